What follows belongs to an exercise in optimizing a design on an open flow for small area; a production flow would make more cautious choices.
Function was checked by simulation only, so behaviour that the tests miss may differ from the original.
Order is by start time. A run may have started before the one above it ended, and the first run may already hold edits.
The series may have gaps, and a smaller design here may also do less where the tests do not look.

$ cat flow/run.sh
#!/bin/bash
# synth_recipe.tcl (not shown) runs the flow's synth.tcl, then flattens the netlist and writes it again
# the make line also repeats each setting of config.mk as NAME=value (left out here)
make -C /OpenROAD-flow-scripts/flow DESIGN_CONFIG=/design/flow/config.mk WORK_HOME=/design/flow/orfs CLKGATE_MAP_FILE= SYNTH_SCRIPT=/design/flow/synth_recipe.tcl finish
$ cat flow/config.mk
export PLATFORM = sky130hd
export DESIGN_NAME = rx_frontend
export DESIGN_NICKNAME = rx_frontend
export VERILOG_FILES = /design/flow/design.v
export SDC_FILE = /design/flow/constraint.sdc
export NUM_CORES = 4
export LEC_CHECK = 0
export CAP_MARGIN = 20
export CORE_MARGIN = 2
export CORE_UTILIZATION = 40
export SLEW_MARGIN = 20
$ cat flow/constraint.sdc
create_clock -name core_clock -period 6.0 [get_ports {clk}]
set_input_delay 1.2000 -clock core_clock [delete_from_list [all_inputs] [get_ports {clk}]]
set_output_delay 1.2000 -clock core_clock [all_outputs]
set_load 0.01 [all_outputs]
$ cat flow/design.v
module cic_integrator( clock, strobe, in_data,  out_data );
parameter WIDTH = 64;
input clock;
input strobe;
input signed [WIDTH-1:0] in_data;
output reg signed [WIDTH-1:0] out_data;
always @(posedge clock)
  if (strobe) out_data <= out_data + in_data;
endmodule
module cic_comb( clock, strobe,  in_data,  out_data );
parameter WIDTH = 64;
input clock;
input strobe;
input signed [WIDTH-1:0] in_data;
output reg signed [WIDTH-1:0] out_data;
reg signed [WIDTH-1:0] prev_data;
always @(posedge clock)  
  if (strobe) 
    begin
    out_data <= in_data - prev_data;
    prev_data <= in_data;
    end
endmodule
/*verilator lint_on WIDTH*/
module cic( rst_all, clock, in_strobe, out_strobe, in_data, out_data );
parameter STAGES = 3;
parameter DECIMATION = 5;
parameter IN_WIDTH = 18;
parameter ACC_WIDTH = 25;  
parameter OUT_WIDTH = 16;  
input rst_all;
input clock;
input in_strobe;
output reg out_strobe;
input signed [IN_WIDTH-1:0] in_data;
output signed [OUT_WIDTH-1:0] out_data;
reg [15:0] sample_no;
always @(posedge clock)
  if (rst_all) begin
    sample_no <= 0;
    out_strobe <= 0;
  end else if (in_strobe) begin
    if (sample_no == (DECIMATION-1))
      begin
      sample_no <= 0;
      out_strobe <= 1;
      end
    else
      begin
      sample_no <= sample_no + 16'd1;
      out_strobe <= 0;
      end
    end
  else
    out_strobe <= 0;
wire signed [ACC_WIDTH-1:0] integrator_data [0:STAGES];
wire signed [ACC_WIDTH-1:0] comb_data [0:STAGES];
assign integrator_data[0] = in_data;
assign comb_data[0] = integrator_data[STAGES];
genvar i;
generate
  for (i=0; i<STAGES; i=i+1)
    begin : cic_stages
    cic_integrator #(ACC_WIDTH) cic_integrator_inst(
      .clock(clock),
      .strobe(in_strobe),
      .in_data(integrator_data[i]),
      .out_data(integrator_data[i+1])
      );
    cic_comb #(ACC_WIDTH) cic_comb_inst(
      .clock(clock),
      .strobe(out_strobe),
      .in_data(comb_data[i]),
      .out_data(comb_data[i+1])
      );
    end
endgenerate
assign out_data = comb_data[STAGES][ACC_WIDTH-1:ACC_WIDTH-OUT_WIDTH] +
  {{(OUT_WIDTH-1){1'b0}}, comb_data[STAGES][ACC_WIDTH-OUT_WIDTH-1]};
endmodule
/*verilator lint_on WIDTH*/
/*verilator lint_off WIDTH*/
module varcic(rst_all, decimation, clock, in_strobe,  out_strobe, in_data, out_data );
  parameter STAGES = 5;
  parameter IN_WIDTH = 18;
  parameter ACC_WIDTH = 45;
  parameter OUT_WIDTH = 18;
  parameter CICRATE = 12;
  input rst_all;
  input [5:0] decimation;
  input clock;
  input in_strobe;
  output reg out_strobe;
  input signed [IN_WIDTH-1:0] in_data;
  output reg signed [OUT_WIDTH-1:0] out_data;
reg [15:0] sample_no;
always @(posedge clock)
  if (rst_all) begin
    sample_no <= 0;
    out_strobe <= 0;
  end else if (in_strobe)
    begin
    if (sample_no == {10'b0,(decimation - 6'h1)})
      begin
      sample_no <= 0;
      out_strobe <= 1;
      end
    else
      begin
      sample_no <= sample_no + 16'd1;
      out_strobe <= 0;
      end
    end
  else
    out_strobe <= 0;
wire signed [ACC_WIDTH-1:0] integrator_data [0:STAGES];
wire signed [ACC_WIDTH-1:0] comb_data [0:STAGES];
assign integrator_data[0] = in_data;
assign comb_data[0] = integrator_data[STAGES];
genvar i;
generate
  for (i=0; i<STAGES; i=i+1)
    begin : cic_stages
    cic_integrator #(ACC_WIDTH) cic_integrator_inst(
      .clock(clock),
      .strobe(in_strobe),
      .in_data(integrator_data[i]),
      .out_data(integrator_data[i+1])
      );
    cic_comb #(ACC_WIDTH) cic_comb_inst(
      .clock(clock),
      .strobe(out_strobe),
      .in_data(comb_data[i]),
      .out_data(comb_data[i+1])
      );
    end
endgenerate
localparam GROWTH2  =  5;
localparam GROWTH4  = 10;
localparam GROWTH8  = 15;
localparam GROWTH16 = 20;
localparam MSB2  =  (IN_WIDTH + GROWTH2)  - 1;           
localparam LSB2  =  (IN_WIDTH + GROWTH2)  - OUT_WIDTH;   
localparam MSB4  =  (IN_WIDTH + GROWTH4)  - 1;            
localparam LSB4  =  (IN_WIDTH + GROWTH4)  - OUT_WIDTH;  
localparam MSB8  =  (IN_WIDTH + GROWTH8)  - 1;           
localparam LSB8  =  (IN_WIDTH + GROWTH8)  - OUT_WIDTH;  
localparam MSB16 =  (IN_WIDTH + GROWTH16) - 1;       
localparam LSB16 =  (IN_WIDTH + GROWTH16) - OUT_WIDTH;
localparam GROWTH3  =  8;
localparam GROWTH6  = 13;
localparam GROWTH12  = 18;
localparam GROWTH24 = 23;
localparam MSB3  =  (IN_WIDTH + GROWTH3)  - 1;           
localparam LSB3  =  (IN_WIDTH + GROWTH3)  - OUT_WIDTH;   
localparam MSB6  =  (IN_WIDTH + GROWTH6)  - 1;            
localparam LSB6  =  (IN_WIDTH + GROWTH6)  - OUT_WIDTH;  
localparam MSB12  =  (IN_WIDTH + GROWTH12)  - 1;           
localparam LSB12  =  (IN_WIDTH + GROWTH12)  - OUT_WIDTH;  
localparam MSB24 =  (IN_WIDTH + GROWTH24) - 1;       
localparam LSB24 =  (IN_WIDTH + GROWTH24) - OUT_WIDTH;
localparam GROWTH5  =  12;
localparam GROWTH10  = 17;
localparam GROWTH20  = 22;
localparam GROWTH40 = 27;
localparam MSB5  =  (IN_WIDTH + GROWTH5)  - 1;           
localparam LSB5  =  (IN_WIDTH + GROWTH5)  - OUT_WIDTH;   
localparam MSB10  =  (IN_WIDTH + GROWTH10)  - 1;            
localparam LSB10  =  (IN_WIDTH + GROWTH10)  - OUT_WIDTH;  
localparam MSB20  =  (IN_WIDTH + GROWTH20)  - 1;           
localparam LSB20  =  (IN_WIDTH + GROWTH20)  - OUT_WIDTH;  
localparam MSB40 =  (IN_WIDTH + GROWTH40) - 1;       
localparam LSB40 =  (IN_WIDTH + GROWTH40) - OUT_WIDTH;
generate
  if (CICRATE == 10)
    always @(posedge clock)
      case (decimation)
         2: out_data <= comb_data[STAGES][MSB2:LSB2]   + comb_data[STAGES][LSB2-1];
         4: out_data <= comb_data[STAGES][MSB4:LSB4]   + comb_data[STAGES][LSB4-1];
         8: out_data <= comb_data[STAGES][MSB8:LSB8]   + comb_data[STAGES][LSB8-1];
        default: out_data <= comb_data[STAGES][MSB16:LSB16] + comb_data[STAGES][LSB16-1];        
      endcase
  else if (CICRATE == 13)
    always @(posedge clock)
      case (decimation)
         2: out_data <= comb_data[STAGES][MSB2:LSB2]   + comb_data[STAGES][LSB2-1];
         4: out_data <= comb_data[STAGES][MSB4:LSB4]   + comb_data[STAGES][LSB4-1];
         8: out_data <= comb_data[STAGES][MSB8:LSB8]   + comb_data[STAGES][LSB8-1];
        default: out_data <= comb_data[STAGES][MSB16:LSB16] + comb_data[STAGES][LSB16-1];        
      endcase
  else if (CICRATE == 5)
    always @(posedge clock)
      case (decimation)
         5: out_data <= comb_data[STAGES][MSB5:LSB5]   + comb_data[STAGES][LSB5-1];
         10: out_data <= comb_data[STAGES][MSB10:LSB10]   + comb_data[STAGES][LSB10-1];
         20: out_data <= comb_data[STAGES][MSB20:LSB20]   + comb_data[STAGES][LSB20-1];
        default: out_data <= comb_data[STAGES][MSB40:LSB40] + comb_data[STAGES][LSB40-1];    
      endcase 
  else
    always @(posedge clock)
      case (decimation)
         3: out_data <= comb_data[STAGES][MSB3:LSB3]   + comb_data[STAGES][LSB3-1];
         6: out_data <= comb_data[STAGES][MSB6:LSB6]   + comb_data[STAGES][LSB6-1];
         12: out_data <= comb_data[STAGES][MSB12:LSB12]   + comb_data[STAGES][LSB12-1];
        default: out_data <= comb_data[STAGES][MSB24:LSB24] + comb_data[STAGES][LSB24-1];        
      endcase
endgenerate    
endmodule
/*verilator lint_on WIDTH*/
module cordic( clock, frequency, in_data, out_data_I, out_data_Q );
parameter IN_WIDTH   = 12;  
parameter EXTRA_BITS = 6;   
localparam WR =  IN_WIDTH + EXTRA_BITS + 1;  
localparam OUT_WIDTH = 18;                   
localparam WZ =  IN_WIDTH + EXTRA_BITS - 1;  
localparam STG = IN_WIDTH + EXTRA_BITS - 2;  
localparam WO = OUT_WIDTH;
localparam WF = 32;  
localparam WP = WF;  
input clock;
input signed [WF-1:0] frequency;
input signed [IN_WIDTH-1:0] in_data;
output signed [WO-1:0] out_data_I;
output signed [WO-1:0] out_data_Q;
localparam WT = 32;
wire signed [WT-1:0] atan_table [1:WT-1];
assign atan_table[01] = 32'b00100101110010000000101000111011;  
assign atan_table[02] = 32'b00010011111101100111000010110111;  
assign atan_table[03] = 32'b00001010001000100010001110101000;  
assign atan_table[04] = 32'b00000101000101100001101010000110;  
assign atan_table[05] = 32'b00000010100010111010111111000011;  
assign atan_table[06] = 32'b00000001010001011110110000111101;  
assign atan_table[07] = 32'b00000000101000101111100010101010;  
assign atan_table[08] = 32'b00000000010100010111110010100111;  
assign atan_table[09] = 32'b00000000001010001011111001011101;  
assign atan_table[10] = 32'b00000000000101000101111100110000;  
assign atan_table[11] = 32'b00000000000010100010111110011000;  
assign atan_table[12] = 32'b00000000000001010001011111001100;  
assign atan_table[13] = 32'b00000000000000101000101111100110;  
assign atan_table[14] = 32'b00000000000000010100010111110011;  
assign atan_table[15] = 32'b00000000000000001010001011111010;  
assign atan_table[16] = 32'b00000000000000000101000101111101;  
assign atan_table[17] = 32'b00000000000000000010100010111110;  
assign atan_table[18] = 32'b00000000000000000001010001011111;  
assign atan_table[19] = 32'b00000000000000000000101000110000;  
assign atan_table[20] = 32'b00000000000000000000010100011000;  
assign atan_table[21] = 32'b00000000000000000000001010001100;  
assign atan_table[22] = 32'b00000000000000000000000101000110;  
assign atan_table[23] = 32'b00000000000000000000000010100011;  
assign atan_table[24] = 32'b00000000000000000000000001010001;  
assign atan_table[25] = 32'b00000000000000000000000000101001;  
assign atan_table[26] = 32'b00000000000000000000000000010100;  
assign atan_table[27] = 32'b00000000000000000000000000001010;  
assign atan_table[28] = 32'b00000000000000000000000000000101;  
assign atan_table[29] = 32'b00000000000000000000000000000011;  
assign atan_table[30] = 32'b00000000000000000000000000000001;  
assign atan_table[31] = 32'b00000000000000000000000000000001;  
reg [WP-1:0] phase;
reg signed [WR-1:0] X [0:STG-1];
reg signed [WR-1:0] Y [0:STG-1];
reg signed [WZ-1:0] Z [0:STG-1];
wire signed [WR-1:0] in_data_ext = {in_data[IN_WIDTH-1], in_data, {EXTRA_BITS{1'b0}}};
wire [1:0] quadrant = phase[WP-1:WP-2];
always @(posedge clock)
  begin
  case (quadrant)
    0: begin X[0] <=  in_data_ext;   Y[0] <=  in_data_ext; end
    1: begin X[0] <= -in_data_ext;   Y[0] <=  in_data_ext; end
    2: begin X[0] <= -in_data_ext;   Y[0] <= -in_data_ext; end
    3: begin X[0] <=  in_data_ext;   Y[0] <= -in_data_ext; end
  endcase
  Z[0] <= {~phase[WP-3], ~phase[WP-3], phase[WP-4:WP-WZ-1]};
  if (frequency == 1'b0)
    phase <= 1'b0;
  else
    phase <= phase + frequency;
  end
genvar n;
generate
  for (n=0; n<=(STG-2); n=n+1)
    begin : stages
    wire signed [WR-1:0] X_shr = {{(n+1){X[n][WR-1]}}, X[n][WR-1:n+1]};
    wire signed [WR-1:0] Y_shr = {{(n+1){Y[n][WR-1]}}, Y[n][WR-1:n+1]};
    wire [WZ-2-n:0] atan = atan_table[n+1][WT-2-n:WT-WZ] + atan_table[n+1][WT-WZ-1];
    wire Z_sign = Z[n][WZ-1-n];
    always @(posedge clock)
      begin
      X[n+1] <= Z_sign ? X[n] + Y_shr + Y[n][n] : X[n] - Y_shr - Y[n][n];
      Y[n+1] <= Z_sign ? Y[n] - X_shr - X[n][n] : Y[n] + X_shr + X[n][n];
      if (n < STG-2)
        begin : angles
        Z[n+1][WZ-2-n:0] <= Z_sign ? Z[n][WZ-2-n:0] + atan : Z[n][WZ-2-n:0] - atan;
        end
      end
    end
endgenerate
generate
  if (OUT_WIDTH == WR)
    begin
    assign out_data_I = X[STG-1];
    assign out_data_Q = Y[STG-1];
    end
  else
    begin
    reg signed [WR-1:0] rounded_I;
    reg signed [WR-1:0] rounded_Q;
    always @(posedge clock)
      begin
     rounded_I <= X[STG-1][WR-1 :0]
							+ {{(WO){1'b0}},
							X[STG-1][WR-WO],
							{(WR-WO-1){!X[STG-1][WR-WO]}}};
		rounded_Q <= Y[STG-1][WR-1 :0]
							+ {{(WO){1'b0}},
							Y[STG-1][WR-WO],
							{(WR-WO-1){!Y[STG-1][WR-WO]}}};
      end
    assign out_data_I = rounded_I[WR-1:WR-WO];
    assign out_data_Q = rounded_Q[WR-1:WR-WO];
    end
endgenerate
endmodule
module rx_frontend(
  input clk,
  input rst,
  input [5:0] rate,
  input [31:0] frequency,
  input signed [11:0] in_data,
  output out_strobe,
  output signed [15:0] out_I,
  output signed [15:0] out_Q
  );
  localparam CICRATE = 5;
  localparam VARCICWIDTH = (CICRATE == 10) ? 36 : (CICRATE == 13) ? 36 : (CICRATE == 5) ? 43 : 39;
  localparam ACCWIDTH = (CICRATE == 10) ? 28 : (CICRATE == 13) ? 30 : (CICRATE == 5) ? 25 : 27;
  wire signed [17:0] cordic_outdata_I;
  wire signed [17:0] cordic_outdata_Q;
  cordic cordic_inst(
    .clock(clk),
    .in_data(in_data),
    .frequency(frequency),
    .out_data_I(cordic_outdata_I),
    .out_data_Q(cordic_outdata_Q)
    );
  wire decimA_avail;
  wire signed [15:0] decimA_real, decimA_imag;
  cic #(.STAGES(3), .DECIMATION(CICRATE), .IN_WIDTH(18), .ACC_WIDTH(ACCWIDTH), .OUT_WIDTH(16))
    cic_inst_I2(
      .rst_all(rst),
      .clock(clk),
      .in_strobe(1'b1),
      .out_strobe(decimA_avail),
      .in_data(cordic_outdata_I),
      .out_data(decimA_real)
      );
  cic #(.STAGES(3), .DECIMATION(CICRATE), .IN_WIDTH(18), .ACC_WIDTH(ACCWIDTH), .OUT_WIDTH(16))
    cic_inst_Q2(
      .rst_all(rst),
      .clock(clk),
      .in_strobe(1'b1),
      .out_strobe(),
      .in_data(cordic_outdata_Q),
      .out_data(decimA_imag)
      );
  varcic #(.STAGES(5), .IN_WIDTH(16), .ACC_WIDTH(VARCICWIDTH), .OUT_WIDTH(16), .CICRATE(CICRATE))
    varcic_inst_I1(
      .rst_all(rst),
      .clock(clk),
      .in_strobe(decimA_avail),
      .decimation(rate),
      .out_strobe(out_strobe),
      .in_data(decimA_real),
      .out_data(out_I)
      );
  varcic #(.STAGES(5), .IN_WIDTH(16), .ACC_WIDTH(VARCICWIDTH), .OUT_WIDTH(16), .CICRATE(CICRATE))
    varcic_inst_Q1(
      .rst_all(rst),
      .clock(clk),
      .in_strobe(decimA_avail),
      .decimation(rate),
      .out_strobe(),
      .in_data(decimA_imag),
      .out_data(out_Q)
      );
endmodule
==> results of run 1 <==
-- cell type report --
type / count / area (µm²)
clock buffers: 405 / 8623
diodes: 2 / 5.005
multi-input cells: 15380 / 114600
fillers: 46350 / 269300
inverters: 2607 / 9786
clock inverters: 178 / 2248
well taps: 6425 / 8039
flip-flops and latches: 2593 / 67470
repair buffers: 144 / 1386
-- per-layer routing --
layer  share of wire (%)  track usage, %  vias to the layer above
li1                    -               -                    74110
met1                  46           20.87                    65870
met2                  48           29.44                     1669
met3                 2.8           1.599                      645
met4                 2.6           4.329                        0
met5                   0               0                        -
-- sequential cells by signal (all words and copies together), names as in the netlist, 147 cells and up --
register / flops
varcic_inst_I1.cic_stages.cic_comb_inst.prev_data: 215
varcic_inst_I1.cic_stages.cic_integrator_inst.out_data: 215
varcic_inst_Q1.cic_stages.cic_comb_inst.out_data: 204
varcic_inst_Q1.cic_stages.cic_integrator_inst.out_data: 215
cordic_inst.Y: 290
varcic_inst_Q1.cic_stages.cic_comb_inst.prev_data: 215
cordic_inst.Z: 147
varcic_inst_I1.cic_stages.cic_comb_inst.out_data: 204
cordic_inst.X: 286
-- Yosys cell counts (157+ instances only) --
library cell	instances
a21o_1	779
a21oi_1	1931
a31oi_1	179
and3_1	196
clkbuf_1	302
dfxtp_1	1041
edfxtp_1	1552
ha_1	2717
inv_1	2604
nand2_1	1065
nand2b_1	251
nand3_1	386
nand4_1	195
nor2_1	1341
nor2b_1	289
nor3_1	313
o21a_1	201
o21ai_0	1134
o21bai_1	264
or3_1	157
xnor2_1	1506
xor2_1	706
-- critical path, cell delays in order, from the launching register on --
cell      delay [ns]
edfxtp_1        0.35
ha_1            0.20
nand4_1         0.16
nor3_1          0.30
nor3b_1         0.37
xor2_2          0.10
buf_4           0.25
ha_1            0.49
a21o_1          0.18
a21oi_1         0.09
o211ai_1        0.18
o21ba_2         0.20
o31ai_1         0.36
nand2_1         0.20
o41ai_1         0.47
a221oi_1        0.19
o21ai_0         0.24
xor2_1          0.09
-- path summary, 6_finish.rpt --
check | end | cells after the start | slack [ns]
min | cordic_inst.Z[1][0] | 0 | 0.32
min reg2reg | cordic_inst.Z[1][0] | 0 | 0.32
max | flip-flop | 17 | 1.32
max reg2reg | flip-flop | 17 | 1.32
-- logic make-up (layout without fill, tap and decap cells) --
| family | after synthesis | in the layout | synth area share (%) |
|---|---|---|---|
| muxes | 99 | 99 | 0.5355 |
| xor gates and xnor gates | 2212 | 2212 | 10.04 |
| other | 0 | 2 | 0 |
| and+or+nand+nor | 4601 | 4601 | 11.50 |
| AOI/OAI and AO/OA | 5606 | 5606 | 18.15 |
| adders and majority gates | 2861 | 2861 | 19.11 |
| buffers and inverters | 2935 | 3334 | 5.710 |
| DFF | 2593 | 2593 | 34.95 |
-- stage by stage --
stage	worst slack (ns)	instance area, µm²	instances
floorplan	0.2319	193000	20910
global placement	1.320	201200	27150
detailed placement	1.293	201200	27150
CTS	1.260	212100	27730
global route	0.8600	212100	27730
finish	1.319	212100	27730
==> flow_metrics.env, run 1 <==
export IMPL_synth_top_area_cell="edfxtp_1"
export IMPL_nNetsFinal=23960
export IMPL_startpoint_type="flip-flop"
export IMPL_ys_seq_area_share_pct=34.95
export IMPL_grt_start_max_net_pins=171
export IMPL_cts_htree_levels=5
export IMPL_cts_setup_buffers=0
export IMPL_coreArea_um2=481500
export IMPL_chipHeight_um=698.6
export IMPL_ant_nets=0
export IMPL_cts_sinks=2593
export IMPL_via_count=142300
export IMPL_drive_above_1_share_pct=3.398
export IMPL_initial_core_util_pct=40.08
export IMPL_slew_limit_headroom_pct=23.11
export IMPL_rsz0062_at_grt="no"
export IMPL_post_drt_via_cell_ratio=5.131
export IMPL_clockRootBuffer="clkbuf_16"
export IMPL_syn_inst=20910
export IMPL_synth_area_leaders="edfxtp_1 (24%), ha_1 (18%), dfxtp_1 (11%)"
export IMPL_drt_iter0_markers=6992
export IMPL_ys_warn_count=10
export IMPL_routed_wl_um=411500
export IMPL_fin_util_pct=44.06
export IMPL_syn_nets=23820
export IMPL_synthArstFlopShare_pct=0
export IMPL_post_route_period_util_pct=78.02
export IMPL_tns_ns=0
export IMPL_syn_area_um2=193000
export IMPL_cp_required_ns=6.69
export IMPL_path_class="reg -> reg"
export IMPL_max_cap_violations=0
export IMPL_synth_avg_cell_area_um2=9.231
export IMPL_arrival_ns=5.37
export IMPL_grt_ovfl_total=0
export IMPL_worstMarginPinSlew_ns=1.153
export IMPL_grtUsageTotal_pct=16.38
export IMPL_cts_buffers=317
export IMPL_final_cell_mix="ha_1 (2717), inv_1 (2604), a21oi_1 (1931)"
export IMPL_mostFrequentLayoutCell="ha_1"
export IMPL_finalHoldWorstSlack_ns=0.3170
export IMPL_die_area_um2=488000
export IMPL_max_freq_ghz=0.2136
export IMPL_status="complete, no violations"
export IMPL_ys_ff_latch=2593
export IMPL_crit_fanout=28
export IMPL_yosysUniqueCellTypes=85
export IMPL_cts_tree="built"
export IMPL_first_global_vias=140000
export IMPL_layout_min_cycle_time_ns=4.681
export IMPL_hpwlAfterDp_um=317700
export IMPL_grt_first_pass_wirelength_um=684600
export IMPL_dr_pass1_iters=6
export IMPL_synthFlopType="edfxtp_1"
export IMPL_ctsResizeCount=0
export IMPL_clkLatencyLatePin_ns=0.96
export IMPL_post_drt_wl_per_cell_um=14.84
export IMPL_synth_edf_count=1552
export IMPL_fp_row_count=255
export IMPL_antenna_found_initial=1
export IMPL_port_buffers=84
export IMPL_setup_viol=0
export IMPL_hold_viol=0
export IMPL_cts_buffer_depth=4
export IMPL_io_pins=85
export IMPL_fin_skew_ns=0.05983
export IMPL_hold_buffers=0
export IMPL_hp_start="cordic_inst.Z[0][0]"
export IMPL_slew_viol_final=0
export IMPL_hold_class="reg -> reg"
export IMPL_place_gp_congestion=0.8677
export IMPL_die_w_um=698.6
export IMPL_clkTransAtPathRegs_ns=0.07
export IMPL_synth_top_cell_area_share_pct=24.15
export IMPL_drc=0
export IMPL_area_growth_pct=9.910
export IMPL_end_kind="flip-flop"
Power of run 1 is not shown: the default activity estimate is doubtful for this run.
==> inputs of run 2 (changes only) <==
==> flow/design.v (replaced) <==
module cic_integrator( clock, strobe, in_data,  out_data );
parameter WIDTH = 64;
input clock;
input strobe;
input signed [WIDTH-1:0] in_data;
output reg signed [WIDTH-1:0] out_data;
always @(posedge clock)
  if (strobe) out_data <= out_data + in_data;
endmodule
module cic_comb( clock, strobe,  in_data,  out_data );
parameter WIDTH = 64;
input clock;
input strobe;
input signed [WIDTH-1:0] in_data;
output reg signed [WIDTH-1:0] out_data;
reg signed [WIDTH-1:0] prev_data;
always @(posedge clock)  
  if (strobe) 
    begin
    out_data <= in_data - prev_data;
    prev_data <= in_data;
    end
endmodule
module cic( clock, take, in_data, out_data, out_round );
input clock;
input take;
input signed [17:0] in_data;
output reg [15:0] out_data;
output reg out_round;
reg [24:0] i1, i2, i3;
reg [24:0] p1, p2, p3;
always @(posedge clock) begin
  i1 <= i1 + {{7{in_data[17]}}, in_data};
  i2 <= i2 + i1;
  i3 <= i3 + i2;
end
wire [24:0] d1 = i3 - p1;
wire [24:0] d2 = d1 - p2;
wire [24:0] d3 = d2 - p3;
always @(posedge clock) begin
  if (take) begin
    p1 <= i3;
    p2 <= d1;
    p3 <= d2;
  end
  out_data <= d3[24:9];
  out_round <= d3[8];
end
endmodule
module varcic( clock, inject, in_data, in_round, load, act, shift, rsel, out_data );
input clock;
input inject;
input signed [15:0] in_data;
input in_round;
input load;
input act;
input shift;
input [1:0] rsel;
output [15:0] out_data;
reg [42:0] w0, w1, w2, w3, w4;
wire [42:0] opb = inject ? {{27{in_data[15]}}, in_data} : w1;
wire ci = inject & in_round;
wire [43:0] sumw = {w0, ci} + {opb, ci};
always @(posedge clock) begin
  w0 <= w1; w1 <= w2; w2 <= w3; w3 <= w4; w4 <= sumw[43:1];
end
reg [42:0] q0, q1, q2, q3, q4;
reg [42:0] t;
always @(posedge clock) begin
  q0 <= q1; q1 <= q2; q2 <= q3; q3 <= q4; q4 <= act ? t : q0;
  t <= load ? w4 : t - (q0 & {43{act}});
end
reg [16:0] sl;
always @(*)
  case (rsel)
    2'd0: sl = t[27:11];
    2'd1: sl = t[32:16];
    2'd2: sl = t[37:21];
    default: sl = t[42:26];
  endcase
wire [15:0] rnd = sl[16:1] + {15'b0, sl[0]};
reg [15:0] d0, d1, d2, d3, d4;
always @(posedge clock)
  if (shift) begin
    d0 <= rnd; d1 <= d0; d2 <= d1; d3 <= d2; d4 <= d3;
  end
assign out_data = d4;
endmodule
module cordic( clock, frequency, in_data, out_data_I, out_data_Q );
parameter [16:0] REGMASK = 17'h1ffff;
input clock;
input [31:0] frequency;
input signed [11:0] in_data;
output signed [17:0] out_data_I;
output signed [17:0] out_data_Q;
function [15:0] atan_r;
  input integer n;
  reg [31:0] a;
  reg [31:0] t;
  begin
    case (n)
      0:  a = 32'd633866811;
      1:  a = 32'd334917815;
      2:  a = 32'd170009512;
      3:  a = 32'd85334662;
      4:  a = 32'd42708931;
      5:  a = 32'd21359677;
      6:  a = 32'd10680490;
      7:  a = 32'd5340327;
      8:  a = 32'd2670173;
      9:  a = 32'd1335088;
      10: a = 32'd667544;
      11: a = 32'd333772;
      12: a = 32'd166886;
      13: a = 32'd83443;
      default: a = 32'd41722;
    endcase
    t = (a >> 15) + ((a >> 14) & 32'd1);
    atan_r = t[15:0];
  end
endfunction
reg [31:0] phase;
always @(posedge clock)
  if (frequency == 32'd0) phase <= 32'd0;
  else phase <= phase + frequency;
wire signed [18:0] in_ext = {in_data[11], in_data, 6'b0};
wire [1:0] quadrant = phase[31:30];
wire signed [18:0] x0 = (quadrant == 2'd1 || quadrant == 2'd2) ? -in_ext : in_ext;
wire signed [18:0] y0 = quadrant[1] ? -in_ext : in_ext;
wire [16:0] z0 = {~phase[29], ~phase[29], phase[28:14]};
wire [18:0] xs [0:15];
wire [18:0] ys [0:15];
wire [16:0] zs [0:15];
generate
  if (REGMASK[0]) begin : r0
    reg [18:0] xr, yr; reg [16:0] zr;
    always @(posedge clock) begin xr <= x0; yr <= y0; zr <= z0; end
    assign xs[0] = xr; assign ys[0] = yr; assign zs[0] = zr;
  end else begin : c0
    assign xs[0] = x0; assign ys[0] = y0; assign zs[0] = z0;
  end
endgenerate
genvar n;
generate
  for (n = 0; n <= 14; n = n + 1) begin : stages
    wire [18:0] x = xs[n];
    wire [18:0] y = ys[n];
    wire [16-n:0] z = zs[n][16-n:0];
    wire s = z[16-n];
    wire [18:0] x_shr = {{(n+1){x[18]}}, x[18:n+1]};
    wire [18:0] y_shr = {{(n+1){y[18]}}, y[18:n+1]};
    wire cx = y[n] ^ ~s;
    wire cy = x[n] ^ s;
    wire [19:0] xw = {x, cx} + {y_shr ^ {19{~s}}, cx};
    wire [19:0] yw = {y, cy} + {x_shr ^ {19{s}}, cy};
    wire [18:0] xn = xw[19:1];
    wire [18:0] yn = yw[19:1];
    wire [16:0] zn;
    if (n < 14) begin : zu
      localparam [15:0] AT = atan_r(n);
      wire [15-n:0] at = AT[15-n:0];
      wire [15-n:0] atn = -at;
      assign zn[15-n:0] = z[15-n:0] + (s ? at : atn);
      if (n > 0) begin : zpad
        assign zn[16:16-n] = {(n+1){1'b0}};
      end else begin : zpad0
        assign zn[16] = 1'b0;
      end
    end else begin : zl
      assign zn = 17'b0;
    end
    if (REGMASK[n+1]) begin : r
      reg [18:0] xr, yr; reg [15-n:0] zr;
      always @(posedge clock) begin xr <= xn; yr <= yn; zr <= zn[15-n:0]; end
      assign xs[n+1] = xr; assign ys[n+1] = yr;
      if (n > 0) begin : zp
        assign zs[n+1] = {{(n+1){1'b0}}, zr};
      end else begin : zp0
        assign zs[n+1] = {1'b0, zr};
      end
    end else begin : c
      assign xs[n+1] = xn; assign ys[n+1] = yn; assign zs[n+1] = zn;
    end
  end
endgenerate
wire [17:0] ri = xs[15][18:1] + {17'b0, xs[15][1] & xs[15][0]};
wire [17:0] rq = ys[15][18:1] + {17'b0, ys[15][1] & ys[15][0]};
generate
  if (REGMASK[16]) begin : rr
    reg [17:0] oi, oq;
    always @(posedge clock) begin oi <= ri; oq <= rq; end
    assign out_data_I = oi; assign out_data_Q = oq;
  end else begin : rc
    assign out_data_I = ri; assign out_data_Q = rq;
  end
endgenerate
endmodule
module rx_frontend(
  input clk,
  input rst,
  input [5:0] rate,
  input [31:0] frequency,
  input signed [11:0] in_data,
  output reg out_strobe,
  output signed [15:0] out_I,
  output signed [15:0] out_Q
  );
  localparam [16:0] REGMASK = 17'h1ffff;
  function integer popc;
    input [16:0] m;
    integer i;
    begin
      popc = 0;
      for (i = 0; i < 17; i = i + 1) popc = popc + m[i];
    end
  endfunction
  localparam integer LC = popc(REGMASK) - 1;
  localparam integer PH_TAKE = (LC - 16 + 50) % 5;    
  localparam integer PH_INJ  = (LC - 30 + 50) % 5;    
  localparam integer LD_OFF  = 33 - LC;               
  localparam integer PH_LD   = (5 - (LD_OFF % 5)) % 5;
  localparam integer K_LD    = (LD_OFF + 4) / 5;      
  localparam integer PH_ACT  = (PH_LD + 1) % 5;
  localparam integer K_ACT   = (PH_LD == 4) ? K_LD - 1 : K_LD;
  reg [2:0] ph;
  reg [5:0] kr;
  wire [2:0] phe = (ph == 3'd5) ? 3'd0 : ph;
  always @(posedge clk)
    if (rst) begin
      ph <= 3'd5;
      kr <= 6'd0;
      out_strobe <= 1'b0;
    end else begin
      ph <= (phe == 3'd4) ? 3'd0 : phe + 3'd1;
      if (phe == 3'd4) kr <= (kr == rate - 6'd1) ? 6'd0 : kr + 6'd1;
      out_strobe <= (ph == 3'd0) && (kr == 6'd0);
    end
  wire take = (phe == PH_TAKE);
  wire inject = (phe == PH_INJ);
  wire load = (phe == PH_LD) && (kr == rate - K_LD);
  wire act = (phe >= PH_ACT) ? (kr == rate - K_ACT) : (kr == rate - K_ACT + 6'd1) || (K_ACT == 1 && kr == 6'd0);
  reg [1:0] rsel;
  always @(*)
    case (rate)
      6'd5: rsel = 2'd0;
      6'd10: rsel = 2'd1;
      6'd20: rsel = 2'd2;
      default: rsel = 2'd3;
    endcase
  wire signed [17:0] cordic_outdata_I;
  wire signed [17:0] cordic_outdata_Q;
  cordic #(.REGMASK(REGMASK)) cordic_inst(
    .clock(clk),
    .in_data(in_data),
    .frequency(frequency),
    .out_data_I(cordic_outdata_I),
    .out_data_Q(cordic_outdata_Q)
    );
  wire [15:0] a_i, a_q;
  wire r_i, r_q;
  cic cic_inst_I2(.clock(clk), .take(take), .in_data(cordic_outdata_I), .out_data(a_i), .out_round(r_i));
  cic cic_inst_Q2(.clock(clk), .take(take), .in_data(cordic_outdata_Q), .out_data(a_q), .out_round(r_q));
  varcic varcic_inst_I1(.clock(clk), .inject(inject), .in_data(a_i), .in_round(r_i),
    .load(load), .act(act), .shift(out_strobe), .rsel(rsel), .out_data(out_I));
  varcic varcic_inst_Q1(.clock(clk), .inject(inject), .in_data(a_q), .in_round(r_q),
    .load(load), .act(act), .shift(out_strobe), .rsel(rsel), .out_data(out_Q));
endmodule
==> run 2 against run 1 <==
Highest routed layer unchanged. Non-clock buffer count rose by 437. Fmax fell by 21%. Register-to-register slack got worse by 1.1 ns. Worst hold slack got worse by 0.016 ns. Die area fell by 45%. Flip-flop and latch count fell by 349. Sequential share of layout area rose by 7.1 points. Via count fell by 48%. Count of clock-buffer cells in the layout fell by 91. Design area fell by 42%. Still clean on timing, DRC and antenna. Largest cell class unchanged. Cell count fell by 46%.
==> flow_metrics.env, run 2 <==
export IMPL_status="complete, no violations"
export IMPL_coreArea_um2=262500
export IMPL_ys_seq_area_share_pct=45.48
export IMPL_whs_path_depth=0
export IMPL_cp_required_ns=6.77
export IMPL_synthArstFlopShare_pct=0
export IMPL_drive_above_1_share_pct=10.91
export IMPL_hold_class="reg -> reg"
export IMPL_mostFrequentLayoutCell="dfxtp_1"
export IMPL_critPathLaunch="rate[3]"
export IMPL_ys_warn_count=4
export IMPL_io_pins=85
export IMPL_max_freq_ghz=0.1697
export IMPL_rrSetupSlack_ns=0.25
export IMPL_worstMarginPinSlew_ns=1.018
export IMPL_post_drt_wl_per_cell_um=15.95
export IMPL_syn_area_um2=105600
export IMPL_synth_top_cell_area_share_pct=36.66
export IMPL_r2r_end="cic_inst_I2.out_data[15]"
export IMPL_chipHeight_um=517.8
export IMPL_post_route_period_util_pct=98.20
export IMPL_antenna_found_initial=3
export IMPL_synthFlopType="dfxtp_1"
export IMPL_ant_nets=0
export IMPL_die_w_um=517.8
export IMPL_routed_wl_um=236700
export IMPL_synth_area_leaders="dfxtp_1 (37%), ha_1 (13%), edfxtp_1 (8.8%)"
export IMPL_startpoint_type="input pin"
export IMPL_end_kind="flip-flop"
export IMPL_fp_row_count=188
export IMPL_cts_buffer_depth=4
export IMPL_synth_most_common_cell="dfxtp_1"
export IMPL_slew_viol_final=0
export IMPL_die_area_um2=268100
export IMPL_slew_limit_headroom_pct=31.92
export IMPL_drt_iter0_markers=3588
export IMPL_synth_top_area_cell="dfxtp_1"
export IMPL_synth_avg_cell_area_um2=10.10
export IMPL_grt_start_max_net_pins=151
export IMPL_endpoint="varcic_inst_Q1.t[34]"
export IMPL_hold_viol=0
export IMPL_rsz0062_at_grt="yes"
export IMPL_first_global_vias=74180
export IMPL_clkLatencyLatePin_ns=0.89
export IMPL_layout_min_cycle_time_ns=5.892
export IMPL_grt_ovfl_total=0
export IMPL_slowest_delay_ns=0.53
export IMPL_fin_skew_ns=0.05031
export IMPL_hpwlAfterDp_um=180900
export IMPL_cts_htree_levels=4
export IMPL_arrival_ns=6.67
export IMPL_yosysUniqueCellTypes=79
export IMPL_drc=0
export IMPL_finalWorstSetupSlack_ns=0.1081
export IMPL_cts_buffers=238
export IMPL_postLayoutCellArea_um2=123600
export IMPL_area_growth_pct=17.04
export IMPL_cts_sinks=2244
export IMPL_max_cap_violations=0
export IMPL_setup_viol=0
export IMPL_clockRootBuffer="clkbuf_16"
export IMPL_crit_fanout=8
export IMPL_initial_core_util_pct=40.23
export IMPL_syn_inst=10450
export IMPL_grtUsageTotal_pct=17.11
export IMPL_dr_pass1_iters=6
export IMPL_place_gp_congestion=0.8693
export IMPL_path_class="in -> reg"
export IMPL_worstRegToRegCells=34
export IMPL_pre_cts_slack_ns=-1.646
export IMPL_timing_rr_start="cic_inst_I2.p1[1]"
export IMPL_crit_path_top_delay_cell="or4_4"
export IMPL_final_cell_mix="dfxtp_1 (1928), ha_1 (1106), xnor2_1 (943)"
export IMPL_syn_nets=11680
export IMPL_grt_first_pass_wirelength_um=380000
export IMPL_via_count=73580
export IMPL_cts_tree="built"
export IMPL_ys_ff_latch=2244
export IMPL_synth_edf_count=310
export IMPL_clkTransAtPathRegs_ns=0.06
export IMPL_nNetsFinal=12360
export IMPL_placed_cell_area_um2=114100
export IMPL_n_antenna_cell=0
export IMPL_reg_top3="cordic_inst.stages.r.xr: 277 flops, cordic_inst.stages.r.yr: 277 flops, cordic_inst.stages.r.zr: 131 flops"
export IMPL_finalHoldWorstSlack_ns=0.3011
export IMPL_port_buffers=84
export IMPL_synthTopCellsByCount="dfxtp_1 (1934), ha_1 (1128), xnor2_1 (946)"
export IMPL_post_drt_via_cell_ratio=4.958
[run 2: changes by cell type after synthesis, moves of 201 or more]
| cell | previous run | this run |
|---|---|---|
| nor2_1 | 1341 | 717 |
| dfxtp_1 | 1041 | 1934 |
| xnor2_1 | 1506 | 946 |
| nand2_1 | 1065 | 709 |
| o21ai_0 | 1134 | 490 |
| inv_1 | 2604 | 619 |
| xor2_1 | 706 | 476 |
| a21oi_1 | 1931 | 795 |
| nand3_1 | 386 | 130 |
| a21o_1 | 779 | 357 |
| clkbuf_1 | 302 | 101 |
| ha_1 | 2717 | 1128 |
| edfxtp_1 | 1552 | 310 |
[run 2: worst min-delay path by stage]
stage / end / from
2_1_floorplan: cordic_inst.stages[0].r.zr[0] / cordic_inst.r0.zr[0]
3_3_place_gp: varcic_inst_Q1.w1[14] / varcic_inst_Q1.w2[14]
3_5_place_dp: varcic_inst_Q1.q0[8] / varcic_inst_Q1.q1[8]
4_1_cts: varcic_inst_I1.w1[18] / varcic_inst_I1.w2[18]
5_1_grt: varcic_inst_I1.w1[18] / varcic_inst_I1.w2[18]
6_report: varcic_inst_Q1.q2[19] / varcic_inst_Q1.q3[19]
[run 2: per-layer routing]
layer | routed length [µm] | global-route usage, % | vias up
met2 | 114700 | 30.29 | 992
li1 | - | - | 37830
met5 | 0 | 0 | -
met1 | 107700 | 21.51 | 34340
met3 | 7001 | 1.944 | 415
met4 | 7315 | 5.663 | 0
[run 2: layout make-up]
type,instances,area (µm²)
fillers,24260,138900
multi-input cells,7441,55660
flip-flops and latches,2244,48040
clock buffers,314,6813
repair buffers,581,4781
well taps,3515,4398
inverters,619,2338
clock inverters,128,1563
[run 2: through the flow]
stage	TNS, ns	std cells	utilization, %
after global placement	-83.08	14350	43.46
after CTS	-0.4484	14800	46.79
after global routing	-1.327	14840	47.08
after detailed placement	-85.69	14350	43.46
after floorplan	-23.89	10450	-
final	0	14840	47.08
[run 2: kinds of logic after synthesis]
family	count (synthesis)	share of synthesized area, %
compound gates	2420	14.51
mux	88	0.9372
simple gates	2329	10.14
fa+ha+maj	1180	14.35
flops	2244	45.48
xor+xnor	1423	11.82
buf+inv	768	2.763
[run 2: timing repair]
action,4_1_cts,5_1_grt
endpoints found under the setup margin,54,59
hold buffers,0,0
setup buffers,16,38
gates cloned,1,3
pin swaps,54,120
resized for setup,72,115
[run 2: critical path: cells and delay by family]
family	cells	cell delay (ns)
buf+inv	7	0.89
fa+ha+maj	3	0.69
xor+xnor	1	0.16
compound gates	8	1.61
simple gates	10	2.11
Power of run 2 is not shown: default switching activity piles up to over one toggle a cycle in this logic, so the estimate is an artifact.
==> inputs of run 3 (changes only) <==
--- a/flow/design.v
+++ b/flow/design.v
@@ -48,5 +48,5 @@
 end
 endmodule
-module varcic( clock, inject, in_data, in_round, load, act, shift, rsel, out_data );
+module varcic #(parameter integer DLY = 0) ( clock, inject, in_data, in_round, load, act, shift, rsel, out_data );
 input clock;
 input inject;
@@ -65,9 +65,10 @@
   w0 <= w1; w1 <= w2; w2 <= w3; w3 <= w4; w4 <= sumw[43:1];
 end
+wire [42:0] xsrc = (DLY == 0) ? w4 : (DLY == 1) ? w3 : (DLY == 2) ? w2 : (DLY == 3) ? w1 : w0;
 reg [42:0] q0, q1, q2, q3, q4;
 reg [42:0] t;
 always @(posedge clock) begin
   q0 <= q1; q1 <= q2; q2 <= q3; q3 <= q4; q4 <= act ? t : q0;
-  t <= load ? w4 : t - (q0 & {43{act}});
+  t <= load ? xsrc : t - (q0 & {43{act}});
 end
 reg [16:0] sl;
@@ -131,12 +132,14 @@
 wire [18:0] xs [0:15];
 wire [18:0] ys [0:15];
-wire [16:0] zs [0:15];
+wire [16:0] zin [0:15];
+wire [14:0] dd;
+assign zin[0] = z0;
 generate
   if (REGMASK[0]) begin : r0
-    reg [18:0] xr, yr; reg [16:0] zr;
-    always @(posedge clock) begin xr <= x0; yr <= y0; zr <= z0; end
-    assign xs[0] = xr; assign ys[0] = yr; assign zs[0] = zr;
+    reg [18:0] xr, yr;
+    always @(posedge clock) begin xr <= x0; yr <= y0; end
+    assign xs[0] = xr; assign ys[0] = yr;
   end else begin : c0
-    assign xs[0] = x0; assign ys[0] = y0; assign zs[0] = z0;
+    assign xs[0] = x0; assign ys[0] = y0;
   end
 endgenerate
@@ -144,8 +147,33 @@
 generate
   for (n = 0; n <= 14; n = n + 1) begin : stages
+    wire [16-n:0] z = zin[n][16-n:0];
+    wire zs = z[16-n];
+    if (n < 14) begin : zu
+      localparam [15:0] AT = atan_r(n);
+      wire [15-n:0] at = AT[15-n:0];
+      wire [15-n:0] atn = -at;
+      wire [15-n:0] zo = z[15-n:0] + (zs ? at : atn);
+      if (REGMASK[n]) begin : zr
+        reg [15-n:0] zreg;
+        reg dreg;
+        always @(posedge clock) begin zreg <= zo; dreg <= zs; end
+        assign zin[n+1] = {{(n+1){1'b0}}, zreg};
+        assign dd[n] = dreg;
+      end else begin : zc
+        assign zin[n+1] = {{(n+1){1'b0}}, zo};
+        assign dd[n] = zs;
+      end
+    end else begin : zl
+      if (REGMASK[n]) begin : zr
+        reg dreg;
+        always @(posedge clock) dreg <= zs;
+        assign dd[n] = dreg;
+      end else begin : zc
+        assign dd[n] = zs;
+      end
+    end
     wire [18:0] x = xs[n];
     wire [18:0] y = ys[n];
-    wire [16-n:0] z = zs[n][16-n:0];
-    wire s = z[16-n];
+    wire s = dd[n];
     wire [18:0] x_shr = {{(n+1){x[18]}}, x[18:n+1]};
     wire [18:0] y_shr = {{(n+1){y[18]}}, y[18:n+1]};
@@ -156,29 +184,10 @@
     wire [18:0] xn = xw[19:1];
     wire [18:0] yn = yw[19:1];
-    wire [16:0] zn;
-    if (n < 14) begin : zu
-      localparam [15:0] AT = atan_r(n);
-      wire [15-n:0] at = AT[15-n:0];
-      wire [15-n:0] atn = -at;
-      assign zn[15-n:0] = z[15-n:0] + (s ? at : atn);
-      if (n > 0) begin : zpad
-        assign zn[16:16-n] = {(n+1){1'b0}};
-      end else begin : zpad0
-        assign zn[16] = 1'b0;
-      end
-    end else begin : zl
-      assign zn = 17'b0;
-    end
     if (REGMASK[n+1]) begin : r
-      reg [18:0] xr, yr; reg [15-n:0] zr;
-      always @(posedge clock) begin xr <= xn; yr <= yn; zr <= zn[15-n:0]; end
+      reg [18:0] xr, yr;
+      always @(posedge clock) begin xr <= xn; yr <= yn; end
       assign xs[n+1] = xr; assign ys[n+1] = yr;
-      if (n > 0) begin : zp
-        assign zs[n+1] = {{(n+1){1'b0}}, zr};
-      end else begin : zp0
-        assign zs[n+1] = {1'b0, zr};
-      end
     end else begin : c
-      assign xs[n+1] = xn; assign ys[n+1] = yn; assign zs[n+1] = zn;
+      assign xs[n+1] = xn; assign ys[n+1] = yn;
     end
   end
@@ -206,5 +215,5 @@
   output signed [15:0] out_Q
   );
-  localparam [16:0] REGMASK = 17'h1ffff;
+  localparam [16:0] REGMASK = 17'b0_1010_1010_1010_1010;
   function integer popc;
     input [16:0] m;
@@ -218,5 +227,6 @@
   localparam integer PH_TAKE = (LC - 16 + 50) % 5;    
   localparam integer PH_INJ  = (LC - 30 + 50) % 5;    
-  localparam integer LD_OFF  = 33 - LC;               
+  localparam integer DLY     = (LC >= 9) ? 0 : 9 - LC;   
+  localparam integer LD_OFF  = 33 - LC - DLY;               
   localparam integer PH_LD   = (5 - (LD_OFF % 5)) % 5;
   localparam integer K_LD    = (LD_OFF + 4) / 5;      
@@ -226,26 +236,25 @@
   reg [5:0] kr;
   wire [2:0] phe = (ph == 3'd5) ? 3'd0 : ph;
-  always @(posedge clk)
-    if (rst) begin
-      ph <= 3'd5;
-      kr <= 6'd0;
-      out_strobe <= 1'b0;
-    end else begin
-      ph <= (phe == 3'd4) ? 3'd0 : phe + 3'd1;
-      if (phe == 3'd4) kr <= (kr == rate - 6'd1) ? 6'd0 : kr + 6'd1;
-      out_strobe <= (ph == 3'd0) && (kr == 6'd0);
-    end
-  wire take = (phe == PH_TAKE);
-  wire inject = (phe == PH_INJ);
-  wire load = (phe == PH_LD) && (kr == rate - K_LD);
-  wire act = (phe >= PH_ACT) ? (kr == rate - K_ACT) : (kr == rate - K_ACT + 6'd1) || (K_ACT == 1 && kr == 6'd0);
+  wire wrap = (kr == rate - 6'd1);
+  wire [2:0] ph_n = rst ? 3'd5 : (phe == 3'd4) ? 3'd0 : phe + 3'd1;
+  wire [5:0] kr_n = rst ? 6'd0 : (phe == 3'd4) ? (wrap ? 6'd0 : kr + 6'd1) : kr;
+  wire [2:0] phe_n = (ph_n == 3'd5) ? 3'd0 : ph_n;
+  reg take, inject, load, act;
   reg [1:0] rsel;
-  always @(*)
+  always @(posedge clk) begin
+    ph <= ph_n;
+    kr <= kr_n;
+    out_strobe <= !rst && (ph == 3'd0) && (kr == 6'd0);
+    take <= (phe_n == PH_TAKE);
+    inject <= (phe_n == PH_INJ);
+    load <= (phe_n == PH_LD) && (kr_n == rate - K_LD);
+    act <= (phe_n >= PH_ACT) ? (kr_n == rate - K_ACT) : ((kr_n == rate - K_ACT + 6'd1) || (K_ACT == 1 && kr_n == 6'd0));
     case (rate)
-      6'd5: rsel = 2'd0;
-      6'd10: rsel = 2'd1;
-      6'd20: rsel = 2'd2;
-      default: rsel = 2'd3;
+      6'd5: rsel <= 2'd0;
+      6'd10: rsel <= 2'd1;
+      6'd20: rsel <= 2'd2;
+      default: rsel <= 2'd3;
     endcase
+  end
   wire signed [17:0] cordic_outdata_I;
   wire signed [17:0] cordic_outdata_Q;
@@ -261,7 +270,7 @@
   cic cic_inst_I2(.clock(clk), .take(take), .in_data(cordic_outdata_I), .out_data(a_i), .out_round(r_i));
   cic cic_inst_Q2(.clock(clk), .take(take), .in_data(cordic_outdata_Q), .out_data(a_q), .out_round(r_q));
-  varcic varcic_inst_I1(.clock(clk), .inject(inject), .in_data(a_i), .in_round(r_i),
+  varcic #(.DLY(DLY)) varcic_inst_I1(.clock(clk), .inject(inject), .in_data(a_i), .in_round(r_i),
     .load(load), .act(act), .shift(out_strobe), .rsel(rsel), .out_data(out_I));
-  varcic varcic_inst_Q1(.clock(clk), .inject(inject), .in_data(a_q), .in_round(r_q),
+  varcic #(.DLY(DLY)) varcic_inst_Q1(.clock(clk), .inject(inject), .in_data(a_q), .in_round(r_q),
     .load(load), .act(act), .shift(out_strobe), .rsel(rsel), .out_data(out_Q));
 endmodule
==> run 3 against run 2 <==
Still clean on timing, DRC and antenna. Flip-flop and latch count down 394. Cell count down 6.8%. Synthesized area down 6.2%. Clock skew up 0.034 ns. First-iteration DRC count up 4.8%. Worst setup slack better by 0.14 ns. Global-route usage down 0.49 points. Sequential share of layout area down 3.3 points. Via count down 4.0%. Non-clock buffer count down 288. Wire length down 10%.
==> flow_metrics.env, run 3 <==
export IMPL_final_cell_mix="dfxtp_1 (1528), ha_1 (1120), xnor2_1 (994)"
export IMPL_worstRegToRegCells=27
export IMPL_syn_area_um2=99070
export IMPL_chipHeight_um=501.7
export IMPL_grt_ovfl_total=0
export IMPL_die_w_um=501.7
export IMPL_dr_pass1_iters=7
export IMPL_pre_cts_slack_ns=-0.1948
export IMPL_syn_nets=11230
export IMPL_hold_class="reg -> reg"
export IMPL_slew_viol_final=0
export IMPL_synthSimpleGateAreaFrac_pct=10.63
export IMPL_hp_start="varcic_inst_I1.q2[6]"
export IMPL_rrSetupSlack_ns=0.25
export IMPL_end_kind="flip-flop"
export IMPL_startpoint_type="flip-flop"
export IMPL_muxShareOfSynthArea_pct=2.164
export IMPL_nFillCells=23060
export IMPL_area_growth_pct=13.90
export IMPL_routed_wl_um=212200
export IMPL_post_route_period_util_pct=95.78
export IMPL_hold_end="varcic_inst_I1.q1[6]"
export IMPL_grtUsageTotal_pct=16.62
export IMPL_ant_nets=0
export IMPL_hpwlAfterDp_um=162900
export IMPL_drt_iter0_markers=3759
export IMPL_synth_area_leaders="dfxtp_1 (31%), ha_1 (14%), edfxtp_1 (9.4%)"
export IMPL_path_class="reg -> reg"
export IMPL_r2r_end="cordic_inst.stages[12].r.yr[18]"
export IMPL_clockRootBuffer="clkbuf_16"
export IMPL_via_count=70650
export IMPL_cts_buffer_depth=3
export IMPL_grt_first_pass_wirelength_um=350900
export IMPL_drc=0
export IMPL_dp_cells=13450
export IMPL_initial_core_util_pct=40.24
export IMPL_first_global_vias=70120
export IMPL_fin_skew_ns=0.08407
export IMPL_cts_htree_levels=4
export IMPL_tns_ns=0
export IMPL_grt_start_max_net_pins=76
export IMPL_setup_viol=0
export IMPL_finalWorstSetupSlack_ns=0.2530
export IMPL_reg_top3="cordic_inst.stages.r.xr: 147 flops, cordic_inst.stages.r.yr: 147 flops, cordic_inst.stages.zu.zr.zreg: 61 flops"
export IMPL_synth_compound_area_share_pct=15.98
export IMPL_rsz0062_at_grt="yes"
export IMPL_synth_top_area_cell="dfxtp_1"
export IMPL_ys_ff_latch=1850
export IMPL_synthAdderAreaFrac_pct=15.16
export IMPL_mostFrequentLayoutCell="dfxtp_1"
export IMPL_final_cells=13830
export IMPL_synth_avg_cell_area_um2=9.904
export IMPL_post_drt_wl_per_cell_um=15.34
export IMPL_coreArea_um2=246200
export IMPL_synth_top_family_by_area="compound AO/OA/AOI/OAI gates"
export IMPL_io_pins=85
export IMPL_syn_inst=10000
export IMPL_port_buffers=84
export IMPL_arrival_ns=6.43
export IMPL_clkLatencyLatePin_ns=0.86
export IMPL_yosysUniqueCellTypes=96
export IMPL_synth_xor_area_share_pct=12.77
export IMPL_clkTransAtPathRegs_ns=0.06
export IMPL_synth_most_common_cell="dfxtp_1"
export IMPL_timing_rr_start="cordic_inst.stages[11].zu.zr.dreg"
export IMPL_nNetsFinal=11570
export IMPL_worstMarginPinSlew_ns=1.045
export IMPL_synthFlopType="dfxtp_1"
export IMPL_drive_above_1_share_pct=8.547
export IMPL_cp_required_ns=6.68
export IMPL_die_area_um2=251700
export IMPL_post_drt_via_cell_ratio=5.108
export IMPL_layout_min_cycle_time_ns=5.747
export IMPL_place_gp_congestion=0.8792
export IMPL_cts_buffers=197
export IMPL_synthTopCellsByCount="dfxtp_1 (1540), ha_1 (1122), xnor2_1 (1002)"
export IMPL_ys_seq_area_share_pct=40.52
export IMPL_synthArstFlopShare_pct=0
export IMPL_max_cap_violations=0
export IMPL_status="complete, no violations"
export IMPL_antenna_found_initial=5
export IMPL_max_freq_ghz=0.1740
export IMPL_slew_limit_headroom_pct=30.33
export IMPL_whs_path_depth=0
export IMPL_synth_top_cell_area_share_pct=31.12
export IMPL_fp_row_count=182
export IMPL_cts_sinks=1850
export IMPL_hold_viol=0
export IMPL_synth_edf_count=310
export IMPL_ys_warn_count=4
export IMPL_cts_tree="built"
export IMPL_crit_fanout=7
[run 3: kinds of logic (layout without fill, tap and decap cells)]
family,after synthesis,in the layout
multiplexers,169,169
adder cells (fa/ha/maj),1171,1171
AO/OA/AOI/OAI,2489,2489
XOR/XNOR,1424,1424
other,0,1
buffers and inverters,729,1244
AND/OR/NAND/NOR,2171,2171
flip-flops,1850,1850
[run 3: worst max path at each step]
stage                                            from                               to  slack [ns]  depth (start not counted)
floorplan           cordic_inst.stages[13].zu.zr.dreg  cordic_inst.stages[14].r.xr[17]        0.03                         25
global placement                    cic_inst_I2.p1[0]         cic_inst_I2.out_data[15]       -0.29                         31
detailed placement                  cic_inst_I2.p1[0]         cic_inst_I2.out_data[15]       -0.19                         31
CTS                                 cic_inst_Q2.p1[1]         cic_inst_Q2.out_data[15]        0.02                         30
global route        cordic_inst.stages[11].zu.zr.dreg  cordic_inst.stages[12].r.yr[18]       -0.11                         27
finish              cordic_inst.stages[11].zu.zr.dreg  cordic_inst.stages[12].r.yr[18]        0.25                         27
[run 3: metrics by stage]
step	hold slack [ns]	cell area, µm²	utilization (%)
after global routing	0.2799	112800	45.84
final	0.2746	112800	45.84
after CTS	0.2649	112300	45.61
after floorplan	0.3096	99080	-
after global placement	0.3097	105000	42.66
after detailed placement	0.3121	105000	42.66
[run 3: what timing repair did]
action                     in CTS  in global routing
hold buffers                    0                  0
setup endpoints to repair      10                 54
buffers inserted                1                 12
pin swaps                       1                 30
resized for setup              22                116
[run 3: final cells by class]
type                            count  area, µm²  share of cell area (%)
Multi-Input combinational cell   7424      56720                   50.26
Sequential cell                  1850      40170                   35.60
Clock buffer                      263       5642                   5.000
Tap cell                         3312       4144                   3.672
Timing Repair Buffer              293       2446                   2.168
Inverter                          583       2188                   1.939
Clock inverter                    105       1530                   1.356
Antenna cell                        1      2.502                0.002218
[run 3: worst max-delay path, cell delays in order, from the launching register on]
cell and delay [ns]:
dfxtp_4 0.37, buf_6 0.15, xnor2_1 0.16, ha_1 0.27
a21o_1 0.20, a21oi_2 0.17, o21bai_1 0.08, a21o_1 0.21
a21oi_2 0.18, o21ai_0 0.10, a21oi_1 0.20, nor2_1 0.09
o41ai_2 0.43, nor2b_4 0.23, xnor2_2 0.13, xnor2_1 0.09
ha_1 0.36, and4_4 0.21, a31oi_2 0.20, o21ai_2 0.10
a211oi_2 0.29, a31oi_4 0.16, o41ai_4 0.39, o21ai_2 0.10
o41a_1 0.35, a21o_1 0.20, a21oi_2 0.14, xnor2_1 0.07
[run 3: metal layers]
layer | vias to the layer above | part of all wire (%) | global-route usage (%)
met5 | - | 0 | 0
met4 | 0 | 1.9 | 3.732
met3 | 298 | 3.6 | 2.133
met2 | 1013 | 45 | 27.47
met1 | 33130 | 49 | 23.03
li1 | 36210 | - | -
Power of run 3 is left out for the same reason.
==> inputs of run 4 (changes only) <==
--- a/flow/config.mk
+++ b/flow/config.mk
@@ -8,4 +8,6 @@
 export CAP_MARGIN = 20
 export CORE_MARGIN = 2
-export CORE_UTILIZATION = 40
+export CORE_UTILIZATION = 55
+export CTS_BUF_LIST = sky130_fd_sc_hd__clkbuf_8
+export CTS_CLUSTER_SIZE = 24
 export SLEW_MARGIN = 20
==> run 4 against run 3 <==
Global-route usage up 6.4 points. Register-to-register slack improved by 0.03 ns. Synthesized area did not move. Cell count fell by 5.4%. Still clean on timing, DRC and antenna. Count of clock-buffer cells in the layout is 134 higher. Critical path type unchanged. Highest routed layer unchanged. Worst hold slack gained 0.0028 ns. First-iteration DRC count shrank 12%. Worst setup slack better by 0.025 ns. Core utilization increased by 16 points. Wire length grew 0.89%. Largest cell class unchanged.
==> flow_metrics.env, run 4 <==
export IMPL_nNetsFinal=11730
export IMPL_max_freq_ghz=0.1748
export IMPL_ant_nets=0
export IMPL_nFillCells=15130
export IMPL_synth_top_area_cell="dfxtp_1"
export IMPL_whs_path_depth=0
export IMPL_rsz0062_at_grt="yes"
export IMPL_synth_area_leaders="dfxtp_1 (31%), ha_1 (14%), edfxtp_1 (9.4%)"
export IMPL_coreArea_um2=178600
export IMPL_syn_area_um2=99070
export IMPL_dp_cells=12510
export IMPL_io_pins=85
export IMPL_first_global_vias=70550
export IMPL_hold_class="reg -> reg"
export IMPL_slew_viol_final=0
export IMPL_cts_sinks=1850
export IMPL_reg_top3="cordic_inst.stages.r.xr: 147 flops, cordic_inst.stages.r.yr: 147 flops, cordic_inst.stages.zu.zr.zreg: 61 flops"
export IMPL_hold_buffers=0
export IMPL_antenna_found_initial=5
export IMPL_chipHeight_um=428.4
export IMPL_cts_buffers=321
export IMPL_end_kind="flip-flop"
export IMPL_fp_row_count=155
export IMPL_post_route_period_util_pct=95.36
export IMPL_crit_fanout=5
export IMPL_drc=0
export IMPL_syn_nets=11230
export IMPL_port_buffers=84
export IMPL_area_growth_pct=12.32
export IMPL_synth_most_common_cell="dfxtp_1"
export IMPL_synth_top_cell_area_share_pct=31.12
export IMPL_ys_warn_count=4
export IMPL_worstRegToRegCells=29
export IMPL_layout_min_cycle_time_ns=5.722
export IMPL_cts_htree_levels=5
export IMPL_grt_util_met2_pct=40.26
export IMPL_grt_use_met1_pct=28.55
export IMPL_die_area_um2=183500
export IMPL_crit_path_top_delay_cell="fa_1"
export IMPL_cts_tree="built"
export IMPL_ys_seq_area_share_pct=40.52
export IMPL_routed_wl_um=214100
export IMPL_arrival_ns=6.60
export IMPL_setup_viol=0
export IMPL_grtUsageTotal_pct=22.98
export IMPL_grt_first_pass_wirelength_um=350700
export IMPL_final_cells=13090
export IMPL_hpwlAfterDp_um=164400
export IMPL_path_class="reg -> reg"
export IMPL_status="complete, no violations"
export IMPL_clockRootBuffer="clkbuf_8"
export IMPL_grt_start_max_net_pins=75
export IMPL_yosysUniqueCellTypes=96
export IMPL_max_cap_violations=0
export IMPL_cp_required_ns=6.88
export IMPL_post_drt_wl_per_cell_um=16.36
export IMPL_drive_above_1_share_pct=9.777
export IMPL_cts_buffer_depth=4
export IMPL_fin_skew_ns=0.07320
export IMPL_clkTransAtPathRegs_ns=0.06
export IMPL_place_gp_congestion=0.8755
export IMPL_worstMarginPinSlew_ns=1.251
export IMPL_slowest_delay_ns=0.40
export IMPL_slew_limit_headroom_pct=15.99
export IMPL_hold_viol=0
export IMPL_synthArstFlopShare_pct=0
export IMPL_dr_pass1_iters=5
export IMPL_syn_inst=10000
export IMPL_grt_busiest_layer="met2"
export IMPL_drt_iter0_markers=3309
export IMPL_die_w_um=428.4
export IMPL_clkLatencyLatePin_ns=1.04
export IMPL_startpoint_type="flip-flop"
export IMPL_ys_ff_latch=1850
export IMPL_initial_core_util_pct=55.46
export IMPL_grt_util_met3_pct=3.098
export IMPL_synthTopCellsByCount="dfxtp_1 (1540), ha_1 (1122), xnor2_1 (1002)"
export IMPL_via_count=70740
export IMPL_synthFlopType="dfxtp_1"
export IMPL_synth_edf_count=310
export IMPL_final_cell_mix="dfxtp_1 (1527), ha_1 (1118), xnor2_1 (993)"
export IMPL_synth_avg_cell_area_um2=9.904
export IMPL_post_drt_via_cell_ratio=5.404
export IMPL_grt_ovfl_total=0
export IMPL_mostFrequentLayoutCell="dfxtp_1"
run 4: cell counts after synthesis:
Identical to the previous run, type by type.
run 4: final cells by class:
cell class                 count  area [µm²]  share of cell area [%]
sequential                  1850       40170                   36.10
inverter                     583        2188                   1.967
antenna                        5       12.51                 0.01124
timing repair buffer         322        2689                   2.416
clock buffer                 397        5464                   4.910
clock inverter               153        1064                  0.9558
tap                         2355        2947                   2.648
multi-input combinational   7424       56740                   50.99
run 4: path summary, 6_finish.rpt:
check / endpoint / slack [ns] / from
max: cic_inst_Q2.out_data[15] / 0.28 / cic_inst_Q2.i3[0]
min: varcic_inst_Q1.w2[10] / 0.28 / varcic_inst_Q1.w3[10]
max reg2reg: cic_inst_Q2.out_data[15] / 0.28 / cic_inst_Q2.i3[0]
min reg2reg: varcic_inst_Q1.w2[10] / 0.28 / varcic_inst_Q1.w3[10]
run 4: logic make-up (layout without fill, tap and decap cells):
group / after synthesis / in the layout / synth area share (%)
xor+xnor: 1424 / 1424 / 12.77
other cells: 0 / 5 / 0
compound gates: 2489 / 2489 / 15.98
buf+inv: 729 / 1455 / 2.785
simple gates: 2171 / 2171 / 10.63
mux: 169 / 169 / 2.164
fa+ha+maj: 1171 / 1171 / 15.16
flops: 1850 / 1850 / 40.52
run 4: routing by layer:
layer / vias up / share of wire, %
met2: 928 / 48
li1: 36550 / -
met4: 0 / 3.7
met3: 427 / 2.7
met5: - / 0
met1: 32830 / 45
run 4: critical path, delay by kind of cell, from the launching register on:
kind | cells | cell delay (ns)
adders and majority gates | 4 | 1.16
AOI/OAI and AO/OA | 12 | 2.14
xor gates and xnor gates | 3 | 0.47
DFF | 1 | 0.32
and+or+nand+nor | 8 | 1.38
buffers and inverters | 2 | 0.12
run 4: timing repair:
| action | CTS | global route |
|---|---|---|
| pin swaps | 6 | 51 |
| endpoints found under the setup margin | 8 | 58 |
| setup buffers | 5 | 24 |
| gates resized for setup | 14 | 138 |
run 4: stage by stage:
| step | setup TNS (ns) | utilization [%] | worst slack, ns | area [µm²] | hold slack (ns) |
|---|---|---|---|---|---|
| 2_1_floorplan | 0 | - | 0.03101 | 99080 | 0.3096 |
| 3_3_place_gp | -0.2269 | 58.19 | -0.2158 | 103900 | 0.3096 |
| 3_5_place_dp | -0.8317 | 58.19 | -0.2276 | 103900 | 0.3121 |
| 4_1_cts | 0 | 61.89 | 0.003331 | 110500 | 0.2761 |
| 5_1_grt | -0.3791 | 62.30 | -0.1336 | 111300 | 0.2812 |
| 6_report | 0 | 62.30 | 0.2782 | 111300 | 0.2774 |
Power of run 4 is left out for the same reason.
==> inputs of run 5 (changes only) <==
--- a/flow/design.v
+++ b/flow/design.v
@@ -1,10 +1,23 @@
-module cic_integrator( clock, strobe, in_data,  out_data );
-parameter WIDTH = 64;
-input clock;
-input strobe;
-input signed [WIDTH-1:0] in_data;
-output reg signed [WIDTH-1:0] out_data;
-always @(posedge clock)
-  if (strobe) out_data <= out_data + in_data;
+module padd #(parameter integer W = 8) (
+  input [W-1:0] a, input [W-1:0] b, input ci, output [W-1:0] s);
+  reg [W-1:0] g, p, pp;
+  reg [W:0] c;
+  integer i, j, l;
+  always @(*) begin
+    pp = a ^ b;
+    g = a & b;
+    p = pp;
+    g[0] = g[0] | (p[0] & ci);
+    for (l = 0; l < 7; l = l + 1)
+      for (i = 0; i < W; i = i + 1)
+        if (((i >> l) & 1) == 1) begin
+          j = ((i >> l) << l) - 1;
+          g[i] = g[i] | (p[i] & g[j]);
+          p[i] = p[i] & p[j];
+        end
+    c[0] = ci;
+    for (i = 0; i < W; i = i + 1) c[i + 1] = g[i];
+  end
+  assign s = pp ^ c[W-1:0];
 endmodule
 module cic_comb( clock, strobe,  in_data,  out_data );
@@ -30,8 +43,12 @@
 reg [24:0] i1, i2, i3;
 reg [24:0] p1, p2, p3;
-always @(posedge clock) begin
-  i1 <= i1 + {{7{in_data[17]}}, in_data};
-  i2 <= i2 + i1;
-  i3 <= i3 + i2;
+wire [24:0] s1, s2, s3;
+padd #(.W(25)) add1(.a(i1), .b({{7{in_data[17]}}, in_data}), .ci(1'b0), .s(s1));
+padd #(.W(25)) add2(.a(i2), .b(i1), .ci(1'b0), .s(s2));
+padd #(.W(25)) add3(.a(i3), .b(i2), .ci(1'b0), .s(s3));
+always @(posedge clock) begin
+  i1 <= s1;
+  i2 <= s2;
+  i3 <= s3;
 end
 wire [24:0] d1 = i3 - p1;
@@ -61,14 +78,17 @@
 wire [42:0] opb = inject ? {{27{in_data[15]}}, in_data} : w1;
 wire ci = inject & in_round;
-wire [43:0] sumw = {w0, ci} + {opb, ci};
-always @(posedge clock) begin
-  w0 <= w1; w1 <= w2; w2 <= w3; w3 <= w4; w4 <= sumw[43:1];
+wire [42:0] sumw;
+padd #(.W(43)) iadd(.a(w0), .b(opb), .ci(ci), .s(sumw));
+always @(posedge clock) begin
+  w0 <= w1; w1 <= w2; w2 <= w3; w3 <= w4; w4 <= sumw;
 end
 wire [42:0] xsrc = (DLY == 0) ? w4 : (DLY == 1) ? w3 : (DLY == 2) ? w2 : (DLY == 3) ? w1 : w0;
 reg [42:0] q0, q1, q2, q3, q4;
 reg [42:0] t;
+wire [42:0] diff;
+padd #(.W(43)) csub(.a(t), .b(~(q0 & {43{act}})), .ci(1'b1), .s(diff));
 always @(posedge clock) begin
   q0 <= q1; q1 <= q2; q2 <= q3; q3 <= q4; q4 <= act ? t : q0;
-  t <= load ? xsrc : t - (q0 & {43{act}});
+  t <= load ? xsrc : diff;
 end
 reg [16:0] sl;
@@ -122,7 +142,9 @@
 endfunction
 reg [31:0] phase;
+wire [31:0] phase_sum;
+padd #(.W(32)) phase_add(.a(phase), .b(frequency), .ci(1'b0), .s(phase_sum));
 always @(posedge clock)
   if (frequency == 32'd0) phase <= 32'd0;
-  else phase <= phase + frequency;
+  else phase <= phase_sum;
 wire signed [18:0] in_ext = {in_data[11], in_data, 6'b0};
 wire [1:0] quadrant = phase[31:30];
--- a/flow/config.mk
+++ b/flow/config.mk
@@ -8,6 +8,4 @@
 export CAP_MARGIN = 20
 export CORE_MARGIN = 2
-export CORE_UTILIZATION = 55
-export CTS_BUF_LIST = sky130_fd_sc_hd__clkbuf_8
-export CTS_CLUSTER_SIZE = 24
+export CORE_UTILIZATION = 40
 export SLEW_MARGIN = 20
==> run 5 against run 4 <==
Still clean. Via count is 5.7% lower. Wire length is 8.2% lower. Synthesized cell count shrank 4.3%. Core utilization fell by 16 points. Worst hold slack better by 0.018 ns. Worst setup slack got worse by 0.19 ns. Cell count up 1.8%. Count of clock-buffer cells in the layout decreased by 140. Largest cell class unchanged. Highest routed layer is now met5.
==> flow_metrics.env, run 5 <==
export IMPL_grt_ovfl_total=0
export IMPL_ys_ff_latch=1850
export IMPL_ant_nets=0
export IMPL_cts_htree_levels=4
export IMPL_finalWorstSetupSlack_ns=0.08566
export IMPL_drive_above_1_share_pct=9.321
export IMPL_clockRootBuffer="clkbuf_16"
export IMPL_synth_edf_count=310
export IMPL_hp_start="varcic_inst_Q1.w4[38]"
export IMPL_crit_fanout=4
export IMPL_arrival_ns=6.63
export IMPL_clkTransAtPathRegs_ns=0.06
export IMPL_max_freq_ghz=0.1691
export IMPL_grt_start_max_net_pins=170
export IMPL_drt_iter0_markers=3014
export IMPL_initial_core_util_pct=40.21
export IMPL_post_drt_via_cell_ratio=5.008
export IMPL_startpoint_type="flip-flop"
export IMPL_nFillCells=22290
export IMPL_path_class="reg -> reg"
export IMPL_worstRegToRegCells=30
export IMPL_area_growth_pct=14.36
export IMPL_coreArea_um2=240300
export IMPL_max_cap_violations=0
export IMPL_cts_tree="built"
export IMPL_status="complete, no violations"
export IMPL_syn_inst=9571
export IMPL_syn_area_um2=96630
export IMPL_multi_input_area_um2=54390
export IMPL_fin_util_pct=45.98
export IMPL_synth_top_area_cell="dfxtp_1"
export IMPL_synthFlopType="dfxtp_1"
export IMPL_yosysUniqueCellTypes=93
export IMPL_clkLatencyLatePin_ns=0.83
export IMPL_rsz0062_at_grt="yes"
export IMPL_drc=0
export IMPL_ys_warn_count=7
export IMPL_cp_required_ns=6.72
export IMPL_antenna_found_initial=8
export IMPL_dr_pass1_iters=5
export IMPL_chipHeight_um=495.5
export IMPL_ys_seq_area_share_pct=41.54
export IMPL_synth_top_cell_area_share_pct=31.91
export IMPL_port_buffers=84
export IMPL_placed_cell_area_um2=102700
export IMPL_post_route_period_util_pct=98.57
export IMPL_fin_skew_ns=0.04454
export IMPL_pre_cts_slack_ns=-0.4118
export IMPL_synth_most_common_cell="dfxtp_1"
export IMPL_routed_wl_um=196500
export IMPL_hold_end="varcic_inst_Q1.w3[38]"
export IMPL_crit_path_top_delay_cell="edfxtp_1"
export IMPL_mostFrequentLayoutCell="dfxtp_1"
export IMPL_whs_path_depth=0
export IMPL_setup_viol=0
export IMPL_hold_class="reg -> reg"
export IMPL_die_w_um=495.5
export IMPL_slew_viol_final=0
export IMPL_timing_rr_start="cic_inst_I2.p1[1]"
export IMPL_syn_nets=10830
export IMPL_first_global_vias=66920
export IMPL_slowest_delay_ns=0.39
export IMPL_synth_area_leaders="dfxtp_1 (32%), ha_1 (14%), edfxtp_1 (9.6%)"
export IMPL_hold_viol=0
export IMPL_ff_latch_area_um2=40170
export IMPL_reg_top3="cordic_inst.stages.r.xr: 147 flops, cordic_inst.stages.r.yr: 147 flops, cordic_inst.stages.zu.zr.zreg: 61 flops"
export IMPL_grtUsageTotal_pct=15.71
export IMPL_layout_min_cycle_time_ns=5.914
export IMPL_die_area_um2=245500
export IMPL_io_pins=85
export IMPL_grt_first_pass_wirelength_um=324200
export IMPL_postLayoutCellArea_um2=110500
export IMPL_rrSetupSlack_ns=0.09
export IMPL_cts_buffer_depth=3
export IMPL_nNetsFinal=11220
export IMPL_critPathLaunch="cic_inst_I2.p1[1]"
export IMPL_final_cell_mix="dfxtp_1 (1525), ha_1 (1099), xnor2_1 (883)"
export IMPL_hold_buffers=0
export IMPL_slew_limit_headroom_pct=27.35
export IMPL_end_kind="flip-flop"
export IMPL_hpwlAfterDp_um=149700
export IMPL_synthArstFlopShare_pct=0
export IMPL_r2r_end="cic_inst_I2.out_data[15]"
export IMPL_cts_sinks=1850
export IMPL_cts_buffers=189
export IMPL_synth_avg_cell_area_um2=10.10
export IMPL_fp_row_count=180
export IMPL_synthTopCellsByCount="dfxtp_1 (1540), ha_1 (1106), xnor2_1 (897)"
export IMPL_post_drt_wl_per_cell_um=14.75
export IMPL_worstMarginPinSlew_ns=1.090
export IMPL_via_count=66710
export IMPL_place_gp_congestion=0.8563
-- run 5: cell count changes after synthesis, sizes merged, moves of 33 or more --
cell and change:
a21o -61, o21ai -55, xnor2 -104, nor2 +43, a21oi -181, fa +50, o21bai -52, inv +66
nand2b -33
-- run 5: cells by family after synthesis --
family	Yosys count	synth area share, %
DFF	1850	41.54
and+or+nand+nor	2130	10.57
buffers and inverters	780	3.048
xor gates and xnor gates	1325	12.24
muxes	170	2.258
AOI/OAI and AO/OA	2111	13.97
adders and majority gates	1205	16.37
-- run 5: critical path: cells and delay by family, from the launching register on --
family                     cells  cell delay, ns
and+or+nand+nor                8            1.50
DFF                            1            0.39
adders and majority gates      3            0.87
buffers and inverters          2            0.19
AOI/OAI and AO/OA             14            2.46
xor gates and xnor gates       3            0.37
-- run 5: cell type report --
class	count	area share [%]
clock buffer	257	4.872
tap	3185	3.606
antenna	6	0.01359
clock inverter	98	1.188
timing repair buffer	334	2.543
sequential	1850	36.36
inverter	648	2.201
multi-input combinational	6941	49.22
-- run 5: repair_timing --
action / in CTS / in global routing
setup buffers: 9 / 29
setup endpoints to repair: 14 / 78
resized for setup: 32 / 184
pin swaps: 20 / 78
-- run 5: stage by stage --
step	setup TNS, ns	hold slack (ns)	cells
after detailed placement	-1.404	0.3121	12920
after global routing	-0.7031	0.3113	13320
after global placement	-1.486	0.3096	12920
after CTS	-0.09299	0.3020	13280
after floorplan	0	0.3096	9571
final	0	0.2951	13320
-- run 5: how the worst max path moves through the flow --
stage / end / slack (ns) / cells after the start
3_3_place_gp: cic_inst_I2.out_data[15] / -0.55 / 31
3_5_place_dp: cic_inst_I2.out_data[15] / -0.41 / 31
4_1_cts: cic_inst_I2.out_data[15] / -0.09 / 30
2_1_floorplan: cordic_inst.stages[14].r.xr[15] / 0.03 / 24
5_1_grt: cic_inst_I2.out_data[15] / -0.25 / 30
6_report: cic_inst_I2.out_data[15] / 0.09 / 30
-- run 5: per-layer routing --
| layer | part of all wire (%) | GRT usage [%] |
|---|---|---|
| met5 | 0.0056 | 0 |
| met4 | 2.6 | 4.909 |
| met3 | 3.2 | 2.360 |
| met2 | 47 | 26.75 |
| met1 | 47 | 20.40 |
Power of run 5 is left out for the same reason.
==> inputs of run 6 (changes only) <==
--- a/flow/design.v
+++ b/flow/design.v
@@ -41,22 +41,20 @@
 output reg [15:0] out_data;
 output reg out_round;
-reg [24:0] i1, i2, i3;
-reg [24:0] p1, p2, p3;
+reg [24:0] i1, i2, j;
+reg [24:0] p2, p3;
 wire [24:0] s1, s2, s3;
 padd #(.W(25)) add1(.a(i1), .b({{7{in_data[17]}}, in_data}), .ci(1'b0), .s(s1));
 padd #(.W(25)) add2(.a(i2), .b(i1), .ci(1'b0), .s(s2));
-padd #(.W(25)) add3(.a(i3), .b(i2), .ci(1'b0), .s(s3));
+padd #(.W(25)) add3(.a(j & {25{~take}}), .b(i2), .ci(1'b0), .s(s3));
 always @(posedge clock) begin
   i1 <= s1;
   i2 <= s2;
-  i3 <= s3;
-end
-wire [24:0] d1 = i3 - p1;
-wire [24:0] d2 = d1 - p2;
+  j <= s3;
+end
+wire [24:0] d2 = j - p2;
 wire [24:0] d3 = d2 - p3;
 always @(posedge clock) begin
   if (take) begin
-    p1 <= i3;
-    p2 <= d1;
+    p2 <= j;
     p3 <= d2;
   end
@@ -175,5 +173,6 @@
       wire [15-n:0] at = AT[15-n:0];
       wire [15-n:0] atn = -at;
-      wire [15-n:0] zo = z[15-n:0] + (zs ? at : atn);
+      wire [15-n:0] zo;
+      padd #(.W(16-n)) zadd(.a(z[15-n:0]), .b(zs ? at : atn), .ci(1'b0), .s(zo));
       if (REGMASK[n]) begin : zr
         reg [15-n:0] zreg;
--- a/flow/config.mk
+++ b/flow/config.mk
@@ -8,4 +8,7 @@
 export CAP_MARGIN = 20
 export CORE_MARGIN = 2
-export CORE_UTILIZATION = 40
+export CORE_UTILIZATION = 55
+export CTS_BUF_LIST = sky130_fd_sc_hd__clkbuf_16
+export CTS_CLUSTER_DIAMETER = 100
+export CTS_CLUSTER_SIZE = 24
 export SLEW_MARGIN = 20
==> run 6 against run 5 <==
Critical path type unchanged. Global-route usage increased by 4.7 points. Cell count fell by 13%. Still clean. Synthesized cell count fell by 4.7%. Register-to-register slack better by 0.24 ns. Count of clock-buffer cells in the layout is 166 lower. Sequential share of layout area increased by 2.3 points. Via count shrank 7.0%. Highest routed layer is now met4.
==> flow_metrics.env, run 6 <==
export IMPL_max_freq_ghz=0.1764
export IMPL_final_cell_mix="dfxtp_1 (1524), ha_1 (1036), xnor2_1 (834)"
export IMPL_synth_most_common_cell="dfxtp_1"
export IMPL_end_kind="flip-flop"
export IMPL_grt_ovfl_total=0
export IMPL_grtUsageTotal_pct=20.36
export IMPL_clockRootBuffer="clkbuf_16"
export IMPL_finalHoldWorstSlack_ns=0.3071
export IMPL_synthTopCellsByCount="dfxtp_1 (1540), ha_1 (1036), xnor2_1 (840)"
export IMPL_ys_seq_area_share_pct=41.69
export IMPL_drive_above_1_share_pct=6.324
export IMPL_synth_edf_count=260
export IMPL_via_count=62020
export IMPL_critPathMostFrequentCell="a21oi_2"
export IMPL_ant_nets=0
export IMPL_io_pins=85
export IMPL_syn_nets=10330
export IMPL_status="complete, no violations"
export IMPL_drt_iter0_markers=3001
export IMPL_synth_top_family_by_area="adder cells"
export IMPL_grt_start_max_net_pins=96
export IMPL_synth_top_cell_area_share_pct=33.27
export IMPL_initial_core_util_pct=55.42
export IMPL_routed_wl_um=178400
export IMPL_cp_required_ns=6.65
export IMPL_synthSimpleGateAreaFrac_pct=10.97
export IMPL_max_cap_violations=0
export IMPL_syn_area_um2=92670
export IMPL_worstMarginPinSlew_ns=1.041
export IMPL_coreArea_um2=167200
export IMPL_final_cells=11570
export IMPL_synth_area_leaders="dfxtp_1 (33%), ha_1 (14%), edfxtp_1 (8.4%)"
export IMPL_syn_inst=9123
export IMPL_post_drt_via_cell_ratio=5.362
export IMPL_cts_buffer_depth=3
export IMPL_path_class="reg -> reg"
export IMPL_grt_first_pass_wirelength_um=297000
export IMPL_synth_top_area_cell="dfxtp_1"
export IMPL_ys_warn_count=21
export IMPL_ys_ff_latch=1800
export IMPL_die_w_um=414.5
export IMPL_synth_xor_area_share_pct=11.94
export IMPL_antenna_found_initial=0
export IMPL_slew_viol_final=0
export IMPL_post_drt_wl_per_cell_um=15.42
export IMPL_post_route_period_util_pct=94.49
export IMPL_cts_sinks=1800
export IMPL_arrival_ns=6.32
export IMPL_chipHeight_um=414.5
export IMPL_rsz0062_at_grt="yes"
export IMPL_reg_top3="cordic_inst.stages.r.xr: 147 flops, cordic_inst.stages.r.yr: 147 flops, cordic_inst.stages.zu.zr.zreg: 61 flops"
export IMPL_clkTransAtPathRegs_ns=0.09
export IMPL_nFillCells=14260
export IMPL_cts_tree="built"
export IMPL_synth_compound_area_share_pct=13.57
export IMPL_drc=0
export IMPL_synthArstFlopShare_pct=0
export IMPL_dp_cells=11420
export IMPL_nNetsFinal=10520
export IMPL_cts_htree_levels=3
export IMPL_slew_limit_headroom_pct=30.10
export IMPL_muxShareOfSynthArea_pct=2.364
export IMPL_layout_min_cycle_time_ns=5.670
export IMPL_hold_viol=0
export IMPL_n_antenna_cell=0
export IMPL_setup_viol=0
export IMPL_synthAdderAreaFrac_pct=16.61
export IMPL_crit_path_top_delay_cell="a311o_1"
export IMPL_hpwlAfterDp_um=138700
export IMPL_synth_avg_cell_area_um2=10.16
export IMPL_fin_skew_ns=0.05331
export IMPL_mostFrequentLayoutCell="dfxtp_1"
export IMPL_fp_row_count=150
export IMPL_synthFlopType="dfxtp_1"
export IMPL_cts_buffers=90
export IMPL_hold_class="reg -> reg"
export IMPL_startpoint_type="flip-flop"
export IMPL_slowest_delay_ns=0.43
export IMPL_first_global_vias=61000
export IMPL_port_buffers=84
export IMPL_dr_pass1_iters=5
export IMPL_clkLatencyLatePin_ns=0.74
export IMPL_die_area_um2=171800
export IMPL_yosysUniqueCellTypes=106
export IMPL_area_growth_pct=7.924
export IMPL_crit_fanout=10
export IMPL_place_gp_congestion=0.8643
-- run 6: changes by cell type in the layout (fill, tap and decap cells not counted), sizes merged, moves of 46 or more --
cell,previous run,this run
a21o,306,223
a21oi,591,538
buf,250,147
clkbuf,257,91
clkinv,58,12
edfxtp,310,260
ha,1106,1036
inv,657,598
nand2,551,483
nor2b,118,181
xnor2,899,842
-- run 6: critical path: cells and delay by family (launching register included) --
family	cells	cell delay, ns
AO/OA/AOI/OAI	18	3.48
adder cells (fa/ha/maj)	2	0.51
buffers and inverters	3	0.49
XOR/XNOR	3	0.47
flip-flops	1	0.38
AND/OR/NAND/NOR	2	0.27
-- run 6: final cells by class --
class / instances / area, µm² / share of cell area (%)
Clock buffer: 91 / 2277 / 2.277
Timing Repair Buffer: 231 / 1993 / 1.993
Inverter: 563 / 2113 / 2.113
Sequential cell: 1800 / 38680 / 38.67
Clock inverter: 50 / 478.0 / 0.4779
Multi-Input combinational cell: 6626 / 51710 / 51.71
Tap cell: 2204 / 2758 / 2.757
-- run 6: cell families after synthesis --
logic type / count (synthesis)
AND/OR/NAND/NOR: 2098
AO/OA/AOI/OAI: 1947
flip-flops: 1800
XOR/XNOR: 1252
adder cells (fa/ha/maj): 1158
buffers and inverters: 697
multiplexers: 171
-- run 6: stage by stage --
| stage | utilization (%) | worst slack [ns] | cell area (µm²) | setup TNS (ns) |
|---|---|---|---|---|
| after floorplan | - | 0.08359 | 92670 | 0 |
| after global placement | 57.94 | -0.02241 | 96880 | -0.02241 |
| after detailed placement | 57.94 | -0.08030 | 96880 | -0.09291 |
| after CTS | 59.59 | 0.009110 | 99650 | 0 |
| after global routing | 59.81 | -0.04695 | 100000 | -0.1015 |
| final | 59.81 | 0.3304 | 100000 | 0 |
-- run 6: routing by layer --
metal | track usage, % | up-vias | routed length (µm)
met3 | 2.176 | 195 | 4265
met1 | 27.89 | 29040 | 87510
met2 | 34.85 | 554 | 83230
li1 | - | 32230 | -
met4 | 4.048 | 0 | 3357
met5 | 0 | - | 0
-- run 6: final timing paths --
path,start,endpoint,slack (ns),cells after the start
worst max-delay path,cordic_inst.stages[9].zu.zr.dreg,cordic_inst.stages[10].r.yr[17],0.33,28
worst min-delay path,varcic_inst_I1.w3[34],varcic_inst_I1.w2[34],0.31,0
worst max register to register,cordic_inst.stages[9].zu.zr.dreg,cordic_inst.stages[10].r.yr[17],0.33,28
worst min register to register,varcic_inst_I1.w3[34],varcic_inst_I1.w2[34],0.31,0
-- run 6: repair_timing --
action                     4_1_cts  5_1_grt
cloned                           0        0
hold buffers                     0        0
resized for setup                7      100
pin swaps                        0        9
setup endpoints to repair        8       63
setup buffers                    0        2
Power of run 6 is left out for the same reason.
==> inputs of run 7 (changes only) <==
--- a/flow/config.mk
+++ b/flow/config.mk
@@ -9,6 +9,6 @@
 export CORE_MARGIN = 2
 export CORE_UTILIZATION = 55
-export CTS_BUF_LIST = sky130_fd_sc_hd__clkbuf_16
-export CTS_CLUSTER_DIAMETER = 100
-export CTS_CLUSTER_SIZE = 24
+export CTS_BUF_LIST = sky130_fd_sc_hd__clkbuf_8
+export CTS_CLUSTER_DIAMETER = 80
+export CTS_CLUSTER_SIZE = 16
 export SLEW_MARGIN = 20
==> run 7 against run 6 <==
First-iteration DRC count fell by 5.3%. Still clean on timing, DRC and antenna. Register-to-register slack improved by 0.05 ns. Critical path type unchanged. Sequential share of layout area rose by 0.062 points. Largest cell class unchanged.
==> flow_metrics.env, run 7 <==
export IMPL_arrival_ns=6.40
export IMPL_ys_warn_count=21
export IMPL_post_drt_wl_per_cell_um=15.40
export IMPL_grtUsageTotal_pct=20.57
export IMPL_via_count=62380
export IMPL_coreArea_um2=167200
export IMPL_synth_top_area_cell="dfxtp_1"
export IMPL_synth_most_common_cell="dfxtp_1"
export IMPL_drc=0
export IMPL_synth_area_leaders="dfxtp_1 (33%), ha_1 (14%), edfxtp_1 (8.4%)"
export IMPL_syn_inst=9123
export IMPL_crit_fanout=7
export IMPL_grt_ovfl_total=0
export IMPL_place_gp_congestion=0.8643
export IMPL_setup_viol=0
export IMPL_synth_top_cell_area_share_pct=33.27
export IMPL_slowest_delay_ns=0.45
export IMPL_synthFlopType="dfxtp_1"
export IMPL_io_pins=85
export IMPL_hold_class="reg -> reg"
export IMPL_mostFrequentLayoutCell="dfxtp_1"
export IMPL_worstRegToRegCells=28
export IMPL_die_w_um=414.5
export IMPL_layout_min_cycle_time_ns=5.616
export IMPL_nNetsFinal=10570
export IMPL_drive_above_1_share_pct=7.056
export IMPL_synthArstFlopShare_pct=0
export IMPL_antenna_found_initial=1
export IMPL_hpwlAfterDp_um=138700
export IMPL_path_class="reg -> reg"
export IMPL_grt_first_pass_wirelength_um=298500
export IMPL_finalHoldWorstSlack_ns=0.2709
export IMPL_post_route_period_util_pct=93.60
export IMPL_port_buffers=84
export IMPL_syn_nets=10330
export IMPL_synth_edf_count=260
export IMPL_crit_path_top_delay_cell="fa_1"
export IMPL_max_cap_violations=0
export IMPL_dr_pass1_iters=7
export IMPL_cts_tree="built"
export IMPL_grt_start_max_net_pins=96
export IMPL_slew_viol_final=0
export IMPL_max_freq_ghz=0.1781
export IMPL_clkLatencyLatePin_ns=0.93
export IMPL_synth_avg_cell_area_um2=10.16
export IMPL_ys_ff_latch=1800
export IMPL_startpoint_type="flip-flop"
export IMPL_cts_buffers=141
export IMPL_ant_nets=0
export IMPL_area_growth_pct=7.758
export IMPL_yosysUniqueCellTypes=106
export IMPL_initial_core_util_pct=55.42
export IMPL_clkTransAtPathRegs_ns=0.10
export IMPL_hold_viol=0
export IMPL_cts_buffer_depth=3
export IMPL_cts_sinks=1800
export IMPL_whs_path_depth=0
export IMPL_syn_area_um2=92670
export IMPL_nFillCells=14360
export IMPL_fin_skew_ns=0.06160
export IMPL_routed_wl_um=179300
export IMPL_cts_htree_levels=4
export IMPL_chipHeight_um=414.5
export IMPL_end_kind="flip-flop"
export IMPL_worstMarginPinSlew_ns=1.036
export IMPL_clockRootBuffer="clkbuf_8"
export IMPL_reg_top3="cordic_inst.stages.r.xr: 147 flops, cordic_inst.stages.r.yr: 147 flops, cordic_inst.stages.zu.zr.zreg: 61 flops"
export IMPL_die_area_um2=171800
export IMPL_drt_iter0_markers=2841
export IMPL_critPathMostFrequentCell="o21bai_1"
export IMPL_status="complete, no violations"
export IMPL_synthTopCellsByCount="dfxtp_1 (1540), ha_1 (1036), xnor2_1 (840)"
export IMPL_final_cell_mix="dfxtp_1 (1524), ha_1 (1036), xnor2_1 (833)"
export IMPL_first_global_vias=61360
export IMPL_ys_seq_area_share_pct=41.69
export IMPL_post_drt_via_cell_ratio=5.357
export IMPL_cp_required_ns=6.78
export IMPL_slew_limit_headroom_pct=30.47
export IMPL_fp_row_count=150
==> run 7: cell count changes in the layout (fill, tap and decap cells not counted), sizes merged <==
| cell | previous run | this run |
|---|---|---|
| inv | 598 | 616 |
| clkinvlp | 1 | 4 |
| clkbuf | 91 | 148 |
| diode | 0 | 1 |
==> run 7: routing by layer <==
layer	global-route usage, %	wire (µm)	up-vias	part of all wire (%)
met5	0	0	-	0
met4	4.936	3552	0	2.0
met3	2.634	4942	230	2.8
met2	34.85	83660	656	47
met1	27.87	87180	29150	49
li1	-	-	32340	-
==> run 7: timing repair <==
item,4_1_cts,5_1_grt
hold buffers,0,0
buffers inserted,0,2
pin swaps,0,10
resized for setup,10,101
setup endpoints to repair,9,58
==> run 7: cell type report <==
class,instances,area [µm²],area share (%)
timing repair buffer,231,1993,1.996
inverter,563,2113,2.116
tap,2204,2758,2.762
antenna,1,2.502,0.002506
sequential,1800,38680,38.73
clock inverter,71,545.5,0.5463
clock buffer,148,2037,2.040
multi-input combinational,6626,51730,51.80
==> run 7: path summary, 6_finish.rpt <==
kind                                      from                         endpoint  slack, ns
max          cordic_inst.stages[11].zu.zr.dreg  cordic_inst.stages[12].r.yr[17]       0.38
min reg2reg              varcic_inst_Q1.w4[21]            varcic_inst_Q1.w3[21]       0.27
max reg2reg  cordic_inst.stages[11].zu.zr.dreg  cordic_inst.stages[12].r.yr[17]       0.38
min                      varcic_inst_Q1.w4[21]            varcic_inst_Q1.w3[21]       0.27
==> run 7: worst max-delay path: cells and delay by family, from the launching register on <==
kind / cells / cell delay (ns)
AND/OR/NAND/NOR: 4 / 0.42
AO/OA/AOI/OAI: 18 / 3.23
XOR/XNOR: 4 / 0.68
flip-flops: 1 / 0.39
adder cells (fa/ha/maj): 2 / 0.75
==> run 7: metrics by stage <==
stage	utilization, %	cells	TNS [ns]	area, µm²	setup slack (ns)
5_1_grt	59.71	11640	-0.007863	99860	-0.004311
2_1_floorplan	-	9123	0	92670	0.08359
6_report	59.71	11640	0	99860	0.3842
3_3_place_gp	57.94	11420	-0.02241	96880	-0.02241
3_5_place_dp	57.94	11420	-0.09291	96880	-0.08030
4_1_cts	59.50	11640	0	99490	0.02537
==> run 7: cells by family (layout without fill, tap and decap cells) <==
group           Yosys count  count (layout)  share of synthesized area (%)
compound gates         1947            1947                          13.57
xor+xnor               1252            1252                          11.94
fa+ha+maj              1158            1158                          16.61
buf+inv                 697            1013                          2.848
flops                  1800            1800                          41.69
mux                     171             171                          2.364
other cells               0               1                              0
simple gates           2098            2098                          10.97
Power of run 7 is left out for the same reason.
==> inputs of run 8 (changes only) <==
--- a/flow/config.mk
+++ b/flow/config.mk
@@ -8,5 +8,5 @@
 export CAP_MARGIN = 20
 export CORE_MARGIN = 2
-export CORE_UTILIZATION = 55
+export CORE_UTILIZATION = 65
 export CTS_BUF_LIST = sky130_fd_sc_hd__clkbuf_8
 export CTS_CLUSTER_DIAMETER = 80
==> run 8 against run 7 <==
Still clean. Synthesized area stayed put. Worst hold slack better by 0.049 ns. Non-clock buffer count fell by 22. Fmax fell by 1.5%. Sequential share of layout area up 0.32 points. Design area is 0.82% lower. Flip-flop and latch count unchanged.
==> flow_metrics.env, run 8 <==
export IMPL_status="complete, no violations"
export IMPL_cts_buffer_depth=3
export IMPL_syn_area_um2=92670
export IMPL_setup_viol=0
export IMPL_postLayoutCellArea_um2=99040
export IMPL_reg_top3="cordic_inst.stages.r.xr: 147 flops, cordic_inst.stages.r.yr: 147 flops, cordic_inst.stages.zu.zr.zreg: 61 flops"
export IMPL_port_buffers=84
export IMPL_worstMarginPinSlew_ns=0.9434
export IMPL_ys_seq_area_share_pct=41.69
export IMPL_die_area_um2=145600
export IMPL_crit_fanout=7
export IMPL_path_class="reg -> reg"
export IMPL_synth_area_leaders="dfxtp_1 (33%), ha_1 (14%), edfxtp_1 (8.4%)"
export IMPL_slowest_delay_ns=0.41
export IMPL_grtUsageTotal_pct=24.28
export IMPL_crit_path_top_delay_cell="a311o_1"
export IMPL_synth_top_cell_area_share_pct=33.27
export IMPL_ant_nets=0
export IMPL_cts_htree_levels=4
export IMPL_placed_cell_area_um2=96300
export IMPL_cts_tree="built"
export IMPL_grt_ovfl_total=0
export IMPL_routed_wl_um=178400
export IMPL_synthTopCellsByCount="dfxtp_1 (1540), ha_1 (1036), xnor2_1 (840)"
export IMPL_max_cap_violations=0
export IMPL_synth_avg_cell_area_um2=10.16
export IMPL_antenna_found_initial=1
export IMPL_syn_nets=10330
export IMPL_post_route_period_util_pct=95.05
export IMPL_synth_top_area_cell="dfxtp_1"
export IMPL_nFillCells=10980
export IMPL_syn_inst=9123
export IMPL_synth_most_common_cell="dfxtp_1"
export IMPL_coreArea_um2=141600
export IMPL_hold_viol=0
export IMPL_clockRootBuffer="clkbuf_8"
export IMPL_first_global_vias=62310
export IMPL_ys_warn_count=21
export IMPL_slew_viol_final=0
export IMPL_dr_pass1_iters=6
export IMPL_cts_sinks=1800
export IMPL_nNetsFinal=10540
export IMPL_drive_above_1_share_pct=6.599
export IMPL_fp_row_count=138
export IMPL_cts_buffers=135
export IMPL_synthFlopType="dfxtp_1"
export IMPL_path_buf_inv=4
export IMPL_cpLargestDelayFamily="compound AO/OA/AOI/OAI gates"
export IMPL_hold_class="reg -> reg"
export IMPL_grt_start_max_net_pins=90
export IMPL_slew_limit_headroom_pct=37.11
export IMPL_ys_ff_latch=1800
export IMPL_max_freq_ghz=0.1754
export IMPL_chipHeight_um=381.6
export IMPL_yosysUniqueCellTypes=106
export IMPL_die_w_um=381.6
export IMPL_end_kind="flip-flop"
export IMPL_fin_skew_ns=0.04254
export IMPL_synthArstFlopShare_pct=0
export IMPL_drc=0
export IMPL_grt_first_pass_wirelength_um=298300
export IMPL_cp_required_ns=6.85
export IMPL_post_drt_wl_per_cell_um=15.80
export IMPL_clkLatencyLatePin_ns=0.90
export IMPL_clkTransAtPathRegs_ns=0.10
export IMPL_whs_path_depth=0
export IMPL_startpoint_type="flip-flop"
export IMPL_hold_buffers=0
export IMPL_synth_edf_count=260
export IMPL_initial_core_util_pct=65.45
export IMPL_layout_min_cycle_time_ns=5.703
export IMPL_area_growth_pct=6.874
export IMPL_hpwlAfterDp_um=137800
export IMPL_final_cell_mix="dfxtp_1 (1524), ha_1 (1035), xnor2_1 (833)"
export IMPL_via_count=62910
export IMPL_post_drt_via_cell_ratio=5.574
export IMPL_place_gp_congestion=0.8928
export IMPL_io_pins=85
export IMPL_worstRegToRegCells=29
export IMPL_rsz0062_at_grt="yes"
export IMPL_mostFrequentLayoutCell="dfxtp_1"
export IMPL_arrival_ns=6.55
export IMPL_cp_depth=29
export IMPL_drt_iter0_markers=3047
run 8: cell counts after synthesis:
No cell type changed its count.
run 8: area by class of cell:
class	count	area, µm²	area share [%]
Multi-Input combinational cell	6626	51770	52.27
Sequential cell	1800	38670	39.05
Tap cell	1890	2365	2.388
Inverter	563	2113	2.134
Clock buffer	138	1899	1.918
Timing Repair Buffer	209	1807	1.824
Clock inverter	60	405.4	0.4093
Antenna cell	1	2.502	0.002527
run 8: final timing paths:
| check | start | endpoint | slack [ns] |
|---|---|---|---|
| hold / removal | varcic_inst_Q1.q2[19] | varcic_inst_Q1.q1[19] | 0.32 |
| hold reg to reg | varcic_inst_Q1.q2[19] | varcic_inst_Q1.q1[19] | 0.32 |
| setup / recovery | cordic_inst.stages[9].zu.zr.dreg | cordic_inst.stages[10].r.yr[17] | 0.30 |
| setup reg to reg | cordic_inst.stages[9].zu.zr.dreg | cordic_inst.stages[10].r.yr[17] | 0.30 |
run 8: per-layer routing:
layer | global-route usage [%] | share of wire (%)
met2 | 42.19 | 48
met3 | 2.916 | 3.1
met4 | 5.351 | 1.6
met1 | 32.42 | 47
met5 | 0 | 0
run 8: worst reg2reg max path, delay by kind of cell, from the launching register on:
family | cells | cell delay [ns]
AOI/OAI and AO/OA | 19 | 3.57
buffers and inverters | 4 | 0.58
adders and majority gates | 2 | 0.58
xor gates and xnor gates | 3 | 0.47
DFF | 1 | 0.37
and+or+nand+nor | 1 | 0.09
run 8: cell families (layout without fill, tap and decap cells):
family          count (synthesis)  after routing  synth area share [%]
xor+xnor                     1252           1252                 11.94
simple gates                 2098           2098                 10.97
buf+inv                       697            970                 2.848
compound gates               1947           1947                 13.57
flops                        1800           1800                 41.69
fa+ha+maj                    1158           1158                 16.61
other cells                     0              1                     0
mux                           171            171                 2.364
run 8: timing repair:
action,4_1_cts,5_1_grt
buffers inserted,0,3
gates resized for setup,6,94
setup endpoints to repair,6,69
pin swaps,0,12
run 8: per-stage QoR:
step / setup WS, ns / hold WS (ns) / setup TNS (ns) / cells / utilization, %
5_1_grt: -0.03481 / 0.3206 / -0.08877 / 11290 / 69.95
2_1_floorplan: 0.08359 / 0.3096 / 0 / 9123 / -
3_5_place_dp: -0.04006 / 0.3121 / -0.04006 / 11090 / 68.02
4_1_cts: 0.03072 / 0.3131 / 0 / 11280 / 69.66
6_report: 0.2973 / 0.3199 / 0 / 11290 / 69.95
3_3_place_gp: 0.09464 / 0.3096 / 0 / 11090 / 68.02
Power of run 8 is left out for the same reason.
==> inputs of run 9 (changes only) <==
--- a/flow/config.mk
+++ b/flow/config.mk
@@ -12,3 +12,4 @@
 export CTS_CLUSTER_DIAMETER = 80
 export CTS_CLUSTER_SIZE = 16
+export GPL_TIMING_DRIVEN = 0
 export SLEW_MARGIN = 20
==> run 9 against run 8 <==
Still clean. Die area is the same. Sequential share of layout area is 0.33 points lower. Synthesized cell count unchanged. Global-route usage rose by 0.19 points. Via count is 0.62% higher. Clock skew up 0.013 ns. Flip-flop and latch count unchanged. Cell count grew 0.53%. Worst hold slack lost 0.035 ns. Register-to-register slack got worse by 0.07 ns. First-iteration DRC count rose by 8.2%. Critical path type unchanged.
==> flow_metrics.env, run 9 <==
export IMPL_dr_pass1_iters=6
export IMPL_worstMarginPinSlew_ns=1.124
export IMPL_ys_warn_count=21
export IMPL_synth_edf_count=260
export IMPL_die_w_um=381.6
export IMPL_clockRootBuffer="clkbuf_8"
export IMPL_cts_sinks=1800
export IMPL_rsz0062_at_grt="yes"
export IMPL_hold_end="varcic_inst_Q1.q1[28]"
export IMPL_synth_top_area_cell="dfxtp_1"
export IMPL_nNetsFinal=10590
export IMPL_hold_viol=0
export IMPL_drt_iter0_markers=3298
export IMPL_cts_buffers=138
export IMPL_ant_nets=0
export IMPL_synth_area_leaders="dfxtp_1 (33%), ha_1 (14%), edfxtp_1 (8.4%)"
export IMPL_grtUsageTotal_pct=24.47
export IMPL_pre_cts_slack_ns=-1.424
export IMPL_clkTransAtPathRegs_ns=0.11
export IMPL_startpoint_type="flip-flop"
export IMPL_cp_required_ns=6.78
export IMPL_layout_min_cycle_time_ns=5.773
export IMPL_post_drt_via_cell_ratio=5.578
export IMPL_slew_viol_final=0
export IMPL_end_kind="flip-flop"
export IMPL_synthArstFlopShare_pct=0
export IMPL_synth_most_common_cell="dfxtp_1"
export IMPL_synthTopCellsByCount="dfxtp_1 (1540), ha_1 (1036), xnor2_1 (840)"
export IMPL_mostFrequentLayoutCell="dfxtp_1"
export IMPL_whs_path_depth=0
export IMPL_slew_limit_headroom_pct=25.08
export IMPL_coreArea_um2=141600
export IMPL_via_count=63300
export IMPL_hold_buffers=0
export IMPL_grt_start_max_net_pins=59
export IMPL_antenna_found_initial=3
export IMPL_crit_fanout=10
export IMPL_max_cap_violations=0
export IMPL_die_area_um2=145600
export IMPL_clkLatencyLatePin_ns=0.90
export IMPL_tns_ns=0
export IMPL_final_cell_mix="dfxtp_1 (1529), ha_1 (1034), xnor2_1 (814)"
export IMPL_cts_tree="built"
export IMPL_synth_avg_cell_area_um2=10.16
export IMPL_finalHoldWorstSlack_ns=0.2853
export IMPL_hpwlAfterDp_um=140200
export IMPL_finalWorstSetupSlack_ns=0.2269
export IMPL_first_global_vias=62140
export IMPL_routed_wl_um=181400
export IMPL_drc=0
export IMPL_final_cells=11350
export IMPL_rrSetupSlack_ns=0.23
export IMPL_drive_above_1_share_pct=7.002
export IMPL_synth_top_cell_area_share_pct=33.27
export IMPL_cts_buffer_depth=3
export IMPL_post_route_period_util_pct=96.22
export IMPL_fp_row_count=138
export IMPL_io_pins=85
export IMPL_setup_viol=0
export IMPL_initial_core_util_pct=65.45
export IMPL_chipHeight_um=381.6
export IMPL_port_buffers=81
export IMPL_r2r_end="cordic_inst.stages[12].r.xr[18]"
export IMPL_status="complete, no violations"
export IMPL_grt_ovfl_total=0
export IMPL_ys_ff_latch=1800
export IMPL_timing_rr_start="cordic_inst.stages[11].zu.zr.dreg"
export IMPL_ys_seq_area_share_pct=41.69
export IMPL_post_drt_wl_per_cell_um=15.98
export IMPL_yosysUniqueCellTypes=106
export IMPL_arrival_ns=6.56
export IMPL_nFillCells=10800
export IMPL_cts_htree_levels=4
export IMPL_reg_top3="cordic_inst.stages.r.xr: 147 flops, cordic_inst.stages.r.yr: 147 flops, cordic_inst.stages.zu.zr.zreg: 61 flops"
export IMPL_synthFlopType="dfxtp_1"
export IMPL_worstRegToRegCells=26
export IMPL_path_class="reg -> reg"
export IMPL_place_gp_congestion=0.8687
export IMPL_syn_nets=10330
export IMPL_max_freq_ghz=0.1732
export IMPL_syn_area_um2=92670
export IMPL_fin_skew_ns=0.05601
export IMPL_area_growth_pct=7.762
export IMPL_syn_inst=9123
export IMPL_grt_first_pass_wirelength_um=298600
export IMPL_hp_start="varcic_inst_Q1.q2[28]"
export IMPL_hold_class="reg -> reg"
export IMPL_dp_cells=11100
-- run 9: cell counts after synthesis --
Identical to the previous run, type by type.
-- run 9: worst max-delay path by stage --
stage / slack [ns] / to / cells past startpoint / startpoint
after global placement: -1.31 / varcic_inst_I1.w4[41] / 20 / inject
final: 0.23 / cordic_inst.stages[12].r.xr[18] / 26 / cordic_inst.stages[11].zu.zr.dreg
after global routing: -0.23 / cordic_inst.stages[8].r.xr[17] / 30 / cordic_inst.stages[7].zu.zr.dreg
after CTS: 0.02 / cordic_inst.stages[8].r.xr[17] / 30 / cordic_inst.stages[7].zu.zr.dreg
after detailed placement: -1.42 / varcic_inst_I1.w4[41] / 20 / inject
after floorplan: 0.08 / cordic_inst.stages[10].r.yr[16] / 24 / cordic_inst.stages[9].zu.zr.dreg
-- run 9: critical path, cell delays in order, from the launching register on --
cell and delay (ns):
dfxtp_1 0.32, buf_6 0.13, buf_12 0.15, xor2_1 0.20, fa_1 0.43, a21o_1 0.17
a21o_1 0.19, a21oi_1 0.20, o21ai_0 0.11, a21oi_1 0.24, o21bai_1 0.14, a31oi_1 0.20
o21ai_1 0.16, nor2_2 0.18, xnor2_2 0.17, xnor2_2 0.11, ha_1 0.39, and3_1 0.18
a21oi_1 0.15, nor3b_1 0.09, a211oi_2 0.37, a21oi_2 0.15, o211ai_1 0.24, a21oi_1 0.14
or3_1 0.39, a311oi_1 0.34, xnor2_1 0.16
-- run 9: kinds of logic after synthesis --
| kind of cell | share of synthesized area, % |
|---|---|
| buf+inv | 2.848 |
| simple gates | 10.97 |
| fa+ha+maj | 16.61 |
| mux | 2.364 |
| xor+xnor | 11.94 |
| compound gates | 13.57 |
| flops | 41.69 |
-- run 9: through the flow --
stage | instance area, µm² | util (%)
after floorplan | 92670 | -
after global placement | 95850 | 67.70
after detailed placement | 95960 | 67.77
after CTS | 99010 | 69.93
after global routing | 99860 | 70.53
final | 99860 | 70.53
-- run 9: final cells by class --
class	count	area, µm²	share of cell area, %
antenna	3	7.507	0.007518
buffer	127	629.4	0.6302
clock buffer	139	1913	1.916
clock inverter	73	539.3	0.5400
inverter	563	2118	2.121
multi-input combinational	6626	52390	52.46
sequential	1800	38670	38.72
tap	1890	2365	2.368
timing repair buffer	126	1232	1.234
-- run 9: timing repair --
item	in CTS	in global routing
endpoints found under the setup margin	181	93
pin swaps	12	41
hold endpoints to repair	0	0
resized for setup	136	153
setup buffers	13	27
-- run 9: metal layers --
metal	global-route usage, %	part of all wire, %	routed length (µm)
met1	31.91	46	83880
met2	43.14	49	88560
met3	2.797	2.7	4926
met4	6.234	2.2	3993
met5	0	0	0
Power of run 9 is left out for the same reason.
==> inputs of run 10 (changes only) <==
--- a/flow/design.v
+++ b/flow/design.v
@@ -21,73 +21,136 @@
   assign s = pp ^ c[W-1:0];
 endmodule
-module cic_comb( clock, strobe,  in_data,  out_data );
-parameter WIDTH = 64;
-input clock;
-input strobe;
-input signed [WIDTH-1:0] in_data;
-output reg signed [WIDTH-1:0] out_data;
-reg signed [WIDTH-1:0] prev_data;
-always @(posedge clock)  
-  if (strobe) 
-    begin
-    out_data <= in_data - prev_data;
-    prev_data <= in_data;
+module rip #(parameter integer W = 8) (
+  input [W-1:0] a, input [W-1:0] b, input ci, output [W-1:0] s, output co);
+  wire [W:0] c;
+  assign c[0] = ci;
+  genvar i;
+  generate
+    for (i = 0; i < W; i = i + 1) begin : bits
+      assign s[i] = a[i] ^ b[i] ^ c[i];
+      assign c[i + 1] = (a[i] & b[i]) | (c[i] & (a[i] ^ b[i]));
     end
+  endgenerate
+  assign co = c[W];
 endmodule
 module cic( clock, take, in_data, out_data, out_round );
 input clock;
-input take;
+input [2:0] take;             
 input signed [17:0] in_data;
-output reg [15:0] out_data;
+output [15:0] out_data;
 output reg out_round;
-reg [24:0] i1, i2, j;
-reg [24:0] p2, p3;
-wire [24:0] s1, s2, s3;
-padd #(.W(25)) add1(.a(i1), .b({{7{in_data[17]}}, in_data}), .ci(1'b0), .s(s1));
-padd #(.W(25)) add2(.a(i2), .b(i1), .ci(1'b0), .s(s2));
-padd #(.W(25)) add3(.a(j & {25{~take}}), .b(i2), .ci(1'b0), .s(s3));
+reg [7:0] c_mid;
+reg sg1, sg2;
 always @(posedge clock) begin
-  i1 <= s1;
-  i2 <= s2;
-  j <= s3;
+  c_mid <= in_data[16:9];
+  sg1 <= in_data[17];
+  sg2 <= sg1;
 end
-wire [24:0] d2 = j - p2;
-wire [24:0] d3 = d2 - p3;
-always @(posedge clock) begin
-  if (take) begin
-    p2 <= j;
-    p3 <= d2;
+wire [24:0] cx = {{8{sg2}}, c_mid, in_data[8:0]};
+wire [24:0] d3;
+genvar q;
+generate
+  for (q = 0; q < 3; q = q + 1) begin : part
+    localparam integer LO = (q == 0) ? 0 : (q == 1) ? 9 : 17;
+    localparam integer WP = (q == 0) ? 9 : 8;
+    reg [WP-1:0] i1, i2, j, p2, p3;
+    wire c1i, c2i, c3i, b2i, b3i;
+    wire c1o, c2o, c3o, b2o, b3o;
+    wire [WP-1:0] s1, s2, s3, e2, e3;
+    rip #(.W(WP)) add1(.a(i1), .b(cx[LO+WP-1:LO]), .ci(c1i), .s(s1), .co(c1o));
+    rip #(.W(WP)) add2(.a(i2), .b(i1), .ci(c2i), .s(s2), .co(c2o));
+    rip #(.W(WP)) add3(.a(j & {WP{~take[q]}}), .b(i2), .ci(c3i), .s(s3), .co(c3o));
+    rip #(.W(WP)) sub2(.a(j), .b(~p2), .ci(b2i), .s(e2), .co(b2o));
+    rip #(.W(WP)) sub3(.a(e2), .b(~p3), .ci(b3i), .s(e3), .co(b3o));
+    assign d3[LO+WP-1:LO] = e3;
+    always @(posedge clock) begin
+      i1 <= s1;
+      i2 <= s2;
+      j <= s3;
+      if (take[q]) begin
+        p2 <= j;
+        p3 <= e2;
+      end
+    end
+    if (q == 0) begin : c0
+      assign c1i = 1'b0; assign c2i = 1'b0; assign c3i = 1'b0;
+      assign b2i = 1'b1; assign b3i = 1'b1;
+    end else begin : cq
+      reg c1r, c2r, c3r, b2r, b3r;
+      always @(posedge clock) begin
+        c1r <= part[q-1].c1o; c2r <= part[q-1].c2o; c3r <= part[q-1].c3o;
+        b2r <= part[q-1].b2o; b3r <= part[q-1].b3o;
+      end
+      assign c1i = c1r; assign c2i = c2r; assign c3i = c3r;
+      assign b2i = b2r; assign b3i = b3r;
+    end
   end
-  out_data <= d3[24:9];
-  out_round <= d3[8];
+endgenerate
+reg [7:0] a_lo, a_hi;
+always @(posedge clock) begin
+  if (take[0]) out_round <= d3[8];
+  if (take[1]) a_lo <= d3[16:9];
+  a_hi <= d3[24:17];
 end
+assign out_data = {a_hi, a_lo};
 endmodule
-module varcic #(parameter integer DLY = 0) ( clock, inject, in_data, in_round, load, act, shift, rsel, out_data );
+module varcic #(parameter integer DLY = 0)
+  ( clock, inject, in_data, in_round, load, act, shift, rsel, out_data );
 input clock;
-input inject;
+input [3:0] inject;
 input signed [15:0] in_data;
 input in_round;
-input load;
-input act;
+input [3:0] load;
+input [3:0] act;
 input shift;
 input [1:0] rsel;
 output [15:0] out_data;
-reg [42:0] w0, w1, w2, w3, w4;
-wire [42:0] opb = inject ? {{27{in_data[15]}}, in_data} : w1;
-wire ci = inject & in_round;
-wire [42:0] sumw;
-padd #(.W(43)) iadd(.a(w0), .b(opb), .ci(ci), .s(sumw));
+reg [4:0] a_hi;
+reg s2, s3;
 always @(posedge clock) begin
-  w0 <= w1; w1 <= w2; w2 <= w3; w3 <= w4; w4 <= sumw;
-end
-wire [42:0] xsrc = (DLY == 0) ? w4 : (DLY == 1) ? w3 : (DLY == 2) ? w2 : (DLY == 3) ? w1 : w0;
-reg [42:0] q0, q1, q2, q3, q4;
-reg [42:0] t;
-wire [42:0] diff;
-padd #(.W(43)) csub(.a(t), .b(~(q0 & {43{act}})), .ci(1'b1), .s(diff));
-always @(posedge clock) begin
-  q0 <= q1; q1 <= q2; q2 <= q3; q3 <= q4; q4 <= act ? t : q0;
-  t <= load ? xsrc : diff;
+  a_hi <= in_data[15:11];
+  s2 <= a_hi[4];
+  s3 <= s2;
 end
+wire [42:0] a_ext = {{10{s3}}, {11{s2}}, {6{a_hi[4]}}, a_hi, in_data[10:0]};
+wire [42:0] t;
+genvar q;
+generate
+  for (q = 0; q < 4; q = q + 1) begin : part
+    localparam integer LO = 11 * q;
+    localparam integer WP = (q == 3) ? 10 : 11;
+    reg [WP-1:0] w0, w1, w2, w3, w4;
+    wire [WP-1:0] opb = inject[q] ? a_ext[LO+WP-1:LO] : w1;
+    wire ci, co;
+    wire [WP-1:0] sum;
+    rip #(.W(WP)) iadd(.a(w0), .b(opb), .ci(ci), .s(sum), .co(co));
+    always @(posedge clock) begin
+      w0 <= w1; w1 <= w2; w2 <= w3; w3 <= w4; w4 <= sum;
+    end
+    wire [WP-1:0] x = (DLY == 0) ? w4 : (DLY == 1) ? w3 : (DLY == 2) ? w2 : (DLY == 3) ? w1 : w0;
+    reg [WP-1:0] p0, p1, p2, p3, p4;
+    reg [WP-1:0] tr;
+    wire bi, bo;
+    wire [WP-1:0] diff;
+    rip #(.W(WP)) csub(.a(tr), .b(~(p0 & {WP{act[q]}})), .ci(bi), .s(diff), .co(bo));
+    always @(posedge clock) begin
+      p0 <= p1; p1 <= p2; p2 <= p3; p3 <= p4; p4 <= act[q] ? tr : p0;
+      tr <= load[q] ? x : diff;
+    end
+    assign t[LO+WP-1:LO] = tr;
+    if (q == 0) begin : c0
+      assign ci = inject[0] & in_round;
+      assign bi = 1'b1;
+    end else begin : cq
+      reg cr, br;
+      always @(posedge clock) begin
+        cr <= part[q-1].co;
+        br <= part[q-1].bo;
+      end
+      assign ci = cr;
+      assign bi = br;
+    end
+  end
+endgenerate
 reg [16:0] sl;
 always @(*)
@@ -247,7 +310,8 @@
   localparam integer LC = popc(REGMASK) - 1;
   localparam integer PH_TAKE = (LC - 16 + 50) % 5;    
-  localparam integer PH_INJ  = (LC - 30 + 50) % 5;    
-  localparam integer DLY     = (LC >= 9) ? 0 : 9 - LC;   
-  localparam integer LD_OFF  = 33 - LC - DLY;               
+  localparam integer LC2 = LC + 2;
+  localparam integer PH_INJ  = (LC2 - 30 + 50) % 5;   
+  localparam integer DLY     = (LC2 >= 9) ? 0 : 9 - LC2;   
+  localparam integer LD_OFF  = 33 - LC2 - DLY;               
   localparam integer PH_LD   = (5 - (LD_OFF % 5)) % 5;
   localparam integer K_LD    = (LD_OFF + 4) / 5;      
@@ -262,4 +326,12 @@
   wire [2:0] phe_n = (ph_n == 3'd5) ? 3'd0 : ph_n;
   reg take, inject, load, act;
+  reg [3:1] inject_d, load_d, act_d;
+  reg [2:1] take_d;
+  always @(posedge clk) begin
+    take_d <= {take_d[1], take};
+    inject_d <= {inject_d[2:1], inject};
+    load_d <= {load_d[2:1], load};
+    act_d <= {act_d[2:1], act};
+  end
   reg [1:0] rsel;
   always @(posedge clk) begin
@@ -289,9 +361,9 @@
   wire [15:0] a_i, a_q;
   wire r_i, r_q;
-  cic cic_inst_I2(.clock(clk), .take(take), .in_data(cordic_outdata_I), .out_data(a_i), .out_round(r_i));
-  cic cic_inst_Q2(.clock(clk), .take(take), .in_data(cordic_outdata_Q), .out_data(a_q), .out_round(r_q));
-  varcic #(.DLY(DLY)) varcic_inst_I1(.clock(clk), .inject(inject), .in_data(a_i), .in_round(r_i),
-    .load(load), .act(act), .shift(out_strobe), .rsel(rsel), .out_data(out_I));
-  varcic #(.DLY(DLY)) varcic_inst_Q1(.clock(clk), .inject(inject), .in_data(a_q), .in_round(r_q),
-    .load(load), .act(act), .shift(out_strobe), .rsel(rsel), .out_data(out_Q));
+  cic cic_inst_I2(.clock(clk), .take({take_d, take}), .in_data(cordic_outdata_I), .out_data(a_i), .out_round(r_i));
+  cic cic_inst_Q2(.clock(clk), .take({take_d, take}), .in_data(cordic_outdata_Q), .out_data(a_q), .out_round(r_q));
+  varcic #(.DLY(DLY)) varcic_inst_I1(.clock(clk), .inject({inject_d, inject}), .in_data(a_i), .in_round(r_i),
+    .load({load_d, load}), .act({act_d, act}), .shift(out_strobe), .rsel(rsel), .out_data(out_I));
+  varcic #(.DLY(DLY)) varcic_inst_Q1(.clock(clk), .inject({inject_d, inject}), .in_data(a_q), .in_round(r_q),
+    .load({load_d, load}), .act({act_d, act}), .shift(out_strobe), .rsel(rsel), .out_data(out_Q));
 endmodule
--- a/flow/config.mk
+++ b/flow/config.mk
@@ -12,4 +12,3 @@
 export CTS_CLUSTER_DIAMETER = 80
 export CTS_CLUSTER_SIZE = 16
-export GPL_TIMING_DRIVEN = 0
 export SLEW_MARGIN = 20
==> run 10 against run 9 <==
Still clean on timing, DRC and antenna. Global-route usage is 0.68 points higher. Fmax up 1.4%. First-iteration DRC count is 24% lower. Synthesized cell count shrank 12%. Synthesized area shrank 4.2%. Flip-flop and latch count up 77. Sequential share of layout area is 3.8 points higher. Non-clock buffer count decreased by 59. Critical endpoint is now cordic_inst.stages[14].r.yr[14].
==> flow_metrics.env, run 10 <==
export IMPL_status="complete, no violations"
export IMPL_post_route_period_util_pct=94.87
export IMPL_synth_most_common_cell="dfxtp_1"
export IMPL_cp_required_ns=6.77
export IMPL_slew_limit_headroom_pct=32.15
export IMPL_initial_core_util_pct=65.54
export IMPL_post_drt_via_cell_ratio=5.426
export IMPL_clkTransAtPathRegs_ns=0.11
export IMPL_drc=0
export IMPL_nFillCells=10030
export IMPL_finalWorstSetupSlack_ns=0.3080
export IMPL_chipHeight_um=373.6
export IMPL_via_count=54590
export IMPL_finalHoldWorstSlack_ns=0.2911
export IMPL_grt_start_max_net_pins=78
export IMPL_die_area_um2=139600
export IMPL_ant_nets=0
export IMPL_path_class="reg -> reg"
export IMPL_hp_start="varcic_inst_Q1.part[2].p3[0]"
export IMPL_area_growth_pct=7.056
export IMPL_slowest_delay_ns=0.56
export IMPL_routed_wl_um=173000
export IMPL_antenna_found_initial=10
export IMPL_io_pins=85
export IMPL_slew_viol_final=0
export IMPL_synthFlopType="dfxtp_1"
export IMPL_rrSetupSlack_ns=0.31
export IMPL_synth_avg_cell_area_um2=11.11
export IMPL_grtUsageTotal_pct=25.15
export IMPL_synthTopCellsByCount="dfxtp_1 (1599), xnor2_1 (748), inv_1 (739)"
export IMPL_startpoint_type="flip-flop"
export IMPL_tns_ns=0
export IMPL_synth_top_area_cell="dfxtp_1"
export IMPL_pre_cts_slack_ns=-0.3741
export IMPL_ys_warn_count=19
export IMPL_worstMarginPinSlew_ns=1.010
export IMPL_nNetsFinal=9358
export IMPL_max_cap_violations=0
export IMPL_hold_buffers=0
export IMPL_cts_tree="built"
export IMPL_first_global_vias=55040
export IMPL_fin_skew_ns=0.06821
export IMPL_cts_htree_levels=4
export IMPL_cts_buffers=143
export IMPL_post_drt_wl_per_cell_um=17.19
export IMPL_arrival_ns=6.46
export IMPL_layout_min_cycle_time_ns=5.692
export IMPL_worstRegToRegCells=24
export IMPL_fp_row_count=135
export IMPL_grt_first_pass_wirelength_um=282600
export IMPL_reg_top3="cordic_inst.stages.r.xr: 147 flops, cordic_inst.stages.r.yr: 147 flops, cordic_inst.stages.zu.zr.zreg: 61 flops"
export IMPL_synth_edf_count=278
export IMPL_hold_end="varcic_inst_Q1.part[2].p2[0]"
export IMPL_setup_viol=0
export IMPL_fin_util_pct=70.16
export IMPL_hold_viol=0
export IMPL_final_cell_mix="dfxtp_1 (1582), inv_1 (786), xnor2_1 (743)"
export IMPL_clkLatencyLatePin_ns=0.94
export IMPL_syn_nets=9152
export IMPL_hold_class="reg -> reg"
export IMPL_ys_seq_area_share_pct=45.46
export IMPL_ys_ff_latch=1877
export IMPL_port_buffers=84
export IMPL_yosysUniqueCellTypes=94
export IMPL_place_gp_congestion=0.9049
export IMPL_cts_buffer_depth=3
export IMPL_max_freq_ghz=0.1757
export IMPL_mostFrequentLayoutCell="dfxtp_1"
export IMPL_timing_rr_start="cordic_inst.stages[12].r.yr[18]"
export IMPL_syn_inst=7990
export IMPL_dr_pass1_iters=5
export IMPL_end_kind="flip-flop"
export IMPL_synthArstFlopShare_pct=0
export IMPL_coreArea_um2=135500
export IMPL_worstPathCellList="xnor2_4, buf_12, buf_4, ha_1, a21oi_1, nor2_1, a2111oi_4, nand2_1, a21o_1, a21oi_1, xnor2_1, xnor2_1, ha_1, and2_1, and4_1, o211a_1, nor4_2, and2_1, o21a_1, a221oi_4, maj3_1, a21oi_1, mux2i_1, xnor2_1"
export IMPL_synth_top_cell_area_share_pct=36.06
export IMPL_clockRootBuffer="clkbuf_8"
export IMPL_cts_sinks=1877
export IMPL_whs_path_depth=0
export IMPL_synth_area_leaders="dfxtp_1 (36%), fa_1 (10%), edfxtp_1 (9.4%)"
export IMPL_syn_area_um2=88780
export IMPL_r2r_end="cordic_inst.stages[14].r.yr[14]"
export IMPL_drive_above_1_share_pct=6.793
export IMPL_crit_path_top_delay_cell="a2111oi_4"
export IMPL_hpwlAfterDp_um=136400
export IMPL_die_w_um=373.6
export IMPL_grt_ovfl_total=0
export IMPL_crit_fanout=10
export IMPL_drt_iter0_markers=2521
[run 10: worst max-delay path: cells and delay by family (launching register included)]
family	cells	cell delay, ns
flip-flops	1	0.45
XOR/XNOR	4	0.62
buffers and inverters	2	0.28
AND/OR/NAND/NOR	6	1.19
adder cells (fa/ha/maj)	3	0.92
multiplexers	1	0.23
AO/OA/AOI/OAI	8	1.85
[run 10: cell families after synthesis]
family                     count (synthesis)  synth area share [%]
muxes                                    188                 2.724
AOI/OAI and AO/OA                       1334                 9.607
adders and majority gates               1112                 19.43
DFF                                     1877                 45.46
and+or+nand+nor                         1565                 8.640
xor gates and xnor gates                1036                 10.39
buffers and inverters                    878                 3.747
[run 10: worst max-delay path by stage]
stage	from	to	slack, ns	depth (start not counted)
after detailed placement	cordic_inst.stages[12].r.yr[18]	cordic_inst.stages[14].r.yr[14]	-0.37	22
after global placement	cordic_inst.stages[13].zu.zr.dreg	cordic_inst.stages[14].r.yr[14]	-0.36	22
after global routing	cordic_inst.stages[9].zu.zr.dreg	cordic_inst.stages[10].r.yr[17]	-0.04	27
final	cordic_inst.stages[12].r.yr[18]	cordic_inst.stages[14].r.yr[14]	0.31	24
after CTS	cordic_inst.stages[9].zu.zr.dreg	cordic_inst.stages[10].r.xr[16]	0.04	26
after floorplan	cordic_inst.stages[9].zu.zr.dreg	cordic_inst.stages[10].r.xr[16]	0.04	23
[run 10: what timing repair did]
item                                    4_1_cts  5_1_grt
buffers inserted                              0        3
endpoints found under the setup margin        7       59
pin swaps                                     0        4
resized for setup                             4       54
[run 10: area by class of cell]
cell class,instances,area [µm²],area share [%]
clock buffer,144,1982,2.085
timing repair buffer,194,1687,1.775
sequential,1877,40380,42.49
inverter,745,2796,2.942
antenna,7,17.52,0.01843
clock inverter,78,608.1,0.6398
tap,1781,2228,2.345
multi-input combinational,5235,45340,47.71
[run 10: routing by layer]
layer	track usage, %	share of wire, %	up-vias
met4	8.754	3.3	0
met2	44.45	50	747
li1	-	-	27370
met1	31.90	44	26220
met3	2.973	2.8	253
met5	0	0	-
[run 10: metrics by stage]
| stage | instances | area [µm²] |
|---|---|---|
| after floorplan | 7990 | 88790 |
| final | 10060 | 95050 |
| after global routing | 10060 | 95040 |
| after CTS | 10050 | 94780 |
| after global placement | 9829 | 92150 |
| after detailed placement | 9829 | 92150 |
Power of run 10 is left out for the same reason.
==> inputs of run 11 (changes only) <==
--- a/flow/config.mk
+++ b/flow/config.mk
@@ -8,5 +8,5 @@
 export CAP_MARGIN = 20
 export CORE_MARGIN = 2
-export CORE_UTILIZATION = 65
+export CORE_UTILIZATION = 75
 export CTS_BUF_LIST = sky130_fd_sc_hd__clkbuf_8
 export CTS_CLUSTER_DIAMETER = 80
==> run 11 against run 10 <==
Still clean on timing, DRC and antenna. Via count rose by 2.7%. Core utilization increased by 10 points. Register-to-register slack worse by 0.17 ns. Worst hold slack gained 0.012 ns. Synthesized cell count is the same. Cell count fell by 2.7%. Critical path type unchanged. Critical endpoint is now varcic_inst_I1.part[0].w4[10].
==> flow_metrics.env, run 11 <==
export IMPL_ys_ff_latch=1877
export IMPL_chipHeight_um=348.1
export IMPL_syn_inst=7990
export IMPL_fp_row_count=126
export IMPL_grtUsageTotal_pct=30.68
export IMPL_syn_area_um2=88780
export IMPL_startpoint_type="flip-flop"
export IMPL_slew_viol_final=0
export IMPL_clockRootBuffer="clkbuf_8"
export IMPL_grt_start_max_net_pins=97
export IMPL_hold_class="reg -> reg"
export IMPL_synthTopCellsByCount="dfxtp_1 (1599), xnor2_1 (748), inv_1 (739)"
export IMPL_arrival_ns=6.71
export IMPL_antenna_found_initial=11
export IMPL_hold_viol=0
export IMPL_grt_busiest_layer="met2"
export IMPL_synth_most_common_cell="dfxtp_1"
export IMPL_die_area_um2=121100
export IMPL_r2r_end="varcic_inst_I1.part[0].w4[10]"
export IMPL_cts_buffers=138
export IMPL_synthArstFlopShare_pct=0
export IMPL_status="complete, no violations"
export IMPL_layout_min_cycle_time_ns=5.864
export IMPL_nNetsFinal=9349
export IMPL_dr_pass1_iters=6
export IMPL_max_freq_ghz=0.1705
export IMPL_hold_buffers=0
export IMPL_reg_top3="cordic_inst.stages.r.xr: 147 flops, cordic_inst.stages.r.yr: 147 flops, cordic_inst.stages.zu.zr.zreg: 61 flops"
export IMPL_slew_limit_headroom_pct=34.94
export IMPL_clkLatencyLatePin_ns=0.92
export IMPL_cts_buffer_depth=3
export IMPL_timing_rr_start="inject"
export IMPL_clkTransAtPathRegs_ns=0.10
export IMPL_critPathLaunch="inject"
export IMPL_max_cap_violations=0
export IMPL_drt_iter0_markers=3045
export IMPL_cp_required_ns=6.85
export IMPL_worstMarginPinSlew_ns=0.9748
export IMPL_post_drt_wl_per_cell_um=18.80
export IMPL_mostFrequentLayoutCell="dfxtp_1"
export IMPL_grt_ovfl_total=0
export IMPL_die_w_um=348.1
export IMPL_post_drt_via_cell_ratio=5.723
export IMPL_drive_above_1_share_pct=6.762
export IMPL_cts_htree_levels=4
export IMPL_port_buffers=84
export IMPL_initial_core_util_pct=75.39
export IMPL_setup_viol=0
export IMPL_area_growth_pct=6.576
export IMPL_routed_wl_um=184100
export IMPL_yosysUniqueCellTypes=94
export IMPL_syn_nets=9152
export IMPL_post_route_period_util_pct=97.73
export IMPL_io_pins=85
export IMPL_pre_cts_slack_ns=-0.01869
export IMPL_grt_use_met1_pct=37.72
export IMPL_first_global_vias=58010
export IMPL_finalWorstSetupSlack_ns=0.1362
export IMPL_drc=0
export IMPL_hpwlAfterDp_um=138200
export IMPL_synthFlopType="dfxtp_1"
export IMPL_coreArea_um2=117800
export IMPL_ys_seq_area_share_pct=45.46
export IMPL_rrSetupSlack_ns=0.14
export IMPL_synth_top_cell_area_share_pct=36.06
export IMPL_fin_skew_ns=0.04765
export IMPL_hp_start="varcic_inst_I1.part[2].p4[8]"
export IMPL_ys_warn_count=19
export IMPL_cts_tree="built"
export IMPL_grt_first_pass_wirelength_um=297000
export IMPL_synth_top_area_cell="dfxtp_1"
export IMPL_crit_fanout=6
export IMPL_worstRegToRegCells=16
export IMPL_hold_end="varcic_inst_I1.part[2].p3[8]"
export IMPL_path_class="reg -> reg"
export IMPL_end_kind="flip-flop"
export IMPL_grt_util_met3_pct=4.114
export IMPL_whs_path_depth=0
export IMPL_final_cell_mix="dfxtp_1 (1584), inv_1 (781), xnor2_1 (736)"
export IMPL_cts_sinks=1877
export IMPL_synth_area_leaders="dfxtp_1 (36%), fa_1 (10%), edfxtp_1 (9.4%)"
export IMPL_synth_avg_cell_area_um2=11.11
export IMPL_synth_edf_count=278
export IMPL_via_count=56050
export IMPL_grt_util_met2_pct=54.96
export IMPL_ant_nets=0
export IMPL_place_gp_congestion=0.9318
## run 11: kinds of logic (layout without fill, tap and decap cells)
kind of cell / after synthesis / in the layout / share of synthesized area (%)
flops: 1877 / 1877 / 45.46
simple gates: 1565 / 1565 / 8.640
compound gates: 1334 / 1334 / 9.607
fa+ha+maj: 1112 / 1112 / 19.43
xor+xnor: 1036 / 1036 / 10.39
buf+inv: 878 / 1140 / 3.747
mux: 188 / 188 / 2.724
other cells: 0 / 5 / 0
## run 11: how the worst max path moves through the flow
stage / end / slack, ns
finish: varcic_inst_I1.part[0].w4[10] / 0.14
global route: cordic_inst.stages[8].r.xr[15] / -0.01
CTS: cordic_inst.stages[10].r.xr[16] / 0.02
detailed placement: cordic_inst.stages[14].r.yr[16] / -0.02
global placement: cordic_inst.stages[10].r.xr[16] / 0.07
floorplan: cordic_inst.stages[10].r.xr[16] / 0.04
## run 11: worst max-delay path: stages, from the launching register on
cell and delay, ns:
dfxtp_1 0.51, mux2_2 0.40, fa_1 0.47, fa_1 0.43, fa_1 0.45, fa_1 0.47
fa_1 0.44, fa_1 0.44, fa_1 0.45, fa_1 0.42, inv_1 0.10, fa_1 0.17
inv_1 0.06, fa_1 0.43, inv_1 0.11, fa_1 0.41, inv_1 0.06
## run 11: area by class of cell
| class | instances | area, µm² |
|---|---|---|
| Multi-Input combinational cell | 5235 | 45410 |
| Sequential cell | 1877 | 40380 |
| Clock buffer | 142 | 1954 |
| Inverter | 745 | 2796 |
| Fill cell | 6923 | 23150 |
| Clock inverter | 63 | 494.2 |
| Antenna cell | 5 | 12.51 |
| Timing Repair Buffer | 190 | 1652 |
| Tap cell | 1536 | 1922 |
## run 11: through the flow
stage	utilization (%)	cell area [µm²]	std cells	hold slack (ns)	setup TNS, ns
3_5_place_dp	77.96	91810	9580	0.3121	-0.01869
5_1_grt	80.34	94620	9792	0.3055	-0.01518
2_1_floorplan	-	88790	7990	0.3096	0
3_3_place_gp	77.96	91810	9580	0.3096	0
4_1_cts	80.05	94270	9785	0.3001	0
6_report	80.35	94620	9793	0.3026	0
## run 11: layer usage
| layer | vias up | wire, µm |
|---|---|---|
| met3 | 415 | 7546 |
| met5 | - | 55 |
| met1 | 27090 | 75100 |
| li1 | 27310 | - |
| met2 | 1229 | 93980 |
| met4 | 8 | 7449 |
## run 11: what timing repair did
item                                   CTS  global route
resized for setup                        1            73
setup buffers                            0             3
pin swaps                                0             3
endpoints found under the hold margin    0             0
setup endpoints to repair                1            59
Power of run 11 is left out for the same reason.
==> inputs of run 12 (changes only) <==
==> flow/flow/run.sh (new file) <==
#!/bin/bash
# The standard layout (standard.sh, unchanged synthesis, floorplan,
# power grid and placement) with two changes: clock tree synthesis without
# dummy loads, and power recovery (downsizing gates off the critical paths)
# after global routing. Each run's full output goes to its own log here.
set -euo pipefail
bash standard.sh RECOVER_POWER=100 \
  "CTS_ARGS=-sink_clustering_enable -repair_clock_nets -sink_clustering_size 16 -sink_clustering_max_diameter 80 -buf_list sky130_fd_sc_hd__clkbuf_8 -dont_use_dummy_load" \
  finish > standard_flow.log 2>&1
==> flow/standard.sh (new file) <==
#!/bin/bash
# synth_recipe.tcl (not shown) runs the flow's synth.tcl, then flattens the netlist and writes it again
# the make line also repeats each setting of config.mk as NAME=value (left out here)
make -C /OpenROAD-flow-scripts/flow DESIGN_CONFIG=/design/flow/config.mk WORK_HOME=/design/flow/orfs CLKGATE_MAP_FILE= SYNTH_SCRIPT=/design/flow/synth_recipe.tcl "${@:-finish}"
--- a/flow/config.mk
+++ b/flow/config.mk
@@ -8,5 +8,5 @@
 export CAP_MARGIN = 20
 export CORE_MARGIN = 2
-export CORE_UTILIZATION = 75
+export CORE_UTILIZATION = 65
 export CTS_BUF_LIST = sky130_fd_sc_hd__clkbuf_8
 export CTS_CLUSTER_DIAMETER = 80
removed: flow/run.sh
==> run 12 against run 11 <==
The layout now fails its checks (max-capacitance violations, max-slew violations). Sequential share of layout area grew 0.12 points. Synthesized cell count stayed put. Die area up 15%. Register-to-register slack better by 0.10 ns. Critical endpoint is now varcic_inst_Q1.part[2].w4[10].
==> flow_metrics.env, run 12 <==
export IMPL_via_count=54430
export IMPL_synthTopCellsByCount="dfxtp_1 (1599), xnor2_1 (748), inv_1 (739)"
export IMPL_mostFrequentLayoutCell="dfxtp_1"
export IMPL_post_route_period_util_pct=96.04
export IMPL_chipHeight_um=373.6
export IMPL_final_cell_mix="dfxtp_1 (1591), xnor2_1 (742), inv_1 (740)"
export IMPL_synthArstFlopShare_pct=0
export IMPL_tns_ns=0
export IMPL_post_drt_via_cell_ratio=5.452
export IMPL_hold_class="reg -> reg"
export IMPL_clockRootBuffer="clkbuf_8"
export IMPL_multi_input_area_um2=45340
export IMPL_cts_sinks=1877
export IMPL_cts_buffer_depth=3
export IMPL_worstRegToRegCells=18
export IMPL_ff_latch_area_um2=40370
export IMPL_die_area_um2=139600
export IMPL_reg_top3="cordic_inst.stages.r.xr: 147 flops, cordic_inst.stages.r.yr: 147 flops, cordic_inst.stages.zu.zr.zreg: 61 flops"
export IMPL_place_gp_congestion=0.9049
export IMPL_cts_htree_levels=4
export IMPL_ys_warn_count=19
export IMPL_post_drt_wl_per_cell_um=17.27
export IMPL_synthFlopType="dfxtp_1"
export IMPL_synth_edf_count=278
export IMPL_max_cap_violations=8
export IMPL_whs_path_depth=0
export IMPL_path_class="reg -> reg"
export IMPL_syn_inst=7990
export IMPL_syn_nets=9152
export IMPL_first_global_vias=54960
export IMPL_dr_pass1_iters=5
export IMPL_synth_area_leaders="dfxtp_1 (36%), fa_1 (10%), edfxtp_1 (9.4%)"
export IMPL_drc=0
export IMPL_cts_buffers=143
export IMPL_status="complete, but fails checks"
export IMPL_crit_fanout=11
export IMPL_setup_viol=0
export IMPL_arrival_ns=6.58
export IMPL_end_kind="flip-flop"
export IMPL_timing_rr_start="inject_d[2]"
export IMPL_synth_avg_cell_area_um2=11.11
export IMPL_fp_row_count=135
export IMPL_grt_ovfl_total=0
export IMPL_layout_min_cycle_time_ns=5.763
export IMPL_cp_required_ns=6.82
export IMPL_ys_seq_area_share_pct=45.46
export IMPL_startpoint_type="flip-flop"
export IMPL_clkLatencyLatePin_ns=0.90
export IMPL_coreArea_um2=135500
export IMPL_hp_start="varcic_inst_Q1.part[2].p3[0]"
export IMPL_initial_core_util_pct=65.54
export IMPL_die_w_um=373.6
export IMPL_pre_cts_slack_ns=-0.3741
export IMPL_hold_end="varcic_inst_Q1.part[2].p2[0]"
export IMPL_port_buffers=84
export IMPL_routed_wl_um=172400
export IMPL_synth_top_area_cell="dfxtp_1"
export IMPL_synth_most_common_cell="dfxtp_1"
export IMPL_final_cells=9983
export IMPL_worstMarginPinSlew_ns=3.671
export IMPL_r2r_end="varcic_inst_Q1.part[2].w4[10]"
export IMPL_check_failures="max-capacitance violations, max-slew violations"
export IMPL_clkTransAtPathRegs_ns=0.11
export IMPL_rrSetupSlack_ns=0.24
export IMPL_finalHoldWorstSlack_ns=0.2944
export IMPL_ant_nets=0
export IMPL_area_growth_pct=6.240
export IMPL_nFillCells=10150
export IMPL_drt_iter0_markers=2593
export IMPL_grtUsageTotal_pct=25.10
export IMPL_cts_tree="built"
export IMPL_yosysUniqueCellTypes=94
export IMPL_dp_cells=9829
export IMPL_antenna_found_initial=10
export IMPL_hpwlAfterDp_um=136400
export IMPL_synth_top_cell_area_share_pct=36.06
export IMPL_syn_area_um2=88780
export IMPL_ys_ff_latch=1877
export IMPL_max_freq_ghz=0.1735
export IMPL_fin_skew_ns=0.1199
export IMPL_nNetsFinal=9358
export IMPL_io_pins=85
export IMPL_grt_start_max_net_pins=78
export IMPL_finalWorstSetupSlack_ns=0.2374
export IMPL_slew_viol_final=330
export IMPL_drive_above_1_share_pct=5.968
export IMPL_grt_first_pass_wirelength_um=281900
export IMPL_slew_limit_headroom_pct=-144.7
export IMPL_hold_viol=0
==> run 12: cell count changes in the layout (fill, tap and decap cells not counted), sizes merged <==
cell           previous run  this run
inv                     795       743
clkinvlp                  2         0
clkbuf                  142       167
diode                     5         8
clkinv                    8         2
clkdlybuf4s50            84        46
buf                     106        86
bufinv                    3         0
dlygate4sd3               0        38
==> run 12: critical path, cell delays in order, from the launching register on <==
cell and delay (ns):
dfxtp_1 0.50, buf_4 0.28, nand2_1 0.09, o21ai_0 0.12
fa_1 0.49, fa_1 0.43, fa_1 0.42, fa_1 0.44
fa_1 0.43, fa_1 0.44, fa_1 0.43, fa_1 0.39
inv_1 0.08, fa_1 0.16, inv_1 0.05, fa_1 0.37
inv_1 0.08, fa_1 0.41, inv_1 0.06
==> run 12: layout make-up <==
type / count / share of cell area [%]
Antenna cell: 8 / 0.02122
Clock buffer: 143 / 2.087
Inverter: 745 / 2.965
Multi-Input combinational cell: 5235 / 48.07
Sequential cell: 1877 / 42.80
Tap cell: 1781 / 2.363
Timing Repair Buffer: 194 / 1.701
==> run 12: kinds of logic (layout without fill, tap and decap cells) <==
kind of cell	count (synthesis)	after routing	share of synthesized area (%)
buf+inv	878	1082	3.747
mux	188	188	2.724
simple gates	1565	1565	8.640
fa+ha+maj	1112	1112	19.43
other cells	0	8	0
compound gates	1334	1334	9.607
xor+xnor	1036	1036	10.39
flops	1877	1877	45.46
==> run 12: worst max-delay path by stage <==
stage	end	start	depth (start not counted)	slack, ns
after CTS	cordic_inst.stages[10].r.xr[16]	cordic_inst.stages[9].zu.zr.dreg	26	0.02
after floorplan	cordic_inst.stages[10].r.xr[16]	cordic_inst.stages[9].zu.zr.dreg	23	0.04
after detailed placement	cordic_inst.stages[14].r.yr[14]	cordic_inst.stages[12].r.yr[18]	22	-0.37
after global routing	cordic_inst.stages[10].r.yr[17]	cordic_inst.stages[9].zu.zr.dreg	26	-0.03
after global placement	cordic_inst.stages[14].r.yr[14]	cordic_inst.stages[13].zu.zr.dreg	22	-0.36
final	varcic_inst_Q1.part[2].w4[10]	inject_d[2]	18	0.24
==> run 12: routing by layer <==
metal | GRT usage [%] | wire, µm | up-vias
met5 | 0 | 0 | -
met2 | 44.32 | 86190 | 756
li1 | - | - | 27270
met4 | 8.800 | 6034 | 0
met3 | 3.001 | 5199 | 273
met1 | 31.82 | 74960 | 26130
==> run 12: repair_timing <==
action | CTS | global route
pin swaps | 0 | 5
buffers inserted | 0 | 3
resized for setup | 4 | 51
setup endpoints to repair | 7 | 54
hold endpoints to repair | 0 | 0
hold buffers | 0 | 0
==> run 12: per-stage QoR <==
stage	instance area, µm²	utilization (%)
finish	94320	69.63
global route	94310	69.62
CTS	94150	69.50
detailed placement	92150	68.03
global placement	92150	68.03
floorplan	88790	-
Power of run 12 is left out for the same reason.
==> inputs of run 13 (changes only) <==
==> flow/run.sh (new file) <==
#!/bin/bash
# synth_recipe.tcl (not shown) runs the flow's synth.tcl, then flattens the netlist and writes it again
# the make line also repeats each setting of config.mk as NAME=value (left out here)
make -C /OpenROAD-flow-scripts/flow DESIGN_CONFIG=/design/flow/config.mk WORK_HOME=/design/flow/orfs CLKGATE_MAP_FILE= SYNTH_SCRIPT=/design/flow/synth_recipe.tcl finish
--- a/flow/config.mk
+++ b/flow/config.mk
@@ -9,6 +9,6 @@
 export CORE_MARGIN = 2
 export CORE_UTILIZATION = 65
-export CTS_BUF_LIST = sky130_fd_sc_hd__clkbuf_8
-export CTS_CLUSTER_DIAMETER = 80
-export CTS_CLUSTER_SIZE = 16
+export CTS_BUF_LIST = sky130_fd_sc_hd__clkbuf_16
+export CTS_CLUSTER_DIAMETER = 100
+export CTS_CLUSTER_SIZE = 28
 export SLEW_MARGIN = 20
removed: flow/flow/run.sh
removed: flow/standard.sh
==> run 13 against run 12 <==
Now clean on timing, DRC and antenna. Flip-flop and latch count unchanged. Via count down 0.20%. Synthesized area unchanged. Count of clock-buffer cells in the layout down 61. Clock skew down 0.081 ns. Worst hold slack gained 0.027 ns. Wire length up 0.18%. Core utilization rose by 0.46 points. Cell count decreased by 0.15%.
==> flow_metrics.env, run 13 <==
export IMPL_syn_area_um2=88780
export IMPL_fin_skew_ns=0.03934
export IMPL_place_gp_congestion=0.9049
export IMPL_cts_buffers=82
export IMPL_slew_limit_headroom_pct=32.16
export IMPL_synthTopCellsByCount="dfxtp_1 (1599), xnor2_1 (748), inv_1 (739)"
export IMPL_clkTransAtPathRegs_ns=0.11
export IMPL_final_cell_mix="dfxtp_1 (1583), inv_1 (769), xnor2_1 (742)"
export IMPL_port_buffers=84
export IMPL_grt_start_max_net_pins=78
export IMPL_synth_avg_cell_area_um2=11.11
export IMPL_cp_required_ns=6.60
export IMPL_io_pins=85
export IMPL_drive_above_1_share_pct=6.001
export IMPL_clockRootBuffer="clkbuf_16"
export IMPL_initial_core_util_pct=65.54
export IMPL_hpwlAfterDp_um=136400
export IMPL_syn_inst=7990
export IMPL_routed_wl_um=172700
export IMPL_startpoint_type="flip-flop"
export IMPL_antenna_found_initial=11
export IMPL_grt_ovfl_total=0
export IMPL_yosysUniqueCellTypes=94
export IMPL_synthArstFlopShare_pct=0
export IMPL_cts_htree_levels=3
export IMPL_cts_tree="built"
export IMPL_cts_setup_buffers=0
export IMPL_synth_area_leaders="dfxtp_1 (36%), fa_1 (10%), edfxtp_1 (9.4%)"
export IMPL_synth_top_cell_area_share_pct=36.06
export IMPL_end_kind="flip-flop"
export IMPL_die_w_um=373.6
export IMPL_worstMarginPinSlew_ns=1.010
export IMPL_synthFlopType="dfxtp_1"
export IMPL_dr_pass1_iters=5
export IMPL_first_global_vias=54810
export IMPL_syn_nets=9152
export IMPL_synth_edf_count=278
export IMPL_final_cells=9968
export IMPL_hold_class="reg -> reg"
export IMPL_grtUsageTotal_pct=25.00
export IMPL_nNetsFinal=9294
export IMPL_synth_top_area_cell="dfxtp_1"
export IMPL_arrival_ns=6.31
export IMPL_post_route_period_util_pct=95.16
export IMPL_crit_fanout=11
export IMPL_reg_top3="cordic_inst.stages.r.xr: 147 flops, cordic_inst.stages.r.yr: 147 flops, cordic_inst.stages.zu.zr.zreg: 61 flops"
export IMPL_clkLatencyLatePin_ns=0.73
export IMPL_ys_warn_count=19
export IMPL_hold_buffers=0
export IMPL_drc=0
export IMPL_setup_viol=0
export IMPL_dp_cells=9829
export IMPL_via_count=54320
export IMPL_drt_iter0_markers=2610
export IMPL_max_freq_ghz=0.1751
export IMPL_fp_row_count=135
export IMPL_slowest_delay_ns=0.57
export IMPL_rsz0062_at_grt="yes"
export IMPL_hold_viol=0
export IMPL_status="complete, no violations"
export IMPL_nFillCells=10010
export IMPL_slew_viol_final=0
export IMPL_area_growth_pct=6.935
export IMPL_coreArea_um2=135500
export IMPL_ys_ff_latch=1877
export IMPL_layout_min_cycle_time_ns=5.709
export IMPL_post_drt_wl_per_cell_um=17.33
export IMPL_worstPathCellList="xnor2_4, ha_1, a21oi_1, nor2_1, a2111oi_4, nand2_1, a21o_1, a21oi_1, xnor2_1, xnor2_1, ha_1, and2_1, and4_1, o211a_1, nor4_2, and2_1, o21a_1, a221oi_4, maj3_1, a21oi_1, mux2i_1, xnor2_1"
export IMPL_post_drt_via_cell_ratio=5.449
export IMPL_ant_nets=0
export IMPL_cts_buffer_depth=3
export IMPL_mostFrequentLayoutCell="dfxtp_1"
export IMPL_crit_path_top_delay_cell="a2111oi_4"
export IMPL_die_area_um2=139600
export IMPL_finalHoldWorstSlack_ns=0.3212
export IMPL_max_cap_violations=0
export IMPL_path_class="reg -> reg"
export IMPL_synth_most_common_cell="dfxtp_1"
export IMPL_grt_first_pass_wirelength_um=282400
export IMPL_chipHeight_um=373.6
export IMPL_ys_seq_area_share_pct=45.46
export IMPL_cts_sinks=1877
-- run 13: cell counts after synthesis --
No cell type changed its count.
-- run 13: critical path: cells and delay by family (launching register included) --
family                     cells  cell delay (ns)
muxes                          1             0.23
AOI/OAI and AO/OA              8             1.87
and+or+nand+nor                6             1.19
DFF                            1             0.39
xor gates and xnor gates       4             0.88
adders and majority gates      3             1.06
-- run 13: metrics by stage --
stage | utilization [%] | worst slack (ns) | cell area (µm²) | TNS [ns]
after floorplan | - | 0.03553 | 88790 | 0
after global placement | 68.03 | -0.3631 | 92150 | -1.076
final | 70.08 | 0.2905 | 94940 | 0
after detailed placement | 68.03 | -0.3741 | 92150 | -1.189
after global routing | 70.07 | -0.04711 | 94930 | -0.06443
after CTS | 69.90 | 0.008517 | 94700 | 0
-- run 13: logic make-up after synthesis --
family	count (synthesis)	synth area share (%)
buffers and inverters	878	3.747
adder cells (fa/ha/maj)	1112	19.43
AND/OR/NAND/NOR	1565	8.640
XOR/XNOR	1036	10.39
flip-flops	1877	45.46
multiplexers	188	2.724
AO/OA/AOI/OAI	1334	9.607
-- run 13: final cells by class --
cell class | count | area [µm²] | area share (%)
diodes | 5 | 12.51 | 0.01318
clock inverters | 52 | 464.2 | 0.4889
inverters | 745 | 2796 | 2.946
well taps | 1781 | 2228 | 2.347
repair buffers | 191 | 1652 | 1.740
clock buffers | 82 | 2052 | 2.161
multi-input cells | 5235 | 45350 | 47.77
flip-flops and latches | 1877 | 40380 | 42.54
-- run 13: final timing paths --
check | start | end | slack (ns) | cells after the start
setup reg to reg | cordic_inst.stages[12].r.yr[18] | cordic_inst.stages[14].r.yr[14] | 0.29 | 22
hold reg to reg | varcic_inst_Q1.part[2].p1[2] | varcic_inst_Q1.part[2].p0[2] | 0.32 | 0
setup / recovery | cordic_inst.stages[12].r.yr[18] | cordic_inst.stages[14].r.yr[14] | 0.29 | 22
hold / removal | varcic_inst_Q1.part[2].p1[2] | varcic_inst_Q1.part[2].p0[2] | 0.32 | 0
-- run 13: what timing repair did --
action                     4_1_cts  5_1_grt
resized for setup                3       58
pin swaps                        0        2
setup endpoints to repair        6       54
cloned                           0        0
-- run 13: routing by layer --
layer | GRT usage, % | share of wire [%]
met5 | 0 | 0
met4 | 8.158 | 3.3
met3 | 2.173 | 2.6
met2 | 44.64 | 50
met1 | 32.03 | 44
Power of run 13 is left out for the same reason.
==> inputs of run 14 (changes only) <==
--- a/flow/design.v
+++ b/flow/design.v
@@ -91,5 +91,5 @@
   if (take[0]) out_round <= d3[8];
   if (take[1]) a_lo <= d3[16:9];
-  a_hi <= d3[24:17];
+  if (take[2]) a_hi <= d3[24:17];
 end
 assign out_data = {a_hi, a_lo};
@@ -106,12 +106,5 @@
 input [1:0] rsel;
 output [15:0] out_data;
-reg [4:0] a_hi;
-reg s2, s3;
-always @(posedge clock) begin
-  a_hi <= in_data[15:11];
-  s2 <= a_hi[4];
-  s3 <= s2;
-end
-wire [42:0] a_ext = {{10{s3}}, {11{s2}}, {6{a_hi[4]}}, a_hi, in_data[10:0]};
+wire [42:0] a_ext = {{27{in_data[15]}}, in_data};
 wire [42:0] t;
 genvar q;
--- a/flow/config.mk
+++ b/flow/config.mk
@@ -9,6 +9,6 @@
 export CORE_MARGIN = 2
 export CORE_UTILIZATION = 65
-export CTS_BUF_LIST = sky130_fd_sc_hd__clkbuf_16
-export CTS_CLUSTER_DIAMETER = 100
-export CTS_CLUSTER_SIZE = 28
+export CTS_BUF_LIST = sky130_fd_sc_hd__clkbuf_8
+export CTS_CLUSTER_DIAMETER = 80
+export CTS_CLUSTER_SIZE = 16
 export SLEW_MARGIN = 20
==> run 14 against run 13 <==
Largest cell class unchanged. Global-route usage is 0.93 points lower. Fmax is 1.2% lower. First-iteration DRC count is 21% higher. Via count is 0.64% higher. Critical endpoint is now cordic_inst.stages[12].r.xr[12]. Core utilization is 0.068 points lower. Still clean.
==> flow_metrics.env, run 14 <==
export IMPL_hold_buffers=0
export IMPL_hold_end="varcic_inst_I1.part[1].p1[10]"
export IMPL_dr_pass1_iters=6
export IMPL_setup_viol=0
export IMPL_synthArstFlopShare_pct=0
export IMPL_fin_skew_ns=0.04781
export IMPL_rrSetupSlack_ns=0.22
export IMPL_post_drt_wl_per_cell_um=16.49
export IMPL_worstRegToRegCells=24
export IMPL_final_cell_mix="dfxtp_1 (1556), inv_1 (791), xnor2_1 (739)"
export IMPL_ys_ff_latch=1863
export IMPL_drt_iter0_markers=3169
export IMPL_cts_htree_levels=4
export IMPL_cts_buffer_depth=3
export IMPL_clkLatencyLatePin_ns=0.90
export IMPL_clockRootBuffer="clkbuf_8"
export IMPL_syn_area_um2=88750
export IMPL_mostFrequentLayoutCell="dfxtp_1"
export IMPL_end_kind="flip-flop"
export IMPL_synth_avg_cell_area_um2=11.11
export IMPL_hpwlAfterDp_um=129800
export IMPL_cts_buffers=139
export IMPL_hp_start="varcic_inst_I1.part[1].p2[10]"
export IMPL_cp_required_ns=6.83
export IMPL_path_class="reg -> reg"
export IMPL_max_cap_violations=0
export IMPL_arrival_ns=6.61
export IMPL_drive_above_1_share_pct=6.672
export IMPL_routed_wl_um=165900
export IMPL_nNetsFinal=9359
export IMPL_die_w_um=373.5
export IMPL_placed_cell_area_um2=92180
export IMPL_first_global_vias=54660
export IMPL_antenna_found_initial=1
export IMPL_startpoint_type="flip-flop"
export IMPL_synthAdderAreaFrac_pct=19.42
export IMPL_ys_seq_area_share_pct=45.34
export IMPL_grt_start_max_net_pins=83
export IMPL_clkTransAtPathRegs_ns=0.10
export IMPL_place_gp_congestion=0.9050
export IMPL_tns_ns=0
export IMPL_r2r_end="cordic_inst.stages[12].r.xr[12]"
export IMPL_die_area_um2=139500
export IMPL_crit_fanout=6
export IMPL_post_route_period_util_pct=96.27
export IMPL_port_buffers=84
export IMPL_finalWorstSetupSlack_ns=0.2237
export IMPL_post_drt_via_cell_ratio=5.436
export IMPL_synth_top_cell_area_share_pct=35.39
export IMPL_cts_setup_buffers=0
export IMPL_pre_cts_slack_ns=0.1517
export IMPL_rsz0062_at_grt="yes"
export IMPL_drc=0
export IMPL_chipHeight_um=373.5
export IMPL_cts_sinks=1863
export IMPL_synth_area_leaders="dfxtp_1 (35%), fa_1 (10%), edfxtp_1 (9.9%)"
export IMPL_layout_min_cycle_time_ns=5.776
export IMPL_area_growth_pct=6.872
export IMPL_via_count=54670
export IMPL_synth_top_family_by_area="adder cells"
export IMPL_timing_rr_start="cordic_inst.stages[11].zu.zr.dreg"
export IMPL_initial_core_util_pct=65.51
export IMPL_synth_xor_area_share_pct=10.30
export IMPL_status="complete, no violations"
export IMPL_fp_row_count=135
export IMPL_syn_inst=7991
export IMPL_muxShareOfSynthArea_pct=2.803
export IMPL_synth_most_common_cell="dfxtp_1"
export IMPL_synth_top_area_cell="dfxtp_1"
export IMPL_whs_path_depth=0
export IMPL_slew_limit_headroom_pct=32.18
export IMPL_synthTopCellsByCount="dfxtp_1 (1569), xnor2_1 (745), inv_1 (743)"
export IMPL_max_freq_ghz=0.1731
export IMPL_yosysUniqueCellTypes=99
export IMPL_worstMarginPinSlew_ns=1.016
export IMPL_postLayoutCellArea_um2=94850
export IMPL_reg_top3="cordic_inst.stages.r.xr: 147 flops, cordic_inst.stages.r.yr: 147 flops, cordic_inst.stages.zu.zr.zreg: 61 flops"
export IMPL_ys_warn_count=19
export IMPL_grt_first_pass_wirelength_um=274600
export IMPL_grtUsageTotal_pct=24.06
export IMPL_ant_nets=0
export IMPL_slew_viol_final=0
export IMPL_cts_tree="built"
export IMPL_synth_edf_count=294
export IMPL_hold_class="reg -> reg"
export IMPL_synthFlopType="dfxtp_1"
export IMPL_synth_compound_area_share_pct=9.490
export IMPL_hold_viol=0
export IMPL_io_pins=85
export IMPL_coreArea_um2=135500
export IMPL_syn_nets=9152
export IMPL_grt_ovfl_total=0
export IMPL_synthSimpleGateAreaFrac_pct=8.896
run 14: cell count changes in the layout (fill, tap and decap cells not counted), moves of 22 or more:
| cell | change |
|---|---|
| nand3_1 | -29 |
| nand2_1 | -22 |
| clkbuf_8 | +143 |
| o21ai_0 | -25 |
| dfxtp_1 | -27 |
| inv_1 | +22 |
| o21ai_1 | +25 |
| clkbuf_16 | -82 |
run 14: layout make-up:
type	instances	area (µm²)
antenna	3	7.507
timing repair buffer	198	1713
sequential	1863	40260
tap	1781	2228
clock inverter	73	518.0
multi-input combinational	5246	45340
fill	10070	40620
clock buffer	143	1968
inverter	750	2815
run 14: layer usage:
| layer | global-route usage [%] | part of all wire [%] |
|---|---|---|
| met1 | 33.09 | 47 |
| met2 | 40.36 | 48 |
| met3 | 2.932 | 3.2 |
| met4 | 6.623 | 2.3 |
| met5 | 0 | 0 |
run 14: critical path, stage by stage (launching register included):
cell and delay [ns]:
dfxtp_2 0.37, buf_4 0.18, xor2_1 0.20, fa_1 0.45, a21o_1 0.18, a21o_1 0.20, a21o_1 0.20, a21oi_2 0.17
o21bai_1 0.11, a21oi_1 0.21, nor2_1 0.08, o31a_1 0.26, or4_1 0.43, a31o_1 0.23, a21o_1 0.20, xnor3_1 0.20
ha_1 0.35, a21oi_1 0.15, nor2_1 0.07, or4_1 0.39, a21o_1 0.20, a31o_1 0.23, a311o_1 0.34, a21oi_1 0.18
xnor2_1 0.13
run 14: timing repair:
item	in CTS	in global routing
endpoints found under the setup margin	0	46
hold endpoints to repair	0	0
gates resized for setup	0	41
run 14: cells by family (layout without fill, tap and decap cells):
kind of cell    Yosys count  count (layout)
mux                     195             195
buf+inv                 882            1164
xor+xnor               1028            1028
fa+ha+maj              1111            1111
simple gates           1585            1585
flops                  1863            1863
compound gates         1327            1327
other cells               0               3
run 14: worst max path at each step:
stage / endpoint / startpoint / slack (ns)
floorplan: cordic_inst.stages[12].r.xr[12] / cordic_inst.stages[11].zu.zr.dreg / 0.10
global placement: cordic_inst.stages[12].r.xr[12] / cordic_inst.stages[11].zu.zr.dreg / 0.25
detailed placement: cordic_inst.stages[8].r.yr[17] / cordic_inst.stages[7].zu.zr.dreg / 0.15
CTS: cordic_inst.stages[8].r.yr[17] / cordic_inst.stages[7].zu.zr.dreg / 0.07
global route: cordic_inst.stages[6].r.xr[15] / cordic_inst.stages[5].zu.zr.dreg / -0.01
finish: cordic_inst.stages[12].r.xr[12] / cordic_inst.stages[11].zu.zr.dreg / 0.22
run 14: stage by stage:
step,cells,hold WS (ns),util (%)
finish,10060,0.3084,70.01
global placement,9838,0.3095,68.04
global route,10060,0.3145,70.01
detailed placement,9838,0.3121,68.04
CTS,10050,0.3115,69.88
floorplan,7991,0.3096,-
Power of run 14 is left out for the same reason.
==> inputs of run 15 (changes only) <==
--- a/flow/config.mk
+++ b/flow/config.mk
@@ -12,3 +12,4 @@
 export CTS_CLUSTER_DIAMETER = 80
 export CTS_CLUSTER_SIZE = 16
+export PLACE_DENSITY = 0.8
 export SLEW_MARGIN = 20
==> run 15 against run 14 <==
Synthesized cell count is the same. Largest cell class unchanged. Clock skew grew 0.0088 ns. Non-clock buffer count shrank 28. Count of clock-buffer cells in the layout decreased by 1. Critical path depth did not move. Register-to-register slack lost 0.04 ns. Synthesized area unchanged. Sequential share of layout area rose by 0.067 points. Global-route usage up 0.11 points. Worst hold slack hardly changed. Via count increased by 0.70%. First-iteration DRC count increased by 8.0%.
==> flow_metrics.env, run 15 <==
export IMPL_slowest_delay_ns=0.45
export IMPL_ys_ff_latch=1863
export IMPL_status="complete, no violations"
export IMPL_synth_avg_cell_area_um2=11.11
export IMPL_synthFlopType="dfxtp_1"
export IMPL_drt_iter0_markers=3422
export IMPL_drive_above_1_share_pct=6.468
export IMPL_ant_nets=0
export IMPL_die_area_um2=139500
export IMPL_hpwlAfterDp_um=130500
export IMPL_post_drt_via_cell_ratio=5.490
export IMPL_die_w_um=373.5
export IMPL_max_freq_ghz=0.1719
export IMPL_routed_wl_um=168100
export IMPL_slew_limit_headroom_pct=38.30
export IMPL_grt_first_pass_wirelength_um=276800
export IMPL_first_global_vias=55800
export IMPL_slew_viol_final=0
export IMPL_fin_skew_ns=0.05659
export IMPL_finalWorstSetupSlack_ns=0.1834
export IMPL_ys_warn_count=19
export IMPL_pre_cts_slack_ns=0.1737
export IMPL_fp_row_count=135
export IMPL_postLayoutCellArea_um2=94690
export IMPL_clkLatencyLatePin_ns=0.92
export IMPL_grt_ovfl_total=0
export IMPL_coreArea_um2=135500
export IMPL_clkTransAtPathRegs_ns=0.09
export IMPL_fin_util_pct=69.90
export IMPL_synth_edf_count=294
export IMPL_max_cap_violations=0
export IMPL_grt_start_max_net_pins=68
export IMPL_antenna_found_initial=4
export IMPL_syn_area_um2=88750
export IMPL_ys_seq_area_share_pct=45.34
export IMPL_crit_fanout=5
export IMPL_arrival_ns=6.62
export IMPL_post_route_period_util_pct=96.94
export IMPL_cts_buffers=139
export IMPL_hold_viol=0
export IMPL_post_drt_wl_per_cell_um=16.77
export IMPL_cts_tree="built"
export IMPL_via_count=55050
export IMPL_clockRootBuffer="clkbuf_8"
export IMPL_synthTopCellsByCount="dfxtp_1 (1569), xnor2_1 (745), inv_1 (743)"
export IMPL_startpoint_type="flip-flop"
export IMPL_cts_sinks=1863
export IMPL_worstPathCellList="buf_4, xor2_1, fa_1, a21o_1, a21o_1, a21o_1, a21oi_2, o21bai_1, a21oi_1, nor2_1, o31a_1, or4_1, a31o_1, a21o_1, xnor3_1, ha_1, a21oi_1, nor2_1, or4_1, a21o_1, a31o_1, a311o_1, a21oi_1, xnor2_1"
export IMPL_worstMarginPinSlew_ns=0.9245
export IMPL_synth_top_area_cell="dfxtp_1"
export IMPL_initial_core_util_pct=65.51
export IMPL_grtUsageTotal_pct=24.17
export IMPL_synth_area_leaders="dfxtp_1 (35%), fa_1 (10%), edfxtp_1 (9.9%)"
export IMPL_mostFrequentLayoutCell="dfxtp_1"
export IMPL_io_pins=85
export IMPL_drc=0
export IMPL_final_cell_mix="dfxtp_1 (1558), inv_1 (789), xnor2_1 (742)"
export IMPL_area_growth_pct=6.697
export IMPL_end_kind="flip-flop"
export IMPL_cts_buffer_depth=3
export IMPL_syn_nets=9152
export IMPL_cts_htree_levels=4
export IMPL_crit_path_top_delay_cell="fa_1"
export IMPL_place_gp_congestion=0.8955
export IMPL_dr_pass1_iters=7
export IMPL_yosysUniqueCellTypes=99
export IMPL_port_buffers=84
export IMPL_critPathMostFrequentCell="a21o_1"
export IMPL_placed_cell_area_um2=91960
export IMPL_chipHeight_um=373.5
export IMPL_synthArstFlopShare_pct=0
export IMPL_layout_min_cycle_time_ns=5.817
export IMPL_hold_buffers=0
export IMPL_setup_viol=0
export IMPL_path_class="reg -> reg"
export IMPL_nNetsFinal=9331
export IMPL_cp_required_ns=6.80
export IMPL_syn_inst=7991
export IMPL_synth_most_common_cell="dfxtp_1"
export IMPL_synth_top_cell_area_share_pct=35.39
export IMPL_hold_class="reg -> reg"
export IMPL_reg_top3="cordic_inst.stages.r.xr: 147 flops, cordic_inst.stages.r.yr: 147 flops, cordic_inst.stages.zu.zr.zreg: 61 flops"
[run 15: worst paths after layout]
check | start | endpoint | slack (ns) | cells after the start
setup / recovery | cordic_inst.stages[11].zu.zr.dreg | cordic_inst.stages[12].r.xr[12] | 0.18 | 24
hold / removal | varcic_inst_Q1.part[1].p1[3] | varcic_inst_Q1.part[1].p0[3] | 0.31 | 0
setup reg to reg | cordic_inst.stages[11].zu.zr.dreg | cordic_inst.stages[12].r.xr[12] | 0.18 | 24
hold reg to reg | varcic_inst_Q1.part[1].p1[3] | varcic_inst_Q1.part[1].p0[3] | 0.31 | 0
[run 15: routing by layer]
metal  wire length, µm  GRT usage [%]
met5                11              0
met4              4032          6.546
met3              6330          3.047
met2             82240          41.63
met1             75490          32.25
[run 15: layout make-up]
class | instances | area (µm²)
multi-input cells | 5246 | 45400
fillers | 9645 | 40780
flip-flops and latches | 1863 | 40260
inverters | 750 | 2815
well taps | 1781 | 2228
clock buffers | 142 | 1954
repair buffers | 170 | 1486
clock inverters | 70 | 535.5
diodes | 4 | 10.01
[run 15: cell families (layout without fill, tap and decap cells)]
logic type      Yosys count  after routing  share of synthesized area [%]
flops                  1863           1863                          45.34
simple gates           1585           1585                          8.896
compound gates         1327           1327                          9.490
fa+ha+maj              1111           1111                          19.42
xor+xnor               1028           1028                          10.30
buf+inv                 882           1132                          3.746
mux                     195            195                          2.803
other cells               0              4                              0
[run 15: through the flow]
stage	instances	hold WS (ns)	TNS (ns)
floorplan	7991	0.3096	0
global placement	9809	0.3098	0
detailed placement	9809	0.3121	0
CTS	10020	0.3002	0
global route	10030	0.3085	-0.03937
finish	10030	0.3084	0
[run 15: repair_timing]
action                     CTS  global route
setup endpoints to repair    0            38
setup buffers                0             1
resized for setup            0            52
[run 15: critical path, delay by kind of cell (launching register included)]
kind / cells / cell delay, ns
compound gates: 14 / 2.84
buf+inv: 1 / 0.17
xor+xnor: 3 / 0.53
fa+ha+maj: 2 / 0.81
flops: 1 / 0.35
simple gates: 4 / 1.03
Power of run 15 is left out for the same reason.
==> inputs of run 16 (changes only) <==
--- a/flow/config.mk
+++ b/flow/config.mk
@@ -9,7 +9,7 @@
 export CORE_MARGIN = 2
 export CORE_UTILIZATION = 65
-export CTS_BUF_LIST = sky130_fd_sc_hd__clkbuf_8
-export CTS_CLUSTER_DIAMETER = 80
-export CTS_CLUSTER_SIZE = 16
+export CTS_BUF_LIST = sky130_fd_sc_hd__clkbuf_16
+export CTS_CLUSTER_DIAMETER = 100
+export CTS_CLUSTER_SIZE = 28
 export PLACE_DENSITY = 0.8
 export SLEW_MARGIN = 20
==> run 16 against run 15 <==
Clock skew decreased by 0.023 ns. Largest cell class unchanged. Wire length increased by 0.68%. Synthesized area unchanged. Critical endpoint unchanged.
==> flow_metrics.env, run 16 <==
export IMPL_synth_edf_count=294
export IMPL_routed_wl_um=169200
export IMPL_slowest_delay_ns=0.45
export IMPL_worstPathCellList="buf_4, xor2_1, fa_1, a21o_1, a21o_1, a21o_1, a21oi_2, o21bai_1, a21oi_2, nor2_1, o31a_1, or4_1, a31o_1, a21o_1, xnor3_1, ha_1, a21oi_1, nor2_1, or4_1, a21o_1, a31o_1, a311o_1, a21oi_1, xnor2_1"
export IMPL_reg_top3="cordic_inst.stages.r.xr: 147 flops, cordic_inst.stages.r.yr: 147 flops, cordic_inst.stages.zu.zr.zreg: 61 flops"
export IMPL_slew_viol_final=0
export IMPL_synthArstFlopShare_pct=0
export IMPL_final_cells=9935
export IMPL_cts_htree_levels=3
export IMPL_hold_end="varcic_inst_Q1.part[2].p1[5]"
export IMPL_post_drt_wl_per_cell_um=17.04
export IMPL_clockRootBuffer="clkbuf_16"
export IMPL_crit_path_top_delay_cell="fa_1"
export IMPL_initial_core_util_pct=65.51
export IMPL_grt_ovfl_total=0
export IMPL_port_buffers=84
export IMPL_ys_seq_area_share_pct=45.34
export IMPL_crit_fanout=5
export IMPL_synth_most_common_cell="dfxtp_1"
export IMPL_layout_min_cycle_time_ns=5.717
export IMPL_ys_ff_latch=1863
export IMPL_hp_start="varcic_inst_Q1.part[2].p2[5]"
export IMPL_cpLargestDelayFamily="compound AO/OA/AOI/OAI gates"
export IMPL_chipHeight_um=373.5
export IMPL_dr_pass1_iters=5
export IMPL_r2r_end="cordic_inst.stages[12].r.xr[12]"
export IMPL_synth_avg_cell_area_um2=11.11
export IMPL_path_class="reg -> reg"
export IMPL_clkLatencyLatePin_ns=0.74
export IMPL_critPathMostFrequentCell="a21o_1"
export IMPL_max_cap_violations=0
export IMPL_synth_area_leaders="dfxtp_1 (35%), fa_1 (10%), edfxtp_1 (9.9%)"
export IMPL_timing_rr_start="cordic_inst.stages[11].zu.zr.dreg"
export IMPL_dp_cells=9809
export IMPL_cts_buffers=79
export IMPL_die_w_um=373.5
export IMPL_grt_first_pass_wirelength_um=278100
export IMPL_first_global_vias=55630
export IMPL_coreArea_um2=135500
export IMPL_synth_top_area_cell="dfxtp_1"
export IMPL_cts_buffer_depth=3
export IMPL_hold_class="reg -> reg"
export IMPL_cp_required_ns=6.65
export IMPL_end_kind="flip-flop"
export IMPL_drc=0
export IMPL_status="complete, no violations"
export IMPL_area_growth_pct=6.516
export IMPL_setup_viol=0
export IMPL_cts_tree="built"
export IMPL_place_gp_congestion=0.8955
export IMPL_syn_area_um2=88750
export IMPL_max_freq_ghz=0.1749
export IMPL_fin_util_pct=69.78
export IMPL_ant_nets=0
export IMPL_arrival_ns=6.37
export IMPL_synthTopCellsByCount="dfxtp_1 (1569), xnor2_1 (745), inv_1 (743)"
export IMPL_grt_start_max_net_pins=68
export IMPL_hpwlAfterDp_um=130500
export IMPL_finalHoldWorstSlack_ns=0.3157
export IMPL_synthFlopType="dfxtp_1"
export IMPL_rrSetupSlack_ns=0.28
export IMPL_via_count=54750
export IMPL_tns_ns=0
export IMPL_drive_above_1_share_pct=5.654
export IMPL_whs_path_depth=0
export IMPL_antenna_found_initial=1
export IMPL_syn_inst=7991
export IMPL_post_route_period_util_pct=95.28
export IMPL_grtUsageTotal_pct=24.24
export IMPL_syn_nets=9152
export IMPL_fp_row_count=135
export IMPL_worstMarginPinSlew_ns=0.9239
export IMPL_drt_iter0_markers=3324
export IMPL_ys_warn_count=19
export IMPL_startpoint_type="flip-flop"
export IMPL_mostFrequentLayoutCell="dfxtp_1"
export IMPL_slew_limit_headroom_pct=38.34
export IMPL_nNetsFinal=9271
export IMPL_clkTransAtPathRegs_ns=0.11
export IMPL_rsz0062_at_grt="no"
export IMPL_synth_top_cell_area_share_pct=35.39
export IMPL_io_pins=85
export IMPL_cts_sinks=1863
export IMPL_worstRegToRegCells=24
export IMPL_die_area_um2=139500
export IMPL_post_drt_via_cell_ratio=5.510
export IMPL_final_cell_mix="dfxtp_1 (1557), inv_1 (771), xnor2_1 (743)"
export IMPL_hold_viol=0
export IMPL_path_buf_inv=1
export IMPL_yosysUniqueCellTypes=99
export IMPL_fin_skew_ns=0.03324
-- run 16: cell types whose count changed in the layout (fill, tap and decap cells not counted), moves of 3 or more --
cell | previous run | this run
clkbuf_16 | 0 | 79
clkinv_16 | 0 | 4
inv_8 | 3 | 0
clkinv_8 | 4 | 1
clkbuf_8 | 142 | 0
inv_12 | 4 | 0
diode_2 | 4 | 1
inv_1 | 789 | 771
-- run 16: what timing repair did --
item,CTS,global route
buffers inserted,0,1
resized for setup,0,50
endpoints found under the setup margin,0,39
hold endpoints to repair,0,0
hold buffers,0,0
-- run 16: layout make-up --
type                       instances  area, µm²
multi-input combinational       5246      45380
fill                            9630      40940
sequential                      1863      40260
inverter                         750       2815
tap                             1781       2228
clock buffer                      79       1977
timing repair buffer             170       1486
clock inverter                    45      377.9
antenna                            1      2.502
-- run 16: routing by layer --
layer / vias to the layer above / track usage [%] / wire length [µm]
met1: 26480 / 32.25 / 76190
met5: - / 0 / 0
li1: 27170 / - / -
met4: 0 / 6.119 / 4153
met3: 248 / 2.601 / 5264
met2: 852 / 42.42 / 83640
-- run 16: worst max-delay path by stage --
stage,start,end,cells past startpoint
floorplan,cordic_inst.stages[11].zu.zr.dreg,cordic_inst.stages[12].r.xr[12],22
global placement,cordic_inst.stages[11].zu.zr.dreg,cordic_inst.stages[12].r.yr[17],22
detailed placement,cordic_inst.stages[5].zu.zr.dreg,cordic_inst.stages[6].r.xr[18],24
CTS,cordic_inst.stages[5].zu.zr.dreg,cordic_inst.stages[6].r.xr[18],24
global route,cordic_inst.stages[9].zu.zr.dreg,cordic_inst.stages[10].r.xr[17],22
finish,cordic_inst.stages[11].zu.zr.dreg,cordic_inst.stages[12].r.xr[12],24
-- run 16: per-stage QoR --
stage | worst slack [ns] | instance area [µm²]
6_report | 0.2830 | 94530
3_5_place_dp | 0.1737 | 91960
5_1_grt | 0.006332 | 94530
3_3_place_gp | 0.2553 | 91960
4_1_cts | 0.1208 | 94320
2_1_floorplan | 0.1040 | 88750
-- run 16: cells by family after synthesis --
family,Yosys count,share of synthesized area (%)
adder cells (fa/ha/maj),1111,19.42
flip-flops,1863,45.34
multiplexers,195,2.803
XOR/XNOR,1028,10.30
buffers and inverters,882,3.746
AND/OR/NAND/NOR,1585,8.896
AO/OA/AOI/OAI,1327,9.490
Power of run 16 is left out for the same reason.
==> inputs of run 17 (changes only) <==
--- a/flow/config.mk
+++ b/flow/config.mk
@@ -6,5 +6,5 @@
 export NUM_CORES = 4
 export LEC_CHECK = 0
-export CAP_MARGIN = 20
+export CAP_MARGIN = 5
 export CORE_MARGIN = 2
 export CORE_UTILIZATION = 65
@@ -13,3 +13,3 @@
 export CTS_CLUSTER_SIZE = 28
 export PLACE_DENSITY = 0.8
-export SLEW_MARGIN = 20
+export SLEW_MARGIN = 5
==> run 17 against run 16 <==
Still clean. Synthesized area unchanged. Fmax did not move. Count of clock-buffer cells in the layout stayed put. Critical endpoint unchanged. Largest cell class unchanged.
==> flow_metrics.env, run 17 <==
export IMPL_status="complete, no violations"
export IMPL_cts_htree_levels=3
export IMPL_post_drt_via_cell_ratio=5.510
export IMPL_antenna_found_initial=1
export IMPL_initial_core_util_pct=65.51
export IMPL_syn_area_um2=88750
export IMPL_ys_ff_latch=1863
export IMPL_synthTopCellsByCount="dfxtp_1 (1569), xnor2_1 (745), inv_1 (743)"
export IMPL_synth_most_common_cell="dfxtp_1"
export IMPL_cts_sinks=1863
export IMPL_end_kind="flip-flop"
export IMPL_cp_required_ns=6.65
export IMPL_synth_edf_count=294
export IMPL_tns_ns=0
export IMPL_r2r_end="cordic_inst.stages[12].r.xr[12]"
export IMPL_cts_buffer_depth=3
export IMPL_timing_rr_start="cordic_inst.stages[11].zu.zr.dreg"
export IMPL_startpoint_type="flip-flop"
export IMPL_layout_min_cycle_time_ns=5.717
export IMPL_clkLatencyLatePin_ns=0.74
export IMPL_cts_buffers=79
export IMPL_critPathLaunch="cordic_inst.stages[11].zu.zr.dreg"
export IMPL_endpoint="cordic_inst.stages[12].r.xr[12]"
export IMPL_drc=0
export IMPL_nFillCells=9630
export IMPL_ys_seq_area_share_pct=45.34
export IMPL_area_growth_pct=6.516
export IMPL_dr_pass1_iters=5
export IMPL_max_cap_violations=0
export IMPL_final_cells=9935
export IMPL_path_class="reg -> reg"
export IMPL_rsz0062_at_grt="no"
export IMPL_syn_nets=9152
export IMPL_final_cell_mix="dfxtp_1 (1557), inv_1 (771), xnor2_1 (743)"
export IMPL_grt_use_met1_pct=32.25
export IMPL_via_count=54750
export IMPL_grt_ovfl_total=0
export IMPL_routed_wl_um=169200
export IMPL_clkTransAtPathRegs_ns=0.11
export IMPL_reg_top3="cordic_inst.stages.r.xr: 147 flops, cordic_inst.stages.r.yr: 147 flops, cordic_inst.stages.zu.zr.zreg: 61 flops"
export IMPL_dp_cells=9809
export IMPL_io_pins=85
export IMPL_hold_viol=0
export IMPL_port_buffers=84
export IMPL_nNetsFinal=9271
export IMPL_worstMarginPinSlew_ns=0.9239
export IMPL_crit_fanout=5
export IMPL_drive_above_1_share_pct=5.654
export IMPL_drt_iter0_markers=3324
export IMPL_slew_limit_headroom_pct=38.34
export IMPL_die_area_um2=139500
export IMPL_post_drt_wl_per_cell_um=17.04
export IMPL_setup_viol=0
export IMPL_fin_skew_ns=0.03324
export IMPL_mostFrequentLayoutCell="dfxtp_1"
export IMPL_rrSetupSlack_ns=0.28
export IMPL_post_route_period_util_pct=95.28
export IMPL_syn_inst=7991
export IMPL_synthArstFlopShare_pct=0
export IMPL_chipHeight_um=373.5
export IMPL_synthFlopType="dfxtp_1"
export IMPL_first_global_vias=55630
export IMPL_clockRootBuffer="clkbuf_16"
export IMPL_grt_util_met2_pct=42.42
export IMPL_coreArea_um2=135500
export IMPL_cts_tree="built"
export IMPL_max_freq_ghz=0.1749
export IMPL_hold_buffers=0
export IMPL_ys_warn_count=19
export IMPL_synth_top_area_cell="dfxtp_1"
export IMPL_yosysUniqueCellTypes=99
export IMPL_grt_util_met3_pct=2.601
export IMPL_worstRegToRegCells=24
export IMPL_synth_area_leaders="dfxtp_1 (35%), fa_1 (10%), edfxtp_1 (9.9%)"
export IMPL_hpwlAfterDp_um=130500
export IMPL_hold_class="reg -> reg"
export IMPL_whs_path_depth=0
export IMPL_synth_avg_cell_area_um2=11.11
export IMPL_grt_first_pass_wirelength_um=278100
export IMPL_grt_busiest_layer="met2"
export IMPL_grt_start_max_net_pins=68
export IMPL_fp_row_count=135
export IMPL_ant_nets=0
export IMPL_arrival_ns=6.37
export IMPL_die_w_um=373.5
export IMPL_grtUsageTotal_pct=24.24
export IMPL_slew_viol_final=0
export IMPL_place_gp_congestion=0.8955
export IMPL_synth_top_cell_area_share_pct=35.39
run 17: cell counts in the layout (fill, tap and decap cells not counted):
Identical to the previous run, type by type.
run 17: worst min path at each step:
stage                                        startpoint                             to  slack [ns]
after CTS                  varcic_inst_Q1.part[2].p2[5]   varcic_inst_Q1.part[2].p1[5]        0.31
after global placement     varcic_inst_Q1.part[1].p1[7]   varcic_inst_Q1.part[1].p0[7]        0.31
after floorplan                         cic_inst_I2.sg1                cic_inst_I2.sg2        0.31
after global routing      varcic_inst_I1.part[2].p4[10]  varcic_inst_I1.part[2].p3[10]        0.32
after detailed placement   varcic_inst_I1.part[2].p1[7]   varcic_inst_I1.part[2].p0[7]        0.31
final                      varcic_inst_Q1.part[2].p2[5]   varcic_inst_Q1.part[2].p1[5]        0.32
run 17: final cells by class:
cell class | count | area (µm²) | share of cell area, %
Clock inverter | 45 | 377.9 | 0.3997
Antenna cell | 1 | 2.502 | 0.002647
Clock buffer | 79 | 1977 | 2.091
Sequential cell | 1863 | 40260 | 42.59
Tap cell | 1781 | 2228 | 2.357
Multi-Input combinational cell | 5246 | 45380 | 48.01
Inverter | 750 | 2815 | 2.978
Timing Repair Buffer | 170 | 1486 | 1.572
run 17: metal layers:
metal,vias up,wire [µm]
met2,852,83640
met4,0,4153
met1,26480,76190
met5,-,0
li1,27170,-
met3,248,5264
run 17: cell families (layout without fill, tap and decap cells):
logic type,count (synthesis),after routing,synth area share (%)
other,0,1,0
adders and majority gates,1111,1111,19.42
xor gates and xnor gates,1028,1028,10.30
buffers and inverters,882,1044,3.746
DFF,1863,1863,45.34
muxes,195,195,2.803
and+or+nand+nor,1585,1585,8.896
AOI/OAI and AO/OA,1327,1327,9.490
run 17: repair_timing:
action | in CTS | in global routing
endpoints found under the setup margin | 0 | 41
buffers inserted | 0 | 1
gates resized for setup | 0 | 51
run 17: critical path: stages, from the launching register on:
cell and delay (ns):
dfxtp_1 0.36, buf_4 0.17, xor2_1 0.20, fa_1 0.45, a21o_1 0.18, a21o_1 0.19
a21o_1 0.18, a21oi_2 0.17, o21bai_1 0.10, a21oi_2 0.17, nor2_1 0.07, o31a_1 0.26
or4_1 0.44, a31o_1 0.24, a21o_1 0.20, xnor3_1 0.20, ha_1 0.34, a21oi_1 0.15
nor2_1 0.08, or4_1 0.41, a21o_1 0.20, a31o_1 0.22, a311o_1 0.34, a21oi_1 0.17
xnor2_1 0.13
run 17: through the flow:
step / setup WS, ns / hold slack, ns / cell area, µm² / utilization, %
6_report: 0.2830 / 0.3157 / 94530 / 69.78
5_1_grt: 0.006332 / 0.3248 / 94530 / 69.78
2_1_floorplan: 0.1040 / 0.3096 / 88750 / -
4_1_cts: 0.1208 / 0.3136 / 94320 / 69.62
3_5_place_dp: 0.1737 / 0.3121 / 91960 / 67.88
3_3_place_gp: 0.2553 / 0.3098 / 91960 / 67.88
Power of run 17 is left out for the same reason.
==> inputs of run 18 (changes only) <==
--- a/flow/config.mk
+++ b/flow/config.mk
@@ -6,5 +6,5 @@
 export NUM_CORES = 4
 export LEC_CHECK = 0
-export CAP_MARGIN = 5
+export CAP_MARGIN = 20
 export CORE_MARGIN = 2
 export CORE_UTILIZATION = 65
@@ -12,4 +12,5 @@
 export CTS_CLUSTER_DIAMETER = 100
 export CTS_CLUSTER_SIZE = 28
+export GPL_ROUTABILITY_DRIVEN = 0
 export PLACE_DENSITY = 0.8
-export SLEW_MARGIN = 5
+export SLEW_MARGIN = 20
==> run 18 against run 17 <==
First-iteration DRC count is 3.0% higher. Synthesized area stayed put. Non-clock buffer count is 3 lower. Worst setup slack worse by 0.071 ns. Count of clock-buffer cells in the layout stayed put. Clock skew is 0.015 ns higher. Synthesized cell count stayed put. Largest cell class unchanged.
==> flow_metrics.env, run 18 <==
export IMPL_drt_iter0_markers=3423
export IMPL_fin_skew_ns=0.04776
export IMPL_grt_util_met3_pct=2.624
export IMPL_startpoint_type="flip-flop"
export IMPL_syn_area_um2=88750
export IMPL_ys_warn_count=19
export IMPL_worstPathCellList="buf_4, xor2_1, fa_1, a21o_1, a21o_1, a21o_1, a21oi_2, o21bai_1, a21oi_2, nor2_1, o31a_1, or4_1, a31o_1, a21o_1, xnor3_1, ha_1, a21oi_2, nor2_1, or4_1, a21o_1, a31o_1, a311o_1, a21oi_1, xnor2_1"
export IMPL_nFillCells=9559
export IMPL_mostFrequentLayoutCell="dfxtp_1"
export IMPL_initial_core_util_pct=65.51
export IMPL_io_pins=85
export IMPL_tns_ns=0
export IMPL_reg_top3="cordic_inst.stages.r.xr: 147 flops, cordic_inst.stages.r.yr: 147 flops, cordic_inst.stages.zu.zr.zreg: 61 flops"
export IMPL_area_growth_pct=6.590
export IMPL_worstMarginPinSlew_ns=0.9837
export IMPL_grt_use_met1_pct=32.70
export IMPL_drive_above_1_share_pct=5.678
export IMPL_whs_path_depth=0
export IMPL_routed_wl_um=170000
export IMPL_grt_busiest_layer="met2"
export IMPL_die_w_um=373.5
export IMPL_max_cap_violations=0
export IMPL_end_kind="flip-flop"
export IMPL_cts_tree="built"
export IMPL_clkTransAtPathRegs_ns=0.11
export IMPL_synth_top_family_by_area="adder cells"
export IMPL_fin_util_pct=69.83
export IMPL_via_count=55140
export IMPL_grtUsageTotal_pct=24.49
export IMPL_fp_row_count=135
export IMPL_first_global_vias=56210
export IMPL_post_drt_via_cell_ratio=5.550
export IMPL_synth_compound_area_share_pct=9.490
export IMPL_arrival_ns=6.47
export IMPL_slew_viol_final=0
export IMPL_chipHeight_um=373.5
export IMPL_n_antenna_cell=0
export IMPL_path_class="reg -> reg"
export IMPL_setup_viol=0
export IMPL_synth_top_cell_area_share_pct=35.39
export IMPL_ys_seq_area_share_pct=45.34
export IMPL_syn_nets=9152
export IMPL_rrSetupSlack_ns=0.21
export IMPL_yosysUniqueCellTypes=99
export IMPL_slowest_delay_ns=0.45
export IMPL_synthFlopType="dfxtp_1"
export IMPL_cts_setup_buffers=0
export IMPL_post_route_period_util_pct=96.47
export IMPL_clockRootBuffer="clkbuf_16"
export IMPL_syn_inst=7991
export IMPL_cts_htree_levels=3
export IMPL_synth_top_area_cell="dfxtp_1"
export IMPL_hold_end="cordic_inst.stages[11].zu.zr.zreg[0]"
export IMPL_ant_nets=0
export IMPL_worstRegToRegCells=24
export IMPL_synthSimpleGateAreaFrac_pct=8.896
export IMPL_layout_min_cycle_time_ns=5.788
export IMPL_final_cell_mix="dfxtp_1 (1557), inv_1 (772), xnor2_1 (738)"
export IMPL_hold_viol=0
export IMPL_status="complete, no violations"
export IMPL_slew_limit_headroom_pct=34.42
export IMPL_ys_ff_latch=1863
export IMPL_r2r_end="cordic_inst.stages[12].r.xr[12]"
export IMPL_synthArstFlopShare_pct=0
export IMPL_muxShareOfSynthArea_pct=2.803
export IMPL_synth_edf_count=294
export IMPL_synthAdderAreaFrac_pct=19.42
export IMPL_hp_start="cordic_inst.stages[9].zu.zr.zreg[0]"
export IMPL_path_buf_inv=1
export IMPL_hpwlAfterDp_um=130600
export IMPL_crit_path_top_delay_cell="fa_1"
export IMPL_cpLargestDelayFamily="compound AO/OA/AOI/OAI gates"
export IMPL_grt_ovfl_total=0
export IMPL_multi_input_area_um2=45440
export IMPL_cp_required_ns=6.68
export IMPL_clkLatencyLatePin_ns=0.75
export IMPL_dr_pass1_iters=6
export IMPL_ff_latch_area_um2=40260
export IMPL_synth_avg_cell_area_um2=11.11
export IMPL_post_drt_wl_per_cell_um=17.11
export IMPL_port_buffers=84
export IMPL_nNetsFinal=9268
export IMPL_synth_most_common_cell="dfxtp_1"
export IMPL_synth_xor_area_share_pct=10.30
export IMPL_cts_sinks=1863
export IMPL_rsz0062_at_grt="no"
export IMPL_cts_buffer_depth=3
export IMPL_synthTopCellsByCount="dfxtp_1 (1569), xnor2_1 (745), inv_1 (743)"
export IMPL_crit_fanout=6
export IMPL_grt_util_met2_pct=42.70
export IMPL_critPathMostFrequentCell="a21o_1"
export IMPL_antenna_found_initial=1
export IMPL_max_freq_ghz=0.1728
export IMPL_cts_buffers=79
export IMPL_coreArea_um2=135500
export IMPL_drc=0
export IMPL_hold_class="reg -> reg"
export IMPL_grt_start_max_net_pins=83
export IMPL_synth_area_leaders="dfxtp_1 (35%), fa_1 (10%), edfxtp_1 (9.9%)"
export IMPL_die_area_um2=139500
export IMPL_timing_rr_start="cordic_inst.stages[11].zu.zr.dreg"
export IMPL_grt_first_pass_wirelength_um=281800
-- run 18: cell counts after synthesis --
No cell type changed its count.
-- run 18: repair_timing --
item	CTS	global route
endpoints found under the setup margin	0	40
hold buffers	0	0
endpoints found under the hold margin	0	0
resized for setup	0	52
-- run 18: worst register-to-register path: stages, from the launching register on --
cell and delay, ns:
dfxtp_1 0.35, buf_4 0.18, xor2_1 0.21, fa_1 0.45
a21o_1 0.17, a21o_1 0.19, a21o_1 0.19, a21oi_2 0.16
o21bai_1 0.11, a21oi_2 0.19, nor2_1 0.08, o31a_1 0.28
or4_1 0.45, a31o_1 0.23, a21o_1 0.20, xnor3_1 0.19
ha_1 0.35, a21oi_2 0.18, nor2_1 0.07, or4_1 0.40
a21o_1 0.20, a31o_1 0.24, a311o_1 0.35, a21oi_1 0.18
xnor2_1 0.15
-- run 18: how the worst max path moves through the flow --
stage | startpoint | to | slack [ns] | cells past startpoint
finish | cordic_inst.stages[11].zu.zr.dreg | cordic_inst.stages[12].r.xr[12] | 0.21 | 24
global route | cordic_inst.stages[9].zu.zr.dreg | cordic_inst.stages[10].r.xr[17] | 0.004 | 21
CTS | cordic_inst.stages[11].zu.zr.dreg | cordic_inst.stages[12].r.yr[17] | 0.08 | 22
detailed placement | cordic_inst.stages[9].zu.zr.dreg | cordic_inst.stages[10].r.yr[17] | 0.17 | 27
global placement | cordic_inst.stages[11].zu.zr.dreg | cordic_inst.stages[12].r.yr[17] | 0.28 | 22
floorplan | cordic_inst.stages[11].zu.zr.dreg | cordic_inst.stages[12].r.xr[12] | 0.10 | 22
-- run 18: final cells by class --
class,instances,area share [%]
well taps,1781,2.356
inverters,750,2.976
multi-input cells,5246,48.03
repair buffers,167,1.548
flip-flops and latches,1863,42.56
clock buffers,79,2.090
clock inverters,49,0.4418
-- run 18: cells by family (layout without fill, tap and decap cells) --
family	Yosys count	count (layout)
XOR/XNOR	1028	1028
adder cells (fa/ha/maj)	1111	1111
multiplexers	195	195
AO/OA/AOI/OAI	1327	1327
AND/OR/NAND/NOR	1585	1585
buffers and inverters	882	1045
flip-flops	1863	1863
-- run 18: routing by layer --
metal,share of wire (%),wire length (µm)
met3,4.0,6727
met2,49,84000
met4,2.3,3888
met1,44,75420
met5,0,0
-- run 18: per-stage QoR --
step                hold slack, ns  setup WS (ns)  cell area (µm²)  instances
floorplan                   0.3096         0.1040            88750       7991
global placement            0.3096         0.2846            91950       9807
detailed placement          0.3121         0.1662            91950       9807
CTS                         0.3081        0.08461            94340       9935
global route                0.3129       0.003590            94600       9935
finish                      0.3076         0.2116            94600       9935
Power of run 18 is left out for the same reason.
==> inputs of run 19 (changes only) <==
--- a/flow/design.v
+++ b/flow/design.v
@@ -154,5 +154,7 @@
     default: sl = t[42:26];
   endcase
-wire [15:0] rnd = sl[16:1] + {15'b0, sl[0]};
+wire [15:0] rnd;
+wire rnd_co;
+rip #(.W(16)) rnd_add(.a(sl[16:1]), .b(16'd0), .ci(sl[0]), .s(rnd), .co(rnd_co));
 reg [15:0] d0, d1, d2, d3, d4;
 always @(posedge clock)
@@ -257,8 +259,14 @@
     wire cx = y[n] ^ ~s;
     wire cy = x[n] ^ s;
-    wire [19:0] xw = {x, cx} + {y_shr ^ {19{~s}}, cx};
-    wire [19:0] yw = {y, cy} + {x_shr ^ {19{s}}, cy};
-    wire [18:0] xn = xw[19:1];
-    wire [18:0] yn = yw[19:1];
+    wire [18:0] xn, yn;
+    if (n == 0) begin : sk
+      padd #(.W(19)) ax(.a(x), .b(y_shr ^ {19{~s}}), .ci(cx), .s(xn));
+      padd #(.W(19)) ay(.a(y), .b(x_shr ^ {19{s}}), .ci(cy), .s(yn));
+    end else begin : ks
+      wire [19:0] xw = {x, cx} + {y_shr ^ {19{~s}}, cx};
+      wire [19:0] yw = {y, cy} + {x_shr ^ {19{s}}, cy};
+      assign xn = xw[19:1];
+      assign yn = yw[19:1];
+    end
     if (REGMASK[n+1]) begin : r
       reg [18:0] xr, yr;
--- a/flow/config.mk
+++ b/flow/config.mk
@@ -12,5 +12,4 @@
 export CTS_CLUSTER_DIAMETER = 100
 export CTS_CLUSTER_SIZE = 28
-export GPL_ROUTABILITY_DRIVEN = 0
 export PLACE_DENSITY = 0.8
 export SLEW_MARGIN = 20
==> run 19 against run 18 <==
Still clean. Synthesized area shrank 0.69%. Register-to-register slack lost 0.03 ns. Wire length shrank 1.2%. Clock skew shrank 0.0091 ns. Fmax shrank 0.57%. Worst hold slack gained 0.012 ns. Die area shrank 0.68%. Global-route usage shrank 0.17 points. Via count shrank 2.0%. Critical path type unchanged.
==> flow_metrics.env, run 19 <==
export IMPL_status="complete, no violations"
export IMPL_routed_wl_um=167900
export IMPL_port_buffers=84
export IMPL_critPathLaunch="cordic_inst.stages[11].zu.zr.dreg"
export IMPL_cts_buffers=81
export IMPL_tns_ns=0
export IMPL_grt_ovfl_total=0
export IMPL_dr_pass1_iters=8
export IMPL_syn_nets=9039
export IMPL_max_cap_violations=0
export IMPL_synth_top_area_cell="dfxtp_1"
export IMPL_slowest_delay_ns=0.43
export IMPL_synth_top_cell_area_share_pct=35.64
export IMPL_final_cells=9828
export IMPL_via_count=54040
export IMPL_synthFlopType="dfxtp_1"
export IMPL_post_drt_wl_per_cell_um=17.09
export IMPL_slew_limit_headroom_pct=38.42
export IMPL_cts_buffer_depth=3
export IMPL_synth_area_leaders="dfxtp_1 (36%), fa_1 (10%), edfxtp_1 (10%)"
export IMPL_finalWorstSetupSlack_ns=0.1783
export IMPL_post_route_period_util_pct=97.03
export IMPL_finalHoldWorstSlack_ns=0.3194
export IMPL_syn_area_um2=88140
export IMPL_crit_fanout=5
export IMPL_drt_iter0_markers=2973
export IMPL_timing_rr_start="cordic_inst.stages[11].zu.zr.dreg"
export IMPL_grt_util_met2_pct=43.34
export IMPL_io_pins=85
export IMPL_grt_util_met3_pct=2.344
export IMPL_startpoint_type="flip-flop"
export IMPL_syn_inst=7837
export IMPL_grt_first_pass_wirelength_um=273700
export IMPL_max_freq_ghz=0.1718
export IMPL_post_drt_via_cell_ratio=5.499
export IMPL_cpLargestDelayFamily="compound AO/OA/AOI/OAI gates"
export IMPL_ys_ff_latch=1863
export IMPL_n_antenna_cell=0
export IMPL_critPathMostFrequentCell="a21oi_2"
export IMPL_hold_class="reg -> reg"
export IMPL_fin_skew_ns=0.03862
export IMPL_arrival_ns=6.42
export IMPL_rrSetupSlack_ns=0.18
export IMPL_fp_row_count=135
export IMPL_reg_top3="cordic_inst.stages.r.xr: 147 flops, cordic_inst.stages.r.yr: 147 flops, cordic_inst.stages.zu.zr.zreg: 61 flops"
export IMPL_synth_most_common_cell="dfxtp_1"
export IMPL_ys_warn_count=20
export IMPL_hold_buffers=0
export IMPL_antenna_found_initial=8
export IMPL_cp_required_ns=6.60
export IMPL_slew_viol_final=0
export IMPL_mostFrequentLayoutCell="dfxtp_1"
export IMPL_cts_htree_levels=3
export IMPL_first_global_vias=54590
export IMPL_die_area_um2=138600
export IMPL_grt_use_met1_pct=31.66
export IMPL_layout_min_cycle_time_ns=5.822
export IMPL_yosysUniqueCellTypes=91
export IMPL_hp_start="varcic_inst_Q1.part[2].w2[2]"
export IMPL_hpwlAfterDp_um=128000
export IMPL_path_buf_inv=2
export IMPL_ys_seq_area_share_pct=45.65
export IMPL_pre_cts_slack_ns=-0.09821
export IMPL_die_w_um=372.2
export IMPL_crit_path_top_delay_cell="fa_2"
export IMPL_grt_start_max_net_pins=98
export IMPL_drc=0
export IMPL_grtUsageTotal_pct=24.32
export IMPL_rsz0062_at_grt="yes"
export IMPL_cts_sinks=1863
export IMPL_synthTopCellsByCount="dfxtp_1 (1569), inv_1 (725), xnor2_1 (724)"
export IMPL_coreArea_um2=135000
export IMPL_dp_cells=9684
export IMPL_drive_above_1_share_pct=6.648
export IMPL_final_cell_mix="dfxtp_1 (1555), inv_1 (761), xnor2_1 (711)"
export IMPL_initial_core_util_pct=65.31
export IMPL_clkLatencyLatePin_ns=0.73
export IMPL_clkTransAtPathRegs_ns=0.10
export IMPL_synth_edf_count=294
export IMPL_worstMarginPinSlew_ns=0.9004
export IMPL_chipHeight_um=372.2
export IMPL_area_growth_pct=7.447
export IMPL_synth_avg_cell_area_um2=11.25
export IMPL_place_gp_congestion=0.9170
export IMPL_hold_viol=0
export IMPL_cts_tree="built"
export IMPL_end_kind="flip-flop"
export IMPL_nNetsFinal=9193
export IMPL_grt_busiest_layer="met2"
export IMPL_synthArstFlopShare_pct=0
export IMPL_clockRootBuffer="clkbuf_16"
export IMPL_path_class="reg -> reg"
export IMPL_ant_nets=0
export IMPL_setup_viol=0
run 19: cell types whose count changed in the layout (fill, tap and decap cells not counted), sizes merged, moves of 12 or more:
cell    change
ha         +37
buf        +35
nor2       -34
and3       -30
nand2      +23
o21ai      +21
xnor2      -18
nor3       -14
xor2       -14
and2       -13
mux2i      -13
or2        -13
inv        -12
nand3b     -12
run 19: metal layers:
metal,up-vias,routed length (µm),share of wire (%)
met5,-,11,0.0066
met4,2,4311,2.6
met3,258,4973,3.0
met2,956,84880,51
met1,26140,73730,44
li1,26680,-,-
run 19: what timing repair did:
action / in CTS / in global routing
pin swaps: 0 / 12
setup endpoints to repair: 2 / 44
gates cloned: 0 / 1
resized for setup: 4 / 92
buffers inserted: 0 / 4
run 19: stage by stage:
| step | cell area, µm² | utilization (%) |
|---|---|---|
| floorplan | 88160 | - |
| global placement | 91600 | 67.87 |
| detailed placement | 91600 | 67.87 |
| CTS | 94200 | 69.80 |
| global route | 94700 | 70.17 |
| finish | 94700 | 70.17 |
run 19: final cells by class:
cell class                      instances  area (µm²)
Clock buffer                           81        2027
Clock inverter                         58       555.5
Fill cell                            9404       40260
Inverter                              731        2744
Multi-Input combinational cell       5111       45100
Sequential cell                      1863       40270
Tap cell                             1781        2228
Timing Repair Buffer                  203        1784
run 19: worst paths after layout:
check	end	cells past startpoint
worst max register to register	cordic_inst.stages[12].r.xr[17]	28
worst min-delay path	varcic_inst_Q1.part[2].w1[2]	0
worst max-delay path	cordic_inst.stages[12].r.xr[17]	28
worst min register to register	varcic_inst_Q1.part[2].w1[2]	0
run 19: logic make-up (layout without fill, tap and decap cells):
family	Yosys count	count (layout)	share of synthesized area, %
xor+xnor	1000	1000	10.21
mux	186	186	2.777
compound gates	1306	1306	9.375
buf+inv	863	1073	3.694
flops	1863	1863	45.65
fa+ha+maj	1152	1152	20.17
simple gates	1467	1467	8.123
Power of run 19 is left out for the same reason.

static timing again, ports no longer ideal:
No port has a modelled driver above. Below, the same layouts with a new extraction and two added sets of constraints. Step 1 (the two cells are an assumption about what drives the block):
set clk [get_ports {clk}]
set_driving_cell -lib_cell sky130_fd_sc_hd__clkbuf_16 $clk
set_driving_cell -lib_cell sky130_fd_sc_hd__buf_2 [delete_from_list [all_inputs] $clk]
Step 2 times the ports against the registers' clock, not the clock port: input delays grow and output delays shrink by t, the midpoint of the rising clock arrivals with the driver on. Three values: ideal, step 1, step 2; two values: the first two.
run	t (ns)	setup WS [ns]	worst setup path at the end	clock arrival spread, ns	cell pins on the clock port's net
run 1	1.026	1.319 / 1.319 / 1.319	register to register	0.088 / 0.089	1
run 2	0.952	0.108 / 0.137 / -0.814	input to register	0.061 / 0.061	1
run 3	0.914	0.253 / 0.253 / 0.253	register to register	0.099 / 0.099	1
run 4	1.077	0.278 / 0.278 / 0.278	register to register	0.080 / 0.081	1
run 5	0.901	0.086 / 0.086 / 0.086	register to register	0.060 / 0.060	1
run 6	0.800	0.330 / 0.330 / 0.330	register to register	0.068 / 0.068	1
run 7	0.976	0.384 / 0.384 / 0.384	register to register	0.066 / 0.067	1
run 8	0.957	0.297 / 0.297 / 0.297	register to register	0.051 / 0.052	1
run 9	0.941	0.227 / 0.227 / 0.227	register to register	0.068 / 0.068	1
run 10	0.988	0.308 / 0.308 / 0.308	register to register	0.069 / 0.069	1
run 11	0.965	0.136 / 0.136 / 0.136	register to register	0.052 / 0.052	1
run 12	0.931	0.237 / 0.237 / 0.237	register to register	0.131 / 0.130	1
run 13	0.786	0.291 / 0.291 / 0.291	register to register	0.044 / 0.044	1
run 14	0.945	0.224 / 0.224 / 0.224	register to register	0.051 / 0.051	1
run 15	0.962	0.183 / 0.183 / 0.183	register to register	0.065 / 0.065	1
run 16	0.802	0.283 / 0.283 / 0.283	register to register	0.047 / 0.048	1
run 17	0.802	0.283 / 0.283 / 0.283	register to register	0.047 / 0.048	1
run 18	0.807	0.212 / 0.212 / 0.212	register to register	0.057 / 0.058	1
run 19	0.798	0.178 / 0.178 / 0.178	register to register	0.061 / 0.061	1
With both steps, setup timing fails in run 2, where it was met with ideal ports. The setup slack of run 2, which loses most, moves by +0.029 ns with the drivers and by -0.922 ns with both steps.
